From an optimization exercise on the open Yosys and OpenROAD flow, aimed at small area; shortcuts taken in it are not production practice.
Where RTL was checked, it was by simulation tests only, not by an equivalence proof against the original.
Order is by start time. A run may have started before the one above it ended, and the first run may already hold edits.
Not every run is shown, and edits may drop behaviour that the tests do not exercise.
The RTL of run 13 was laid out without a check of its function.
Power is estimated from default activity; no workload was simulated.

## design/flow/run.sh

```bash
#!/bin/bash
# synth_recipe.tcl (not shown) runs the flow's synth.tcl, then flattens the netlist and writes it again
# the make line also repeats each setting of config.mk as NAME=value (left out here)
make -C /OpenROAD-flow-scripts/flow DESIGN_CONFIG=/design/flow/config.mk WORK_HOME=/design/flow/orfs CLKGATE_MAP_FILE= SYNTH_SCRIPT=/design/flow/synth_recipe.tcl finish
```

## design/flow/config.mk

```make
export PLATFORM = sky130hd
export DESIGN_NAME = controller
export DESIGN_NICKNAME = controller
export VERILOG_FILES = /design/flow/design.v
export SDC_FILE = /design/flow/constraint.sdc
export NUM_CORES = 4
export LEC_CHECK = 0
export CAP_MARGIN = 20
export CORE_MARGIN = 2
export CORE_UTILIZATION = 40
export SLEW_MARGIN = 20
```

## design/flow/constraint.sdc

```tcl
create_clock -name core_clock -period 20.0 [get_ports {clk}]
set_input_delay 4.0000 -clock core_clock [delete_from_list [all_inputs] [get_ports {clk}]]
set_output_delay 4.0000 -clock core_clock [all_outputs]
set_load 0.01 [all_outputs]
```

## design/flow/design.v

```verilog
module FIFO
	#(
		parameter SIZE = 16,
		parameter WORD_LEN = 8
	)
	(
		input										clk,
		input										rst,
		input			[WORD_LEN-1:0]			in,
		input										we,
		input										re,
		output reg	[WORD_LEN-1:0]			out,
		output 									empty
	);
	reg [WORD_LEN-1:0] data [SIZE-1:0];
	reg [$clog2(SIZE)-1:0] rpointer, wpointer;
	assign empty = (rpointer == wpointer);
	always @(posedge clk)
		begin
			if (rst)
			begin
				rpointer <= 0;
				wpointer <= 0;
			end
			else
			begin
				if (we)
				begin
					data[wpointer] <= in;
					wpointer <= wpointer + 1;
				end
				if (re)
				begin
					out <= data[rpointer];
					rpointer <= rpointer + 1;
				end
			end
		end
endmodule
module rx_controller 
	#(
		parameter CLKS_PER_BIT = 5208
	)
	(
		input						clk,
		input						rst,
		input						UART_RXD,
		output	reg [7:0] 	RX_DATA,
		output	reg 			RX_DONE
	);
	parameter IDLE         = 3'b000;
	parameter START = 3'b001;
	parameter DATA = 3'b010;
	parameter STOP 		 = 3'b011;
	parameter CLEANUP      = 3'b100;
	reg [2:0] state;
	reg [15:0] counter;
	reg [2:0]  index;
	always @(posedge clk)
	begin
		if (rst)
		begin
			state <= IDLE;
			counter <= 0;
			index <= 0;
			RX_DONE <= 1'b0;
		end
		else
		case (state)
			IDLE:
				begin
					counter <= 0;
					index <= 0;
					RX_DONE <= 0;
					if (UART_RXD == 1'b0)
						state <= START;
					else
						state <= IDLE;
				end
			START:
				begin
					if (counter == CLKS_PER_BIT/2)
						begin
							if (UART_RXD == 1'b0)
								begin
									counter <= 0;
									state <= DATA;
								end
							else
								state <= IDLE;
						end
					else
						begin
							counter <= counter + 1;
							state <= START;
						end
				end
			DATA:
				begin
					if (counter < CLKS_PER_BIT - 1)
					begin
						counter <= counter + 1;
						state <= DATA;
					end
					else
					begin
						counter <= 0;
						RX_DATA[index] <= UART_RXD;
						if (index < 7)
						begin
							index <= index + 1;
							state <= DATA;
						end
						else
						begin
							index <= 0;
							state <= STOP;
						end
					end
				end
			STOP:
				begin
					if (counter < CLKS_PER_BIT - 1)
					begin
						counter <= counter + 1;
						state <= STOP;
					end
					else
					begin
						counter <= 0;
						state <= CLEANUP;
					end
				end
			CLEANUP:
				begin
					RX_DONE <= 1'b1;
					state <= IDLE;
				end
			default:
				state <= IDLE;
		endcase
	end			
endmodule
module tx_controller 
	#(
		parameter CLKS_PER_BIT = 5208
	)
	(
		input		[7:0]		TX_DATA,
		input					TX_SEND,
		input					clk,
		input					rst,
		output	reg		UART_TXD,
		output	reg		TX_DONE,
		output	reg		TX_BUSY
	);
	parameter IDLE         = 3'b000;
	parameter START = 3'b001;
	parameter DATA = 3'b010;
	parameter STOP 		 = 3'b011;
	parameter CLEANUP      = 3'b100;
	reg [2:0] state;
	reg [15:0] counter;
	reg [2:0]  index;
	always @(posedge clk)
	begin
		if (rst)
		begin
			state <= IDLE;
			counter <= 0;
			index <= 0;
			UART_TXD <= 1'b1;
			TX_DONE <= 1'b0;
			TX_BUSY <= 1'b0;
		end
		else
		case (state)
			IDLE:
				begin
					TX_DONE <= 1'b0;
					counter <= 0;
					index <= 0;
					TX_BUSY <= 0;
					if (TX_SEND == 1'b0)
					begin
						UART_TXD <= 1'b1;
						state <= IDLE;
					end
					else
					begin
						UART_TXD <= 1'b0;
						state <= START;
						TX_BUSY <= 1'b1;
					end
				end
			START:
				begin
					if (counter < CLKS_PER_BIT - 1)
						begin
							counter <= counter + 1;
							UART_TXD <= 1'b0;
							state <= START;
						end
					else
						begin
							counter <= 0;
							state <= DATA;
							index <= 0;
						end
				end
			DATA:
				begin
					UART_TXD <= TX_DATA[index];
					if (counter < CLKS_PER_BIT - 1)
					begin
						counter <= counter + 1;
						state <= DATA;
					end
					else
					begin
						if (index < 7)
						begin
							counter <= 0;
							state <= DATA;
							index <= index + 1;
						end
						else
						begin
							counter <= 0;
							state <= STOP;
							index <= 0;
						end
					end
				end
			STOP:
				begin
					UART_TXD <= 1'b1;
					if (counter < CLKS_PER_BIT - 1)
					begin
						counter <= counter + 1;
						state <= STOP;
					end
					else
					begin
						counter <= 0;
						state <= CLEANUP;
					end
				end
			CLEANUP:
				begin
					TX_DONE <= 1'b1;
					state <= IDLE;
				end
			default:
				begin
					state <= IDLE;
				end
		endcase
	end	
endmodule
module controller
	#(
		parameter CLKS_PER_BIT = 5208,
		parameter FIFO_RX_SIZE = 16,
		parameter FIFO_TX_SIZE = 16
	)
	(
		input							clk,
		input							rst,
		output 						UART_TXD,
		input							UART_RXD,
		input							RE,
		input							WE,
		input			[7:0]			send_data,
		output		[7:0]			receive_data,
		output						rx_empty
	);
	wire [7:0] rx_data, tx_data;
	wire tx_busy, tx_done, rx_done, tx_empty;
	assign tx_done = ~(tx_empty|tx_busy);
	rx_controller #(.CLKS_PER_BIT(CLKS_PER_BIT)) rx (
		.clk(clk),
		.rst(rst),
		.UART_RXD(UART_RXD),
		.RX_DATA(rx_data),
		.RX_DONE(rx_done)
	);
	FIFO #(.SIZE(FIFO_RX_SIZE)) fifo_rx (
		.clk(clk),
		.rst(rst),
		.in(rx_data),
		.we(rx_done),
		.re(RE),
		.out(receive_data),
		.empty(rx_empty)
	);
	FIFO #(.SIZE(FIFO_TX_SIZE)) fifo_tx (
		.clk(clk),
		.rst(rst),
		.in(send_data),
		.we(WE),
		.re(tx_done),
		.out(tx_data),
		.empty(tx_empty)
	);
	tx_controller #(.CLKS_PER_BIT(CLKS_PER_BIT)) tx (
		.clk(clk),
		.rst(rst),
		.TX_SEND(tx_done),
		.UART_TXD(UART_TXD),
		.TX_DATA(tx_data),
		.TX_DONE(),
		.TX_BUSY(tx_busy)
	);
endmodule
```

==> run summary, run 1 <==
* Status: complete, no violations
* Core footprint at 34500 um2
* CTS Hold Bufs at 0
* Final Cycle Share at 32.0%
* EDFF count, synth at 280
* Die area at between 30000 and 40000 um2
* # DRC at 0
* Post-CTS Setup Inserts at 0
* Max FO, Critical Path at 10
* Register area share after synthesis at between 60% and 70%
* Maximum clock rate at roughly 160 MHz
* Syn Nets at 861
* CTS root buf: clkbuf_16
* Initial Util at a little over 40%
* Antenna Nets Post-Route at 0
* Count of final setup violators at 0
* Synth area leader: edfxtp_1
* First-pass GRT wire length at approximately 43000 um
* Total global-route track usage at 15.6%
* Post-DP Area at 14700 um2
* Clock buffer depth at 3
* Synth Warn # at 3
* Total clock buffers created by CTS at 37
* RD Place Congestion at 0.742
* Design Area, Final at 15800 um2
* Met2 routed WL at 13300 um
* Leak pwr at 4.96 nW
* Antenna violations before repair at 0
* Port bufs at 22
* WL/cell at approximately 20 um
* Placed cell count at 1279
* FP Rows at 68
* Area grow syn2layout at 13.1%
* Power per Cell Area at between 100 and 150 nW/um2
* Slew HR at 42.7%
* Finished Layout Cells at 1346
* Peak supply drop at 0.0711 mV
* Max_cap viols at 0
* Finished Core Util at 45.9%
* Setup TNS at 0 ns
* Synth Register Bits at 343
* WL final at 27500 um
* Initial DRC count at 509
* Worst Path Arrival at roughly 2.4 ns
* Synth top area cells: edfxtp_1 60%, mux4_2 13%, dfxtp_1 9.0%
* Hold Fails Final Rpt at 0
* Post-synth top area share at 60.1%
* CTS tree: yes
* Mapped Area at 14000 um2
* Clock skew at 0.0231 ns
* Critical Path RT at 16.00 ns
* CTS Sinks at 343
* DRT Pass-1 Iters at 5
* Via density at 5.19
* Max-slew violation count at 0
* M1 WL at around 13000 um
* Vias in the first global route at about 7100
* DPL Wire Length at between 15000 and 20000 um
* CP Class: reg -> out
* Async set-reset flop share out of synthesis at 0%
* Vias post-DR at 6991
* Synth Instances at 830
* Worst-Skew Late Latency at ~0.51 ns
* Top layer in use: met4
* Cts repair resizes at 0
* Path category of the worst min-delay check: reg -> reg
* Fin crit period at 6.39 ns
* I/O pin count at 23
* CP endpoint kind: primary output
* Synth cell types at 54
* Worst-margin pin slew at 0.848 ns
* Die width at 191 um
* Synth Area per Inst at 16.9 um2
* # fillers at 2965
* Clock-pin slew of the registers on the worst-case setup and hold paths at approximately 0.060 ns
* RSZ-0062 raised after global routing: false
* Largest net degree at the start of global routing at 43
* Top FF cell, synth: edfxtp_1
* ANT cells at 0
* Htree depth at 2
* Global route total overflow at 0
* Layout Nets at 894
* DR WL met3 at 1060 um
* Type of origin of the critical path: register
* Die Span Y at around 190 um
* Share of cells above drive strength 1 at 17.1%
worst paths after layout:
path / slack, ns / cells past startpoint / start / end
max reg2reg: 17.16 / 6 / rx.counter[0] / rx.RX_DATA[4]
max: 13.61 / 3 / fifo_rx.rpointer[3] / rx_empty
min: 0.46 / 1 / tx.UART_TXD / tx.UART_TXD
min reg2reg: 0.46 / 1 / tx.UART_TXD / tx.UART_TXD
metal layers:
layer	up-vias	track usage (%)
met3	40	2.52
met4	0	4.35
met2	128	25.4
li1	3293	-
met5	-	0
met1	3530	21.9
flip-flops by register name (all words and copies together), names as in the netlist:
name and count:
rx.counter 16, fifo_rx.data 128, fifo_tx.rpointer 4, fifo_tx.wpointer 4
fifo_tx.data 128, rx.index 3, tx.counter 16, tx.state 3
rx.state 3, tx.UART_TXD 1, rx.RX_DATA 8, tx.TX_BUSY 1
fifo_rx.rpointer 4, fifo_rx.out 8, fifo_tx.out 8, rx.RX_DONE 1
tx.index 3, fifo_rx.wpointer 4
where the power goes:
group / switching, mW / internal [mW]
clock network: 0.267 / 0.376
registers: 0.00890 / 0.786
logic: 0.0943 / 0.0886
total: 0.371 / 1.25
cell families after synthesis:
logic type               count (synthesis)  synth area share [%]
AO/OA/AOI/OAI                           54                  2.67
XOR/XNOR                                48                  3.01
adder cells (fa/ha/maj)                 19                  1.68
buffers and inverters                   48                  1.38
flip-flops                             343                  69.1
multiplexers                            90                  13.9
AND/OR/NAND/NOR                        228                  8.26
cell type report:
cell class / count / area, um2 / share of cell area [%]
sequential: 343 / 9670 / 61.1
timing repair buffer: 27 / 253 / 1.60
multi-input combinational: 439 / 4130 / 26.1
clock buffer: 48 / 987 / 6.24
tap: 455 / 569 / 3.60
inverter: 15 / 56.3 / 0.356
clock inverter: 19 / 159 / 1.00
worst max-delay path, cell delays in order, from the launching register on:
cell and delay, ns:
dfxtp_1 0.72, xor2_1 0.14, nor4_1 0.39, clkdlybuf4s50_1 0.63
synthesized netlist by cell type, drive strengths merged, types with 2 or more instances:
library cell / instances
nor4: 4
and4: 2
a22o: 3
nand2b: 3
dfxtp: 63
mux4: 83
a21oi: 13
a211oi: 3
nor2: 68
nand4: 19
ha: 18
a31oi: 3
nand3: 11
mux2i: 5
and2: 34
edfxtp: 280
mux2: 2
o21ai: 17
or4: 2
buf: 13
xnor2: 21
and3: 9
or2: 2
o21a: 2
xor2: 27
nor3b: 3
nand2: 39
inv: 15
or3: 4
nor2b: 8
a21o: 2
clkbuf: 20
nor3: 15
placed cells by master, fill, tap and decap left out, drive strengths merged, types with 18 or more instances in the layout:
cell	Yosys	routed
ha	18	18
dfxtp	63	63
edfxtp	280	280
and2	34	34
clkbuf	20	48
clkdlybuf4s50	0	21
mux4	83	83
xor2	27	27
nand4	19	19
nand2	39	39
xnor2	21	21
nor2	68	68
through the flow:
stage	hold slack, ns	setup WS [ns]	total power, mW
global route	0.499	13.44	1.69
CTS	0.475	13.49	1.64
global placement	0.454	13.91	0.995
detailed placement	0.457	13.85	0.997
finish	0.465	13.61	1.62
floorplan	0.445	14.52	0.939
==> run 2: changes to the inputs <==
==> design/flow/design.v (replaced) <==
module rx_ring
	(
		input				clk,
		input				rst,
		input				UART_RXD,
		input				RE,
		output	[7:0]	receive_data,
		output			rx_empty
	);
	localparam [8:0] TICKS = 9'd324;	 
	localparam [8:0] HALF  = 9'd165;	 
	reg  [127:0] ring;
	reg  [3:0]   cq;		 
	reg  [3:0]   hp;		 
	reg  [3:0]   bitn;		 
	reg  [8:0]   tick;
	wire [7:0] last = ring[127:120];
	wire       tap = (cq == 4'd0);
	wire       bnd = (tick == TICKS);
	wire       idle = (bitn == 4'd0);
	wire       shift = tap & bnd & (bitn >= 4'd2) & (bitn <= 4'd9);
	wire       complete = shift & (bitn == 4'd9);
	assign receive_data = ring[8*hp +: 8];
	assign rx_empty = (hp == cq);
	always @(posedge clk) begin
		ring <= {ring[119:0], shift ? {UART_RXD, last[7:1]} : last};
		if (rst) begin
			cq <= 4'd0;
			hp <= 4'd0;
			bitn <= 4'd0;
			tick <= 9'd0;
		end else begin
			if (!complete)
				cq <= cq + 4'd1;
			if (!RE)
				hp <= hp + 4'd1;
			if (tap) begin
				if (idle) begin
					if (!UART_RXD) begin
						bitn <= 4'd1;
						tick <= HALF;
					end
				end else if (bnd) begin
					tick <= 9'd0;
					bitn <= (bitn == 4'd10) ? 4'd0 : bitn + 4'd1;
				end else
					tick <= tick + 9'd1;
			end
		end
	end
endmodule
module tx_ring
	(
		input				clk,
		input				rst,
		input				WE,
		input		[7:0]	send_data,
		output	reg		UART_TXD
	);
	localparam [127:0] INV = {8{16'hff00}};
	localparam [8:0]   TICKS = 9'd324;	 
	reg  [127:0] ring;
	reg  [3:0]   wq;		 
	reg  [3:0]   rq;		 
	reg          sweep;		 
	reg  [3:0]   bitn;		 
	reg  [8:0]   tick;
	wire [127:0] v = ring ^ INV;
	wire [7:0]   last = v[127:120];
	wire         tap = (rq == 4'd0);
	wire         bnd = (tick == TICKS);
	wire         idle = (bitn == 4'd0);
	wire         go = tap & idle & (wq != rq);
	wire         shift = tap & bnd & (bitn >= 4'd1) & (bitn <= 4'd8);
	wire         done = tap & bnd & (bitn == 4'd10);
	wire         clr = rst | sweep;
	wire [7:0] head = clr ? 8'd0 : (shift ? {1'b0, last[7:1]} : last);
	reg [127:0] vn;
	integer p;
	always @(*) begin
		vn[7:0] = head | (send_data & {8{WE & (wq == 4'd0)}});
		for (p = 1; p < 16; p = p + 1)
			vn[8*p +: 8] = v[8*(p-1) +: 8] | (send_data & {8{WE & (wq == p)}});
	end
	always @(posedge clk) begin
		ring <= vn ^ INV;
		if (rst) begin
			wq <= 4'd1;
			rq <= 4'd1;
			sweep <= 1'b1;
			bitn <= 4'd0;
			tick <= 9'd0;
			UART_TXD <= 1'b1;
		end else begin
			if (!WE)
				wq <= wq + 4'd1;
			if (!done)
				rq <= rq + 4'd1;
			if (rq == 4'd15)
				sweep <= 1'b0;
			if (go) begin
				bitn <= 4'd1;
				tick <= 9'd0;
				UART_TXD <= 1'b0;
			end else if (tap & !idle) begin
				if (bnd) begin
					tick <= 9'd0;
					bitn <= done ? 4'd0 : bitn + 4'd1;
					UART_TXD <= shift ? last[0] : 1'b1;
				end else
					tick <= tick + 9'd1;
			end
		end
	end
endmodule
module controller
	#(
		parameter CLKS_PER_BIT = 5208,
		parameter FIFO_RX_SIZE = 16,
		parameter FIFO_TX_SIZE = 16
	)
	(
		input							clk,
		input							rst,
		output 						UART_TXD,
		input							UART_RXD,
		input							RE,
		input							WE,
		input			[7:0]			send_data,
		output		[7:0]			receive_data,
		output						rx_empty
	);
	wire [7:0] tx_rd;
	tx_ring tx (
		.clk(clk),
		.rst(rst),
		.WE(WE),
		.send_data(send_data),
		.UART_TXD(UART_TXD)
	);
	rx_ring rx (
		.clk(clk),
		.rst(rst),
		.UART_RXD(UART_RXD),
		.RE(RE),
		.receive_data(receive_data),
		.rx_empty(rx_empty)
	);
endmodule
==> run 2 against run 1 <==
Against the previous run:
- clock-buffer cell count shrank 8
- combinational power shrank 62%
- largest cell class unchanged
- die area shrank 29%
- utilization grew 0.68 points
- sequential cell count shrank 43
- still clean on timing, DRC and antenna
- power shrank 19%
==> run summary, run 2 <==
* Count of final setup violators at 0 (unchanged)
* Via density at 4.88 (was 5.19)
* Register area share after synthesis at 60.8% (was 69.1%)
* Post-synth top area share at 60.8% (was 60.1%)
* Synth Register Bits at 300 (was 343)
* Clock buffer depth at 3 (unchanged)
* DPL Wire Length at 10900 um (was 17200 um)
* Synth top area cells: dfxtp_1 61%, mux4_2 9.1%, nand2_1 5.0% (was edfxtp_1 60%, mux4_2 13%, dfxtp_1 9.0%)
* Antenna violations before repair at 0 (unchanged)
* WL/cell at 14.2 um (was 20.4 um)
* Design Area, Final at 11300 um2 (was 15800 um2)
* Power per Cell Area at 115 nW/um2 (was 102 nW/um2)
* Area grow syn2layout at 14.6% (was 13.1%)
* CP Class: reg -> out (unchanged)
* Peak supply drop at 0.0655 mV (was 0.0711 mV)
* Synth Warn # at 2 (was 3)
* Leak pwr at 4.51 nW (was 4.96 nW)
* Most common cell after layout, fill and taps aside: dfxtp_1 (was edfxtp_1)
* First-pass GRT wire length at 29700 um (was 43000 um)
* I/O pin count at 23 (unchanged)
* Port bufs at 22 (unchanged)
* Cts repair resizes at 0 (unchanged)
* RD Place Congestion at 0.770 (was 0.742)
* Global route total overflow at 0 (unchanged)
* RSZ-0062 raised after global routing: false (unchanged)
* Initial Util at 40.6% (about the same)
* Worst-margin pin slew at 0.787 ns (was 0.848 ns)
* Worst Path Arrival at 2.97 ns (was 2.39 ns)
* FP Rows at 57 (was 68)
* Status: complete, no violations (unchanged)
* Vias post-DR at 5901 (was 6991)
* Post-synth top cells: 300 x dfxtp_1, 133 x nand2_1, 80 x a21oi_1 (was 280 x edfxtp_1, 83 x mux4_2, 68 x nor2_1)
* Type of origin of the critical path: register (unchanged)
* Async set-reset flop share out of synthesis at 0% (unchanged)
* Share of cells above drive strength 1 at 13.0% (was 17.1%)
* Critical Path RT at 16.00 ns (about the same)
* Total clock buffers created by CTS at 29 (was 37)
* Synth Instances at 861 (was 830)
* Clock-pin slew of the registers on the worst-case setup and hold paths at 0.06 ns (about the same)
* WL final at 17200 um (was 27500 um)
* # DRC at 0 (unchanged)
* EDFF count, synth at 0 (was 280)
* Vias in the first global route at 5844 (was 7146)
* Worst-Skew Late Latency at 0.53 ns (was 0.51 ns)
* Maximum clock rate at 144 MHz (was 156 MHz)
* ANT cells at 0 (unchanged)
* DRT Pass-1 Iters at 5 (unchanged)
* CTS Hold Bufs at 0 (unchanged)
* Regs by FF count: rx.ring (128), tx.ring (128) (was fifo_rx.data (128), fifo_tx.data (128))
* Die area at 26000 um2 (was 36500 um2)
* Clock skew at 0.00917 ns (was 0.0231 ns)
* Hold Fails Final Rpt at 0 (unchanged)
* Pre-CTS setup slack at 13.52 ns (was 13.85 ns)
* Finished Core Util at 46.6% (was 45.9%)
* Post-CTS Setup Inserts at 0 (unchanged)
* Layout Nets at 893 (was 894)
* Antenna Nets Post-Route at 0 (unchanged)
* Final Cycle Share at 34.8% (was 32.0%)
* Die Span Y at 161 um (was 191 um)
* Path category of the worst min-delay check: reg -> reg (unchanged)
* Core footprint at 24300 um2 (was 34500 um2)
* Worst setup slack after layout at 13.03 ns (was 13.61 ns)
* Synth area leader: dfxtp_1 (was edfxtp_1)
* Total power at 1.31 mW (was 1.62 mW)
* Slew HR at 47.5% (was 42.7%)
* Post-DP Area at 10300 um2 (was 14700 um2)
* CP endpoint kind: primary output (unchanged)
* Syn Nets at 892 (was 861)
* CTS root buf: clkbuf_16 (unchanged)
* Die width at 161 um (was 191 um)
* Mapped Area at 9890 um2 (was 14000 um2)
* Synth Area per Inst at 11.5 um2 (was 16.9 um2)
* Synth cell types at 57 (was 54)
* Top FF cell, synth: dfxtp_1 (was edfxtp_1)
* CTS tree: yes (unchanged)
* CTS Sinks at 300 (was 343)
* Max_cap viols at 0 (unchanged)
* # fillers at 2208 (was 2965)
* Initial DRC count at 350 (was 509)
* Max-slew violation count at 0 (unchanged)
* Htree depth at 1 (was 2)
* Count leader, synth: dfxtp_1 (was edfxtp_1)
* Setup TNS at 0 ns (unchanged)
* Fin crit period at 6.97 ns (was 6.39 ns)
* Max FO, Critical Path at 34 (was 10)
* Largest net degree at the start of global routing at 35 (was 43)
* Most frequent cells in the layout: 299 x dfxtp_1, 133 x nand2_1, 80 x a21oi_1, 40 x mux4_2, 33 x nor2_1 (was 280 x edfxtp_1, 83 x mux4_2, 68 x nor2_1, 61 x dfxtp_1, 39 x nand2_1)
* Total global-route track usage at 13.7% (was 15.6%)
==> run 2: metrics by stage <==
step / hold slack (ns) / instances
2_1_floorplan: 0.326 / 861
3_3_place_gp: 0.329 / 1155
3_5_place_dp: 0.332 / 1155
4_1_cts: 0.348 / 1208
5_1_grt: 0.352 / 1208
6_report: 0.344 / 1208
==> run 2: kinds of logic (layout without fill, tap and decap cells) <==
logic type / Yosys count / after routing / share of synthesized area, %
xor+xnor: 27 / 27 / 2.39
flops: 300 / 300 / 60.8
simple gates: 272 / 272 / 13.7
mux: 53 / 53 / 10.8
fa+ha+maj: 18 / 18 / 2.28
compound gates: 119 / 119 / 7.06
buf+inv: 72 / 95 / 3.00
==> run 2: final cells by class <==
cell class,count,area [um2],share of cell area [%]
sequential,300,6010,53.0
multi-input combinational,489,3580,31.6
clock buffer,40,837,7.39
tap,324,405,3.58
timing repair buffer,25,243,2.14
clock inverter,13,193,1.70
inverter,17,63.8,0.563
==> run 2: layer usage <==
| metal | GRT usage (%) | up-vias | part of all wire, % |
|---|---|---|---|
| met4 | 3.61 | 0 | 2.2 |
| met3 | 2.44 | 29 | 3.6 |
| met1 | 18.7 | 2818 | 48 |
| li1 | - | 2976 | - |
| met2 | 22.6 | 78 | 46 |
| met5 | 0 | - | 0 |
==> run 2: where the power goes <==
part / internal (mW) / leakage [nW] / total, mW / switching [mW]
clock: 0.356 / 0.511 / 0.574 / 0.219
combinational: 0.0297 / 1.55 / 0.0691 / 0.0395
sequential: 0.643 / 2.45 / 0.662 / 0.0188
total: 1.03 / 4.51 / 1.31 / 0.277
==> run 2: critical path: stages, from the launching register on <==
cell             delay [ns]
dfxtp_2                0.34
buf_4                  0.51
mux4_2                 0.58
mux4_2                 0.49
clkdlybuf4s50_1        0.49
==> run 2: final timing paths <==
| check | slack, ns | cells after the start | to | start |
|---|---|---|---|---|
| worst max-delay path | 13.03 | 4 | receive_data[4] | rx.hp[0] |
| worst min-delay path | 0.34 | 0 | rx.ring[23] | rx.ring[15] |
| worst max register to register | 17.58 | 6 | tx.ring[6] | tx.rq[0] |
| worst min register to register | 0.34 | 0 | rx.ring[23] | rx.ring[15] |
==> run 3: changes to the inputs <==
==> design/flow/design.v (replaced) <==
module rx_ring
	(
		input				clk,
		input				rst,
		input				tick,
		input				UART_RXD,
		input				RE,
		output	[7:0]	receive_data,
		output			rx_empty
	);
	reg  [127:0] ring;
	reg  [3:0]   cq;		 
	reg  [3:0]   hp;		 
	reg  [3:0]   bitn;		 
	reg  [3:0]   sub;		 
	reg          pend;		 
	wire [7:0] last = ring[127:120];
	wire       tap = (cq == 4'd0);
	wire       bnd = tick & (sub == 4'd12);
	wire       idle = (bitn == 4'd0);
	wire       shift = tap & pend;
	wire       complete = shift & (bitn == 4'd10);
	assign receive_data = ring[8*hp +: 8];
	assign rx_empty = (hp == cq);
	always @(posedge clk) begin
		ring <= {ring[119:0], shift ? {UART_RXD, last[7:1]} : last};
		if (rst) begin
			cq <= 4'd0;
			hp <= 4'd0;
			bitn <= 4'd0;
			sub <= 4'd0;
			pend <= 1'b0;
		end else begin
			if (!complete)
				cq <= cq + 4'd1;
			if (!RE)
				hp <= hp + 4'd1;
			if (shift)
				pend <= 1'b0;
			if (tick) begin
				if (idle) begin
					if (!UART_RXD) begin
						bitn <= 4'd1;
						sub <= 4'd7;
					end
				end else if (bnd) begin
					sub <= 4'd0;
					bitn <= (bitn == 4'd10) ? 4'd0 : bitn + 4'd1;
					if (bitn >= 4'd2 && bitn <= 4'd9)
						pend <= 1'b1;
				end else
					sub <= sub + 4'd1;
			end
		end
	end
endmodule
module tx_ring
	(
		input				clk,
		input				rst,
		input				WE,
		input		[7:0]	send_data,
		output	reg		UART_TXD,
		output			tick
	);
	localparam [127:0] INV = {8{16'hff00}};
	reg  [127:0] ring;
	reg  [3:0]   wq;		 
	reg  [3:0]   rq;		 
	reg          sweep;		 
	reg  [4:0]   pre;		 
	reg  [3:0]   bitn;		 
	reg  [3:0]   sub;		 
	wire [127:0] v = ring ^ INV;
	wire [7:0]   last = v[127:120];
	wire         tap = (rq == 4'd0);
	assign       tick = tap & (pre == 5'd24);
	wire         bnd = tick & (sub == 4'd12);
	wire         idle = (bitn == 4'd0);
	wire         go = tick & idle & (wq != rq);
	wire         shift = bnd & (bitn >= 4'd1) & (bitn <= 4'd8);
	wire         done = bnd & (bitn == 4'd10);
	wire         clr = rst | sweep;
	wire [7:0] head = clr ? 8'd0 : (shift ? {1'b0, last[7:1]} : last);
	reg [127:0] vn;
	integer p;
	always @(*) begin
		vn[7:0] = head | (send_data & {8{WE & (wq == 4'd0)}});
		for (p = 1; p < 16; p = p + 1)
			vn[8*p +: 8] = v[8*(p-1) +: 8] | (send_data & {8{WE & (wq == p)}});
	end
	always @(posedge clk) begin
		ring <= vn ^ INV;
		if (rst) begin
			wq <= 4'd1;
			rq <= 4'd1;
			sweep <= 1'b1;
			pre <= 5'd0;
			bitn <= 4'd0;
			sub <= 4'd0;
			UART_TXD <= 1'b1;
		end else begin
			if (!WE)
				wq <= wq + 4'd1;
			if (!done)
				rq <= rq + 4'd1;
			if (rq == 4'd15)
				sweep <= 1'b0;
			if (tap)
				pre <= tick ? 5'd0 : pre + 5'd1;
			if (go) begin
				bitn <= 4'd1;
				sub <= 4'd0;
				UART_TXD <= 1'b0;
			end else if (tick & !idle) begin
				if (bnd) begin
					sub <= 4'd0;
					bitn <= done ? 4'd0 : bitn + 4'd1;
					UART_TXD <= shift ? last[0] : 1'b1;
				end else
					sub <= sub + 4'd1;
			end
		end
	end
endmodule
module controller
	#(
		parameter CLKS_PER_BIT = 5208,
		parameter FIFO_RX_SIZE = 16,
		parameter FIFO_TX_SIZE = 16
	)
	(
		input							clk,
		input							rst,
		output 						UART_TXD,
		input							UART_RXD,
		input							RE,
		input							WE,
		input			[7:0]			send_data,
		output		[7:0]			receive_data,
		output						rx_empty
	);
	wire tick;
	tx_ring tx (
		.clk(clk),
		.rst(rst),
		.WE(WE),
		.send_data(send_data),
		.UART_TXD(UART_TXD),
		.tick(tick)
	);
	rx_ring rx (
		.clk(clk),
		.rst(rst),
		.tick(tick),
		.UART_RXD(UART_RXD),
		.RE(RE),
		.receive_data(receive_data),
		.rx_empty(rx_empty)
	);
endmodule
--- a/design/flow/config.mk
+++ b/design/flow/config.mk
@@ -7,5 +7,6 @@
 export LEC_CHECK = 0
 export CAP_MARGIN = 20
 export CORE_MARGIN = 2
-export CORE_UTILIZATION = 40
+export CORE_UTILIZATION = 60
+export CTS_BUF_LIST = sky130_fd_sc_hd__clkbuf_2 sky130_fd_sc_hd__clkbuf_4 sky130_fd_sc_hd__clkbuf_8
 export SLEW_MARGIN = 20
==> run 3 against run 2 <==
Against the previous run:
- still clean on timing, DRC and antenna
- clock power decreased by 8.2%
- global-route usage up 7.5 points
- non-clock buffer count grew 1
- cell count is 9.8% lower
- utilization increased by 23 points
- routed wire length is 1.0% lower
- area after synthesis is 3.3% lower
- largest power group unchanged
- highest routed layer unchanged
==> run summary, run 3 <==
* Status: complete, no violations (unchanged)
* Max_cap viols at 0 (unchanged)
* Final Cycle Share at 34.8% (about the same)
* # DRC at 0 (unchanged)
* Worst-margin pin slew at 0.923 ns (was 0.787 ns)
* Top FF cell, synth: dfxtp_1 (unchanged)
* Count of final setup violators at 0 (unchanged)
* WL final at 17000 um (was 17200 um)
* Async set-reset flop share out of synthesis at 0% (unchanged)
* Post-synth top area share at 62.0% (was 60.8%)
* Regs by FF count: rx.ring (128), tx.ring (128), tx.pre (5) (was rx.ring (128), tx.ring (128))
* CTS tree: yes (unchanged)
* RD Place Congestion at 0.824 (was 0.770)
* Max FO, Critical Path at 36 (was 34)
* Setup TNS at 0 ns (unchanged)
* Via density at 5.36 (was 4.88)
* Total global-route track usage at 21.2% (was 13.7%)
* Layout Nets at 872 (was 893)
* Register area share after synthesis at 62.0% (was 60.8%)
* Synth Area in Adders at 2.62% (was 2.28%)
* Design Area, Final at 10900 um2 (was 11300 um2)
* Global route total overflow at 0 (unchanged)
* Synth cell types at 58 (was 57)
* CP endpoint kind: primary output (unchanged)
* Vias in the first global route at 5892 (was 5844)
* Antenna violations before repair at 0 (unchanged)
* Post-CTS Setup Inserts at 0 (unchanged)
* Post-Synth Simple-Gate Area at 12.1% (was 13.7%)
* Most frequent cells in the layout: 295 x dfxtp_1, 122 x nand2_1, 71 x a21oi_1, 62 x clkbuf_8, 40 x mux4_2 (was 299 x dfxtp_1, 133 x nand2_1, 80 x a21oi_1, 40 x mux4_2, 33 x nor2_1)
* Post-DP Area at 9870 um2 (was 10300 um2)
* Peak supply drop at 0.0757 mV (was 0.0655 mV)
* Multiplexer area fraction after synthesis at 10.9% (was 10.8%)
* Max-slew violation count at 0 (unchanged)
* Clock-pin slew of the registers on the worst-case setup and hold paths at 0.06 ns (about the same)
* Critical Path RT at 16.00 ns (about the same)
* Worst Path Arrival at 2.97 ns (about the same)
* Mapped Area at 9560 um2 (was 9890 um2)
* Synth Instances at 822 (was 861)
* First-pass GRT wire length at 28600 um (was 29700 um)
* Post-synth top cells: 296 x dfxtp_1, 122 x nand2_1, 71 x a21oi_1 (was 300 x dfxtp_1, 133 x nand2_1, 80 x a21oi_1)
* Core footprint at 15700 um2 (was 24300 um2)
* Synth top area cells: dfxtp_1 62%, mux4_2 9.4%, nand2_1 4.8% (was dfxtp_1 61%, mux4_2 9.1%, nand2_1 5.0%)
* Antenna Nets Post-Route at 0 (unchanged)
* ANT cells at 0 (unchanged)
* Largest family of logic cells by synthesized area: simple AND/OR/NAND/NOR gates (unchanged)
* Type of origin of the critical path: register (unchanged)
* Largest net degree at the start of global routing at 39 (was 35)
* Share of cells above drive strength 1 at 16.8% (was 13.0%)
* Vias post-DR at 5841 (was 5901)
* Htree depth at 2 (was 1)
* Die Span Y at 130 um (was 161 um)
* Initial Util at 60.9% (was 40.6%)
* Path category of the worst min-delay check: reg -> reg (unchanged)
* Syn Nets at 855 (was 892)
* Slew HR at 37.9% (was 47.5%)
* CTS root buf: clkbuf_8 (was clkbuf_16)
* # fillers at 1182 (was 2208)
* Synth area leader: dfxtp_1 (unchanged)
* I/O pin count at 23 (unchanged)
* CTS Sinks at 296 (was 300)
* Synth Warn # at 2 (unchanged)
* Clock buffer depth at 3 (unchanged)
* Leak pwr at 4.41 nW (was 4.51 nW)
* Complex-gate fraction of the synthesized area at 6.95% (was 7.06%)
* Worst-Skew Late Latency at 0.56 ns (was 0.53 ns)
* RSZ-0062 raised after global routing: false (unchanged)
* WL/cell at 15.6 um (was 14.2 um)
* Maximum clock rate at 144 MHz (about the same)
* Area grow syn2layout at 13.9% (was 14.6%)
* DRT Pass-1 Iters at 4 (was 5)
* DPL Wire Length at 10800 um (was 10900 um)
* Most common cell after layout, fill and taps aside: dfxtp_1 (unchanged)
* Die width at 130 um (was 161 um)
* Fin crit period at 6.97 ns (about the same)
* Port bufs at 22 (unchanged)
* Synth Register Bits at 296 (was 300)
* CP Class: reg -> out (unchanged)
* Synth Area per Inst at 11.6 um2 (was 11.5 um2)
* Clock skew at 0.0191 ns (was 0.00917 ns)
* Die area at 17000 um2 (was 26000 um2)
* Initial DRC count at 232 (was 350)
* Cts repair resizes at 0 (unchanged)
* EDFF count, synth at 0 (unchanged)
* CTS Hold Bufs at 0 (unchanged)
* Power per Cell Area at 113 nW/um2 (was 115 nW/um2)
* Xor and xnor area share after synthesis at 2.38% (was 2.39%)
* Count leader, synth: dfxtp_1 (unchanged)
* Total clock buffers created by CTS at 46 (was 29)
* Hold Fails Final Rpt at 0 (unchanged)
* FP Rows at 46 (was 57)
[run 3: changes by cell type in the layout (fill, tap and decap cells not counted), moves of 6 or more]
cell,previous run,this run
clkbuf_4,0,16
mux2_4,8,0
clkbuf_16,29,0
or3_1,7,1
clkbuf_8,7,62
nor3_1,8,14
nor2_1,33,27
mux2_2,0,8
nand2_1,133,122
a21oi_1,80,71
[run 3: power breakdown]
group | switching, mW | internal [mW] | total [mW] | leakage [nW]
sequential | 0.0156 | 0.634 | 0.649 | 2.42
combinational | 0.0314 | 0.0247 | 0.0560 | 1.45
clock | 0.220 | 0.307 | 0.527 | 0.540
[run 3: stage by stage]
stage                     setup slack (ns)  util [%]  total power [mW]  hold WS (ns)  cells
after floorplan                      13.96         -             0.700         0.326    822
after global placement               13.57      62.8             0.716         0.333   1007
after detailed placement             13.54      62.8             0.719         0.335   1007
after CTS                            12.95      69.3              1.25         0.346   1090
after global routing                 12.85      69.3              1.29         0.352   1090
final                                13.03      69.3              1.23         0.338   1090
[run 3: critical path, stage by stage, from the launching register on]
cell	delay [ns]
dfxtp_2	0.31
buf_4	0.52
mux4_2	0.58
mux4_2	0.49
clkdlybuf4s50_1	0.50
[run 3: area by class of cell]
class,instances,area (um2),area share (%)
Multi-Input combinational cell,450,3350,30.8
Tap cell,216,270,2.48
Timing Repair Buffer,26,250,2.30
Inverter,19,71.3,0.655
Clock buffer,78,973,8.94
Sequential cell,296,5930,54.4
Clock inverter,5,45.0,0.414
[run 3: kinds of logic after synthesis]
kind of cell | count (synthesis)
flops | 296
xor+xnor | 26
fa+ha+maj | 20
simple gates | 241
compound gates | 110
mux | 53
buf+inv | 76
[run 3: path summary, 6_finish.rpt]
check        cells past startpoint  slack, ns         endpoint          from
max reg2reg                      6      17.29       tx.ring[4]     tx.pre[0]
min                              0       0.34     rx.ring[123]  rx.ring[115]
max                              4      13.03  receive_data[3]      rx.hp[0]
min reg2reg                      0       0.34     rx.ring[123]  rx.ring[115]
[run 3: metal layers]
layer	global-route usage, %	wire length, um
met5	0	0
met3	4.35	698
met1	27.2	7780
met4	9.04	422
met2	35.2	8090
==> run 4: changes to the inputs <==
--- a/design/flow/config.mk
+++ b/design/flow/config.mk
@@ -8,5 +8,6 @@
 export CAP_MARGIN = 20
 export CORE_MARGIN = 2
 export CORE_UTILIZATION = 60
-export CTS_BUF_LIST = sky130_fd_sc_hd__clkbuf_2 sky130_fd_sc_hd__clkbuf_4 sky130_fd_sc_hd__clkbuf_8
+export CTS_BUF_LIST = sky130_fd_sc_hd__clkbuf_4
+export CTS_CLUSTER_SIZE = 30
 export SLEW_MARGIN = 20
==> run 4 against run 3 <==
Against the previous run:
- still clean
- sequential cell count stayed put
- synthesized cell count stayed put
- clock-buffer cell count is 25 higher
- first-iteration DRC count is 9.9% lower
- sequential power hardly changed
- critical path depth stayed put
- critical path type unchanged
- largest power group unchanged
- highest routed layer unchanged
==> run summary, run 4 <==
* Area of the multi-input gates at 3350 um2 (unchanged)
* RD Place Congestion at 0.824 (unchanged)
* Synth cell types at 58 (unchanged)
* Met3 GRT Util at 6.23% (was 4.35%)
* Synth Area per Inst at 11.6 um2 (unchanged)
* Port bufs at 22 (unchanged)
* Post-synth top area share at 62.0% (unchanged)
* WL final at 17100 um (was 17000 um)
* Top FF cell, synth: dfxtp_1 (unchanged)
* Max stage delay cell, worst path: mux4_2 (unchanged)
* Vias in the first global route at 6126 (was 5892)
* Total global-route track usage at 21.7% (was 21.2%)
* Die Span Y at 130 um (unchanged)
* Die area at 17000 um2 (unchanged)
* Critical Path RT at 16.00 ns (about the same)
* Crit path launch: rx.hp[0] (unchanged)
* Syn Nets at 855 (unchanged)
* Global route total overflow at 0 (unchanged)
* # DRC at 0 (unchanged)
* Count of final setup violators at 0 (unchanged)
* CP Capture Point: receive_data[3] (unchanged)
* Via density at 5.30 (was 5.36)
* Met1 Use GR at 27.0% (was 27.2%)
* Synth Instances at 822 (unchanged)
* Cts repair resizes at 0 (unchanged)
* Clock buffer depth at 3 (unchanged)
* Max-slew violation count at 0 (unchanged)
* Worst Hold Slack at 0.323 ns (was 0.338 ns)
* Met2 Usage GRT at 35.4% (was 35.2%)
* Crit path top cell by count: mux4_2 (unchanged)
* Antenna violations before repair at 1 (was 0)
* CTS Sinks at 296 (unchanged)
* CP endpoint kind: primary output (unchanged)
* Max_cap viols at 0 (unchanged)
* Power per Cell Area at 111 nW/um2 (was 113 nW/um2)
* Layout Nets at 898 (was 872)
* R2R Setup Slk at 17.31 ns (was 17.29 ns)
* Reg-to-reg endpoint: tx.ring[4] (unchanged)
* Total clock buffers created by CTS at 72 (was 46)
* Max FO, Critical Path at 36 (unchanged)
* CTS Hold Bufs at 0 (unchanged)
* CTS root buf: clkbuf_4 (was clkbuf_8)
* Vias post-DR at 5937 (was 5841)
* Antenna Nets Post-Route at 0 (unchanged)
* Synth Register Bits at 296 (unchanged)
* Status: complete, no violations (unchanged)
* I/O pin count at 23 (unchanged)
* Path category of the worst min-delay check: reg -> reg (unchanged)
* CP Class: reg -> out (unchanged)
* First-pass GRT wire length at 29000 um (was 28600 um)
* Initial Util at 60.9% (unchanged)
* Initial DRC count at 209 (was 232)
* Slew HR at 37.9% (about the same)
* Fin crit period at 7.05 ns (was 6.97 ns)
* Largest net degree at the start of global routing at 39 (unchanged)
* Final Cycle Share at 35.3% (was 34.8%)
* Setup TNS at 0 ns (unchanged)
* Clock skew at 0.0322 ns (was 0.0191 ns)
* Gr busiest metal: met2 (unchanged)
* Regs by FF count: rx.ring (128), tx.ring (128), tx.pre (5) (unchanged)
* Synth Warn # at 2 (unchanged)
* RSZ-0062 raised after global routing: false (unchanged)
* Area grow syn2layout at 12.6% (was 13.9%)
* Share of cells above drive strength 1 at 19.0% (was 16.8%)
* Mapped Area at 9560 um2 (unchanged)
* CTS tree: yes (unchanged)
* Most frequent cells in the layout: 295 x dfxtp_1, 122 x nand2_1, 103 x clkbuf_4, 71 x a21oi_1, 40 x mux4_2 (was 295 x dfxtp_1, 122 x nand2_1, 71 x a21oi_1, 62 x clkbuf_8, 40 x mux4_2)
* Post-DP Area at 9870 um2 (unchanged)
* Register area share after synthesis at 62.0% (unchanged)
* CP cell instances: buf_4, mux4_2, mux4_2, clkdlybuf4s50_1 (unchanged)
* FP Rows at 46 (unchanged)
* Worst-margin pin slew at 0.924 ns (was 0.923 ns)
* DPL Wire Length at 10800 um (unchanged)
* Peak supply drop at 0.0719 mV (was 0.0757 mV)
* Hold Fails Final Rpt at 0 (unchanged)
* Most common cell after layout, fill and taps aside: dfxtp_1 (unchanged)
* RR Startpoint: tx.pre[0] (unchanged)
* Core footprint at 15700 um2 (unchanged)
* WL/cell at 15.3 um (was 15.6 um)
* Die width at 130 um (unchanged)
* Async set-reset flop share out of synthesis at 0% (unchanged)
* R2R depth at 6 (unchanged)
* Htree depth at 3 (was 2)
* Maximum clock rate at 142 MHz (was 144 MHz)
* Worst Path Arrival at 3.05 ns (was 2.97 ns)
* Design Area, Final at 10800 um2 (was 10900 um2)
* # fillers at 1211 (was 1182)
* Worst-Skew Late Latency at 0.65 ns (was 0.56 ns)
* Type of origin of the critical path: register (unchanged)
* Synth area leader: dfxtp_1 (unchanged)
* Register area at 5930 um2 (unchanged)
* Clock-pin slew of the registers on the worst-case setup and hold paths at 0.07 ns (was 0.06 ns)
* Synth top area cells: dfxtp_1 62%, mux4_2 9.4%, nand2_1 4.8% (unchanged)
* EDFF count, synth at 0 (unchanged)
* DRT Pass-1 Iters at 5 (was 4)
* Post-CTS Setup Inserts at 0 (unchanged)
* CP peak stage delay at 0.58 ns (about the same)
* Post-synth top cells: 296 x dfxtp_1, 122 x nand2_1, 71 x a21oi_1 (unchanged)
* Count leader, synth: dfxtp_1 (unchanged)
* Leak pwr at 4.40 nW (was 4.41 nW)
run 4: cell counts after synthesis:
Identical to the previous run, type by type.
run 4: metrics by stage:
step                      utilization, %  cells  total power, mW  setup slack (ns)
after global placement              62.8   1007            0.716             13.57
after floorplan                        -    822            0.700             13.96
after global routing                68.5   1121             1.25             12.74
final                               68.5   1121             1.19             12.95
after detailed placement            62.8   1007            0.719             13.54
after CTS                           68.5   1120             1.21             12.85
run 4: worst min path at each step:
| stage | start | endpoint | depth (start not counted) |
|---|---|---|---|
| after floorplan | rx.ring[112] | rx.ring[120] | 0 |
| after global placement | rx.ring[53] | rx.ring[61] | 0 |
| after detailed placement | rx.ring[62] | rx.ring[70] | 0 |
| after CTS | rx.ring[34] | rx.ring[42] | 0 |
| after global routing | rx.ring[34] | rx.ring[42] | 0 |
| final | rx.ring[34] | rx.ring[42] | 0 |
run 4: kinds of logic after synthesis:
logic type | share of synthesized area, %
AOI/OAI and AO/OA | 6.95
and+or+nand+nor | 12.1
DFF | 62.0
adders and majority gates | 2.62
buffers and inverters | 3.11
xor gates and xnor gates | 2.38
muxes | 10.9
run 4: worst max-delay path: cells and delay by family, from the launching register on:
family	cells	cell delay, ns
buf+inv	2	1.03
flops	1	0.31
mux	2	1.07
run 4: cell type report:
cell class	count	share of cell area, %
clock inverters	10	1.12
repair buffers	26	2.32
flip-flops and latches	296	55.1
well taps	216	2.51
clock buffers	103	7.18
diodes	1	0.0232
multi-input cells	450	31.1
inverters	19	0.662
run 4: report_power, final:
part	internal (mW)	leakage (nW)	switching, mW	total, mW
clock network	0.272	0.529	0.213	0.486
logic	0.0247	1.45	0.0315	0.0562
registers	0.633	2.42	0.0155	0.649
run 4: per-layer routing:
metal	routed length, um	part of all wire [%]
met5	0	0
met3	706	4.1
met1	7750	45
met4	322	1.9
met2	8350	49
==> run 5: changes to the inputs <==
--- a/design/flow/config.mk
+++ b/design/flow/config.mk
@@ -8,6 +8,7 @@
 export CAP_MARGIN = 20
 export CORE_MARGIN = 2
 export CORE_UTILIZATION = 60
-export CTS_BUF_LIST = sky130_fd_sc_hd__clkbuf_4
+export CTS_BUF_LIST = sky130_fd_sc_hd__clkbuf_16
+export CTS_CLUSTER_DIAMETER = 80
 export CTS_CLUSTER_SIZE = 30
 export SLEW_MARGIN = 20
==> run 5 against run 4 <==
Against the previous run:
- still clean on timing, DRC and antenna
- via count is 5.8% lower
- die area stayed put
- worst hold slack better by 0.016 ns
- power is 14% lower
- sequential share of layout area is 2.6 points higher
- clock-buffer cell count is 88 lower
- sequential power hardly changed
- setup slack better by 0.13 ns
- critical path type unchanged
- critical endpoint unchanged
- largest cell class unchanged
==> run summary, run 5 <==
* Synth Warn # at 2 (unchanged)
* Total global-route track usage at 20.2% (was 21.7%)
* Power per Cell Area at 99.3 nW/um2 (was 111 nW/um2)
* Worst Path Arrival at 2.92 ns (was 3.05 ns)
* Via density at 5.46 (was 5.30)
* R2R Setup Slk at 17.24 ns (was 17.31 ns)
* Final Cycle Share at 34.6% (was 35.3%)
* Fin crit period at 6.92 ns (was 7.05 ns)
* FP Rows at 46 (unchanged)
* Die width at 130 um (unchanged)
* Worst-Skew Late Latency at 0.49 ns (was 0.65 ns)
* Global route total overflow at 0 (unchanged)
* Die Span Y at 130 um (unchanged)
* Port bufs at 22 (unchanged)
* Area of the multi-input gates at 3350 um2 (unchanged)
* Area grow syn2layout at 7.51% (was 12.6%)
* Hold Fails Final Rpt at 0 (unchanged)
* CP endpoint kind: primary output (unchanged)
* Critical Path RT at 16.00 ns (about the same)
* Cts repair resizes at 0 (unchanged)
* Slew HR at 38.6% (was 37.9%)
* Synth top area cells: dfxtp_1 62%, mux4_2 9.4%, nand2_1 4.8% (unchanged)
* Register area at 5930 um2 (unchanged)
* RSZ-0062 raised after global routing: false (unchanged)
* CP Class: reg -> out (unchanged)
* Setup TNS at 0 ns (unchanged)
* Design Area, Final at 10300 um2 (was 10800 um2)
* Clock buffer depth at 3 (unchanged)
* CTS Hold Bufs at 0 (unchanged)
* Syn Nets at 855 (unchanged)
* Antenna violations before repair at 0 (was 1)
* Share of cells above drive strength 1 at 10.0% (was 19.0%)
* Total clock buffers created by CTS at 14 (was 72)
* Core footprint at 15700 um2 (unchanged)
* Most frequent cells in the layout: 295 x dfxtp_1, 122 x nand2_1, 71 x a21oi_1, 40 x mux4_2, 27 x nor2_1 (was 295 x dfxtp_1, 122 x nand2_1, 103 x clkbuf_4, 71 x a21oi_1, 40 x mux4_2)
* Largest net degree at the start of global routing at 39 (unchanged)
* Worst-margin pin slew at 0.913 ns (was 0.924 ns)
* Synth Instances at 822 (unchanged)
* DRT Pass-1 Iters at 5 (unchanged)
* Peak supply drop at 0.0670 mV (was 0.0719 mV)
* Type of origin of the critical path: register (unchanged)
* Clock-pin slew of the registers on the worst-case setup and hold paths at 0.11 ns (was 0.07 ns)
* Status: complete, no violations (unchanged)
* Count leader, synth: dfxtp_1 (unchanged)
* First-pass GRT wire length at 27600 um (was 29000 um)
* Post-DP Area at 9870 um2 (unchanged)
* Most common cell after layout, fill and taps aside: dfxtp_1 (unchanged)
* Htree depth at 1 (was 3)
* Post-synth top area share at 62.0% (unchanged)
* Clock skew at 0.0294 ns (was 0.0322 ns)
* # fillers at 1216 (was 1211)
* RD Place Congestion at 0.824 (unchanged)
* Async set-reset flop share out of synthesis at 0% (unchanged)
* Post-CTS Setup Inserts at 0 (unchanged)
* Regs by FF count: rx.ring (128), tx.ring (128), tx.pre (5) (unchanged)
* Synth Area per Inst at 11.6 um2 (unchanged)
* Maximum clock rate at 144 MHz (was 142 MHz)
* Max_cap viols at 0 (unchanged)
* Initial Util at 60.9% (unchanged)
* Vias in the first global route at 5577 (was 6126)
* Register area share after synthesis at 62.0% (unchanged)
* Die area at 17000 um2 (unchanged)
* DPL Wire Length at 10800 um (unchanged)
* I/O pin count at 23 (unchanged)
* Top FF cell, synth: dfxtp_1 (unchanged)
* CTS root buf: clkbuf_16 (was clkbuf_4)
* Synth Register Bits at 296 (unchanged)
* Synth area leader: dfxtp_1 (unchanged)
* WL/cell at 16.1 um (was 15.3 um)
* Max-slew violation count at 0 (unchanged)
* Initial DRC count at 225 (was 209)
* WL final at 16500 um (was 17100 um)
* Synth cell types at 58 (unchanged)
* EDFF count, synth at 0 (unchanged)
* ANT cells at 0 (was 1)
* Path category of the worst min-delay check: reg -> reg (unchanged)
* Max FO, Critical Path at 36 (unchanged)
* # DRC at 0 (unchanged)
* Antenna Nets Post-Route at 0 (unchanged)
* Count of final setup violators at 0 (unchanged)
* Vias post-DR at 5593 (was 5937)
* Layout Nets at 840 (was 898)
* Leak pwr at 4.07 nW (was 4.40 nW)
* Mapped Area at 9560 um2 (unchanged)
* CTS Sinks at 296 (unchanged)
* CTS tree: yes (unchanged)
* Worst Hold Slack at 0.339 ns (was 0.323 ns)
* Post-synth top cells: 296 x dfxtp_1, 122 x nand2_1, 71 x a21oi_1 (unchanged)
## run 5: final cells by class
class | count | area share, %
Clock buffer | 15 | 3.65
Tap cell | 216 | 2.63
Timing Repair Buffer | 26 | 2.43
Inverter | 19 | 0.694
Sequential cell | 296 | 57.6
Multi-Input combinational cell | 450 | 32.6
Clock inverter | 2 | 0.353
## run 5: kinds of logic after synthesis
logic type               Yosys count  synth area share, %
multiplexers                      53                 10.9
adder cells (fa/ha/maj)           20                 2.62
flip-flops                       296                 62.0
AO/OA/AOI/OAI                    110                 6.95
AND/OR/NAND/NOR                  241                 12.1
buffers and inverters             76                 3.11
XOR/XNOR                          26                 2.38
## run 5: power by group
group	internal, mW	total, mW	switching, mW
registers	0.633	0.648	0.0155
logic	0.0247	0.0562	0.0315
clock network	0.140	0.317	0.177
total	0.797	1.02	0.224
## run 5: worst paths after layout
kind | from | endpoint | cells past startpoint
max | rx.hp[0] | receive_data[3] | 4
min | rx.ring[75] | rx.ring[83] | 0
max reg2reg | tx.pre[0] | tx.ring[4] | 6
min reg2reg | rx.ring[75] | rx.ring[83] | 0
## run 5: worst max-delay path, stage by stage (launching register included)
cell and delay (ns):
dfxtp_2 0.33, buf_4 0.52, mux4_2 0.58, mux4_2 0.49, clkdlybuf4s50_1 0.50
## run 5: stage by stage
| stage | setup slack, ns | utilization [%] | power [mW] | instances |
|---|---|---|---|---|
| 3_3_place_gp | 13.57 | 62.8 | 0.716 | 1007 |
| 5_1_grt | 12.90 | 65.4 | 1.07 | 1024 |
| 2_1_floorplan | 13.96 | - | 0.700 | 822 |
| 3_5_place_dp | 13.54 | 62.8 | 0.719 | 1007 |
| 4_1_cts | 13.02 | 65.4 | 1.03 | 1024 |
| 6_report | 13.08 | 65.4 | 1.02 | 1024 |
## run 5: metal layers
layer	part of all wire (%)	vias up	global-route usage, %	wire length [um]
li1	-	2766	-	-
met1	47	2728	27.2	7700
met2	49	78	34.8	8020
met3	3.3	21	3.08	538
met4	1.5	0	4.81	242
met5	0	-	0	0
==> run 6: changes to the inputs <==
--- a/design/flow/config.mk
+++ b/design/flow/config.mk
@@ -8,7 +8,7 @@
 export CAP_MARGIN = 20
 export CORE_MARGIN = 2
 export CORE_UTILIZATION = 60
-export CTS_BUF_LIST = sky130_fd_sc_hd__clkbuf_16
-export CTS_CLUSTER_DIAMETER = 80
-export CTS_CLUSTER_SIZE = 30
+export CTS_BUF_LIST = sky130_fd_sc_hd__clkbuf_8
+export CTS_CLUSTER_DIAMETER = 60
+export CTS_CLUSTER_SIZE = 20
 export SLEW_MARGIN = 20
==> run 6 against run 5 <==
Against the previous run:
- still clean on timing, DRC and antenna
- synthesized cell count stayed put
- final area down 0.77%
- maximum frequency is 0.58% lower
- non-clock buffer count did not move
- first-iteration DRC count grew 5.3%
- clock power decreased by 12%
==> run summary, run 6 <==
* Slew HR at 38.0% (was 38.6%)
* Htree depth at 1 (unchanged)
* CP Class: reg -> out (unchanged)
* Die area at 17000 um2 (unchanged)
* EDFF count, synth at 0 (unchanged)
* Status: complete, no violations (unchanged)
* CP peak stage delay at 0.60 ns (was 0.58 ns)
* Clock-pin slew of the registers on the worst-case setup and hold paths at 0.11 ns (about the same)
* Synth Area per Inst at 11.6 um2 (unchanged)
* Vias in the first global route at 5576 (was 5577)
* FP Rows at 46 (unchanged)
* Regs by FF count: rx.ring (128), tx.ring (128), tx.pre (5) (unchanged)
* Post-CTS Setup Inserts at 0 (unchanged)
* Sequential power share at 65.9% (was 63.5%)
* WL final at 16500 um (about the same)
* DRT Pass-1 Iters at 4 (was 5)
* Synth Instances at 822 (unchanged)
* Antenna violations before repair at 0 (unchanged)
* Synth cell types at 58 (unchanged)
* Initial Util at 60.9% (unchanged)
* Combinational share of power at 5.7% (was 5.5%)
* Sw power at 219 uW (was 224 uW)
* ANT cells at 0 (unchanged)
* Layout Nets at 845 (was 840)
* Max-slew violation count at 0 (unchanged)
* Largest net degree at the start of global routing at 39 (unchanged)
* Top FF cell, synth: dfxtp_1 (unchanged)
* RSZ-0062 raised after global routing: false (unchanged)
* Total clock buffers created by CTS at 19 (was 14)
* Most common cell after layout, fill and taps aside: dfxtp_1 (unchanged)
* Maximum clock rate at 144 MHz (about the same)
* CTS tree: yes (unchanged)
* Die Span Y at 130 um (unchanged)
* Count leader, synth: dfxtp_1 (unchanged)
* Critical Path RT at 16.00 ns (about the same)
* Worst Path Arrival at 2.96 ns (was 2.92 ns)
* Synth area leader: dfxtp_1 (unchanged)
* Initial DRC count at 237 (was 225)
* Placed cell count at 1007 (unchanged)
* Leak pwr at 4.04 nW (was 4.07 nW)
* Setup TNS at 0 ns (unchanged)
* Crit path top cell by count: mux4_2 (unchanged)
* Global route total overflow at 0 (unchanged)
* Core footprint at 15700 um2 (unchanged)
* Most frequent cells in the layout: 295 x dfxtp_1, 122 x nand2_1, 71 x a21oi_1, 40 x mux4_2, 27 x nor2_1 (unchanged)
* CTS root buf: clkbuf_8 (was clkbuf_16)
* Int Power at 764 uW (was 797 uW)
* Clock skew at 0.0110 ns (was 0.0294 ns)
* Finished Core Util at 64.9% (was 65.4%)
* Post-synth top cells: 296 x dfxtp_1, 122 x nand2_1, 71 x a21oi_1 (unchanged)
* Register area share after synthesis at 62.0% (unchanged)
* Fin crit period at 6.96 ns (was 6.92 ns)
* Hold Fails Final Rpt at 0 (unchanged)
* Peak supply drop at 0.0749 mV (was 0.0670 mV)
* Via density at 5.45 (was 5.46)
* Synth Warn # at 2 (unchanged)
* Mapped Area at 9560 um2 (unchanged)
* Count of final setup violators at 0 (unchanged)
* Path category of the worst min-delay check: reg -> reg (unchanged)
* Type of origin of the critical path: register (unchanged)
* Power per Cell Area at 96.4 nW/um2 (was 99.3 nW/um2)
* Max FO, Critical Path at 36 (unchanged)
* Clock share of power at 28.4% (was 31.0%)
* CTS Sinks at 296 (unchanged)
* Worst-Skew Late Latency at 0.53 ns (was 0.49 ns)
* Synth top area cells: dfxtp_1 62%, mux4_2 9.4%, nand2_1 4.8% (unchanged)
* Switching part of the total power at 22.3% (was 21.9%)
* DPL Wire Length at 10800 um (unchanged)
* # DRC at 0 (unchanged)
* CP cell instances: buf_4, mux4_2, mux4_2, clkdlybuf4s50_1 (unchanged)
* CTS Hold Bufs at 0 (unchanged)
* Cts repair resizes at 0 (unchanged)
* Synth Register Bits at 296 (unchanged)
* WL/cell at 16.0 um (was 16.1 um)
* Max_cap viols at 0 (unchanged)
* First-pass GRT wire length at 27500 um (was 27600 um)
* Share of cells above drive strength 1 at 10.8% (was 10.0%)
* Max stage delay cell, worst path: mux4_2 (unchanged)
* Async set-reset flop share out of synthesis at 0% (unchanged)
* Antenna Nets Post-Route at 0 (unchanged)
* Area grow syn2layout at 6.69% (was 7.51%)
* Post-synth top area share at 62.0% (unchanged)
* Final Cycle Share at 34.8% (was 34.6%)
* Die width at 130 um (unchanged)
* I/O pin count at 23 (unchanged)
* Total global-route track usage at 20.2% (about the same)
* Port bufs at 22 (unchanged)
* Worst-margin pin slew at 0.927 ns (was 0.913 ns)
* Clock buffer depth at 3 (unchanged)
* Vias post-DR at 5617 (was 5593)
* CP endpoint kind: primary output (unchanged)
* RD Place Congestion at 0.824 (unchanged)
* Finished Layout Cells at 1031 (was 1024)
* Syn Nets at 855 (unchanged)
* # fillers at 1219 (was 1216)
-- run 6: kinds of logic (layout without fill, tap and decap cells) --
| family | count (synthesis) | in the layout | share of synthesized area (%) |
|---|---|---|---|
| DFF | 296 | 296 | 62.0 |
| xor gates and xnor gates | 26 | 26 | 2.38 |
| AOI/OAI and AO/OA | 110 | 110 | 6.95 |
| adders and majority gates | 20 | 20 | 2.62 |
| and+or+nand+nor | 241 | 241 | 12.1 |
| buffers and inverters | 76 | 69 | 3.11 |
| muxes | 53 | 53 | 10.9 |
-- run 6: final timing paths --
kind               startpoint              end  slack (ns)  cells after the start
hold / removal    rx.ring[71]      rx.ring[79]        0.35                      0
setup / recovery     rx.hp[0]  receive_data[5]       13.04                      4
setup reg to reg    tx.pre[0]       tx.ring[5]       17.28                      6
hold reg to reg   rx.ring[71]      rx.ring[79]        0.35                      0
-- run 6: layer usage --
layer | wire length [um] | part of all wire [%] | up-vias | global-route usage [%]
li1 | - | - | 2769 | -
met1 | 7690 | 47 | 2733 | 27.1
met2 | 7890 | 48 | 86 | 34.2
met3 | 571 | 3.5 | 29 | 3.12
met4 | 299 | 1.8 | 0 | 6.01
met5 | 0 | 0 | - | 0
-- run 6: layout make-up --
type	count	area, um2	share of cell area, %
clock inverters	4	57.6	0.564
inverters	19	71.3	0.699
clock buffers	20	275	2.70
well taps	216	270	2.65
repair buffers	26	250	2.45
multi-input cells	450	3350	32.8
flip-flops and latches	296	5930	58.1
-- run 6: stage by stage --
stage / setup slack [ns] / power [mW] / cell area [um2] / hold slack, ns
2_1_floorplan: 13.96 / 0.700 / 9560 / 0.326
6_report: 13.04 / 0.983 / 10200 / 0.346
4_1_cts: 12.95 / 0.994 / 10200 / 0.347
3_3_place_gp: 13.57 / 0.716 / 9860 / 0.333
5_1_grt: 12.84 / 1.03 / 10200 / 0.353
3_5_place_dp: 13.54 / 0.719 / 9870 / 0.335
-- run 6: power groups by stage --
stage / registers (mW) / logic (mW) / clock network, mW
after global routing: 0.652 / 0.0636 / 0.312
after global placement: 0.662 / 0.0547 / 0
after detailed placement: 0.662 / 0.0569 / 0
final: 0.648 / 0.0559 / 0.279
after CTS: 0.648 / 0.0571 / 0.289
after floorplan: 0.656 / 0.0444 / 0
-- run 6: critical path: cells and delay by family, from the launching register on --
family | cells | cell delay (ns)
multiplexers | 2 | 1.08
buffers and inverters | 2 | 1.01
flip-flops | 1 | 0.33
==> run 7: changes to the inputs <==
==> design/flow/flow/run.sh (new file) <==
#!/bin/bash
# The standard layout (standard.sh), with two changes made through ORFS's own
# make variables: port buffers use the smallest buffer cell, and clock tree
# synthesis clusters up to 20 flip-flops per clkbuf_8 and adds no dummy loads.
set -euo pipefail
bash standard.sh \
  "BUFFER_PORTS_ARGS=-buffer_cell sky130_fd_sc_hd__buf_1" \
  "CTS_ARGS=-sink_clustering_enable -repair_clock_nets -sink_clustering_size 20 -sink_clustering_max_diameter 60 -buf_list sky130_fd_sc_hd__clkbuf_8 -dont_use_dummy_load" \
  finish > flow.log 2>&1
==> design/flow/standard.sh (new file) <==
#!/bin/bash
# synth_recipe.tcl (not shown) runs the flow's synth.tcl, then flattens the netlist and writes it again
# the make line also repeats each setting of config.mk as NAME=value (left out here)
make -C /OpenROAD-flow-scripts/flow DESIGN_CONFIG=/design/flow/config.mk WORK_HOME=/design/flow/orfs CLKGATE_MAP_FILE= SYNTH_SCRIPT=/design/flow/synth_recipe.tcl "${@:-finish}"
removed: design/flow/run.sh
==> run 7 against run 6 <==
Against the previous run:
- still clean on timing, DRC and antenna
- utilization is 1.3 points lower
- first-iteration DRC count is 0.42% lower
- power is 3.1% lower
==> run summary, run 7 <==
* Path category of the worst min-delay check: reg -> reg (unchanged)
* CP top delay family: multiplexers (unchanged)
* Worst-margin pin slew at 0.913 ns (was 0.927 ns)
* Largest net degree at the start of global routing at 39 (unchanged)
* Synth Register Bits at 296 (unchanged)
* WL/cell at 16.2 um (was 16.0 um)
* R2R depth at 6 (unchanged)
* Maximum clock rate at 145 MHz (was 144 MHz)
* Worst-Skew Late Latency at 0.54 ns (was 0.53 ns)
* Post-CTS Setup Inserts at 0 (unchanged)
* Finished Layout Cells at 1026 (was 1031)
* Die Span Y at 130 um (unchanged)
* Critical Path RT at 16.00 ns (about the same)
* Max-slew violation count at 0 (unchanged)
* Antenna violations before repair at 0 (unchanged)
* Post-synth top cells: 296 x dfxtp_1, 122 x nand2_1, 71 x a21oi_1 (unchanged)
* DRT Pass-1 Iters at 4 (unchanged)
* CTS Hold Bufs at 0 (unchanged)
* # DRC at 0 (unchanged)
* Synth Area per Inst at 11.6 um2 (unchanged)
* CP Class: reg -> out (unchanged)
* RR Startpoint: tx.pre[0] (unchanged)
* EDFF count, synth at 0 (unchanged)
* Crit path top cell by count: mux4_2 (unchanged)
* Leak pwr at 3.95 nW (was 4.04 nW)
* Global route total overflow at 0 (unchanged)
* Hold path cells at 0 (unchanged)
* Register area share after synthesis at 62.0% (unchanged)
* Htree depth at 1 (unchanged)
* Antenna Nets Post-Route at 0 (unchanged)
* Clock skew at 0.0562 ns (was 0.0110 ns)
* Vias post-DR at 5573 (was 5617)
* Pre-CTS setup slack at 13.60 ns (was 13.54 ns)
* Total clock buffers created by CTS at 19 (unchanged)
* Placed cell count at 1007 (unchanged)
* Cts repair resizes at 0 (unchanged)
* Hold Startpoint: rx.ring[100] (was rx.ring[71])
* Regs by FF count: rx.ring (128), tx.ring (128), tx.pre (5) (unchanged)
* I/O pin count at 23 (unchanged)
* FP Rows at 46 (unchanged)
* RSZ-0062 raised after global routing: false (unchanged)
* Vias in the first global route at 5488 (was 5576)
* Layout Nets at 845 (unchanged)
* Port bufs at 22 (unchanged)
* Most common cell after layout, fill and taps aside: dfxtp_1 (unchanged)
* Core footprint at 15700 um2 (unchanged)
* Top FF cell, synth: dfxtp_1 (unchanged)
* RD Place Congestion at 0.783 (was 0.824)
* WL final at 16600 um (was 16500 um)
* Max stage delay cell, worst path: dfxtp_2 (was mux4_2)
* Synth area leader: dfxtp_1 (unchanged)
* Met2 Usage GRT at 34.8% (was 34.2%)
* Synth cell types at 58 (unchanged)
* Syn Nets at 855 (unchanged)
* Synth Warn # at 2 (unchanged)
* Clock-pin slew of the registers on the worst-case setup and hold paths at 0.11 ns (about the same)
* CP peak stage delay at 0.71 ns (was 0.60 ns)
* Worst Path Buf+Inv at 2 (unchanged)
* Total global-route track usage at 20.3% (was 20.2%)
* Mapped Area at 9560 um2 (unchanged)
* R2R Setup Slk at 17.35 ns (was 17.28 ns)
* Peak supply drop at 0.0740 mV (was 0.0749 mV)
* Power per Cell Area at 95.3 nW/um2 (was 96.4 nW/um2)
* Die width at 130 um (unchanged)
* First-pass GRT wire length at 27700 um (was 27500 um)
* Worst setup slack after layout at 13.10 ns (was 13.04 ns)
* Clock buffer depth at 3 (unchanged)
* Initial Util at 60.9% (unchanged)
* Async set-reset flop share out of synthesis at 0% (unchanged)
* Hold Crit Endpoint: rx.ring[108] (was rx.ring[79])
* Met1 Use GR at 27.0% (was 27.1%)
* Type of origin of the critical path: register (unchanged)
* CTS root buf: clkbuf_8 (unchanged)
* Slew HR at 39.2% (was 38.0%)
* Die area at 17000 um2 (unchanged)
* Synth Instances at 822 (unchanged)
* Worst Hold Slack at 0.313 ns (was 0.346 ns)
* Synth top area cells: dfxtp_1 62%, mux4_2 9.4%, nand2_1 4.8% (unchanged)
* CP cell instances: buf_4, mux4_2, mux4_2, buf_1 (was buf_4, mux4_2, mux4_2, clkdlybuf4s50_1)
* Max_cap viols at 0 (unchanged)
* CP endpoint kind: primary output (unchanged)
* Post-synth top area share at 62.0% (unchanged)
* Share of cells above drive strength 1 at 10.2% (was 10.8%)
* CTS tree: yes (unchanged)
* Most frequent cells in the layout: 295 x dfxtp_1, 122 x nand2_1, 71 x a21oi_1, 40 x mux4_2, 27 x nor2_1 (unchanged)
* ANT cells at 0 (unchanged)
* Reg-to-reg endpoint: tx.ring[4] (was tx.ring[5])
* Fin crit period at 6.90 ns (was 6.96 ns)
* Via density at 5.43 (was 5.45)
* Count leader, synth: dfxtp_1 (unchanged)
* Max FO, Critical Path at 20 (was 36)
* Worst Path Arrival at 2.90 ns (was 2.96 ns)
* Met3 GRT Util at 3.57% (was 3.12%)
* DPL Wire Length at 10900 um (was 10800 um)
* Area grow syn2layout at 4.50% (was 6.69%)
* CTS Sinks at 296 (unchanged)
* Gr busiest metal: met2 (unchanged)
* Hold Fails Final Rpt at 0 (unchanged)
* Status: complete, no violations (unchanged)
* Final Cycle Share at 34.5% (was 34.8%)
* Initial DRC count at 236 (was 237)
* Count of final setup violators at 0 (unchanged)
* Setup TNS at 0 ns (unchanged)
-- run 7: cells by family after synthesis --
kind of cell             synth area share (%)
AO/OA/AOI/OAI                            6.95
XOR/XNOR                                 2.38
flip-flops                               62.0
buffers and inverters                    3.11
adder cells (fa/ha/maj)                  2.62
AND/OR/NAND/NOR                          12.1
multiplexers                             10.9
-- run 7: area by class of cell --
class,instances,area (um2)
clock buffers,19,262
multi-input cells,450,3350
well taps,216,270
fillers,1225,5720
repair buffers,26,113
inverters,19,71.3
flip-flops and latches,296,5930
-- run 7: how the worst max path moves through the flow --
stage                         from         endpoint  slack [ns]  depth (start not counted)
after CTS                 rx.hp[0]  receive_data[2]       12.99                          4
after floorplan           rx.hp[0]  receive_data[1]       13.96                          4
after detailed placement  rx.hp[0]  receive_data[2]       13.60                          4
after global placement    rx.hp[0]  receive_data[4]       13.67                          4
after global routing      rx.hp[0]  receive_data[2]       12.89                          4
final                     rx.hp[0]  receive_data[2]       13.10                          4
-- run 7: stage by stage --
| stage | total power, mW | cell area, um2 | util (%) |
|---|---|---|---|
| finish | 0.953 | 9990 | 63.6 |
| global route | 0.997 | 9990 | 63.6 |
| CTS | 0.964 | 9990 | 63.6 |
| detailed placement | 0.716 | 9730 | 61.9 |
| global placement | 0.714 | 9730 | 61.9 |
| floorplan | 0.700 | 9560 | - |
-- run 7: power breakdown --
group / internal (mW) / leakage, nW / switching [mW]
Combinational: 0.0224 / 1.39 / 0.0289
Clock: 0.0863 / 0.137 / 0.165
Sequential: 0.633 / 2.42 / 0.0179
-- run 7: routing by layer --
layer | wire length [um] | vias to the layer above
met5 | 0 | -
met4 | 295 | 0
met3 | 588 | 28
met2 | 7970 | 70
met1 | 7730 | 2704
li1 | - | 2771
==> run 8: changes to the inputs <==
--- a/design/flow/design.v
+++ b/design/flow/design.v
@@ -18,40 +18,19 @@
 	wire       tap = (cq == 4'd0);
 	wire       bnd = tick & (sub == 4'd12);
 	wire       idle = (bitn == 4'd0);
+	wire       det = tick & idle & !UART_RXD;
+	wire       step = bnd & !idle;
 	wire       shift = tap & pend;
 	wire       complete = shift & (bitn == 4'd10);
 	assign receive_data = ring[8*hp +: 8];
 	assign rx_empty = (hp == cq);
 	always @(posedge clk) begin
 		ring <= {ring[119:0], shift ? {UART_RXD, last[7:1]} : last};
-		if (rst) begin
-			cq <= 4'd0;
-			hp <= 4'd0;
-			bitn <= 4'd0;
-			sub <= 4'd0;
-			pend <= 1'b0;
-		end else begin
-			if (!complete)
-				cq <= cq + 4'd1;
-			if (!RE)
-				hp <= hp + 4'd1;
-			if (shift)
-				pend <= 1'b0;
-			if (tick) begin
-				if (idle) begin
-					if (!UART_RXD) begin
-						bitn <= 4'd1;
-						sub <= 4'd7;
-					end
-				end else if (bnd) begin
-					sub <= 4'd0;
-					bitn <= (bitn == 4'd10) ? 4'd0 : bitn + 4'd1;
-					if (bitn >= 4'd2 && bitn <= 4'd9)
-						pend <= 1'b1;
-				end else
-					sub <= sub + 4'd1;
-			end
-		end
+		sub <= det ? 4'd7 : bnd ? 4'd0 : sub + {3'd0, tick & !idle};
+		pend <= (pend & !shift) | (step & (bitn >= 4'd2) & (bitn <= 4'd9));
+		cq <= rst ? 4'd0 : cq + {3'd0, !complete};
+		hp <= rst ? 4'd0 : hp + {3'd0, !RE};
+		bitn <= (rst | (step & (bitn == 4'd10))) ? 4'd0 : bitn + {3'd0, det | step};
 	end
 endmodule
 module tx_ring
@@ -78,7 +57,8 @@
 	wire         bnd = tick & (sub == 4'd12);
 	wire         idle = (bitn == 4'd0);
 	wire         go = tick & idle & (wq != rq);
-	wire         shift = bnd & (bitn >= 4'd1) & (bitn <= 4'd8);
+	wire         step = bnd & !idle;
+	wire         shift = step & (bitn <= 4'd8);
 	wire         done = bnd & (bitn == 4'd10);
 	wire         clr = rst | sweep;
 	wire [7:0] head = clr ? 8'd0 : (shift ? {1'b0, last[7:1]} : last);
@@ -91,36 +71,13 @@
 	end
 	always @(posedge clk) begin
 		ring <= vn ^ INV;
-		if (rst) begin
-			wq <= 4'd1;
-			rq <= 4'd1;
-			sweep <= 1'b1;
-			pre <= 5'd0;
-			bitn <= 4'd0;
-			sub <= 4'd0;
-			UART_TXD <= 1'b1;
-		end else begin
-			if (!WE)
-				wq <= wq + 4'd1;
-			if (!done)
-				rq <= rq + 4'd1;
-			if (rq == 4'd15)
-				sweep <= 1'b0;
-			if (tap)
-				pre <= tick ? 5'd0 : pre + 5'd1;
-			if (go) begin
-				bitn <= 4'd1;
-				sub <= 4'd0;
-				UART_TXD <= 1'b0;
-			end else if (tick & !idle) begin
-				if (bnd) begin
-					sub <= 4'd0;
-					bitn <= done ? 4'd0 : bitn + 4'd1;
-					UART_TXD <= shift ? last[0] : 1'b1;
-				end else
-					sub <= sub + 4'd1;
-			end
-		end
+		pre <= tick ? 5'd0 : pre + {4'd0, tap};
+		sub <= (go | bnd) ? 4'd0 : sub + {3'd0, tick & !idle};
+		wq <= rst ? 4'd1 : wq + {3'd0, !WE};
+		rq <= rst ? 4'd1 : rq + {3'd0, !done};
+		sweep <= rst | (sweep & (rq != 4'd15));
+		bitn <= (rst | done) ? 4'd0 : bitn + {3'd0, go | step};
+		UART_TXD <= rst | (!go & ((step & (!shift | last[0])) | (!step & UART_TXD)));
 	end
 endmodule
 module controller
==> run 8 against run 7 <==
Against the previous run:
- still clean on timing, DRC and antenna
- clock skew is 0.021 ns higher
- sequential cell count stayed put
- setup slack better by 0.38 ns
- worst hold slack better by 0.0038 ns
- die area is 3.8% lower
- critical path type unchanged
- largest cell class unchanged
- largest power group unchanged
==> run summary, run 8 <==
* Cts repair resizes at 0 (unchanged)
* Post-CTS Setup Inserts at 0 (unchanged)
* # DRC at 0 (unchanged)
* Initial DRC count at 309 (was 236)
* Synth Warn # at 2 (unchanged)
* Path category of the worst min-delay check: reg -> reg (unchanged)
* Synth Register Bits at 296 (unchanged)
* CP cell instances: mux4_2, mux4_2, buf_1 (was buf_4, mux4_2, mux4_2, buf_1)
* CTS Sinks at 296 (unchanged)
* FP Rows at 45 (was 46)
* WL/cell at 16.4 um (was 16.2 um)
* Syn Nets at 785 (was 855)
* Count leader, synth: dfxtp_1 (unchanged)
* Peak supply drop at 0.0691 mV (was 0.0740 mV)
* First-pass GRT wire length at 25900 um (was 27700 um)
* Global route total overflow at 0 (unchanged)
* Max stage delay cell, worst path: dfxtp_4 (was dfxtp_2)
* Post-synth top area share at 64.5% (was 62.0%)
* Post-synth top cells: 296 x dfxtp_1, 125 x nand2_1, 68 x a21oi_1 (was 296 x dfxtp_1, 122 x nand2_1, 71 x a21oi_1)
* Largest net degree at the start of global routing at 35 (was 39)
* Count of final setup violators at 0 (unchanged)
* Type of origin of the critical path: register (unchanged)
* DRT Pass-1 Iters at 4 (unchanged)
* Worst Hold Slack at 0.317 ns (was 0.313 ns)
* Fin crit period at 6.52 ns (was 6.90 ns)
* Reg-to-reg endpoint: rx.bitn[1] (was tx.ring[4])
* Most common cell after layout, fill and taps aside: dfxtp_1 (unchanged)
* Post-DP Area at 9390 um2 (was 9730 um2)
* Worst-margin pin slew at 0.928 ns (was 0.913 ns)
* Worst Path Arrival at 2.52 ns (was 2.90 ns)
* Crit path launch: rx.hp[0] (unchanged)
* Top FF cell, synth: dfxtp_1 (unchanged)
* CP Class: reg -> out (unchanged)
* Regs by FF count: rx.ring (128), tx.ring (128), tx.pre (5) (unchanged)
* Gr busiest metal: met2 (unchanged)
* R2R Setup Slk at 17.55 ns (was 17.35 ns)
* Die area at 16300 um2 (was 17000 um2)
* EDFF count, synth at 0 (unchanged)
* Met2 Usage GRT at 32.4% (was 34.8%)
* Area grow syn2layout at 5.13% (was 4.50%)
* # fillers at 1172 (was 1225)
* Htree depth at 1 (unchanged)
* RR Startpoint: tx.rq[2] (was tx.pre[0])
* CP Capture Point: receive_data[4] (was receive_data[2])
* CP endpoint kind: primary output (unchanged)
* RSZ-0062 raised after global routing: false (unchanged)
* Max_cap viols at 0 (unchanged)
* Synth Instances at 754 (was 822)
* CTS Hold Bufs at 0 (unchanged)
* Leak pwr at 3.90 nW (was 3.95 nW)
* Vias in the first global route at 5244 (was 5488)
* Layout Nets at 795 (was 845)
* Most frequent cells in the layout: 295 x dfxtp_1, 125 x nand2_1, 68 x a21oi_1, 40 x mux4_2, 34 x nor2_1 (was 295 x dfxtp_1, 122 x nand2_1, 71 x a21oi_1, 40 x mux4_2, 27 x nor2_1)
* Hold Fails Final Rpt at 0 (unchanged)
* Power per Cell Area at 101 nW/um2 (was 95.3 nW/um2)
* R2R depth at 6 (unchanged)
* Antenna violations before repair at 0 (unchanged)
* Port bufs at 22 (unchanged)
* Initial Util at 60.9% (about the same)
* Total global-route track usage at 19.5% (was 20.3%)
* Vias post-DR at 5250 (was 5573)
* Core footprint at 15100 um2 (was 15700 um2)
* Design Area, Final at 9660 um2 (was 9990 um2)
* I/O pin count at 23 (unchanged)
* Antenna Nets Post-Route at 0 (unchanged)
* Synth area leader: dfxtp_1 (unchanged)
* Register area at 5930 um2 (about the same)
* Setup TNS at 0 ns (unchanged)
* Final Cycle Share at 32.6% (was 34.5%)
* Met1 Use GR at 27.3% (was 27.0%)
* Clock skew at 0.0777 ns (was 0.0562 ns)
* Synth cell types at 45 (was 58)
* Finished Layout Cells at 950 (was 1026)
* Slew HR at 38.1% (was 39.2%)
* Crit path top cell by count: mux4_2 (unchanged)
* DPL Wire Length at 10100 um (was 10900 um)
* Synth Area per Inst at 12.2 um2 (was 11.6 um2)
* Synth top area cells: dfxtp_1 64%, mux4_2 9.8%, nand2_1 5.1% (was dfxtp_1 62%, mux4_2 9.4%, nand2_1 4.8%)
* Pre-CTS setup slack at 13.58 ns (was 13.60 ns)
* Clock buffer depth at 3 (unchanged)
* Status: complete, no violations (unchanged)
* Max FO, Critical Path at 34 (was 20)
* Register area share after synthesis at 64.5% (was 62.0%)
* Area of the multi-input gates at 3110 um2 (was 3350 um2)
* Maximum clock rate at 153 MHz (was 145 MHz)
* Placed cell count at 931 (was 1007)
* Share of cells above drive strength 1 at 11.8% (was 10.2%)
* CP peak stage delay at 0.77 ns (was 0.71 ns)
* CTS tree: yes (unchanged)
* WL final at 15600 um (was 16600 um)
* Via density at 5.53 (was 5.43)
* Clock-pin slew of the registers on the worst-case setup and hold paths at 0.11 ns (about the same)
* Worst-Skew Late Latency at 0.53 ns (was 0.54 ns)
* Total clock buffers created by CTS at 19 (unchanged)
* Async set-reset flop share out of synthesis at 0% (unchanged)
* CTS root buf: clkbuf_8 (unchanged)
* Critical Path RT at 16.00 ns (about the same)
* Mapped Area at 9190 um2 (was 9560 um2)
* Die width at 128 um (was 130 um)
* ANT cells at 0 (unchanged)
* Die Span Y at 128 um (was 130 um)
* RD Place Congestion at 0.820 (was 0.783)
* Max-slew violation count at 0 (unchanged)
* Met3 GRT Util at 2.67% (was 3.57%)
* Worst setup slack after layout at 13.48 ns (was 13.10 ns)
==> run 8: cell types whose count changed after synthesis, moves of 5 or more <==
cell | previous run | this run
o41ai_2 | 0 | 5
nor3b_1 | 5 | 0
a221o_1 | 6 | 0
mux2i_1 | 5 | 0
buf_1 | 1 | 11
xor2_1 | 14 | 20
inv_1 | 19 | 5
clkbuf_1 | 51 | 20
nor2_1 | 27 | 34
and3_1 | 7 | 0
and2_1 | 16 | 6
nor3_1 | 14 | 7
==> run 8: final cells by class <==
cell class                      instances  share of cell area, %
Timing Repair Buffer                   26                   1.17
Sequential cell                       296                   61.4
Inverter                                5                  0.194
Clock buffer                           19                   2.71
Multi-Input combinational cell        416                   32.1
Tap cell                              188                   2.43
==> run 8: how the worst min path moves through the flow <==
stage                             from           end  slack, ns  cells after the start
final                      rx.ring[38]   rx.ring[46]       0.32                      0
after global routing       rx.ring[38]   rx.ring[46]       0.33                      0
after CTS                  rx.ring[75]   rx.ring[83]       0.31                      0
after detailed placement  rx.ring[116]  rx.ring[124]       0.33                      0
after global placement     rx.ring[89]   rx.ring[97]       0.33                      0
after floorplan           rx.ring[112]  rx.ring[120]       0.33                      0
==> run 8: through the flow <==
stage	util [%]	power, mW
after global placement	62.3	0.738
after floorplan	-	0.720
after CTS	64.0	0.985
after detailed placement	62.3	0.740
final	64.0	0.974
after global routing	64.0	1.02
==> run 8: layer usage <==
| layer | part of all wire [%] | routed length (um) |
|---|---|---|
| met5 | 0 | 0 |
| met4 | 1.6 | 244 |
| met3 | 3.2 | 499 |
| met2 | 47 | 7390 |
| met1 | 48 | 7460 |
==> run 8: where the power goes <==
part	switching (mW)	internal (mW)
logic	0.0307	0.0284
clock network	0.162	0.0863
registers	0.0274	0.640
total	0.220	0.755
==> run 8: logic make-up after synthesis <==
logic type	share of synthesized area [%]
DFF	64.5
and+or+nand+nor	10.7
AOI/OAI and AO/OA	7.08
muxes	10.8
buffers and inverters	1.86
xor gates and xnor gates	2.67
adders and majority gates	2.45
==> run 8: worst max-delay path: cells and delay by family (launching register included) <==
| kind | cells | cell delay (ns) |
|---|---|---|
| buf+inv | 1 | 0.14 |
| mux | 2 | 1.08 |
| flops | 1 | 0.77 |
==> run 9: changes to the inputs <==
==> design/flow/flow/run.sh (replaced) <==
#!/bin/bash
set -euo pipefail
bash standard.sh \
  "BUFFER_PORTS_ARGS=-buffer_cell sky130_fd_sc_hd__buf_1" \
  "CTS_ARGS=-sink_clustering_enable -repair_clock_nets -sink_clustering_size 30 -sink_clustering_max_diameter 80 -buf_list sky130_fd_sc_hd__clkbuf_16 -dont_use_dummy_load" \
  finish > flow.log 2>&1
==> run 9 against run 8 <==
Against the previous run:
- worst hold slack got worse by 0.0089 ns
- via count fell by 0.67%
- combinational power about the same
- critical endpoint is now receive_data[5]
- largest cell class unchanged
==> run summary, run 9 <==
* Met3 GRT Util at 2.67% (unchanged)
* Die width at 128 um (unchanged)
* Crit path launch: rx.hp[0] (unchanged)
* Worst setup slack after layout at 13.50 ns (was 13.48 ns)
* Syn Nets at 785 (unchanged)
* Layout Nets at 790 (was 795)
* Largest net degree at the start of global routing at 35 (unchanged)
* Port bufs at 22 (unchanged)
* Finished Layout Cells at 945 (was 950)
* Gr busiest metal: met2 (unchanged)
* Worst Hold Slack at 0.308 ns (was 0.317 ns)
* RR Startpoint: tx.rq[3] (was tx.rq[2])
* ANT cells at 0 (unchanged)
* Pre-CTS setup slack at 13.58 ns (unchanged)
* # fillers at 1158 (was 1172)
* Core footprint at 15100 um2 (unchanged)
* Share of cells above drive strength 1 at 11.2% (was 11.8%)
* EDFF count, synth at 0 (unchanged)
* CTS Sinks at 296 (unchanged)
* Die Span Y at 128 um (unchanged)
* Initial Util at 60.9% (unchanged)
* Clock buffer depth at 3 (unchanged)
* Register area at 5930 um2 (unchanged)
* Initial DRC count at 281 (was 309)
* Max FO, Critical Path at 34 (unchanged)
* DPL Wire Length at 10100 um (unchanged)
* Met1 Use GR at 27.7% (was 27.3%)
* Maximum clock rate at 154 MHz (was 153 MHz)
* Worst Path Arrival at 2.50 ns (was 2.52 ns)
* Hold Startpoint: tx.ring[77] (was rx.ring[38])
* Synth Register Bits at 296 (unchanged)
* RD Place Congestion at 0.820 (unchanged)
* Synth Warn # at 2 (unchanged)
* Leak pwr at 3.93 nW (was 3.90 nW)
* Area of the multi-input gates at 3110 um2 (unchanged)
* Top FF cell, synth: dfxtp_1 (unchanged)
* Antenna violations before repair at 0 (unchanged)
* Synth area leader: dfxtp_1 (unchanged)
* # DRC at 0 (unchanged)
* Register area share after synthesis at 64.5% (unchanged)
* Antenna Nets Post-Route at 0 (unchanged)
* Worst-margin pin slew at 0.929 ns (was 0.928 ns)
* Synth Instances at 754 (unchanged)
* DRT Pass-1 Iters at 4 (unchanged)
* Via density at 5.52 (was 5.53)
* Total power at 1.02 mW (was 974 uW)
* CP endpoint kind: primary output (unchanged)
* Slew HR at 38.1% (about the same)
* Vias post-DR at 5215 (was 5250)
* Path category of the worst min-delay check: reg -> reg (unchanged)
* Total global-route track usage at 19.5% (about the same)
* Cts repair resizes at 0 (unchanged)
* First-pass GRT wire length at 26000 um (was 25900 um)
* CTS root buf: clkbuf_16 (was clkbuf_8)
* Regs by FF count: rx.ring (128), tx.ring (128), tx.pre (5) (unchanged)
* Fin crit period at 6.50 ns (was 6.52 ns)
* FP Rows at 45 (unchanged)
* Placed cell count at 931 (unchanged)
* Peak supply drop at 0.0775 mV (was 0.0691 mV)
* Worst-Skew Late Latency at 0.48 ns (was 0.53 ns)
* Setup TNS at 0 ns (unchanged)
* Die area at 16300 um2 (unchanged)
* WL/cell at 16.4 um (about the same)
* Synth top area cells: dfxtp_1 64%, mux4_2 9.8%, nand2_1 5.1% (unchanged)
* RSZ-0062 raised after global routing: false (unchanged)
* Synth cell types at 45 (unchanged)
* Count of final setup violators at 0 (unchanged)
* Met2 Usage GRT at 32.3% (was 32.4%)
* WL final at 15500 um (was 15600 um)
* Type of origin of the critical path: register (unchanged)
* I/O pin count at 23 (unchanged)
* Htree depth at 1 (unchanged)
* Clock skew at 0.0565 ns (was 0.0777 ns)
* Max_cap viols at 0 (unchanged)
* CTS Hold Bufs at 0 (unchanged)
* Post-CTS Setup Inserts at 0 (unchanged)
* Vias in the first global route at 5194 (was 5244)
* Global route total overflow at 0 (unchanged)
* Most frequent cells in the layout: 295 x dfxtp_1, 125 x nand2_1, 68 x a21oi_1, 40 x mux4_2, 34 x nor2_1 (unchanged)
* Status: complete, no violations (unchanged)
* Async set-reset flop share out of synthesis at 0% (unchanged)
* Most common cell after layout, fill and taps aside: dfxtp_1 (unchanged)
* Critical Path RT at 16.00 ns (about the same)
* Mapped Area at 9190 um2 (unchanged)
* Synth Area per Inst at 12.2 um2 (unchanged)
* CP Class: reg -> out (unchanged)
* Hold Fails Final Rpt at 0 (unchanged)
* Post-synth top area share at 64.5% (unchanged)
* Count leader, synth: dfxtp_1 (unchanged)
* Area grow syn2layout at 6.10% (was 5.13%)
* Power per Cell Area at 104 nW/um2 (was 101 nW/um2)
* Clock-pin slew of the registers on the worst-case setup and hold paths at 0.11 ns (about the same)
* Final Cycle Share at 32.5% (was 32.6%)
* Post-synth top cells: 296 x dfxtp_1, 125 x nand2_1, 68 x a21oi_1 (unchanged)
* Max-slew violation count at 0 (unchanged)
* CTS tree: yes (unchanged)
* Total clock buffers created by CTS at 14 (was 19)
## run 9: critical path, stage by stage, from the launching register on
cell,delay [ns]
dfxtp_4,0.79
mux4_2,0.59
mux4_2,0.49
buf_1,0.14
## run 9: kinds of logic (layout without fill, tap and decap cells)
logic type                 after synthesis  after routing  share of synthesized area (%)
AOI/OAI and AO/OA                      104            104                           7.08
buffers and inverters                   42             45                           1.86
and+or+nand+nor                        218            218                           10.7
muxes                                   48             48                           10.8
xor gates and xnor gates                28             28                           2.67
adders and majority gates               18             18                           2.45
DFF                                    296            296                           64.5
## run 9: power by group
group	switching, mW	total, mW	internal [mW]
Clock	0.164	0.290	0.126
Combinational	0.0308	0.0592	0.0284
Sequential	0.0276	0.668	0.640
Total	0.223	1.02	0.795
## run 9: cell type report
type	count	share of cell area, %
timing repair buffer	26	1.15
inverter	5	0.192
multi-input combinational	416	31.8
tap	188	2.41
clock buffer	14	3.59
sequential	296	60.8
## run 9: worst paths after layout
check                                  endpoint  slack, ns  cells past startpoint
worst max-delay path            receive_data[5]      13.50                      3
worst min register to register      tx.ring[85]       0.31                      1
worst min-delay path                tx.ring[85]       0.31                      1
worst max register to register       rx.bitn[1]      17.55                      6
## run 9: metrics by stage
step	instance area, um2	utilization, %
6_report	9750	64.6
5_1_grt	9750	64.6
4_1_cts	9740	64.6
3_5_place_dp	9390	62.3
3_3_place_gp	9390	62.3
2_1_floorplan	9190	-
## run 9: per-layer routing
metal | wire length (um) | vias up | share of wire [%]
met5 | 0 | - | 0
met4 | 306 | 0 | 2.0
met3 | 426 | 25 | 2.7
met2 | 7360 | 72 | 47
met1 | 7450 | 2524 | 48
li1 | - | 2594 | -
==> run 10: changes to the inputs <==
==> design/flow/flow/run.sh (replaced) <==
#!/bin/bash
set -euo pipefail
bash standard.sh \
  "BUFFER_PORTS_ARGS=-buffer_cell sky130_fd_sc_hd__buf_1" \
  "CTS_ARGS=-sink_clustering_enable -repair_clock_nets -sink_clustering_size 12 -sink_clustering_max_diameter 40 -buf_list sky130_fd_sc_hd__clkbuf_4 -dont_use_dummy_load" \
  finish > flow.log 2>&1
==> run 10 against run 9 <==
Against the previous run:
- largest power group unchanged
- critical endpoint is now receive_data[4]
- still clean on timing, DRC and antenna
- maximum frequency fell by 1.6%
- critical path depth is the same
- cell count grew 2.2%
- largest cell class unchanged
- non-clock buffer count did not move
- utilization down 0.61 points
- synthesized cell count is the same
==> run summary, run 10 <==
* Global route total overflow at 0 (unchanged)
* Register area share after synthesis at 64.5% (unchanged)
* Area grow syn2layout at 5.09% (was 6.10%)
* Post-synth top area share at 64.5% (unchanged)
* Maximum clock rate at 151 MHz (was 154 MHz)
* CP Class: reg -> out (unchanged)
* Total power at 973 uW (was 1.02 mW)
* Post-synth top cells: 296 x dfxtp_1, 125 x nand2_1, 68 x a21oi_1 (unchanged)
* CTS Sinks at 296 (unchanged)
* I/O pin count at 23 (unchanged)
* Max FO, Critical Path at 34 (unchanged)
* Async set-reset flop share out of synthesis at 0% (unchanged)
* Setup TNS at 0 ns (unchanged)
* # DRC at 0 (unchanged)
* Leak pwr at 3.91 nW (was 3.93 nW)
* Die area at 16300 um2 (unchanged)
* Vias in the first global route at 5322 (was 5194)
* Peak supply drop at 0.0574 mV (was 0.0775 mV)
* Synth cell types at 45 (unchanged)
* WL/cell at 16.4 um (about the same)
* Max_cap viols at 0 (unchanged)
* EDFF count, synth at 0 (unchanged)
* Path category of the worst min-delay check: reg -> reg (unchanged)
* Synth Warn # at 2 (unchanged)
* RSZ-0062 raised after global routing: false (unchanged)
* Most common cell after layout, fill and taps aside: dfxtp_1 (unchanged)
* Htree depth at 2 (was 1)
* CP top delay family: multiplexers (unchanged)
* Slew HR at 39.1% (was 38.1%)
* Synth top area cells: dfxtp_1 64%, mux4_2 9.8%, nand2_1 5.1% (unchanged)
* Clock share of power at 25.3% (was 28.6%)
* Design Area, Final at 9660 um2 (was 9750 um2)
* Initial DRC count at 235 (was 281)
* Pre-CTS setup slack at 13.58 ns (unchanged)
* Hold Fails Final Rpt at 0 (unchanged)
* Worst Hold Slack at 0.331 ns (was 0.308 ns)
* WL final at 15800 um (was 15500 um)
* Count of final setup violators at 0 (unchanged)
* Synth Area per Inst at 12.2 um2 (unchanged)
* Largest net degree at the start of global routing at 35 (unchanged)
* Final Cycle Share at 33.0% (was 32.5%)
* Worst Path Buf+Inv at 1 (unchanged)
* Critical Path RT at 16.00 ns (about the same)
* Clock-pin slew of the registers on the worst-case setup and hold paths at 0.12 ns (was 0.11 ns)
* Mapped Area at 9190 um2 (unchanged)
* Power per Cell Area at 101 nW/um2 (was 104 nW/um2)
* Max-slew violation count at 0 (unchanged)
* Synth Instances at 754 (unchanged)
* Count leader, synth: dfxtp_1 (unchanged)
* CP cell instances: mux4_2, mux4_2, buf_1 (unchanged)
* Total clock buffers created by CTS at 34 (was 14)
* Synth area leader: dfxtp_1 (unchanged)
* Post-CTS Setup Inserts at 0 (unchanged)
* First-pass GRT wire length at 26400 um (was 26000 um)
* Synth Register Bits at 296 (unchanged)
* Top FF cell, synth: dfxtp_1 (unchanged)
* Share of cells above drive strength 1 at 13.5% (was 11.2%)
* Worst-Skew Late Latency at 0.63 ns (was 0.48 ns)
* Clock buffer depth at 3 (unchanged)
* FP Rows at 45 (unchanged)
* Worst setup slack after layout at 13.40 ns (was 13.50 ns)
* Layout Nets at 810 (was 790)
* Sw power at 226 uW (was 223 uW)
* Antenna violations before repair at 1 (was 0)
* RD Place Congestion at 0.820 (unchanged)
* CTS root buf: clkbuf_4 (was clkbuf_16)
* Port bufs at 22 (unchanged)
* Syn Nets at 785 (unchanged)
* Antenna Nets Post-Route at 0 (unchanged)
* Initial Util at 60.9% (unchanged)
* Total global-route track usage at 20.2% (was 19.5%)
* CP endpoint kind: primary output (unchanged)
* Core footprint at 15100 um2 (unchanged)
* Die Span Y at 128 um (unchanged)
* Worst-margin pin slew at 0.913 ns (was 0.929 ns)
* CTS Hold Bufs at 0 (unchanged)
* Cts repair resizes at 0 (unchanged)
* Via density at 5.54 (was 5.52)
* Regs by FF count: rx.ring (128), tx.ring (128), tx.pre (5) (unchanged)
* CTS tree: yes (unchanged)
* Int Power at 747 uW (was 795 uW)
* Sequential power share at 68.6% (was 65.6%)
* Switching part of the total power at 23.2% (was 21.9%)
* Vias post-DR at 5349 (was 5215)
* Status: complete, no violations (unchanged)
* Most frequent cells in the layout: 295 x dfxtp_1, 125 x nand2_1, 68 x a21oi_1, 40 x mux4_2 (was 295 x dfxtp_1, 125 x nand2_1, 68 x a21oi_1, 40 x mux4_2, 34 x nor2_1)
* Worst Path Arrival at 2.60 ns (was 2.50 ns)
* DRT Pass-1 Iters at 4 (unchanged)
* Max stage delay cell, worst path: dfxtp_4 (unchanged)
* Clock skew at 0.0881 ns (was 0.0565 ns)
* Post-DP Area at 9390 um2 (unchanged)
* Type of origin of the critical path: register (unchanged)
* DPL Wire Length at 10100 um (unchanged)
* CP peak stage delay at 0.79 ns (about the same)
* Combinational share of power at 6.1% (was 5.8%)
* Fin crit period at 6.60 ns (was 6.50 ns)
* Crit path top cell by count: mux4_2 (unchanged)
* Die width at 128 um (unchanged)
-- run 10: cell counts after synthesis --
No cell type changed its count.
-- run 10: logic make-up (layout without fill, tap and decap cells) --
family	Yosys count	count (layout)	synth area share (%)
compound gates	104	104	7.08
xor+xnor	28	28	2.67
fa+ha+maj	18	18	2.45
buf+inv	42	65	1.86
flops	296	296	64.5
mux	48	48	10.8
other cells	0	1	0
simple gates	218	218	10.7
-- run 10: per-stage QoR --
step	instances	utilization [%]
after floorplan	754	-
after global placement	931	62.3
after detailed placement	931	62.3
after CTS	965	63.9
after global routing	966	64.0
final	966	64.0
-- run 10: layout make-up --
cell class	instances	area, um2
Antenna cell	1	2.50
Clock buffer	34	255
Fill cell	1185	5430
Inverter	5	18.8
Multi-Input combinational cell	416	3110
Sequential cell	296	5930
Tap cell	188	235
Timing Repair Buffer	26	113
-- run 10: path summary, 6_finish.rpt --
path,endpoint,slack [ns],start,cells past startpoint
worst min-delay path,rx.ring[119],0.33,rx.ring[111],0
worst max register to register,rx.bitn[1],17.55,tx.rq[3],6
worst max-delay path,receive_data[4],13.40,rx.hp[0],3
worst min register to register,rx.ring[119],0.33,rx.ring[111],0
-- run 10: layer usage --
layer	vias to the layer above	global-route usage [%]	routed length, um
li1	2642	-	-
met1	2570	27.7	7490
met2	107	31.9	7350
met3	30	4.05	657
met4	0	7.82	339
met5	-	0	0
-- run 10: worst register-to-register path: stages, from the launching register on --
cell and delay [ns]:
dfxtp_1 0.36, or4_1 0.66, or3_1 0.48, o31ai_1 0.28
ha_1 0.21, ha_1 0.22, and2_1 0.13
-- run 10: power groups by stage --
stage	Clock, mW	Sequential [mW]	Combinational, mW
after floorplan	0	0.668	0.0522
after global placement	0	0.680	0.0578
after detailed placement	0	0.680	0.0596
after CTS	0.256	0.668	0.0602
after global routing	0.283	0.673	0.0669
final	0.247	0.667	0.0593
==> run 11: changes to the inputs <==
--- a/design/flow/design.v
+++ b/design/flow/design.v
@@ -62,15 +62,24 @@
 	wire         done = bnd & (bitn == 4'd10);
 	wire         clr = rst | sweep;
 	wire [7:0] head = clr ? 8'd0 : (shift ? {1'b0, last[7:1]} : last);
-	reg [127:0] vn;
-	integer p;
-	always @(*) begin
-		vn[7:0] = head | (send_data & {8{WE & (wq == 4'd0)}});
-		for (p = 1; p < 16; p = p + 1)
-			vn[8*p +: 8] = v[8*(p-1) +: 8] | (send_data & {8{WE & (wq == p)}});
-	end
+	wire [15:0] w;
+	genvar g, b;
+	generate for (g = 0; g < 16; g = g + 1) begin : dec
+		assign w[g] = WE & (wq == g);
+	end endgenerate
+	wire [7:0] dn = ~send_data;
+	wire [127:0] qn;
+	assign qn[7:0] = head | (send_data & {8{w[0]}});
+	generate for (g = 1; g < 16; g = g + 1) begin : row
+		for (b = 0; b < 8; b = b + 1) begin : col
+			if (g & 1)
+				assign qn[8*g+b] = ~((w[g] & send_data[b]) | ring[8*(g-1)+b]);
+			else
+				tx_oai c (.a(~w[g]), .b(dn[b]), .c(ring[8*(g-1)+b]), .y(qn[8*g+b]));
+		end
+	end endgenerate
 	always @(posedge clk) begin
-		ring <= vn ^ INV;
+		ring <= qn;
 		pre <= tick ? 5'd0 : pre + {4'd0, tap};
 		sub <= (go | bnd) ? 4'd0 : sub + {3'd0, tick & !idle};
 		wq <= rst ? 4'd1 : wq + {3'd0, !WE};
@@ -79,6 +88,9 @@
 		bitn <= (rst | done) ? 4'd0 : bitn + {3'd0, go | step};
 		UART_TXD <= rst | (!go & ((step & (!shift | last[0])) | (!step & UART_TXD)));
 	end
+endmodule
+module tx_oai (input a, input b, input c, output y);
+	assign y = ~((a | b) & c);
 endmodule
 module controller
 	#(
==> design/flow/flow/run.sh (replaced) <==
#!/bin/bash
# The standard layout (standard.sh), with these changes made through ORFS's
# own make variables:
# - the transmit ring's OAI cell module is mapped on its own (it is then
#   flattened like the rest), so each even stage bit gets one o21ai gate;
# - port buffers use the smallest buffer cell;
# - clock tree synthesis clusters up to 12 flip-flops per clkbuf_4 and adds
#   no dummy loads.
set -euo pipefail
bash standard.sh \
  "SYNTH_KEEP_MODULES=tx_oai" \
  "BUFFER_PORTS_ARGS=-buffer_cell sky130_fd_sc_hd__buf_1" \
  "CTS_ARGS=-sink_clustering_enable -repair_clock_nets -sink_clustering_size 12 -sink_clustering_max_diameter 40 -buf_list sky130_fd_sc_hd__clkbuf_4 -dont_use_dummy_load" \
  finish > flow.log 2>&1
==> run 11 against run 10 <==
Against the previous run:
- sequential power about the same
- clock power up 3%
- worst hold slack got worse by 0.019 ns
- sequential share of layout area up 0.56 points
- clock-buffer cell count increased by 2
- routed wire length is 1.4% higher
- highest routed layer unchanged
- first-iteration DRC count rose by 12%
- critical path depth rose by 1
- critical endpoint is now receive_data[3]
- still clean on timing, DRC and antenna
- critical path type unchanged
- setup slack got worse by 0.070 ns
- via count down 1.4%
- synthesized cell count shrank 7.3%
==> run summary, run 11 <==
* Max FO, Critical Path at 24 (was 34)
* Synth cell types at 46 (was 45)
* Antenna Nets Post-Route at 0 (unchanged)
* Count of final setup violators at 0 (unchanged)
* CP Class: reg -> out (unchanged)
* CTS Sinks at 296 (unchanged)
* Die area at 16200 um2 (was 16300 um2)
* Global route total overflow at 0 (unchanged)
* Post-synth top area share at 65.0% (was 64.5%)
* Finished Core Util at 63.7% (was 64.0%)
* Count leader, synth: dfxtp_1 (unchanged)
* Worst-margin pin slew at 0.827 ns (was 0.913 ns)
* Hold Fails Final Rpt at 0 (unchanged)
* Synth Register Bits at 296 (unchanged)
* Power per Cell Area at 102 nW/um2 (was 101 nW/um2)
* # DRC at 0 (unchanged)
* Worst Hold Slack at 0.312 ns (was 0.331 ns)
* Area grow syn2layout at 5.05% (was 5.09%)
* CP endpoint kind: primary output (unchanged)
* WL final at 16100 um (was 15800 um)
* I/O pin count at 23 (unchanged)
* Hold path cells at 0 (unchanged)
* Max stage delay cell, worst path: dfxtp_1 (was dfxtp_4)
* Layout Nets at 768 (was 810)
* Maximum clock rate at 150 MHz (was 151 MHz)
* Hold Crit Endpoint: rx.ring[33] (was rx.ring[119])
* RR Startpoint: tx.wq[2] (was tx.rq[3])
* Regs by FF count: rx.ring (128), tx.ring (128), tx.pre (5) (unchanged)
* Mapped Area at 9110 um2 (was 9190 um2)
* Worst-Skew Late Latency at 0.61 ns (was 0.63 ns)
* R2R Setup Slk at 17.57 ns (was 17.55 ns)
* Share of cells above drive strength 1 at 11.8% (was 13.5%)
* Max-slew violation count at 0 (unchanged)
* Worst Path Arrival at 2.67 ns (was 2.60 ns)
* CP cell instances: buf_4, mux4_2, mux4_2, buf_1 (was mux4_2, mux4_2, buf_1)
* DRT Pass-1 Iters at 5 (was 4)
* EDFF count, synth at 0 (unchanged)
* Via density at 5.70 (was 5.54)
* Async set-reset flop share out of synthesis at 0% (unchanged)
* Synth top area cells: dfxtp_1 65%, mux4_2 7.2%, a21oi_1 3.7% (was dfxtp_1 64%, mux4_2 9.8%, nand2_1 5.1%)
* Die Span Y at 127 um (was 128 um)
* WL/cell at 17.4 um (was 16.4 um)
* Syn Nets at 730 (was 785)
* Initial DRC count at 263 (was 235)
* Synth Area per Inst at 13.0 um2 (was 12.2 um2)
* First-pass GRT wire length at 27000 um (was 26400 um)
* Initial Util at 60.6% (was 60.9%)
* Synth area leader: dfxtp_1 (unchanged)
* Hold Startpoint: rx.ring[25] (was rx.ring[111])
* Vias post-DR at 5272 (was 5349)
* Fin crit period at 6.67 ns (was 6.60 ns)
* Peak supply drop at 0.0554 mV (was 0.0574 mV)
* Crit path top cell by count: mux4_2 (unchanged)
* RD Place Congestion at 0.789 (was 0.820)
* Slew HR at 44.7% (was 39.1%)
* Clock skew at 0.0847 ns (was 0.0881 ns)
* Top FF cell, synth: dfxtp_1 (unchanged)
* FP Rows at 45 (unchanged)
* Leak pwr at 3.73 nW (was 3.91 nW)
* Synth Warn # at 2 (unchanged)
* R2R depth at 7 (was 6)
* Register area share after synthesis at 65.0% (was 64.5%)
* Critical Path RT at 16.00 ns (about the same)
* Vias in the first global route at 5366 (was 5322)
* CTS root buf: clkbuf_4 (unchanged)
* Type of origin of the critical path: register (unchanged)
* Post-synth top cells: 296 x dfxtp_1, 68 x a21oi_1, 56 x o21ai_1 (was 296 x dfxtp_1, 125 x nand2_1, 68 x a21oi_1)
* DPL Wire Length at 10400 um (was 10100 um)
* Synth Instances at 699 (was 754)
* Reg-to-reg endpoint: tx.bitn[2] (was rx.bitn[1])
* Most frequent cells in the layout: 295 x dfxtp_1, 68 x a21oi_1, 56 x o21ai_1, 36 x clkbuf_4, 32 x nor2_1 (was 295 x dfxtp_1, 125 x nand2_1, 68 x a21oi_1, 40 x mux4_2)
* Total clock buffers created by CTS at 36 (was 34)
* Core footprint at 15000 um2 (was 15100 um2)
* CTS Hold Bufs at 0 (unchanged)
* Post-CTS Setup Inserts at 0 (unchanged)
* Final Cycle Share at 33.4% (was 33.0%)
* Max_cap viols at 0 (unchanged)
* Cts repair resizes at 0 (unchanged)
* Total global-route track usage at 21.0% (was 20.2%)
* CP peak stage delay at 0.65 ns (was 0.79 ns)
* Htree depth at 2 (unchanged)
* Setup TNS at 0 ns (unchanged)
* Clock buffer depth at 3 (unchanged)
* Largest net degree at the start of global routing at 35 (unchanged)
* Clock-pin slew of the registers on the worst-case setup and hold paths at 0.11 ns (was 0.12 ns)
* Port bufs at 22 (unchanged)
* RSZ-0062 raised after global routing: false (unchanged)
* Antenna violations before repair at 1 (unchanged)
* Most common cell after layout, fill and taps aside: dfxtp_1 (unchanged)
* Die width at 127 um (was 128 um)
* CTS tree: yes (unchanged)
* Status: complete, no violations (unchanged)
* Path category of the worst min-delay check: reg -> reg (unchanged)
[run 11: cell count changes after synthesis, sizes merged, moves of 4 or more]
cell    delta
a22o       -4
a31oi      -6
a32o       +7
clkbuf     -8
inv        +9
nand2    -107
nand3      +9
nor3       -4
o21ai     +62
o41ai      -5
[run 11: logic make-up after synthesis]
kind of cell | share of synthesized area, %
and+or+nand+nor | 7.15
xor gates and xnor gates | 2.69
adders and majority gates | 2.47
AOI/OAI and AO/OA | 8.78
DFF | 65.0
muxes | 11.3
buffers and inverters | 2.54
[run 11: cell type report]
class	count	area [um2]
multi-input combinational	362	2960
inverter	14	52.6
tap	188	235
sequential	296	5930
fill	1173	5460
timing repair buffer	27	120
clock buffer	36	270
antenna	2	5.00
[run 11: layer usage]
layer  track usage [%]  routed length, um  up-vias
li1                  -                  -     2576
met1              28.5               7470     2563
met2              34.0               7680      106
met3              3.98                619       27
met4              7.95                296        0
met5                 0                  0        -
[run 11: how the worst max path moves through the flow]
stage                         from              end  slack (ns)  cells after the start
final                     rx.hp[1]  receive_data[3]       13.33                      4
after global routing      rx.hp[0]  receive_data[0]       13.17                      3
after CTS                 rx.hp[0]  receive_data[3]       12.89                      3
after detailed placement  rx.hp[0]  receive_data[0]       13.60                      3
after global placement    rx.hp[0]  receive_data[0]       13.71                      3
after floorplan           rx.hp[0]  receive_data[1]       14.37                      4
[run 11: stage by stage]
step	area [um2]	power, mW	std cells	setup slack, ns
2_1_floorplan	9110	0.721	699	14.37
3_3_place_gp	9290	0.735	887	13.71
3_5_place_dp	9290	0.738	887	13.60
4_1_cts	9560	0.992	923	12.89
5_1_grt	9570	1.03	925	13.17
6_report	9570	0.979	925	13.33
[run 11: modules after synthesis (local to each module, per instance)]
module / cells inside / times used
controller: 643 / 1
tx_oai: 1 / 56
[run 11: critical path: cells and delay by family (launching register included)]
| family | cells | cell delay (ns) |
|---|---|---|
| buffers and inverters | 2 | 0.55 |
| DFF | 1 | 0.65 |
| muxes | 2 | 0.85 |
[run 11: where the power goes]
part | internal (mW) | switching (mW)
sequential | 0.639 | 0.0278
combinational | 0.0293 | 0.0290
clock | 0.0835 | 0.170
total | 0.752 | 0.227
==> run 12: changes to the inputs <==
--- a/design/flow/design.v
+++ b/design/flow/design.v
@@ -62,24 +62,15 @@
 	wire         done = bnd & (bitn == 4'd10);
 	wire         clr = rst | sweep;
 	wire [7:0] head = clr ? 8'd0 : (shift ? {1'b0, last[7:1]} : last);
-	wire [15:0] w;
-	genvar g, b;
-	generate for (g = 0; g < 16; g = g + 1) begin : dec
-		assign w[g] = WE & (wq == g);
-	end endgenerate
-	wire [7:0] dn = ~send_data;
-	wire [127:0] qn;
-	assign qn[7:0] = head | (send_data & {8{w[0]}});
-	generate for (g = 1; g < 16; g = g + 1) begin : row
-		for (b = 0; b < 8; b = b + 1) begin : col
-			if (g & 1)
-				assign qn[8*g+b] = ~((w[g] & send_data[b]) | ring[8*(g-1)+b]);
-			else
-				tx_oai c (.a(~w[g]), .b(dn[b]), .c(ring[8*(g-1)+b]), .y(qn[8*g+b]));
-		end
-	end endgenerate
+	reg [127:0] vn;
+	integer p;
+	always @(*) begin
+		vn[7:0] = head | (send_data & {8{WE & (wq == 4'd0)}});
+		for (p = 1; p < 16; p = p + 1)
+			vn[8*p +: 8] = v[8*(p-1) +: 8] | (send_data & {8{WE & (wq == p)}});
+	end
 	always @(posedge clk) begin
-		ring <= qn;
+		ring <= vn ^ INV;
 		pre <= tick ? 5'd0 : pre + {4'd0, tap};
 		sub <= (go | bnd) ? 4'd0 : sub + {3'd0, tick & !idle};
 		wq <= rst ? 4'd1 : wq + {3'd0, !WE};
@@ -88,9 +79,6 @@
 		bitn <= (rst | done) ? 4'd0 : bitn + {3'd0, go | step};
 		UART_TXD <= rst | (!go & ((step & (!shift | last[0])) | (!step & UART_TXD)));
 	end
-endmodule
-module tx_oai (input a, input b, input c, output y);
-	assign y = ~((a | b) & c);
 endmodule
 module controller
 	#(
==> design/flow/flow/run.sh (replaced) <==
#!/bin/bash
set -euo pipefail
bash standard.sh \
  "BUFFER_PORTS_ARGS=-buffer_cell sky130_fd_sc_hd__buf_1" \
  "CTS_ARGS=-sink_clustering_enable -repair_clock_nets -sink_clustering_size 12 -sink_clustering_max_diameter 40 -buf_list sky130_fd_sc_hd__clkbuf_4 -dont_use_dummy_load" \
  finish > flow.log 2>&1
==> design/flow/config.mk (replaced) <==
export PLATFORM = sky130hd
export DESIGN_NAME = controller
export DESIGN_NICKNAME = controller
export VERILOG_FILES = /design/flow/design.v
export SDC_FILE = /design/flow/constraint.sdc
export NUM_CORES = 4
export LEC_CHECK = 0
export CAP_MARGIN = 0
export CORE_MARGIN = 2
export CORE_UTILIZATION = 60
export SLEW_MARGIN = 0
==> run 12 against run 11 <==
Against the previous run:
- combinational power grew 2%
- largest power group unchanged
- still clean on timing, DRC and antenna
- critical path depth shrank 1
- cell count grew 4.4%
==> run summary, run 12 <==
* Max_cap viols at 0 (unchanged)
* Worst-margin pin slew at 1.16 ns (was 0.827 ns)
* Port bufs at 22 (unchanged)
* RD Place Congestion at 0.820 (was 0.789)
* Antenna Nets Post-Route at 0 (unchanged)
* Post-DP Area at 9390 um2 (was 9290 um2)
* Synth cell types at 45 (was 46)
* Share of cells above drive strength 1 at 13.4% (was 11.8%)
* Synth Area per Inst at 12.2 um2 (was 13.0 um2)
* Path category of the worst min-delay check: reg -> reg (unchanged)
* Antenna violations before repair at 1 (unchanged)
* EDFF count, synth at 0 (unchanged)
* CTS tree: yes (unchanged)
* Finished Core Util at 64.0% (was 63.7%)
* Synth Register Bits at 296 (unchanged)
* Worst Path Buf+Inv at 1 (was 2)
* # DRC at 0 (unchanged)
* CTS root buf: clkbuf_4 (unchanged)
* Design Area, Final at 9650 um2 (was 9570 um2)
* Syn Nets at 785 (was 730)
* Clock skew at 0.0955 ns (was 0.0847 ns)
* # fillers at 1188 (was 1173)
* Most frequent cells in the layout: 295 x dfxtp_1, 125 x nand2_1, 68 x a21oi_1, 40 x mux4_2 (was 295 x dfxtp_1, 68 x a21oi_1, 56 x o21ai_1, 36 x clkbuf_4, 32 x nor2_1)
* Layout Nets at 810 (was 768)
* CP top delay family: flip-flops (was multiplexers)
* Worst-Skew Late Latency at 0.63 ns (was 0.61 ns)
* Slew HR at 22.9% (was 44.7%)
* WL/cell at 16.4 um (was 17.4 um)
* Post-CTS Setup Inserts at 0 (unchanged)
* Peak supply drop at 0.0576 mV (was 0.0554 mV)
* Count leader, synth: dfxtp_1 (unchanged)
* RSZ-0062 raised after global routing: false (unchanged)
* First-pass GRT wire length at 26400 um (was 27000 um)
* Die width at 128 um (was 127 um)
* Post-synth top area share at 64.5% (was 65.0%)
* Reg-to-reg endpoint: rx.bitn[1] (was tx.bitn[2])
* Hold path cells at 1 (was 0)
* I/O pin count at 23 (unchanged)
* Clock-pin slew of the registers on the worst-case setup and hold paths at 0.12 ns (was 0.11 ns)
* Total global-route track usage at 20.2% (was 21.0%)
* Max stage delay cell, worst path: dfxtp_2 (was dfxtp_1)
* Cts repair resizes at 0 (unchanged)
* Fin crit period at 6.95 ns (was 6.67 ns)
* Critical Path RT at 16.00 ns (about the same)
* DPL Wire Length at 10100 um (was 10400 um)
* CP cell instances: mux4_2, mux4_2, buf_1 (was buf_4, mux4_2, mux4_2, buf_1)
* CTS Sinks at 296 (unchanged)
* Maximum clock rate at 144 MHz (was 150 MHz)
* Initial DRC count at 254 (was 263)
* Vias post-DR at 5316 (was 5272)
* DRT Pass-1 Iters at 5 (unchanged)
* Clock buffer depth at 3 (unchanged)
* R2R depth at 6 (was 7)
* Post-synth top cells: 296 x dfxtp_1, 125 x nand2_1, 68 x a21oi_1 (was 296 x dfxtp_1, 68 x a21oi_1, 56 x o21ai_1)
* CP peak stage delay at 1.11 ns (was 0.65 ns)
* Async set-reset flop share out of synthesis at 0% (unchanged)
* Top FF cell, synth: dfxtp_1 (unchanged)
* Worst Path Arrival at 2.95 ns (was 2.67 ns)
* Die area at 16300 um2 (was 16200 um2)
* Hold Crit Endpoint: tx.ring[8] (was rx.ring[33])
* R2R Setup Slk at 17.56 ns (was 17.57 ns)
* Synth Instances at 754 (was 699)
* RR Startpoint: tx.rq[3] (was tx.wq[2])
* WL final at 15800 um (was 16100 um)
* Total clock buffers created by CTS at 34 (was 36)
* Register area share after synthesis at 64.5% (was 65.0%)
* FP Rows at 45 (unchanged)
* Max-slew violation count at 0 (unchanged)
* Initial Util at 60.9% (was 60.6%)
* CP Class: reg -> out (unchanged)
* Synth top area cells: dfxtp_1 64%, mux4_2 9.8%, nand2_1 5.1% (was dfxtp_1 65%, mux4_2 7.2%, a21oi_1 3.7%)
* Mapped Area at 9190 um2 (was 9110 um2)
* CTS Hold Bufs at 0 (unchanged)
* Worst Hold Slack at 0.323 ns (was 0.312 ns)
* Hold Fails Final Rpt at 0 (unchanged)
* Htree depth at 2 (unchanged)
* Core footprint at 15100 um2 (was 15000 um2)
* Crit path top cell by count: mux4_2 (unchanged)
* Type of origin of the critical path: register (unchanged)
* Status: complete, no violations (unchanged)
* Largest net degree at the start of global routing at 35 (unchanged)
* Regs by FF count: rx.ring (128), tx.ring (128), tx.pre (5) (unchanged)
* Final Cycle Share at 34.8% (was 33.4%)
* Global route total overflow at 0 (unchanged)
* CP endpoint kind: primary output (unchanged)
* Hold Startpoint: tx.ring[0] (was rx.ring[25])
* Synth Warn # at 2 (unchanged)
* Area grow syn2layout at 5.01% (was 5.05%)
* Power per Cell Area at 101 nW/um2 (was 102 nW/um2)
* Via density at 5.50 (was 5.70)
* Max FO, Critical Path at 34 (was 24)
* Die Span Y at 128 um (was 127 um)
* Setup TNS at 0 ns (unchanged)
* Leak pwr at 3.91 nW (was 3.73 nW)
* Count of final setup violators at 0 (unchanged)
* Synth area leader: dfxtp_1 (unchanged)
* Most common cell after layout, fill and taps aside: dfxtp_1 (unchanged)
* Vias in the first global route at 5322 (was 5366)
run 12: changes by cell type in the layout (fill, tap and decap cells not counted), sizes merged, moves of 3 or more:
cell,delta
a22o,+4
a31oi,+6
a32o,-7
and3,-3
inv,-9
nand2,+107
nand3,-9
nor3,+4
o21ai,-62
o41ai,+5
or3,+3
run 12: worst max path at each step:
stage | start | to | slack (ns) | depth (start not counted)
2_1_floorplan | rx.hp[0] | receive_data[1] | 14.08 | 4
3_3_place_gp | rx.hp[0] | receive_data[3] | 13.65 | 3
3_5_place_dp | rx.hp[0] | receive_data[7] | 13.58 | 3
4_1_cts | rx.hp[0] | receive_data[7] | 12.92 | 3
5_1_grt | rx.hp[0] | receive_data[4] | 12.81 | 3
6_report | rx.hp[0] | receive_data[4] | 13.05 | 3
run 12: routing by layer:
metal  share of wire (%)  track usage (%)  up-vias
met5                   0                0        -
met4                 2.3             7.82        0
met3                 4.5             4.05       34
met2                  46             31.9       98
met1                  47             27.7     2542
li1                    -                -     2642
run 12: final cells by class:
type / instances / area, um2 / area share, %
Sequential cell: 296 / 5930 / 61.4
Tap cell: 188 / 235 / 2.44
Multi-Input combinational cell: 416 / 3100 / 32.1
Clock buffer: 34 / 255 / 2.64
Inverter: 5 / 18.8 / 0.194
Timing Repair Buffer: 26 / 113 / 1.17
Antenna cell: 1 / 2.50 / 0.0259
run 12: worst register-to-register path, delay by kind of cell, from the launching register on:
kind | cells | cell delay [ns]
adders and majority gates | 2 | 0.43
DFF | 1 | 0.36
and+or+nand+nor | 3 | 1.27
AOI/OAI and AO/OA | 1 | 0.28
run 12: metrics by stage:
stage	total power [mW]	cells	setup WS, ns
final	0.974	966	13.05
after global routing	1.02	966	12.81
after CTS	0.984	965	12.92
after detailed placement	0.740	931	13.58
after global placement	0.738	931	13.65
after floorplan	0.720	754	14.08
run 12: power breakdown:
| part | switching (mW) | internal, mW |
|---|---|---|
| clock | 0.168 | 0.0791 |
| combinational | 0.0308 | 0.0285 |
| sequential | 0.0273 | 0.640 |
run 12: kinds of logic (layout without fill, tap and decap cells):
kind of cell | after synthesis | count (layout) | synth area share, %
multiplexers | 48 | 48 | 10.8
buffers and inverters | 42 | 65 | 1.86
AND/OR/NAND/NOR | 218 | 218 | 10.7
XOR/XNOR | 28 | 28 | 2.67
adder cells (fa/ha/maj) | 18 | 18 | 2.45
flip-flops | 296 | 296 | 64.5
AO/OA/AOI/OAI | 104 | 104 | 7.08
other | 0 | 1 | 0
==> run 13: changes to the inputs <==
--- a/design/flow/design.v
+++ b/design/flow/design.v
@@ -22,7 +22,18 @@
 	wire       step = bnd & !idle;
 	wire       shift = tap & pend;
 	wire       complete = shift & (bitn == 4'd10);
-	assign receive_data = ring[8*hp +: 8];
+	wire [15:0] sel;
+	genvar g, b;
+	generate for (g = 0; g < 16; g = g + 1) begin : dec
+		assign sel[g] = (hp == g);
+	end endgenerate
+	generate for (b = 0; b < 8; b = b + 1) begin : lane
+		wire [15:0] col;
+		for (g = 0; g < 16; g = g + 1) begin : st
+			assign col[g] = ring[8*g+b];
+		end
+		rx_sel m (.sel(sel), .d(col), .y(receive_data[b]));
+	end endgenerate
 	assign rx_empty = (hp == cq);
 	always @(posedge clk) begin
 		ring <= {ring[119:0], shift ? {UART_RXD, last[7:1]} : last};
@@ -32,6 +43,9 @@
 		hp <= rst ? 4'd0 : hp + {3'd0, !RE};
 		bitn <= (rst | (step & (bitn == 4'd10))) ? 4'd0 : bitn + {3'd0, det | step};
 	end
+endmodule
+module rx_sel (input [15:0] sel, input [15:0] d, output y);
+	assign y = |(sel & d);
 endmodule
 module tx_ring
 	(
@@ -62,15 +76,24 @@
 	wire         done = bnd & (bitn == 4'd10);
 	wire         clr = rst | sweep;
 	wire [7:0] head = clr ? 8'd0 : (shift ? {1'b0, last[7:1]} : last);
-	reg [127:0] vn;
-	integer p;
-	always @(*) begin
-		vn[7:0] = head | (send_data & {8{WE & (wq == 4'd0)}});
-		for (p = 1; p < 16; p = p + 1)
-			vn[8*p +: 8] = v[8*(p-1) +: 8] | (send_data & {8{WE & (wq == p)}});
-	end
+	wire [15:0] w;
+	genvar g, b;
+	generate for (g = 0; g < 16; g = g + 1) begin : dec
+		assign w[g] = WE & (wq == g);
+	end endgenerate
+	wire [7:0] dn = ~send_data;
+	wire [127:0] qn;
+	assign qn[7:0] = head | (send_data & {8{w[0]}});
+	generate for (g = 1; g < 16; g = g + 1) begin : row
+		for (b = 0; b < 8; b = b + 1) begin : col
+			if (g & 1)
+				assign qn[8*g+b] = ~((w[g] & send_data[b]) | ring[8*(g-1)+b]);
+			else
+				tx_oai c (.a(~w[g]), .b(dn[b]), .c(ring[8*(g-1)+b]), .y(qn[8*g+b]));
+		end
+	end endgenerate
 	always @(posedge clk) begin
-		ring <= vn ^ INV;
+		ring <= qn;
 		pre <= tick ? 5'd0 : pre + {4'd0, tap};
 		sub <= (go | bnd) ? 4'd0 : sub + {3'd0, tick & !idle};
 		wq <= rst ? 4'd1 : wq + {3'd0, !WE};
@@ -79,6 +102,9 @@
 		bitn <= (rst | done) ? 4'd0 : bitn + {3'd0, go | step};
 		UART_TXD <= rst | (!go & ((step & (!shift | last[0])) | (!step & UART_TXD)));
 	end
+endmodule
+module tx_oai (input a, input b, input c, output y);
+	assign y = ~((a | b) & c);
 endmodule
 module controller
 	#(
==> design/flow/flow/run.sh (replaced) <==
#!/bin/bash
set -euo pipefail
bash standard.sh \
  "SYNTH_KEEP_MODULES=tx_oai rx_sel" \
  "BUFFER_PORTS_ARGS=-buffer_cell sky130_fd_sc_hd__buf_1" \
  "CTS_ARGS=-sink_clustering_enable -repair_clock_nets -sink_clustering_size 12 -sink_clustering_max_diameter 40 -buf_list sky130_fd_sc_hd__clkbuf_4 -dont_use_dummy_load" \
  finish > flow.log 2>&1
==> run 13 against run 12 <==
Against the previous run:
- largest cell class unchanged
- still clean on timing, DRC and antenna
- critical path depth increased by 2
- final area decreased by 1.0%
- utilization increased by 1.3 points
- sequential share of layout area increased by 0.62 points
- routed wire length increased by 14%
- first-iteration DRC count increased by 22%
- critical path type unchanged
- die area decreased by 1.4%
- synthesized cell count decreased by 1.5%
==> run summary, run 13 <==
* Status: complete, no violations (unchanged)
* Regs by FF count: rx.ring (128), tx.ring (128), tx.pre (5) (unchanged)
* Leak pwr at 3.76 nW (was 3.91 nW)
* Fin crit period at 6.85 ns (was 6.95 ns)
* Critical Path RT at 16.00 ns (about the same)
* CTS tree: yes (unchanged)
* First-pass GRT wire length at 29600 um (was 26400 um)
* CTS Sinks at 296 (unchanged)
* Worst-margin pin slew at 1.28 ns (was 1.16 ns)
* FP Rows at 44 (was 45)
* Vias post-DR at 5702 (was 5316)
* Via density at 5.90 (was 5.50)
* CP endpoint kind: primary output (unchanged)
* Finished Core Util at 65.2% (was 64.0%)
* Total power at 970 uW (was 974 uW)
* Setup TNS at 0 ns (unchanged)
* # fillers at 1163 (was 1188)
* Total clock buffers created by CTS at 34 (unchanged)
* Syn Nets at 774 (was 785)
* Max_cap viols at 0 (unchanged)
* Post-CTS Setup Inserts at 0 (unchanged)
* Layout Nets at 815 (was 810)
* Clock-pin slew of the registers on the worst-case setup and hold paths at 0.11 ns (was 0.12 ns)
* Htree depth at 2 (unchanged)
* Port bufs at 22 (unchanged)
* Global route total overflow at 0 (unchanged)
* Post-synth top area share at 65.4% (was 64.5%)
* Worst setup slack after layout at 13.15 ns (was 13.05 ns)
* WL/cell at 18.6 um (was 16.4 um)
* Die width at 127 um (was 128 um)
* Synth cell types at 48 (was 45)
* Mapped Area at 9050 um2 (was 9190 um2)
* Antenna Nets Post-Route at 0 (unchanged)
* DRT Pass-1 Iters at 4 (was 5)
* Type of origin of the critical path: register (unchanged)
* Top FF cell, synth: dfxtp_1 (unchanged)
* Core footprint at 14600 um2 (was 15100 um2)
* DPL Wire Length at 12200 um (was 10100 um)
* CTS Hold Bufs at 0 (unchanged)
* Register area share after synthesis at 65.4% (was 64.5%)
* Die area at 16100 um2 (was 16300 um2)
* Share of cells above drive strength 1 at 13.2% (was 13.4%)
* Max FO, Critical Path at 10 (was 34)
* Maximum clock rate at 146 MHz (was 144 MHz)
* Worst-Skew Late Latency at 0.61 ns (was 0.63 ns)
* Largest net degree at the start of global routing at 26 (was 35)
* Vias in the first global route at 5990 (was 5322)
* RR Startpoint: tx.rq[0] (was tx.rq[3])
* Area grow syn2layout at 5.50% (was 5.01%)
* Synth Warn # at 2 (unchanged)
* Power per Cell Area at 102 nW/um2 (was 101 nW/um2)
* Synth Area per Inst at 12.2 um2 (about the same)
* Max-slew violation count at 0 (unchanged)
* Initial Util at 61.8% (was 60.9%)
* Async set-reset flop share out of synthesis at 0% (unchanged)
* # DRC at 0 (unchanged)
* I/O pin count at 23 (unchanged)
* Antenna violations before repair at 1 (unchanged)
* Most frequent cells in the layout: 296 x dfxtp_1, 68 x a21oi_1, 61 x o21ai_1, 37 x nor2_1, 34 x clkbuf_4 (was 295 x dfxtp_1, 125 x nand2_1, 68 x a21oi_1, 40 x mux4_2)
* Cts repair resizes at 0 (unchanged)
* Total global-route track usage at 23.2% (was 20.2%)
* Path category of the worst min-delay check: reg -> reg (unchanged)
* Post-synth top cells: 296 x dfxtp_1, 68 x a21oi_1, 61 x o21ai_1 (was 296 x dfxtp_1, 125 x nand2_1, 68 x a21oi_1)
* Hold Fails Final Rpt at 0 (unchanged)
* Slew HR at 14.7% (was 22.9%)
* WL final at 18000 um (was 15800 um)
* Clock skew at 0.0585 ns (was 0.0955 ns)
* Synth area leader: dfxtp_1 (unchanged)
* Count leader, synth: dfxtp_1 (unchanged)
* RD Place Congestion at 0.807 (was 0.820)
* RSZ-0062 raised after global routing: false (unchanged)
* Pre-CTS setup slack at 13.78 ns (was 13.58 ns)
* Peak supply drop at 0.0680 mV (was 0.0576 mV)
* Initial DRC count at 310 (was 254)
* Crit path launch: rx.hp[2] (was rx.hp[0])
* Synth Register Bits at 296 (unchanged)
* CTS root buf: clkbuf_4 (unchanged)
* Count of final setup violators at 0 (unchanged)
* Final Cycle Share at 34.2% (was 34.8%)
* Clock buffer depth at 3 (unchanged)
* Worst Path Arrival at 2.85 ns (was 2.95 ns)
* Die Span Y at 127 um (was 128 um)
* EDFF count, synth at 0 (unchanged)
* Synth Instances at 743 (was 754)
* Synth top area cells: dfxtp_1 65%, a221oi_2 5.3%, a21oi_1 3.8% (was dfxtp_1 64%, mux4_2 9.8%, nand2_1 5.1%)
* Most common cell after layout, fill and taps aside: dfxtp_1 (unchanged)
* Hold Startpoint: rx.ring[101] (was tx.ring[0])
* CP Class: reg -> out (unchanged)
-- run 13: cell count changes after synthesis, sizes merged, moves of 7 or more --
| cell | before | now |
|---|---|---|
| nand3 | 14 | 22 |
| inv | 5 | 12 |
| a221oi | 0 | 32 |
| o21ai | 3 | 65 |
| nand4 | 1 | 9 |
| a22o | 5 | 33 |
| nand2 | 125 | 16 |
| a32o | 0 | 7 |
| buf | 17 | 5 |
| mux4 | 40 | 0 |
-- run 13: path summary, 6_finish.rpt --
check,end,slack [ns],cells past startpoint
min,rx.ring[109],0.32,0
min reg2reg,rx.ring[109],0.32,0
max reg2reg,rx.bitn[1],17.49,8
max,receive_data[4],13.15,5
-- run 13: area by class of cell --
| cell class | count | area [um2] | share of cell area [%] |
|---|---|---|---|
| Inverter | 12 | 45.0 | 0.472 |
| Sequential cell | 296 | 5930 | 62.0 |
| Multi-Input combinational cell | 414 | 2980 | 31.2 |
| Tap cell | 184 | 230 | 2.41 |
| Clock buffer | 34 | 255 | 2.67 |
| Antenna cell | 1 | 2.50 | 0.0262 |
| Timing Repair Buffer | 26 | 113 | 1.18 |
-- run 13: report_power, final --
group	total [mW]	internal [mW]	switching [mW]	leakage [nW]
Clock	0.247	0.0791	0.168	0.156
Sequential	0.663	0.639	0.0241	2.42
Combinational	0.0601	0.0268	0.0333	1.18
Total	0.970	0.745	0.225	3.76
-- run 13: cells by family after synthesis --
group / count (synthesis) / share of synthesized area [%]
AO/OA/AOI/OAI: 218 / 17.9
XOR/XNOR: 28 / 2.71
adder cells (fa/ha/maj): 18 / 2.49
buffers and inverters: 33 / 1.98
flip-flops: 296 / 65.4
multiplexers: 8 / 0.995
AND/OR/NAND/NOR: 142 / 8.50
-- run 13: critical path: stages (launching register included) --
cell and delay, ns:
dfxtp_1 0.59, nand2_1 0.20, nor3_2 0.96, a221oi_2 0.18
nand4_1 0.17, buf_1 0.16
-- run 13: modules after synthesis (local to each module, per instance) --
module	copies in the design	cells inside	flops+latches	area [um2]
controller	1	615	296	7960
rx_sel	8	9	0	101
tx_oai	56	1	0	5.00
-- run 13: per-layer routing --
metal / global-route usage (%) / share of wire [%]
met5: 0 / 0
met4: 9.89 / 2.9
met3: 4.47 / 3.8
met2: 39.9 / 49
met1: 28.5 / 44
-- run 13: metrics by stage --
step                      area (um2)  std cells  hold slack [ns]
after CTS                       9550        966            0.321
after floorplan                 9050        743            0.331
after detailed placement        9300        932            0.337
after global placement          9300        932            0.334
after global routing            9550        967            0.325
final                           9550        967            0.322
==> run 14: changes to the inputs <==
--- a/design/flow/design.v
+++ b/design/flow/design.v
@@ -13,39 +13,28 @@
 	reg  [3:0]   hp;		 
 	reg  [3:0]   bitn;		 
 	reg  [3:0]   sub;		 
-	reg          pend;		 
 	wire [7:0] last = ring[127:120];
 	wire       tap = (cq == 4'd0);
 	wire       bnd = tick & (sub == 4'd12);
 	wire       idle = (bitn == 4'd0);
 	wire       det = tick & idle & !UART_RXD;
 	wire       step = bnd & !idle;
-	wire       shift = tap & pend;
-	wire       complete = shift & (bitn == 4'd10);
-	wire [15:0] sel;
-	genvar g, b;
-	generate for (g = 0; g < 16; g = g + 1) begin : dec
-		assign sel[g] = (hp == g);
-	end endgenerate
-	generate for (b = 0; b < 8; b = b + 1) begin : lane
-		wire [15:0] col;
-		for (g = 0; g < 16; g = g + 1) begin : st
-			assign col[g] = ring[8*g+b];
-		end
-		rx_sel m (.sel(sel), .d(col), .y(receive_data[b]));
-	end endgenerate
+	wire       wr = tap & bitn[3] & (sub == 4'd0);
+	wire       complete = step & (bitn == 4'd15);
+	assign receive_data = ring[8*hp +: 8];
 	assign rx_empty = (hp == cq);
+	reg [7:0] head;
+	integer b;
+	always @(*)
+		for (b = 0; b < 8; b = b + 1)
+			head[b] = (wr & (bitn[2:0] == b)) ? UART_RXD : last[b];
 	always @(posedge clk) begin
-		ring <= {ring[119:0], shift ? {UART_RXD, last[7:1]} : last};
+		ring <= {ring[119:0], head};
 		sub <= det ? 4'd7 : bnd ? 4'd0 : sub + {3'd0, tick & !idle};
-		pend <= (pend & !shift) | (step & (bitn >= 4'd2) & (bitn <= 4'd9));
 		cq <= rst ? 4'd0 : cq + {3'd0, !complete};
 		hp <= rst ? 4'd0 : hp + {3'd0, !RE};
-		bitn <= (rst | (step & (bitn == 4'd10))) ? 4'd0 : bitn + {3'd0, det | step};
+		bitn <= rst ? 4'd0 : det ? 4'd6 : bitn + {3'd0, step};
 	end
-endmodule
-module rx_sel (input [15:0] sel, input [15:0] d, output y);
-	assign y = |(sel & d);
 endmodule
 module tx_ring
 	(
==> design/flow/flow/run.sh (replaced) <==
#!/bin/bash
set -euo pipefail
bash standard.sh \
  "SYNTH_KEEP_MODULES=tx_oai" \
  "BUFFER_PORTS_ARGS=-buffer_cell sky130_fd_sc_hd__buf_1" \
  "CTS_ARGS=-sink_clustering_enable -repair_clock_nets -sink_clustering_size 12 -sink_clustering_max_diameter 80 -buf_list sky130_fd_sc_hd__clkbuf_4 -dont_use_dummy_load" \
  finish > flow.log 2>&1
==> run 14 against run 13 <==
Against the previous run:
- global-route usage fell by 1.5 points
- combinational power barely moved
- power fell by 1.7%
- setup slack got worse by 0.18 ns
- largest power group unchanged
- synthesized cell count fell by 5.0%
- utilization fell by 0.41 points
- sequential share of layout area rose by 0.19 points
- still clean on timing, DRC and antenna
- sequential cell count fell by 1
==> run summary, run 14 <==
* Status: complete, no violations (unchanged)
* Switching part of the total power at 23.2% (about the same)
* Syn Nets at 737 (was 774)
* Worst-margin pin slew at 1.14 ns (was 1.28 ns)
* R2R depth at 8 (unchanged)
* DPL Wire Length at 10400 um (was 12200 um)
* Slew HR at 24.2% (was 14.7%)
* Hold Startpoint: rx.ring[64] (was rx.ring[101])
* Largest net degree at the start of global routing at 35 (was 26)
* Antenna Nets Post-Route at 0 (unchanged)
* Fin crit period at 7.03 ns (was 6.85 ns)
* Layout Nets at 762 (was 815)
* Cts repair resizes at 0 (unchanged)
* WL/cell at 18.0 um (was 18.6 um)
* # DRC at 0 (unchanged)
* Path category of the worst min-delay check: reg -> reg (unchanged)
* Die width at 127 um (about the same)
* Register area share after synthesis at 65.1% (was 65.4%)
* Sequential power share at 69.8% (was 68.4%)
* R2R Setup Slk at 17.40 ns (was 17.49 ns)
* CTS Sinks at 295 (was 296)
* Vias post-DR at 5259 (was 5702)
* CP Class: reg -> out (unchanged)
* # fillers at 1132 (was 1163)
* Share of cells above drive strength 1 at 12.2% (was 13.2%)
* Power per Cell Area at 101 nW/um2 (was 102 nW/um2)
* Worst Hold Slack at 0.352 ns (was 0.322 ns)
* Post-CTS Setup Inserts at 0 (unchanged)
* Leak pwr at 3.63 nW (was 3.76 nW)
* Combinational share of power at 6.3% (was 6.2%)
* Core footprint at 14600 um2 (unchanged)
* Clock-pin slew of the registers on the worst-case setup and hold paths at 0.12 ns (was 0.11 ns)
* Top FF cell, synth: dfxtp_1 (unchanged)
* DRT Pass-1 Iters at 4 (unchanged)
* Setup TNS at 0 ns (unchanged)
* WL final at 16500 um (was 18000 um)
* Htree depth at 1 (was 2)
* CP peak stage delay at 1.11 ns (was 0.96 ns)
* Post-synth top area share at 65.1% (was 65.4%)
* Count leader, synth: dfxtp_1 (unchanged)
* Port bufs at 22 (unchanged)
* Most frequent cells in the layout: 294 x dfxtp_1, 69 x a21oi_1, 56 x o21ai_1, 40 x mux4_2, 34 x nor2_1 (was 296 x dfxtp_1, 68 x a21oi_1, 61 x o21ai_1, 37 x nor2_1, 34 x clkbuf_4)
* CTS root buf: clkbuf_4 (unchanged)
* Mapped Area at 9070 um2 (was 9050 um2)
* Type of origin of the critical path: register (unchanged)
* RD Place Congestion at 0.837 (was 0.807)
* Peak supply drop at 0.0670 mV (was 0.0680 mV)
* Critical Path RT at 16.00 ns (about the same)
* FP Rows at 44 (unchanged)
* Synth top area cells: dfxtp_1 65%, mux4_2 9.9%, a21oi_1 3.8% (was dfxtp_1 65%, a221oi_2 5.3%, a21oi_1 3.8%)
* Antenna violations before repair at 1 (unchanged)
* RSZ-0062 raised after global routing: false (unchanged)
* Hold path cells at 0 (unchanged)
* Worst-Skew Late Latency at 0.66 ns (was 0.61 ns)
* Reg-to-reg endpoint: rx.bitn[1] (unchanged)
* Vias in the first global route at 5485 (was 5990)
* Crit path top cell by count: mux4_2
* Maximum clock rate at 142 MHz (was 146 MHz)
* Global route total overflow at 0 (unchanged)
* Area grow syn2layout at 4.65% (was 5.50%)
* Max-slew violation count at 0 (unchanged)
* CP endpoint kind: primary output (unchanged)
* Synth Area per Inst at 12.8 um2 (was 12.2 um2)
* Max_cap viols at 0 (unchanged)
* CTS Hold Bufs at 0 (unchanged)
* RR Startpoint: tx.rq[0] (unchanged)
* Total power at 954 uW (was 970 uW)
* Max FO, Critical Path at 34 (was 10)
* Hold Crit Endpoint: rx.ring[72] (was rx.ring[109])
* EDFF count, synth at 0 (unchanged)
* Regs by FF count: rx.ring (128), tx.ring (128), tx.pre (5) (unchanged)
* Synth area leader: dfxtp_1 (unchanged)
* CTS tree: yes (unchanged)
* Synth Instances at 706 (was 743)
* Final Cycle Share at 35.1% (was 34.2%)
* CP cell instances: mux4_2, mux4_2, buf_1 (was nand2_1, nor3_2, a221oi_2, nand4_1, buf_1)
* Die Span Y at 127 um (about the same)
* Async set-reset flop share out of synthesis at 0% (unchanged)
* Initial DRC count at 254 (was 310)
* Clock buffer depth at 3 (unchanged)
* Sw power at 222 uW (was 225 uW)
* Max stage delay cell, worst path: dfxtp_2 (was nor3_2)
* Count of final setup violators at 0 (unchanged)
* Via density at 5.75 (was 5.90)
* Synth Register Bits at 295 (was 296)
* Initial Util at 61.9% (was 61.8%)
* Clock share of power at 23.9% (was 25.4%)
* Hold Fails Final Rpt at 0 (unchanged)
* Int Power at 732 uW (was 745 uW)
* Synth Warn # at 2 (unchanged)
* Worst Path Arrival at 3.03 ns (was 2.85 ns)
* Post-synth top cells: 295 x dfxtp_1, 69 x a21oi_1, 56 x o21ai_1 (was 296 x dfxtp_1, 68 x a21oi_1, 61 x o21ai_1)
* Total global-route track usage at 21.6% (was 23.2%)
* I/O pin count at 23 (unchanged)
* Synth cell types at 50 (was 48)
* Die area at 16100 um2 (about the same)
* First-pass GRT wire length at 28000 um (was 29600 um)
* Total clock buffers created by CTS at 28 (was 34)
* Clock skew at 0.0378 ns (was 0.0585 ns)
* Most common cell after layout, fill and taps aside: dfxtp_1 (unchanged)
## run 14: kinds of logic (layout without fill, tap and decap cells)
family / after synthesis / after routing / synth area share, %
buffers and inverters: 40 / 63 / 1.78
AO/OA/AOI/OAI: 158 / 158 / 9.41
adder cells (fa/ha/maj): 18 / 18 / 2.48
AND/OR/NAND/NOR: 120 / 120 / 7.70
XOR/XNOR: 27 / 27 / 2.61
multiplexers: 48 / 48 / 10.9
other: 0 / 1 / 0
flip-flops: 295 / 295 / 65.1
## run 14: worst max-delay path by stage
stage | from | to | depth (start not counted) | slack (ns)
floorplan | rx.hp[0] | receive_data[0] | 4 | 14.08
global placement | rx.hp[0] | receive_data[1] | 3 | 13.66
detailed placement | rx.hp[0] | receive_data[1] | 3 | 13.56
CTS | rx.hp[0] | receive_data[1] | 3 | 12.81
global route | rx.hp[0] | receive_data[3] | 3 | 12.68
finish | rx.hp[0] | receive_data[1] | 3 | 12.97
## run 14: metrics by stage
step                      utilization [%]  setup WS [ns]  cell area (um2)  cells
after global placement               63.4          13.66             9280    885
after floorplan                         -          14.08             9070    706
final                                64.8          12.97             9490    914
after detailed placement             63.4          13.56             9280    885
after CTS                            64.8          12.81             9490    913
after global routing                 64.8          12.68             9490    914
## run 14: final cells by class
cell class	count	area, um2	share of cell area [%]
antenna	1	2.50	0.0264
clock buffer	28	210	2.21
inverter	11	41.3	0.435
multi-input combinational	371	3000	31.6
sequential	295	5910	62.2
tap	184	230	2.43
timing repair buffer	24	97.6	1.03
## run 14: metal layers
metal / global-route usage [%] / wire length (um) / vias to the layer above
met5: 0 / 0 / -
met4: 6.66 / 463 / 0
met3: 5.15 / 856 / 38
met2: 34.2 / 7600 / 108
met1: 29.9 / 7550 / 2553
li1: - / - / 2560
## run 14: critical path, delay by kind of cell (launching register included)
family,cells,cell delay [ns]
flip-flops,1,1.11
multiplexers,2,1.12
buffers and inverters,1,0.15
## run 14: power by group through the flow
stage / clock network, mW / logic, mW / registers [mW]
CTS: 0.239 / 0.0608 / 0.666
detailed placement: 0 / 0.0604 / 0.678
finish: 0.228 / 0.0601 / 0.666
global route: 0.261 / 0.0687 / 0.672
floorplan: 0 / 0.0528 / 0.666
global placement: 0 / 0.0576 / 0.678
## run 14: modules after synthesis (local to each module, per instance)
| module | flops+latches | cells inside |
|---|---|---|
| controller | 295 | 650 |
| tx_oai | 0 | 1 |
==> run 15: changes to the inputs <==
==> design/flow/flow/run.sh (replaced) <==
#!/bin/bash
set -euo pipefail
bash standard.sh \
  "SYNTH_KEEP_MODULES=tx_oai" \
  "BUFFER_PORTS_ARGS=-buffer_cell sky130_fd_sc_hd__buf_1" \
  "CTS_ARGS=-sink_clustering_enable -repair_clock_nets -sink_clustering_size 12 -sink_clustering_max_diameter 40 -buf_list sky130_fd_sc_hd__clkbuf_4 -dont_use_dummy_load" \
  finish > flow.log 2>&1
--- a/design/flow/config.mk
+++ b/design/flow/config.mk
@@ -7,5 +7,5 @@
 export LEC_CHECK = 0
 export CAP_MARGIN = 0
 export CORE_MARGIN = 2
-export CORE_UTILIZATION = 60
+export CORE_UTILIZATION = 70
 export SLEW_MARGIN = 0
==> run 15 against run 14 <==
Against the previous run:
- global-route usage is 3.0 points higher
- worst hold slack worse by 0.020 ns
- critical path depth stayed put
- synthesized cell count stayed put
- sequential share of layout area hardly changed
- maximum frequency hardly changed
- utilization is 10 points higher
- setup slack hardly changed
- clock-buffer cell count is 3 higher
- sequential cell count stayed put
- sequential power hardly changed
- largest power group unchanged
==> run summary, run 15 <==
* Placed cell count at 873 (was 885)
* Max_cap viols at 0 (unchanged)
* Reg-to-reg endpoint: rx.cq[2] (was rx.bitn[1])
* Die width at 118 um (was 127 um)
* Top FF cell, synth: dfxtp_1 (unchanged)
* Int Power at 739 uW (was 732 uW)
* Combinational share of power at 6.2% (was 6.3%)
* Area grow syn2layout at 4.70% (was 4.65%)
* Initial DRC count at 294 (was 254)
* Register area share after synthesis at 65.1% (unchanged)
* Die Span Y at 118 um (was 127 um)
* RD Place Congestion at 0.833 (was 0.837)
* Async set-reset flop share out of synthesis at 0% (unchanged)
* Largest net degree at the start of global routing at 35 (unchanged)
* Clock buffer depth at 3 (unchanged)
* Post-CTS Setup Inserts at 0 (unchanged)
* DPL Wire Length at 10500 um (was 10400 um)
* Post-synth top area share at 65.1% (unchanged)
* Synth top area cells: dfxtp_1 65%, mux4_2 9.9%, a21oi_1 3.8% (unchanged)
* ANT cells at 0 (was 1)
* Core footprint at 12600 um2 (was 14600 um2)
* Synth cell types at 50 (unchanged)
* Synth area leader: dfxtp_1 (unchanged)
* CTS root buf: clkbuf_4 (unchanged)
* Multiplexer area fraction after synthesis at 10.9% (unchanged)
* WL final at 16400 um (was 16500 um)
* Antenna Nets Post-Route at 0 (unchanged)
* Worst-margin pin slew at 1.13 ns (was 1.14 ns)
* Synth Warn # at 2 (unchanged)
* Total clock buffers created by CTS at 31 (was 28)
* Slew HR at 24.9% (was 24.2%)
* Synth Area per Inst at 12.8 um2 (unchanged)
* Clock skew at 0.0665 ns (was 0.0378 ns)
* Clock-pin slew of the registers on the worst-case setup and hold paths at 0.12 ns (about the same)
* # DRC at 0 (unchanged)
* I/O pin count at 23 (unchanged)
* Antenna violations before repair at 0 (was 1)
* R2R depth at 8 (unchanged)
* Worst-Skew Late Latency at 0.69 ns (was 0.66 ns)
* Synth Register Bits at 295 (unchanged)
* RR Startpoint: tx.rq[1] (was tx.rq[0])
* Hold Fails Final Rpt at 0 (unchanged)
* Sequential power share at 69.1% (was 69.8%)
* Initial Util at 71.9% (was 61.9%)
* Most frequent cells in the layout: 294 x dfxtp_1, 69 x a21oi_1, 56 x o21ai_1, 40 x mux4_2, 34 x nor2_1 (unchanged)
* Setup TNS at 0 ns (unchanged)
* Status: complete, no violations (unchanged)
* Complex-gate fraction of the synthesized area at 9.41% (unchanged)
* Peak supply drop at 0.0702 mV (was 0.0670 mV)
* Post-synth top cells: 295 x dfxtp_1, 69 x a21oi_1, 56 x o21ai_1 (unchanged)
* Path category of the worst min-delay check: reg -> reg (unchanged)
* Count leader, synth: dfxtp_1 (unchanged)
* Total power at 963 uW (was 954 uW)
* Max FO, Critical Path at 34 (unchanged)
* Leak pwr at 3.64 nW (was 3.63 nW)
* Hold Crit Endpoint: rx.ring[47] (was rx.ring[72])
* Global route total overflow at 0 (unchanged)
* Critical Path RT at 16.00 ns (about the same)
* Cts repair resizes at 0 (unchanged)
* Total global-route track usage at 24.6% (was 21.6%)
* Largest family of logic cells by synthesized area: multiplexers (unchanged)
* Maximum clock rate at 142 MHz (about the same)
* Die area at 13900 um2 (was 16100 um2)
* FP Rows at 41 (was 44)
* Worst Path Arrival at 3.03 ns (about the same)
* Layout Nets at 765 (was 762)
* CP endpoint kind: primary output (unchanged)
* CP Class: reg -> out (unchanged)
* Switching part of the total power at 23.3% (was 23.2%)
* Post-Synth Simple-Gate Area at 7.70% (unchanged)
* Final Cycle Share at 35.1% (about the same)
* Clock share of power at 24.7% (was 23.9%)
* Max-slew violation count at 0 (unchanged)
* Htree depth at 1 (unchanged)
* Synth Instances at 706 (unchanged)
* Port bufs at 22 (unchanged)
* Worst Hold Slack at 0.332 ns (was 0.352 ns)
* Count of final setup violators at 0 (unchanged)
* Vias in the first global route at 5584 (was 5485)
* Hold Startpoint: rx.ring[39] (was rx.ring[64])
* Xor and xnor area share after synthesis at 2.61% (unchanged)
* WL/cell at 18.1 um (was 18.0 um)
* Finished Layout Cells at 904 (was 914)
* First-pass GRT wire length at 27500 um (was 28000 um)
* Type of origin of the critical path: register (unchanged)
* CTS Hold Bufs at 0 (unchanged)
* Most common cell after layout, fill and taps aside: dfxtp_1 (unchanged)
* Share of cells above drive strength 1 at 12.6% (was 12.2%)
* Power per Cell Area at 101 nW/um2 (about the same)
* Mapped Area at 9070 um2 (unchanged)
* Syn Nets at 737 (unchanged)
* EDFF count, synth at 0 (unchanged)
* Synth Area in Adders at 2.48% (unchanged)
* Fin crit period at 7.03 ns (about the same)
* R2R Setup Slk at 17.34 ns (was 17.40 ns)
* Vias post-DR at 5320 (was 5259)
* Sw power at 224 uW (was 222 uW)
* RSZ-0062 raised after global routing: false (unchanged)
* Regs by FF count: rx.ring (128), tx.ring (128), tx.pre (5) (unchanged)
* Via density at 5.88 (was 5.75)
* DRT Pass-1 Iters at 6 (was 4)
* Hold path cells at 0 (unchanged)
* CTS Sinks at 295 (unchanged)
* CTS tree: yes (unchanged)
-- run 15: changes by cell type in the layout (fill, tap and decap cells not counted) --
cell and delta:
clkbuf_4 +3, diode_2 -1
-- run 15: final cells by class --
cell class              instances  area, um2
clock buffers                  31        233
inverters                      11       41.3
fillers                       866       3120
well taps                     172        215
multi-input cells             371       3000
repair buffers                 24       97.6
flip-flops and latches        295       5910
-- run 15: per-module statistics from Yosys, one instance, submodules excluded --
module / cells inside / times used / area, um2
controller: 650 / 1 / 8790
tx_oai: 1 / 56 / 5.00
-- run 15: logic make-up (layout without fill, tap and decap cells) --
group           Yosys count  after routing
simple gates            120            120
xor+xnor                 27             27
compound gates          158            158
flops                   295            295
mux                      48             48
buf+inv                  40             66
fa+ha+maj                18             18
-- run 15: worst max-delay path, cell delays in order, from the launching register on --
cell and delay (ns):
dfxtp_2 1.10, mux4_2 0.62, mux4_2 0.50, buf_1 0.14
-- run 15: power groups by stage --
stage | Clock, mW | Sequential [mW] | Combinational [mW]
2_1_floorplan | 0 | 0.666 | 0.0528
4_1_cts | 0.243 | 0.665 | 0.0607
3_3_place_gp | 0 | 0.677 | 0.0567
5_1_grt | 0.265 | 0.671 | 0.0688
6_report | 0.238 | 0.666 | 0.0599
3_5_place_dp | 0 | 0.678 | 0.0602
-- run 15: worst max-delay path by stage --
stage | start | endpoint | slack [ns]
global route | rx.hp[0] | receive_data[1] | 12.71
floorplan | rx.hp[0] | receive_data[0] | 14.08
finish | rx.hp[0] | receive_data[1] | 12.97
CTS | rx.hp[0] | receive_data[1] | 12.86
detailed placement | rx.hp[0] | receive_data[1] | 13.60
global placement | rx.hp[0] | receive_data[1] | 13.65
-- run 15: metrics by stage --
| stage | worst slack (ns) | area, um2 | utilization (%) |
|---|---|---|---|
| after floorplan | 14.08 | 9070 | - |
| after global placement | 13.65 | 9270 | 73.4 |
| after detailed placement | 13.60 | 9270 | 73.4 |
| after CTS | 12.86 | 9500 | 75.3 |
| after global routing | 12.71 | 9500 | 75.3 |
| final | 12.97 | 9500 | 75.3 |
-- run 15: layer usage --
layer / up-vias / GRT usage, % / share of wire (%)
li1: 2571 / - / -
met1: 2596 / 33.4 / 46
met5: - / 0 / 0
met4: 0 / 8.13 / 2.6
met2: 114 / 40.1 / 47
met3: 39 / 4.75 / 4.1
==> run 16: changes to the inputs <==
--- a/design/flow/flow/run.sh
+++ b/design/flow/flow/run.sh
@@ -1,4 +1,12 @@
 #!/bin/bash
+# The standard layout (standard.sh), with these changes made through ORFS's
+# own make variables:
+# - the transmit ring's OAI cell module (tx_oai) is mapped on its own and then
+#   flattened like the rest, so each even stage bit gets one o21ai gate;
+# - port buffers use the smallest buffer cell;
+# - clock tree synthesis clusters up to 12 flip-flops per clkbuf_4 and adds
+#   no dummy loads.
+# make's full output goes to flow.log; ORFS keeps each step's log under orfs/logs.
 set -euo pipefail
 bash standard.sh \
   "SYNTH_KEEP_MODULES=tx_oai" \
==> run 16 against run 15 <==
Against the previous run:
- utilization is the same
- register-to-register slack about the same
- via count unchanged
- largest power group unchanged
- sequential share of layout area is the same
- cell count unchanged
- critical endpoint unchanged
- power unchanged
- worst hold slack unchanged
- critical path depth is the same
- setup slack stayed put
- largest cell class unchanged
- clock power about the same
- combinational power hardly changed
==> run summary, run 16 <==
* # DRC at 0 (unchanged)
* Type of origin of the critical path: register (unchanged)
* Async set-reset flop share out of synthesis at 0% (unchanged)
* Regs by FF count: rx.ring (128), tx.ring (128), tx.pre (5) (unchanged)
* Leak pwr at 3.64 nW (unchanged)
* Most frequent cells in the layout: 294 x dfxtp_1, 69 x a21oi_1, 56 x o21ai_1, 40 x mux4_2, 34 x nor2_1 (unchanged)
* Count of final setup violators at 0 (unchanged)
* Worst Hold Slack at 0.332 ns (unchanged)
* Register area at 5910 um2 (unchanged)
* Status: complete, no violations (unchanged)
* Met2 Usage GRT at 40.1% (unchanged)
* Pre-CTS setup slack at 13.60 ns (unchanged)
* Post-synth top area share at 65.1% (unchanged)
* CTS Sinks at 295 (unchanged)
* Synth Instances at 706 (unchanged)
* Global route total overflow at 0 (unchanged)
* WL/cell at 18.1 um (unchanged)
* Max stage delay cell, worst path: dfxtp_2 (unchanged)
* Maximum clock rate at 142 MHz (unchanged)
* I/O pin count at 23 (unchanged)
* First-pass GRT wire length at 27500 um (unchanged)
* Antenna Nets Post-Route at 0 (unchanged)
* Htree depth at 1 (unchanged)
* Final Cycle Share at 35.1% (unchanged)
* Worst setup slack after layout at 12.97 ns (unchanged)
* Path category of the worst min-delay check: reg -> reg (unchanged)
* Synth Warn # at 2 (unchanged)
* Core footprint at 12600 um2 (unchanged)
* Vias in the first global route at 5584 (unchanged)
* ANT cells at 0 (unchanged)
* Hold path cells at 0 (unchanged)
* DRT Pass-1 Iters at 6 (unchanged)
* CP Class: reg -> out (unchanged)
* Total power at 963 uW (unchanged)
* Synth area leader: dfxtp_1 (unchanged)
* Synth Area per Inst at 12.8 um2 (unchanged)
* Max FO, Critical Path at 34 (unchanged)
* CTS root buf: clkbuf_4 (unchanged)
* Worst-Skew Late Latency at 0.69 ns (about the same)
* Synth cell types at 50 (unchanged)
* Syn Nets at 737 (unchanged)
* Slew HR at 24.9% (unchanged)
* Power per Cell Area at 101 nW/um2 (unchanged)
* Share of cells above drive strength 1 at 12.6% (unchanged)
* Critical Path RT at 16.00 ns (about the same)
* Met1 Use GR at 33.4% (unchanged)
* Mapped Area at 9070 um2 (unchanged)
* CTS Hold Bufs at 0 (unchanged)
* Crit path top cell by count: mux4_2 (unchanged)
* Max_cap viols at 0 (unchanged)
* Fin crit period at 7.03 ns (unchanged)
* Post-CTS Setup Inserts at 0 (unchanged)
* Max-slew violation count at 0 (unchanged)
* Worst Path Arrival at 3.03 ns (about the same)
* Antenna violations before repair at 0 (unchanged)
* WL final at 16400 um (unchanged)
* Port bufs at 22 (unchanged)
* # fillers at 866 (unchanged)
* Initial Util at 71.9% (unchanged)
* Top FF cell, synth: dfxtp_1 (unchanged)
* CTS tree: yes (unchanged)
* Setup TNS at 0 ns (unchanged)
* Largest net degree at the start of global routing at 35 (unchanged)
* Area of the multi-input gates at 3000 um2 (unchanged)
* RSZ-0062 raised after global routing: false (unchanged)
* Count leader, synth: dfxtp_1 (unchanged)
* Finished Core Util at 75.3% (unchanged)
* Worst-margin pin slew at 1.13 ns (unchanged)
* R2R depth at 8 (unchanged)
* Most common cell after layout, fill and taps aside: dfxtp_1 (unchanged)
* Clock buffer depth at 3 (unchanged)
* Total global-route track usage at 24.6% (unchanged)
* Initial DRC count at 294 (unchanged)
* Vias post-DR at 5320 (unchanged)
* Clock skew at 0.0665 ns (unchanged)
* Layout Nets at 765 (unchanged)
* Clock-pin slew of the registers on the worst-case setup and hold paths at 0.12 ns (about the same)
* Via density at 5.88 (unchanged)
* RD Place Congestion at 0.833 (unchanged)
* Total clock buffers created by CTS at 31 (unchanged)
* Gr busiest metal: met2 (unchanged)
* Peak supply drop at 0.0702 mV (unchanged)
* Die width at 118 um (unchanged)
* Synth top area cells: dfxtp_1 65%, mux4_2 9.9%, a21oi_1 3.8% (unchanged)
* Register area share after synthesis at 65.1% (unchanged)
* CP endpoint kind: primary output (unchanged)
* Die Span Y at 118 um (unchanged)
* Synth Register Bits at 295 (unchanged)
* EDFF count, synth at 0 (unchanged)
* Area grow syn2layout at 4.70% (unchanged)
* Cts repair resizes at 0 (unchanged)
* FP Rows at 41 (unchanged)
* Die area at 13900 um2 (unchanged)
* Met3 GRT Util at 4.75% (unchanged)
* DPL Wire Length at 10500 um (unchanged)
* Hold Fails Final Rpt at 0 (unchanged)
* CP peak stage delay at 1.10 ns (about the same)
* CP cell instances: mux4_2, mux4_2, buf_1 (unchanged)
* Post-synth top cells: 295 x dfxtp_1, 69 x a21oi_1, 56 x o21ai_1 (unchanged)
run 16: cell counts after synthesis:
No cell type changed its count.
run 16: path summary, 6_finish.rpt:
path / start / to / slack, ns
hold / removal: rx.ring[39] / rx.ring[47] / 0.33
setup reg to reg: tx.rq[1] / rx.cq[2] / 17.34
hold reg to reg: rx.ring[39] / rx.ring[47] / 0.33
setup / recovery: rx.hp[0] / receive_data[1] / 12.97
run 16: power by group:
part | total [mW] | internal, mW | switching (mW)
Sequential | 0.666 | 0.637 | 0.0281
Clock | 0.238 | 0.0711 | 0.167
Combinational | 0.0599 | 0.0304 | 0.0295
run 16: cells by family after synthesis:
kind of cell | after synthesis | share of synthesized area (%)
and+or+nand+nor | 120 | 7.70
adders and majority gates | 18 | 2.48
muxes | 48 | 10.9
DFF | 295 | 65.1
AOI/OAI and AO/OA | 158 | 9.41
xor gates and xnor gates | 27 | 2.61
buffers and inverters | 40 | 1.78
run 16: Yosys stat by module, one instance, submodules excluded:
module	copies in the design	cells inside	flops+latches	cell area, um2
controller	1	650	295	8790
tx_oai	56	1	0	5.00
run 16: metal layers:
layer,wire length [um],up-vias
met5,0,-
met4,432,0
met3,667,39
met2,7750,114
met1,7520,2596
li1,-,2571
run 16: area by class of cell:
class | count | area share [%]
timing repair buffer | 24 | 1.03
inverter | 11 | 0.435
clock buffer | 31 | 2.45
multi-input combinational | 371 | 31.6
tap | 172 | 2.27
sequential | 295 | 62.2
run 16: critical path: cells and delay by family (launching register included):
kind	cells	cell delay, ns
DFF	1	1.10
muxes	2	1.12
buffers and inverters	1	0.14
run 16: through the flow:
step                area, um2  std cells
floorplan                9070        706
global placement         9270        873
detailed placement       9270        873
CTS                      9500        904
global route             9500        904
finish                   9500        904

[separate check: timing with driven ports]
In the flow no input, the clock included, has a driving cell. The finished layouts below were timed again as built, in two steps.
Step 1 assumes that a clkbuf_16 drives the clock port and a buf_2 every other input.
Step 2 also shifts input and output timing later by t, the mid clock arrival at the registers, as if the neighbouring blocks saw the same clock.
a / b / c = no drivers / after step 1 / after step 2; a / b = the first two.
| run | t (ns) | setup slack, ns | latest minus earliest clock arrival (ns) | worst register clock-pin slew, ns |
|---|---|---|---|---|
| run 1 | 0.553 | 13.605 / 13.555 / 13.788 | 0.024 / 0.024 | 0.06 / 0.06 |
| run 2 | 0.569 | 13.033 / 12.988 / 13.557 | 0.016 / 0.016 | 0.06 / 0.06 |
| run 3 | 0.586 | 13.034 / 12.996 / 13.582 | 0.022 / 0.022 | 0.07 / 0.07 |
| run 4 | 0.665 | 12.947 / 12.910 / 13.574 | 0.042 / 0.041 | 0.07 / 0.07 |
| run 5 | 0.522 | 13.076 / 13.032 / 13.554 | 0.033 / 0.033 | 0.11 / 0.11 |
| run 6 | 0.561 | 13.036 / 12.998 / 13.559 | 0.013 / 0.012 | 0.11 / 0.11 |
| run 7 | 0.552 | 13.099 / 13.060 / 13.612 | 0.056 / 0.056 | 0.12 / 0.12 |
| run 8 | 0.529 | 13.484 / 13.449 / 13.978 | 0.078 / 0.078 | 0.12 / 0.12 |
| run 9 | 0.492 | 13.502 / 13.461 / 13.953 | 0.060 / 0.060 | 0.11 / 0.11 |
| run 10 | 0.619 | 13.396 / 13.359 / 13.978 | 0.089 / 0.089 | 0.12 / 0.12 |
| run 11 | 0.614 | 13.327 / 13.291 / 13.905 | 0.097 / 0.098 | 0.12 / 0.12 |
| run 12 | 0.621 | 13.046 / 13.008 / 13.629 | 0.096 / 0.096 | 0.12 / 0.12 |
| run 13 | 0.619 | 13.155 / 13.118 / 13.737 | 0.061 / 0.061 | 0.12 / 0.12 |
| run 14 | 0.685 | 12.970 / 12.930 / 13.615 | 0.038 / 0.038 | 0.13 / 0.13 |
| run 15 | 0.691 | 12.970 / 12.935 / 13.625 | 0.071 / 0.071 | 0.12 / 0.12 |
| run 16 | 0.691 | 12.970 / 12.935 / 13.625 | 0.071 / 0.071 | 0.12 / 0.12 |
After both steps setup and hold are still met in every run listed.
